Source: an optimization exercise on an open RTL-to-GDS flow (aim: small area). Production flows keep margins and buffers that such runs may drop.
Where RTL was checked, it was by simulation tests only, not by an equivalence proof against the original.
Order is by start time. A run may have started before the one above it ended, and the first run may already hold edits.
Some runs may be left out. An edit can pass the tests and still lose a function that they never use.
No functional check of the RTL was part of run 3.
No driver is modelled on the clock port, so clocking that relies on it looks cheaper here than on a real chip.
Power and IR drop assume default switching activity.

===== flow/run.sh =====
#!/bin/bash
# synth_recipe.tcl (not shown) runs the flow's synth.tcl, then flattens the netlist and writes it again
# the make line also repeats each setting of config.mk as NAME=value (left out here)
make -C /OpenROAD-flow-scripts/flow DESIGN_CONFIG=/design/flow/config.mk WORK_HOME=/design/flow/orfs CLKGATE_MAP_FILE= SYNTH_SCRIPT=/design/flow/synth_recipe.tcl finish

===== flow/constraint.sdc =====
create_clock -name core_clock -period 25.0 [get_ports {iCLK}]
set_input_delay 5.0000 -clock core_clock [delete_from_list [all_inputs] [get_ports {iCLK}]]
set_output_delay 5.0000 -clock core_clock [all_outputs]
set_load 0.01 [all_outputs]

===== flow/design.v =====
module motor_pwm_phase #(parameter SIZE=16)(
                        iCLK, iENABLE,
                        iPERIOD, iDUTY, iDEADBAND,
                        iCOUNTER,
                        oPAD_P, oPAD_N );
  input iCLK, iENABLE;
  input [SIZE-1:0] iPERIOD, iDUTY, iDEADBAND, iCOUNTER;
  output oPAD_P, oPAD_N;
  reg [SIZE-1:0] A, B, C, D;
  reg pad_p, pad_n;
  always @( negedge iCLK or negedge iENABLE )
  begin
    if( !iENABLE ) begin
      pad_p <= 0;
      pad_n <= 1;
      A = -16'd1;
      B = -16'd1;
      C = 0;
      D = 0;
    end else begin
      if( iCOUNTER == 0 ) begin
        A = ( iPERIOD - iDUTY ) >> 1;
        B = A + iDEADBAND;
        C = A + iDUTY;
        D = C + iDEADBAND;
      end
      if( ( iCOUNTER < A ) || ( iCOUNTER > D ) ) begin
        pad_n <= 1;
      end else begin
        pad_n <= 0;
      end
      if( ( iCOUNTER < B ) || ( iCOUNTER > C ) ) begin
        pad_p <= 0;
      end else begin
        pad_p <= 1;
      end
    end
  end
  assign oPAD_P = pad_p;
  assign oPAD_N = pad_n;
endmodule
module motor_pwm #(parameter SIZE=16)(
                    iCLK, iENABLE,
                    iPERIOD, iDEADBAND,
                    iDUTY_A, iDUTY_B, iDUTY_C,
                    oPAD_AP, oPAD_AN,
                    oPAD_BP, oPAD_BN,
                    oPAD_CP, oPAD_CN );
  input iCLK, iENABLE;
  input [SIZE-1:0] iPERIOD, iDEADBAND;
  input [SIZE-1:0] iDUTY_A, iDUTY_B, iDUTY_C;
  output oPAD_AP, oPAD_AN;
  output oPAD_BP, oPAD_BN;
  output oPAD_CP, oPAD_CN;
  reg [SIZE-1:0] counter;
  motor_pwm_phase phaseA ( iCLK, iENABLE,
                           iPERIOD, iDUTY_A, iDEADBAND,
                           counter,
                           oPAD_AP, oPAD_AN );
  motor_pwm_phase phaseB ( iCLK, iENABLE,
                           iPERIOD, iDUTY_B, iDEADBAND,
                           counter,
                           oPAD_BP, oPAD_BN );
  motor_pwm_phase phaseC ( iCLK, iENABLE,
                           iPERIOD, iDUTY_C, iDEADBAND,
                           counter,
                           oPAD_CP, oPAD_CN );
  always @( posedge iCLK or negedge iENABLE )
  begin
    if( !iENABLE ) begin
      counter <= 16'hFFFF;
    end else begin
      counter <= counter + 1;
      if( counter >= iPERIOD ) begin
        counter <= 0;
      end
    end
  end
endmodule

===== flow/config.mk =====
export PLATFORM = sky130hd
export DESIGN_NAME = motor_pwm
export DESIGN_NICKNAME = motor_pwm
export VERILOG_FILES = /design/flow/design.v
export SDC_FILE = /design/flow/constraint.sdc
export NUM_CORES = 4
export LEC_CHECK = 0
export CAP_MARGIN = 20
export CORE_MARGIN = 2
export CORE_UTILIZATION = 40
export SLEW_MARGIN = 20

==> results.tsv, run 1 <==
stage	metric	value	unit
global_routing	number of global-route vias before repair	19310	
final_layout	leading cell type in the layout, fill and taps excluded	ha_1	
drt	via count normalized by instance count	5.612	
logic_synthesis	part of the Yosys area used for sequential elements	0.2552	
timing	Worst Clk Skew	0.06518	ns
worst_hold_path	hold path start	phaseB.D[3]$_DFF_NN0_	
setup_path	logic depth of the worst register-to-register path	19	
drt	routed via count	18280	
global_routing	pin count of the biggest net entering global routing	120	
die	chip height	236.1	um
logic_synthesis	number of distinct library cells after synthesis	73	
pwr	power per cell area	116.7	mW/mm^2
final_layout	most frequent cells in the layout	391 x ha_1, 364 x inv_1, 159 x a21oi_1	
logic_synthesis	simple-gate area share of the yosys netlist	0.1149	
clocking	number of resized instances in the post-cts repair step	0	
place	Port Buffer Count	87	
clocking	clock net sink count	214	
pwr	net load switching power	1.266	mW
logic_synthesis	number of nets in the synthesized netlist	2832	
pwr	portion of total power attributed to the clock network	0.169	
setup_path	worst flop-to-flop path startpoint	counter[0]$_DFF_PN1_	
status	status	finished clean	
setup_path	required time at the endpoint of the critical path	13.07	ns
clocking	maximum level of the CTS H-tree	1	
clocking	CTS tree	yes	
flow_run	max-cap violations	0	
final_layout	# fillers	5140	
die	initial cell density of the core	0.4028	
logic_synthesis	fraction of synthesized area in multiplexers	0.1006	
logic_synthesis	number of synthesized register bits	214	
die	Core Area	0.05350	sq mm
setup_path	class of the most critical setup path	in -> reg	
place	pre-CTS setup slack	0.5997	ns
clocking	later-pin clock latency in the skew report	0.63	ns
logic_synthesis	mean cell area of the mapped netlist	9.181	sq um
place	half-perimeter wire length after detailed placement	50210	um
drt	WL per Instance	20.04	um
timing	slew at the pin closest to its max-slew limit	0.9364	ns
pwr	post-route total power	2.868	mW
worst_hold_path	worst hold path type	reg -> reg	
clocking	CTS clk-pin slew, worst paths	0.05	ns
final_layout	Inserted Diodes	0	
die	Horiz. Die Dim	236.1	um
logic_synthesis	adder-cell area share of the yosys netlist	0.2382	
global_routing	global-route wire length before repair	102900	um
final_layout	area of all placed cells without fillers	0.02458	sq mm
setup_path	data arrival time of the critical path	11.81	ns
drt	Remaining DRCs	0	
drt	number of iterations in the first detailed-routing pass	5	
logic_synthesis	share of the synthesized netlist area taken by xor and xnor gates	0.06568	
logic_synthesis	post-synthesis compound-gate area fraction	0.1726	
global_routing	number of antenna violations at the first check in global routing	0	
timing	Final setup violation count	0	
final_layout	Area growth, synth to finish	14.09	%
clocking	number of buffers created by CTS	29	
logic_synthesis	number of standard cells after synthesis	2347	
logic_synthesis	total of warnings raised by yosys	2	
drt	count of antenna-violating nets left after detailed routing	0	
pwr	Max IR drop VDD	0.05906	mV
global_routing	aggregate global-route resource usage	0.2343	
setup_path	setup slack of the most critical reg-to-reg path	6.40	ns
logic_synthesis	synthesized area	0.02155	sq mm
die	cell row count	85	
final_layout	net count of the finished layout	3024	
logic_synthesis	primary flip-flop cell chosen by synthesis mapping	dfstp_2	
global_routing	gr ovfl total	0	
final_layout	layout cell share with drive strength beyond 1	0.1331	
setup_path	CP startpoint kind	input pin	
timing	total negative setup slack	0	ns
die	I/O Pins	88	
timing	unrepaired setup endpoints after global routing	false	
clocking	number of setup buffers added after CTS	0	
clocking	clock root cell	clkbuf_16	
drt	violation count after the first detailed-routing iteration	980	
pwr	leakage power total	12.72	nW
timing	final-report max-slew violation count	0	
logic_synthesis	number of enable flip-flop cells after synthesis	0	
pwr	fraction of power spent switching nets	0.4416	
logic_synthesis	largest family of logic cells by synthesized area	adder cells	
place	placed cell areas	0.02324	sq mm
timing	Post-Route Hold Slack	0.4218	ns
worst_hold_path	cell depth of the worst min-delay path	1	
setup_path	type of element capturing the critical path	flop	
timing	final critical-path setup slack	1.267	ns
setup_path	maximum fanout encountered on the critical timing path	6	
drt	drt total wl	65300	um
place	final weighted congestion in routability-driven placement	0.9161	
pwr	Sequential Power Share	0.251	
clocking	total of hold buffers inserted after clock tree synthesis	0	
pwr	Int Pwr	1.601	mW
worst_hold_path	end of the worst hold path	phaseB.D[3]$_DFF_NN0_	
die	area of the die	0.05574	sq mm
setup_path	Worst R2R End	phaseB.pad_n$_DFF_NN1_	
setup_path	crit path from	iPERIOD[1]	
clocking	Bufs on Longest Clock Path	3	
logic_synthesis	Async SR Flop Fraction	1.000	
pwr	power share of the combinational group	0.580	
timing	count of final hold-check violations	0	
timing	Max-slew headroom	0.3596	
==> worst max-delay path: stages <==
cell and delay [ns]:
clkdlybuf4s50_1 0.75, ha_1 0.31, a21oi_1 0.26, o21ai_0 0.18
a21o_1 0.21, a21o_1 0.19, xor2_1 0.17, ha_1 0.35
a21boi_0 0.25, o21ai_0 0.14, a21boi_0 0.49, o21ai_0 0.21
xnor2_1 0.34, ha_1 0.34, a21oi_1 0.23, o21ai_0 0.13
o21ba_2 0.27, o2111ai_1 0.12, a21oi_1 0.19, xnor3_1 0.25
xnor2_1 0.18, mux2i_1 0.10, ha_1 0.33, nand4_1 0.22
nor2_1 0.21, o21ai_0 0.13, o211ai_1 0.10, a22o_1 0.16
==> flip-flops by register name, indices dropped and copies added, names as in the netlist, 16 cells and up <==
register / count
phaseB.B: 16
phaseA.B: 16
phaseA.C: 16
phaseC.B: 16
phaseC.D: 16
phaseB.D: 16
phaseB.C: 16
phaseA.D: 16
phaseC.A: 16
phaseA.A: 16
counter: 16
phaseC.C: 16
phaseB.A: 16
==> power groups by stage <==
stage | clock [mW] | combinational, mW | sequential [mW]
CTS | 0.498 | 1.66 | 0.718
detailed placement | 0.0242 | 1.65 | 0.721
floorplan | 0.0242 | 1.24 | 0.658
finish | 0.485 | 1.66 | 0.720
global route | 0.524 | 1.87 | 0.739
global placement | 0.0242 | 1.59 | 0.713
==> cells by family (layout without fill, tap and decap cells) <==
logic type                 Yosys count  count (layout)
DFF                                214             214
and+or+nand+nor                    496             496
xor gates and xnor gates           160             160
muxes                              198             198
AOI/OAI and AO/OA                  574             574
adders and majority gates          403             403
buffers and inverters              302             517
==> worst max-delay path by stage <==
stage,to,cells after the start
final,phaseB.pad_n$_DFF_NN1_,28
after global routing,phaseB.pad_n$_DFF_NN1_,28
after CTS,phaseC.pad_n$_DFF_NN1_,28
after detailed placement,phaseC.pad_n$_DFF_NN1_,28
after global placement,phaseC.pad_n$_DFF_NN1_,28
after floorplan,phaseA.pad_n$_DFF_NN1_,27
==> layout make-up <==
cell class | count | area, sq um | area share
Inverter | 265 | 994.7 | 0.04046
Clock buffer | 38 | 814.5 | 0.03313
Tap cell | 696 | 870.8 | 0.03542
Multi-Input combinational cell | 1831 | 14910 | 0.6067
Clock inverter | 115 | 504.2 | 0.02051
Sequential cell | 214 | 5499 | 0.2237
Timing Repair Buffer | 99 | 985.9 | 0.04011
==> cells in the mapped netlist (22+ instances only) <==
cell,n,share of area
xor2_1,56,0.023
dfrtn_1,99,0.11
nor2_1,109,0.019
xnor2_1,103,0.042
nor2b_1,39,0.011
nor3_1,39,0.0091
dfstp_2,115,0.14
o21a_1,44,0.015
inv_1,266,0.046
nand2_1,129,0.022
clkbuf_1,29,0.0051
nand2b_1,25,0.0073
a21oi_1,159,0.037
ha_1,391,0.23
mux2_2,145,0.076
a31oi_1,22,0.0064
o21ai_0,112,0.026
nand3_1,30,0.0070
a21o_1,93,0.032
nand4_1,50,0.015
mux2i_1,52,0.024
==> metal layers <==
metal  wire [um]  up-vias  share of wire  global-route usage
li1            -     8811              -                   -
met1       28000     8911           0.43              0.2865
met2       31670      416           0.49              0.4164
met3        2537      145          0.039             0.02528
met4        3095        0          0.047              0.1009
met5           0        -              0                   0
==> stage by stage <==
| stage | utilization | std cells |
|---|---|---|
| finish | 0.4595 | 3258 |
| global route | 0.4595 | 3258 |
| CTS | 0.4590 | 3257 |
| detailed placement | 0.4344 | 3105 |
| global placement | 0.4342 | 3104 |
| floorplan | - | 2347 |
==> run 2: changes to the inputs <==
==> flow/design.v (replaced) <==
module motor_pwm_phase #(parameter SIZE=16)(
                        iCLK, iENABLE, iLOAD, iFIRST,
                        iPERIOD, iDUTY,
                        iCOUNTER, iCOUNTER_DB,
                        oPAD_P, oPAD_N );
  input iCLK, iENABLE, iLOAD, iFIRST;
  input [SIZE-1:0] iPERIOD, iDUTY, iCOUNTER, iCOUNTER_DB;
  output oPAD_P, oPAD_N;
  reg [SIZE-1:0] duty_q;
  wire [SIZE-1:0] duty_d = iLOAD ? iDUTY : duty_q;
  always @( posedge iCLK )
    duty_q <= duty_d;
  wire [SIZE:0] dc, sc;
  wire [SIZE-1:0] dif, sum;
  assign dc[0] = 1'b1;
  assign sc[0] = 1'b0;
  genvar i;
  generate
    for (i = 0; i < SIZE; i = i + 1) begin : g_add
      assign dif[i]  = iPERIOD[i] ^ ~duty_d[i] ^ dc[i];
      assign dc[i+1] = (iPERIOD[i] & ~duty_d[i]) | (dc[i] & (iPERIOD[i] ^ ~duty_d[i]));
      assign sum[i]  = iPERIOD[i] ^ duty_d[i] ^ sc[i];
      assign sc[i+1] = (iPERIOD[i] & duty_d[i]) | (sc[i] & (iPERIOD[i] ^ duty_d[i]));
    end
  endgenerate
  wire [SIZE-1:0] A = {1'b0, dif[SIZE-1:1]};
  wire [SIZE-1:0] C = {sc[SIZE] ^ ~dc[SIZE], sum[SIZE-1:1]};
  wire eqA = (iCOUNTER    == A);
  wire eqB = (iCOUNTER_DB == A);
  wire eqC = (iCOUNTER    == C);
  wire eqD = (iCOUNTER_DB == C);
  reg ltA, ltB, geC, geD;
  wire ltA_d = (iLOAD | ltA) & ~eqA;
  wire ltB_d = (iLOAD | ltB) & ~eqB;
  wire geC_d = (~iLOAD & geC) | eqC;
  wire geD_d = (~iLOAD & geD) | eqD;
  wire gtC = ~iLOAD & geC;
  wire gtD = ~iLOAD & geD;
  always @( negedge iCLK ) begin
    ltA <= ltA_d;
    ltB <= ltB_d;
    geC <= geC_d;
    geD <= geD_d;
  end
  reg pad_p, pad_n;
  always @( negedge iCLK or negedge iENABLE )
  begin
    if( !iENABLE ) begin
      pad_p <= 0;
      pad_n <= 1;
    end else begin
      pad_n <= iFIRST | ltA_d | gtD;
      pad_p <= ~iFIRST & ~ltB_d & ~gtC;
    end
  end
  assign oPAD_P = pad_p;
  assign oPAD_N = pad_n;
endmodule
module motor_pwm #(parameter SIZE=16)(
                    iCLK, iENABLE,
                    iPERIOD, iDEADBAND,
                    iDUTY_A, iDUTY_B, iDUTY_C,
                    oPAD_AP, oPAD_AN,
                    oPAD_BP, oPAD_BN,
                    oPAD_CP, oPAD_CN );
  input iCLK, iENABLE;
  input [SIZE-1:0] iPERIOD, iDEADBAND;
  input [SIZE-1:0] iDUTY_A, iDUTY_B, iDUTY_C;
  output oPAD_AP, oPAD_AN;
  output oPAD_BP, oPAD_BN;
  output oPAD_CP, oPAD_CN;
  reg [SIZE-1:0] counter;
  reg first;
  reg [SIZE-1:0] period_q, deadband_q;
  wire load = ~|counter;
  wire [SIZE-1:0] period_d   = load ? iPERIOD   : period_q;
  wire [SIZE-1:0] deadband_d = load ? iDEADBAND : deadband_q;
  wire [SIZE:0] lt;
  assign lt[0] = 1'b0;
  genvar i;
  generate
    for (i = 0; i < SIZE; i = i + 1) begin : g_cmp
      assign lt[i+1] = (~counter[i] & iPERIOD[i]) | (~(counter[i] ^ iPERIOD[i]) & lt[i]);
    end
  endgenerate
  wire wrap = first | ~lt[SIZE];
  wire [SIZE:0] ic;
  wire [SIZE-1:0] inc;
  assign ic[0] = 1'b1;
  generate
    for (i = 0; i < SIZE; i = i + 1) begin : g_inc
      assign inc[i]  = counter[i] ^ ic[i];
      assign ic[i+1] = counter[i] & ic[i];
    end
  endgenerate
  always @( posedge iCLK or negedge iENABLE )
    if( !iENABLE ) first <= 1'b1;
    else           first <= 1'b0;
  always @( posedge iCLK ) begin
    counter    <= wrap ? {SIZE{1'b0}} : inc;
    period_q   <= period_d;
    deadband_q <= deadband_d;
  end
  wire [SIZE:0] kc;
  wire [SIZE-1:0] kd;
  assign kc[0] = 1'b1;
  generate
    for (i = 0; i < SIZE; i = i + 1) begin : g_kd
      assign kd[i]   = counter[i] ^ ~deadband_d[i] ^ kc[i];
      assign kc[i+1] = (counter[i] & ~deadband_d[i]) | (kc[i] & (counter[i] ^ ~deadband_d[i]));
    end
  endgenerate
  motor_pwm_phase phaseA ( iCLK, iENABLE, load, first, period_d, iDUTY_A,
                           counter, kd, oPAD_AP, oPAD_AN );
  motor_pwm_phase phaseB ( iCLK, iENABLE, load, first, period_d, iDUTY_B,
                           counter, kd, oPAD_BP, oPAD_BN );
  motor_pwm_phase phaseC ( iCLK, iENABLE, load, first, period_d, iDUTY_C,
                           counter, kd, oPAD_CP, oPAD_CN );
endmodule
==> results.tsv, run 2 <==
stage	metric	value	unit
setup_path	CP startpoint kind	input pin	
die	Core Area	0.02196	sq mm
logic_synthesis	primary flip-flop cell chosen by synthesis mapping	dfxtp_1	
logic_synthesis	library cell with the largest summed area after synthesis	dfxtp_1	
logic_synthesis	most area-consuming cells after synthesis	dfxtp_1 24%, fa_1 22%, xor2_1 13%	
flow_run	max-cap violations	0	
timing	final-report max-slew violation count	0	
setup_path	class of the most critical setup path	in -> reg	
setup_path	slowest cell on the critical path	fa_1	
setup_path	data arrival time of the critical path	12.72	ns
clocking	CTS clk-pin slew, worst paths	0.05	ns
global_routing	aggregate global-route resource usage	0.2337	
timing	Worst Clk Skew	0.05881	ns
clocking	total of hold buffers inserted after clock tree synthesis	0	
worst_hold_path	worst hold path type	reg -> reg	
logic_synthesis	Async SR Flop Fraction	0.06087	
drt	violation count after the first detailed-routing iteration	450	
logic_synthesis	number of nets in the synthesized netlist	1061	
final_layout	net count of the finished layout	1181	
die	I/O Pins	88	
final_layout	most frequent cells in the layout	128 x xor2_1, 111 x inv_1, 108 x dfxtp_1	
global_routing	global-route wire length before repair	40350	um
timing	unrepaired setup endpoints after global routing	true	
drt	drt total wl	26710	um
setup_path	Slowest Stage Delay on Critical Path	0.50	ns
clocking	clock root cell	clkbuf_16	
drt	count of antenna-violating nets left after detailed routing	0	
logic_synthesis	synthesized area	0.008999	sq mm
timing	Final setup violation count	0	
place	half-perimeter wire length after detailed placement	21720	um
clocking	CTS tree	yes	
clocking	later-pin clock latency in the skew report	0.46	ns
global_routing	number of antenna violations at the first check in global routing	0	
drt	routed via count	6263	
drt	WL per Instance	21.28	um
final_layout	layout cell share with drive strength beyond 1	0.1949	
place	final weighted congestion in routability-driven placement	0.9910	
final_layout	Area growth, synth to finish	26.49	%
logic_synthesis	mean cell area of the mapped netlist	10.69	sq um
pwr	power per cell area	107.7	mW/mm^2
drt	Remaining DRCs	0	
place	placed cell areas	0.01032	sq mm
clocking	number of buffers created by CTS	17	
die	area of the die	0.02371	sq mm
logic_synthesis	number of synthesized register bits	115	
logic_synthesis	number of standard cells after synthesis	842	
logic_synthesis	most used standard cell by instance count after synthesis	xor2_1	
clocking	Bufs on Longest Clock Path	2	
setup_path	type of element capturing the critical path	flop	
drt	number of iterations in the first detailed-routing pass	5	
pwr	Max IR drop VDD	0.05083	mV
pwr	post-route total power	1.226	mW
clocking	clock net sink count	115	
place	Port Buffer Count	87	
drt	via count normalized by instance count	4.990	
timing	slew at the pin closest to its max-slew limit	1.011	ns
logic_synthesis	part of the Yosys area used for sequential elements	0.2603	
global_routing	pin count of the biggest net entering global routing	54	
status	status	finished clean	
final_layout	leading cell type in the layout, fill and taps excluded	xor2_1	
timing	Max-slew headroom	0.3243	
setup_path	required time at the endpoint of the critical path	12.88	ns
final_layout	# fillers	2006	
global_routing	number of global-route vias before repair	6591	
logic_synthesis	number of distinct library cells after synthesis	45	
timing	count of final hold-check violations	0	
logic_synthesis	ranking of synthesized cells by instance count	129 x xor2_1, 108 x dfxtp_1, 101 x inv_1	
die	chip height	154.0	um
die	cell row count	54	
logic_synthesis	number of enable flip-flop cells after synthesis	0	
logic_synthesis	share of the synthesized area in the top cell type	0.2403	
setup_path	maximum fanout encountered on the critical timing path	5	
die	initial cell density of the core	0.4098	
die	Horiz. Die Dim	154.0	um
logic_synthesis	total of warnings raised by yosys	2	
setup_path	Critical Path Most Common Cell	fa_2	
global_routing	gr ovfl total	0	
final_layout	area of all placed cells without fillers	0.01138	sq mm
clocking	maximum level of the CTS H-tree	4	
final_layout	Inserted Diodes	0	
pwr	leakage power total	5.057	nW
-- run 2: critical path: cells and delay by family --
kind / cells / cell delay (ns)
buffers and inverters: 4 / 0.44
adder cells (fa/ha/maj): 15 / 6.00
AO/OA/AOI/OAI: 3 / 0.60
AND/OR/NAND/NOR: 3 / 0.54
XOR/XNOR: 1 / 0.15
-- run 2: timing repair --
item / CTS / global route
buffers inserted: 1 / 2
resized for setup: 66 / 51
pin swaps: 19 / 38
setup endpoints to repair: 18 / 18
-- run 2: worst paths after layout --
check | slack [ns] | start | cells after the start | endpoint
min in group asynchronous | 5.11 | iENABLE | 1 | first$_DFF_PN1_
worst min register to register | 0.46 | deadband_q[0]$_DFF_P_ | 2 | deadband_q[0]$_DFF_P_
worst max register to register | 2.66 | counter[13]$_SDFF_PP0_ | 27 | phaseA.pad_p$_DFF_NN0_
worst max-delay path | 0.16 | iPERIOD[0] | 26 | phaseA.pad_p$_DFF_NN0_
worst min-delay path | 0.46 | deadband_q[0]$_DFF_P_ | 2 | deadband_q[0]$_DFF_P_
max in group asynchronous | 7.38 | iENABLE | 1 | phaseA.pad_n$_DFF_NN1_
-- run 2: per-layer routing --
metal / vias to the layer above / share of wire / GRT usage
li1: 2967 / - / -
met1: 3055 / 0.44 / 0.3018
met2: 202 / 0.49 / 0.3961
met3: 39 / 0.053 / 0.04932
met4: 0 / 0.020 / 0.06720
met5: - / 0 / 0
-- run 2: cell type report --
cell class | count | area [sq um] | share of cell area
well taps | 280 | 350.3 | 0.03078
clock buffers | 23 | 478.0 | 0.04199
repair buffers | 134 | 1239 | 0.1088
clock inverters | 24 | 230.2 | 0.02023
inverters | 100 | 375.4 | 0.03298
flip-flops and latches | 115 | 2342 | 0.2058
multi-input cells | 579 | 6367 | 0.5594
-- run 2: stage by stage --
| stage | cells | setup WS [ns] | setup TNS (ns) | hold WS, ns | util |
|---|---|---|---|---|---|
| after floorplan | 842 | 0.04568 | 0 | 0.4095 | - |
| after global placement | 1208 | -1.343 | -15.30 | 0.4339 | 0.4700 |
| after detailed placement | 1208 | -1.501 | -17.22 | 0.4443 | 0.4700 |
| after CTS | 1255 | 0.005199 | 0 | 0.4572 | 0.5126 |
| after global routing | 1255 | -0.05812 | -0.1376 | 0.4836 | 0.5183 |
| final | 1255 | 0.1607 | 0 | 0.4597 | 0.5183 |
-- run 2: kinds of logic after synthesis --
logic type                 after synthesis  share of synthesized area
xor gates and xnor gates               195                     0.1898
adders and majority gates              137                     0.2739
buffers and inverters                  148                    0.06994
and+or+nand+nor                        135                    0.08815
DFF                                    115                     0.2603
muxes                                   72                    0.08148
other                                    1                  0.0004167
AOI/OAI and AO/OA                       39                    0.03601
-- run 2: power by group --
part | switching [mW] | leakage (nW) | internal, mW
clock | 0.0975 | 0.397 | 0.188
combinational | 0.401 | 3.67 | 0.321
sequential | 0.00936 | 0.985 | 0.209
==> run 3: changes to the inputs <==
--- a/flow/design.v
+++ b/flow/design.v
@@ -2,3 +2,3 @@
                         iCLK, iENABLE, iLOAD, iFIRST,
-                        iPERIOD, iDUTY,
+                        iPERIOD, iPERIOD_N, iDUTY,
                         iCOUNTER, iCOUNTER_DB,
@@ -6,3 +6,3 @@
   input iCLK, iENABLE, iLOAD, iFIRST;
-  input [SIZE-1:0] iPERIOD, iDUTY, iCOUNTER, iCOUNTER_DB;
+  input [SIZE-1:0] iPERIOD, iPERIOD_N, iDUTY, iCOUNTER, iCOUNTER_DB;
   output oPAD_P, oPAD_N;
@@ -13,4 +13,4 @@
   wire [SIZE:0] dc, sc;
-  wire [SIZE-1:0] dif, sum;
-  assign dc[0] = 1'b1;
+  wire [SIZE-1:0] ndif, sum;
+  assign dc[0] = 1'b0;
   assign sc[0] = 1'b0;
@@ -19,4 +19,4 @@
     for (i = 0; i < SIZE; i = i + 1) begin : g_add
-      assign dif[i]  = iPERIOD[i] ^ ~duty_d[i] ^ dc[i];
-      assign dc[i+1] = (iPERIOD[i] & ~duty_d[i]) | (dc[i] & (iPERIOD[i] ^ ~duty_d[i]));
+      assign ndif[i] = iPERIOD_N[i] ^ duty_d[i] ^ dc[i];
+      assign dc[i+1] = (iPERIOD_N[i] & duty_d[i]) | (dc[i] & (iPERIOD_N[i] ^ duty_d[i]));
       assign sum[i]  = iPERIOD[i] ^ duty_d[i] ^ sc[i];
@@ -25,4 +25,4 @@
   endgenerate
-  wire [SIZE-1:0] A = {1'b0, dif[SIZE-1:1]};
-  wire [SIZE-1:0] C = {sc[SIZE] ^ ~dc[SIZE], sum[SIZE-1:1]};
+  wire [SIZE-1:0] A = {1'b0, ~ndif[SIZE-1:1]};
+  wire [SIZE-1:0] C = {sc[SIZE] ^ dc[SIZE], sum[SIZE-1:1]};
   wire eqA = (iCOUNTER    == A);
@@ -73,4 +73,4 @@
   reg first;
+  reg load;
   reg [SIZE-1:0] period_q, deadband_q;
-  wire load = ~|counter;
   wire [SIZE-1:0] period_d   = load ? iPERIOD   : period_q;
@@ -82,3 +82,3 @@
     for (i = 0; i < SIZE; i = i + 1) begin : g_cmp
-      assign lt[i+1] = (~counter[i] & iPERIOD[i]) | (~(counter[i] ^ iPERIOD[i]) & lt[i]);
+      assign lt[i+1] = iPERIOD[i] ? (~counter[i] | lt[i]) : (~counter[i] & lt[i]);
     end
@@ -100,2 +100,3 @@
     counter    <= wrap ? {SIZE{1'b0}} : inc;
+    load       <= wrap;
     period_q   <= period_d;
@@ -112,7 +113,8 @@
   endgenerate
-  motor_pwm_phase phaseA ( iCLK, iENABLE, load, first, period_d, iDUTY_A,
+  wire [SIZE-1:0] period_n = ~period_d;
+  motor_pwm_phase phaseA ( iCLK, iENABLE, load, first, period_d, period_n, iDUTY_A,
                            counter, kd, oPAD_AP, oPAD_AN );
-  motor_pwm_phase phaseB ( iCLK, iENABLE, load, first, period_d, iDUTY_B,
+  motor_pwm_phase phaseB ( iCLK, iENABLE, load, first, period_d, period_n, iDUTY_B,
                            counter, kd, oPAD_BP, oPAD_BN );
-  motor_pwm_phase phaseC ( iCLK, iENABLE, load, first, period_d, iDUTY_C,
+  motor_pwm_phase phaseC ( iCLK, iENABLE, load, first, period_d, period_n, iDUTY_C,
                            counter, kd, oPAD_CP, oPAD_CN );
==> results.tsv, run 3 <==
stage	metric	value	unit
status	status	finished clean	
setup_path	Stages on worst setup path	24	
timing	count of final hold-check violations	0	
setup_path	Slowest Stage Delay on Critical Path	0.49	ns
logic_synthesis	most area-consuming cells after synthesis	dfxtp_1 25%, fa_1 24%, xor2_1 11%	
setup_path	required time at the endpoint of the critical path	12.90	ns
place	half-perimeter wire length after detailed placement	20270	um
worst_hold_path	cell depth of the worst min-delay path	2	
setup_path	CP startpoint kind	input pin	
global_routing	gr ovfl total	0	
logic_synthesis	synthesized area	0.008852	sq mm
final_layout	Area growth, synth to finish	24.55	%
clocking	maximum level of the CTS H-tree	4	
drt	count of antenna-violating nets left after detailed routing	0	
logic_synthesis	library cell with the largest summed area after synthesis	dfxtp_1	
die	I/O Pins	88	
die	cell row count	54	
drt	Remaining DRCs	0	
setup_path	Critical Path Most Common Cell	fa_1	
logic_synthesis	number of standard cells after synthesis	792	
logic_synthesis	ranking of synthesized cells by instance count	115 x xor2_1, 109 x dfxtp_1, 104 x fa_1	
logic_synthesis	Async SR Flop Fraction	0.06034	
global_routing	global-route wire length before repair	37970	um
clocking	CTS clk-pin slew, worst paths	0.06	ns
setup_path	cell-by-cell trace of the critical path	clkdlybuf4s50_1 > mux2_4 > buf_4 > nand2_1 > fa_1 > fa_1 > fa_2 > fa_2 > fa_1 > fa_1 > fa_1 > fa_1 > fa_1 > fa_1 > fa_2 > fa_1 > fa_1 > fa_1 > inv_1 > fa_2 > xnor2_2 > nand4_1 > nor4_2 > a21o_1	
place	Port Buffer Count	87	
drt	drt total wl	24670	um
flow_run	max-cap violations	0	
clocking	clock net sink count	116	
timing	Max-slew headroom	0.3337	
die	area of the die	0.02334	sq mm
setup_path	class of the most critical setup path	in -> reg	
clocking	clock root cell	clkbuf_16	
place	final weighted congestion in routability-driven placement	0.9360	
logic_synthesis	mean cell area of the mapped netlist	11.18	sq um
final_layout	most frequent cells in the layout	115 x xor2_1, 108 x dfxtp_1, 105 x inv_1	
pwr	fraction of power spent switching nets	0.4161	
logic_synthesis	most used standard cell by instance count after synthesis	xor2_1	
worst_hold_path	worst hold path type	reg -> reg	
logic_synthesis	total of warnings raised by yosys	2	
final_layout	net count of the finished layout	1111	
setup_path	maximum fanout encountered on the critical timing path	5	
pwr	power share of the combinational group	0.583	
die	Core Area	0.02176	sq mm
global_routing	pin count of the biggest net entering global routing	36	
timing	Worst Clk Skew	0.05264	ns
timing	Post-Route Hold Slack	0.4532	ns
logic_synthesis	number of enable flip-flop cells after synthesis	0	
place	pre-CTS setup slack	-0.7042	ns
drt	via count normalized by instance count	4.917	
pwr	Sequential Power Share	0.189	
global_routing	number of antenna violations at the first check in global routing	0	
clocking	Bufs on Longest Clock Path	2	
setup_path	type of element capturing the critical path	flop	
drt	routed via count	5915	
setup_path	data arrival time of the critical path	12.61	ns
final_layout	leading cell type in the layout, fill and taps excluded	xor2_1	
pwr	net load switching power	0.5022	mW
setup_path	slowest cell on the critical path	clkdlybuf4s50_1	
logic_synthesis	number of nets in the synthesized netlist	993	
logic_synthesis	primary flip-flop cell chosen by synthesis mapping	dfxtp_1	
clocking	CTS tree	yes	
pwr	post-route total power	1.207	mW
logic_synthesis	number of synthesized register bits	116	
pwr	power per cell area	109.5	mW/mm^2
setup_path	critical path buffer and inverter count	3	
logic_synthesis	share of the synthesized area in the top cell type	0.2465	
timing	total negative setup slack	0	ns
timing	unrepaired setup endpoints after global routing	true	
logic_synthesis	number of distinct library cells after synthesis	63	
drt	WL per Instance	20.51	um
pwr	portion of total power attributed to the clock network	0.228	
die	initial cell density of the core	0.4069	
global_routing	aggregate global-route resource usage	0.2188	
clocking	later-pin clock latency in the skew report	0.45	ns
drt	number of iterations in the first detailed-routing pass	4	
pwr	leakage power total	4.711	nW
final_layout	layout cell share with drive strength beyond 1	0.1831	
clocking	number of buffers created by CTS	17	
timing	Final setup violation count	0	
final_layout	Inserted Diodes	0	
logic_synthesis	part of the Yosys area used for sequential elements	0.2669	
timing	slew at the pin closest to its max-slew limit	0.9717	ns
pwr	Int Pwr	0.7047	mW
place	Placed Instances	1155	
global_routing	number of global-route vias before repair	6209	
setup_path	logic depth of the worst register-to-register path	21	
drt	violation count after the first detailed-routing iteration	405	
timing	final critical-path setup slack	0.2856	ns
pwr	Max IR drop VDD	0.05752	mV
die	Horiz. Die Dim	152.8	um
final_layout	number of non-filler instances in the completed layout	1203	
timing	final-report max-slew violation count	0	
die	chip height	152.8	um
setup_path	Top delay family on crit path	adder cells	
[run 3: cell families after synthesis]
| logic type | synth area share |
|---|---|
| xor+xnor | 0.1898 |
| buf+inv | 0.07025 |
| fa+ha+maj | 0.2588 |
| flops | 0.2669 |
| simple gates | 0.06686 |
| mux | 0.09145 |
| compound gates | 0.05555 |
| other cells | 0.0004236 |
[run 3: final timing paths]
check	slack [ns]	endpoint	from
setup / recovery	0.29	phaseA.geC$_DFF_N_	iPERIOD[0]
hold / removal	0.45	period_q[9]$_DFF_P_	period_q[9]$_DFF_P_
setup reg to reg	4.41	phaseB.pad_n$_DFF_NN1_	load$_DFF_P_
hold reg to reg	0.45	period_q[9]$_DFF_P_	period_q[9]$_DFF_P_
max in group asynchronous	7.35	phaseC.pad_n$_DFF_NN1_	iENABLE
min in group asynchronous	5.14	first$_DFF_PN1_	iENABLE
[run 3: cell type report]
| type | count | area (sq um) |
|---|---|---|
| tap | 280 | 350.3 |
| multi-input combinational | 538 | 6063 |
| sequential | 116 | 2366 |
| clock inverter | 24 | 203.9 |
| fill | 1983 | 10730 |
| clock buffer | 23 | 478.0 |
| inverter | 93 | 362.8 |
| timing repair buffer | 129 | 1201 |
[run 3: through the flow]
stage	util	area, sq um
3_3_place_gp	0.4670	10160
4_1_cts	0.5020	10920
2_1_floorplan	-	8879
6_report	0.5068	11030
5_1_grt	0.5068	11030
3_5_place_dp	0.4670	10160
[run 3: routing by layer]
| layer | vias to the layer above | track usage | wire length [um] |
|---|---|---|---|
| li1 | 2801 | - | - |
| met1 | 2904 | 0.3047 | 11390 |
| met5 | - | 0 | 0 |
| met3 | 19 | 0.03840 | 1194 |
| met4 | 0 | 0.05203 | 336 |
| met2 | 191 | 0.3564 | 11760 |
[run 3: worst reg2reg max path, cell delays in order (launching register included)]
cell,delay (ns)
dfxtp_4,0.68
mux2_2,0.45
nor2b_1,0.15
fa_2,0.36
fa_2,0.37
fa_2,0.37
fa_2,0.37
fa_2,0.38
fa_2,0.39
fa_2,0.38
fa_2,0.37
fa_2,0.37
fa_2,0.37
fa_2,0.37
fa_2,0.37
fa_2,0.37
fa_2,0.37
fa_2,0.57
xnor2_1,0.09
nor4_1,0.27
a31oi_1,0.15
or3b_2,0.46
[run 3: power groups by stage]
stage	sequential [mW]	combinational, mW	clock [mW]
floorplan	0.221	0.484	0.00392
global placement	0.232	0.662	0.00392
detailed placement	0.232	0.660	0.00392
CTS	0.229	0.681	0.278
global route	0.231	0.760	0.286
finish	0.229	0.703	0.275
[run 3: what timing repair did]
action                     CTS  global route
setup endpoints to repair   10            14
hold buffers                 0             0
gates resized for setup     25            25
pin swaps                   12            12
setup buffers                0             2
==> run 4: changes to the inputs <==
--- a/flow/design.v
+++ b/flow/design.v
@@ -38,3 +38,3 @@
   wire gtD = ~iLOAD & geD;
-  always @( negedge iCLK ) begin
+  always @( posedge iCLK ) begin
     ltA <= ltA_d;
--- a/flow/config.mk
+++ b/flow/config.mk
@@ -9,3 +9,6 @@
 export CORE_MARGIN = 2
-export CORE_UTILIZATION = 40
+export CORE_UTILIZATION = 65
+export CTS_BUF_LIST = sky130_fd_sc_hd__clkbuf_4
+export CTS_CLUSTER_DIAMETER = 50
+export CTS_CLUSTER_SIZE = 20
 export SLEW_MARGIN = 20
==> results.tsv, run 4 <==
stage	metric	value	unit
die	initial cell density of the core	0.6614	
timing	count of final hold-check violations	0	
logic_synthesis	most area-consuming cells after synthesis	dfxtp_1 24%, fa_1 23%, xor2_1 13%	
pwr	Max IR drop VDD	0.05349	mV
logic_synthesis	Async SR Flop Fraction	0.06034	
logic_synthesis	total of warnings raised by yosys	2	
global_routing	number of global-route vias before repair	6756	
drt	violation count after the first detailed-routing iteration	586	
timing	slew at the pin closest to its max-slew limit	1.001	ns
setup_path	required time at the endpoint of the critical path	12.99	ns
final_layout	# fillers	893	
logic_synthesis	number of distinct library cells after synthesis	55	
logic_synthesis	share of the synthesized area in the top cell type	0.2386	
setup_path	maximum fanout encountered on the critical timing path	4	
drt	number of iterations in the first detailed-routing pass	8	
status	status	finished clean	
clocking	clock root cell	clkbuf_4	
global_routing	gr ovfl total	0	
timing	final critical-path setup slack	0.2517	ns
clocking	number of buffers created by CTS	17	
clocking	Bufs on Longest Clock Path	2	
final_layout	most frequent cells in the layout	132 x xor2_1, 108 x dfxtp_1, 87 x inv_1, 87 x clkdlybuf4s50_1, 76 x fa_1	
drt	count of antenna-violating nets left after detailed routing	0	
clocking	clock net sink count	116	
die	Horiz. Die Dim	122.6	um
logic_synthesis	number of synthesized register bits	116	
place	Port Buffer Count	87	
drt	routed via count	6374	
global_routing	number of antenna violations at the first check in global routing	1	
die	area of the die	0.01503	sq mm
clocking	total of hold buffers inserted after clock tree synthesis	0	
drt	Remaining DRCs	0	
drt	WL per Instance	22.55	um
timing	Worst Clk Skew	0.07977	ns
final_layout	leading cell type in the layout, fill and taps excluded	xor2_1	
die	cell row count	43	
timing	final-report max-slew violation count	0	
setup_path	CP startpoint kind	input pin	
setup_path	class of the most critical setup path	in -> reg	
clocking	later-pin clock latency in the skew report	0.55	ns
global_routing	global-route wire length before repair	38650	um
flow_run	max-cap violations	0	
timing	Max-slew headroom	0.3138	
die	I/O Pins	88	
logic_synthesis	most used standard cell by instance count after synthesis	xor2_1	
drt	drt total wl	25240	um
worst_hold_path	hold path start	phaseA.ltA$_DFF_P_	
global_routing	pin count of the biggest net entering global routing	50	
logic_synthesis	synthesized area	0.009145	sq mm
pwr	leakage power total	4.526	nW
logic_synthesis	library cell with the largest summed area after synthesis	dfxtp_1	
logic_synthesis	number of nets in the synthesized netlist	1028	
setup_path	type of element capturing the critical path	flop	
place	pre-CTS setup slack	-0.7197	ns
place	half-perimeter wire length after detailed placement	20610	um
final_layout	layout cell share with drive strength beyond 1	0.1547	
timing	Final setup violation count	0	
setup_path	setup slack of the most critical reg-to-reg path	3.57	ns
logic_synthesis	number of enable flip-flop cells after synthesis	0	
pwr	power per cell area	106.1	mW/mm^2
global_routing	aggregate global-route resource usage	0.3584	
setup_path	crit path from	iPERIOD[1]	
final_layout	net count of the finished layout	1125	
drt	via count normalized by instance count	5.696	
worst_hold_path	worst hold path type	reg -> reg	
logic_synthesis	mean cell area of the mapped netlist	11.06	sq um
final_layout	area of all placed cells without fillers	0.01062	sq mm
setup_path	worst flop-to-flop path startpoint	load$_DFF_P_	
clocking	CTS clk-pin slew, worst paths	0.11	ns
logic_synthesis	primary flip-flop cell chosen by synthesis mapping	dfxtp_1	
logic_synthesis	number of standard cells after synthesis	827	
setup_path	data arrival time of the critical path	12.74	ns
place	final weighted congestion in routability-driven placement	1.024	
logic_synthesis	part of the Yosys area used for sequential elements	0.2583	
die	Core Area	0.01383	sq mm
place	placed cell areas	0.01023	sq mm
clocking	maximum level of the CTS H-tree	4	
logic_synthesis	ranking of synthesized cells by instance count	132 x xor2_1, 109 x dfxtp_1, 104 x fa_1	
final_layout	Area growth, synth to finish	16.08	%
clocking	CTS tree	yes	
die	chip height	122.6	um
==> run 4: cell count changes after synthesis, moves of 4 or more <==
cell and delta:
xor2_1 +17, buf_4 +9, a21boi_2 -10, o22ai_1 +5
nor4_1 -4, nand2b_1 +5, nor2b_1 +6, a21boi_1 -4
xnor2_1 -16, nand4_1 +6, nand3b_1 +28, o22ai_2 +10
inv_1 -6
==> run 4: cell families (layout without fill, tap and decap cells) <==
kind of cell / Yosys count / after routing / synth area share
other cells: 1 / 3 / 0.0004101
buf+inv: 140 / 250 / 0.07224
flops: 116 / 116 / 0.2583
simple gates: 136 / 136 / 0.09140
xor+xnor: 192 / 192 / 0.1859
mux: 80 / 80 / 0.08989
compound gates: 42 / 42 / 0.05240
fa+ha+maj: 120 / 120 / 0.2494
==> run 4: stage by stage <==
step	hold slack, ns	setup TNS, ns	utilization	cells	power [mW]
detailed placement	0.4620	-3.146	0.7398	1080	0.9564
global placement	0.4555	-1.954	0.7398	1080	0.9431
finish	0.4872	0	0.7677	1119	1.127
floorplan	0.4184	0	-	827	0.7559
global route	0.4986	-0.02054	0.7675	1118	1.197
CTS	0.4774	0	0.7609	1114	1.104
==> run 4: critical path, cell delays in order <==
cell	delay [ns]
clkdlybuf4s50_1	0.53
mux2i_4	0.13
buf_4	0.21
fa_1	0.43
fa_1	0.40
fa_2	0.36
fa_1	0.38
fa_1	0.40
fa_2	0.36
fa_1	0.40
fa_1	0.41
fa_1	0.41
fa_1	0.40
fa_1	0.38
fa_1	0.36
inv_1	0.08
fa_1	0.19
fa_1	0.21
fa_1	0.47
buf_4	0.16
xor2_1	0.15
nor4_1	0.30
nand4_1	0.23
o22a_1	0.25
nor3_1	0.14
==> run 4: path summary, 6_finish.rpt <==
| check | end | depth (start not counted) |
|---|---|---|
| setup / recovery | phaseA.pad_p$_DFF_NN0_ | 25 |
| setup reg to reg | phaseB.pad_p$_DFF_NN0_ | 24 |
| min in group asynchronous | first$_DFF_PN1_ | 1 |
| hold reg to reg | phaseA.ltA$_DFF_P_ | 2 |
| hold / removal | phaseA.ltA$_DFF_P_ | 2 |
| max in group asynchronous | phaseC.pad_n$_DFF_NN1_ | 1 |
==> run 4: metal layers <==
metal / share of wire / global-route usage
met2: 0.48 / 0.5792
met3: 0.073 / 0.07017
met1: 0.43 / 0.4833
met4: 0.025 / 0.1272
met5: 0 / 0
==> run 4: what timing repair did <==
| item | 4_1_cts | 5_1_grt |
|---|---|---|
| pin swaps | 3 | 13 |
| setup endpoints to repair | 3 | 6 |
| resized for setup | 5 | 14 |
| setup buffers | 0 | 0 |
==> run 4: final cells by class <==
type	count	area, sq um	area share
timing repair buffer	125	1167	0.1100
clock buffer	18	135.1	0.01273
inverter	90	340.3	0.03206
sequential	116	2366	0.2229
antenna	2	5.005	0.0004715
tap	180	225.2	0.02122
multi-input combinational	571	6228	0.5868
clock inverter	17	147.6	0.01391
==> run 4: power by group <==
group	leakage (nW)	total (mW)	switching, mW	internal (mW)
combinational	3.37	0.746	0.423	0.323
sequential	0.995	0.240	0.0280	0.212
clock	0.156	0.140	0.0802	0.0601
==> run 5: changes to the inputs <==
--- a/flow/config.mk
+++ b/flow/config.mk
@@ -10,5 +10,5 @@
 export CORE_UTILIZATION = 65
-export CTS_BUF_LIST = sky130_fd_sc_hd__clkbuf_4
-export CTS_CLUSTER_DIAMETER = 50
-export CTS_CLUSTER_SIZE = 20
+export CTS_BUF_LIST = sky130_fd_sc_hd__clkbuf_8
+export CTS_CLUSTER_DIAMETER = 60
+export CTS_CLUSTER_SIZE = 30
 export SLEW_MARGIN = 20
==> results.tsv, run 5 <==
stage	metric	value	unit
logic_synthesis	total of warnings raised by yosys	2	
global_routing	fraction of met3 tracks used by global routing	0.06645	
setup_path	class of the most critical setup path	in -> reg	
pwr	power per cell area	109.2	mW/mm^2
die	cell row count	43	
global_routing	number of global-route vias before repair	6913	
global_routing	layer with the highest usage	met2	
drt	violation count after the first detailed-routing iteration	599	
drt	routed via count	6461	
place	Port Buffer Count	87	
place	pre-CTS setup slack	-0.7197	ns
final_layout	net count of the finished layout	1126	
logic_synthesis	ranking of synthesized cells by instance count	132 x xor2_1, 109 x dfxtp_1, 104 x fa_1	
drt	count of antenna-violating nets left after detailed routing	0	
die	chip height	122.6	um
pwr	Max IR drop VDD	0.06631	mV
drt	Remaining DRCs	0	
timing	final-report max-slew violation count	0	
clocking	Bufs on Longest Clock Path	2	
logic_synthesis	part of the Yosys area used for sequential elements	0.2583	
timing	unrepaired setup endpoints after global routing	false	
timing	Final setup violation count	0	
timing	total negative setup slack	0	ns
final_layout	most frequent cells in the layout	132 x xor2_1, 108 x dfxtp_1, 88 x inv_1	
logic_synthesis	number of standard cells after synthesis	827	
timing	Post-Route Hold Slack	0.4769	ns
logic_synthesis	number of enable flip-flop cells after synthesis	0	
clocking	maximum level of the CTS H-tree	4	
setup_path	CP startpoint kind	input pin	
final_layout	Area growth, synth to finish	17.60	%
logic_synthesis	Async SR Flop Fraction	0.06034	
timing	count of final hold-check violations	0	
logic_synthesis	most area-consuming cells after synthesis	dfxtp_1 24%, fa_1 23%, xor2_1 13%	
timing	Worst Clk Skew	0.05491	ns
drt	via count normalized by instance count	5.779	
clocking	clock root cell	clkbuf_8	
clocking	later-pin clock latency in the skew report	0.46	ns
global_routing	global-route wire length before repair	39740	um
logic_synthesis	synthesized area	0.009145	sq mm
place	half-perimeter wire length after detailed placement	20610	um
final_layout	final core occ	0.7778	
drt	number of iterations in the first detailed-routing pass	5	
logic_synthesis	share of the synthesized area in the top cell type	0.2386	
drt	WL per Instance	23.28	um
worst_hold_path	worst hold path type	reg -> reg	
logic_synthesis	number of distinct library cells after synthesis	55	
clocking	clock net sink count	116	
logic_synthesis	number of nets in the synthesized netlist	1028	
place	placed cell areas	0.01023	sq mm
global_routing	met2 Resource Use GR	0.6024	
final_layout	leading cell type in the layout, fill and taps excluded	xor2_1	
timing	Max-slew headroom	0.2935	
final_layout	# fillers	875	
timing	slew at the pin closest to its max-slew limit	1.030	ns
setup_path	maximum fanout encountered on the critical timing path	4	
global_routing	number of antenna violations at the first check in global routing	0	
die	I/O Pins	88	
global_routing	aggregate global-route resource usage	0.3692	
place	final weighted congestion in routability-driven placement	1.024	
final_layout	Inserted Diodes	0	
die	area of the die	0.01503	sq mm
global_routing	gr ovfl total	0	
global_routing	pin count of the biggest net entering global routing	50	
die	initial cell density of the core	0.6614	
setup_path	required time at the endpoint of the critical path	12.92	ns
status	status	finished clean	
logic_synthesis	mean cell area of the mapped netlist	11.06	sq um
clocking	total of hold buffers inserted after clock tree synthesis	0	
setup_path	type of element capturing the critical path	flop	
logic_synthesis	number of synthesized register bits	116	
clocking	CTS clk-pin slew, worst paths	0.08	ns
logic_synthesis	library cell with the largest summed area after synthesis	dfxtp_1	
die	Horiz. Die Dim	122.6	um
clocking	number of buffers created by CTS	17	
final_layout	area of all placed cells without fillers	0.01075	sq mm
global_routing	met1 Resource Use GR	0.4871	
logic_synthesis	most used standard cell by instance count after synthesis	xor2_1	
pwr	leakage power total	4.595	nW
final_layout	layout cell share with drive strength beyond 1	0.1599	
timing	final critical-path setup slack	0.2357	ns
clocking	CTS tree	yes	
die	Core Area	0.01383	sq mm
flow_run	max-cap violations	0	
logic_synthesis	primary flip-flop cell chosen by synthesis mapping	dfxtp_1	
setup_path	data arrival time of the critical path	12.68	ns
drt	drt total wl	26030	um
## run 5: cell counts after synthesis
No cell type changed its count.
## run 5: worst max-delay path, cell delays in order
cell and delay [ns]:
clkdlybuf4s50_1 0.47, mux2_2 0.20, buf_4 0.13, nor2b_1 0.05, fa_1 0.38, fa_1 0.40
fa_2 0.36, fa_1 0.38, fa_1 0.40, fa_2 0.37, fa_1 0.41, fa_2 0.36
fa_1 0.41, fa_1 0.41, fa_1 0.40, fa_1 0.38, inv_1 0.10, fa_2 0.21
fa_2 0.21, fa_1 0.44, buf_4 0.16, xor2_1 0.15, nor4_1 0.29, nand4_1 0.23
o22a_1 0.25, nor3_1 0.15
## run 5: timing repair
action	4_1_cts	5_1_grt
buffers inserted	0	1
gates resized for setup	9	15
cloned	0	0
setup endpoints to repair	4	6
pin swaps	3	21
## run 5: cells by family (layout without fill, tap and decap cells)
logic type               after synthesis  after routing  share of synthesized area
other                                  1              1                  0.0004101
adder cells (fa/ha/maj)              120            120                     0.2494
XOR/XNOR                             192            192                     0.1859
multiplexers                          80             80                    0.08989
AND/OR/NAND/NOR                      136            136                    0.09140
buffers and inverters                140            251                    0.07224
AO/OA/AOI/OAI                         42             42                    0.05240
flip-flops                           116            116                     0.2583
## run 5: metal layers
layer,vias up,wire length (um)
met3,48,1840
met4,0,722
li1,2896,-
met1,3228,10850
met2,289,12610
met5,-,0
## run 5: path summary, 6_finish.rpt
check,from,endpoint,slack [ns],cells after the start
hold reg to reg,phaseA.ltA$_DFF_P_,phaseA.ltA$_DFF_P_,0.48,2
min in group asynchronous,iENABLE,first$_DFF_PN1_,5.14,1
max in group asynchronous,iENABLE,phaseC.pad_n$_DFF_NN1_,7.31,1
setup reg to reg,load$_DFF_P_,phaseA.pad_p$_DFF_NN0_,3.59,23
hold / removal,phaseA.ltA$_DFF_P_,phaseA.ltA$_DFF_P_,0.48,2
setup / recovery,iPERIOD[0],phaseA.pad_p$_DFF_NN0_,0.24,26
## run 5: per-stage QoR
stage	instances	power, mW
floorplan	827	0.7559
global placement	1080	0.9431
detailed placement	1080	0.9564
CTS	1114	1.151
global route	1118	1.244
finish	1118	1.175
## run 5: power by group
part / switching [mW] / internal (mW) / leakage, nW
combinational: 0.430 / 0.326 / 3.39
clock: 0.0844 / 0.0938 / 0.212
sequential: 0.0278 / 0.213 / 0.995
total: 0.542 / 0.633 / 4.59
## run 5: final cells by class
cell class / count / area, sq um / share of cell area
tap: 180 / 225.2 / 0.02094
sequential: 116 / 2366 / 0.2200
multi-input combinational: 571 / 6236 / 0.5799
timing repair buffer: 126 / 1181 / 0.1098
inverter: 90 / 340.3 / 0.03165
clock inverter: 16 / 143.9 / 0.01338
clock buffer: 19 / 261.5 / 0.02432
==> run 6: changes to the inputs <==
==> flow/flow/run.sh (new file) <==
#!/bin/bash
# Standard ORFS layout (standard.sh, standard synthesis unchanged), with the
# port buffers inserted as the smallest buffer cell instead of the default choice.
set -euo pipefail
export BUFFER_PORTS_ARGS="-buffer_cell sky130_fd_sc_hd__buf_1"
bash standard.sh "BUFFER_PORTS_ARGS=$BUFFER_PORTS_ARGS" finish > standard_make.log 2>&1
==> flow/standard.sh (new file) <==
#!/bin/bash
# synth_recipe.tcl (not shown) runs the flow's synth.tcl, then flattens the netlist and writes it again
# the make line also repeats each setting of config.mk as NAME=value (left out here)
make -C /OpenROAD-flow-scripts/flow DESIGN_CONFIG=/design/flow/config.mk WORK_HOME=/design/flow/orfs CLKGATE_MAP_FILE= SYNTH_SCRIPT=/design/flow/synth_recipe.tcl "${@:-finish}"
--- a/flow/config.mk
+++ b/flow/config.mk
@@ -10,5 +10,5 @@
 export CORE_UTILIZATION = 65
-export CTS_BUF_LIST = sky130_fd_sc_hd__clkbuf_8
-export CTS_CLUSTER_DIAMETER = 60
-export CTS_CLUSTER_SIZE = 30
+export CTS_BUF_LIST = sky130_fd_sc_hd__clkbuf_4
+export CTS_CLUSTER_DIAMETER = 50
+export CTS_CLUSTER_SIZE = 20
 export SLEW_MARGIN = 20
removed: flow/run.sh
==> results.tsv, run 6 <==
stage	metric	value	unit
status	status	finished clean	
logic_synthesis	number of distinct library cells after synthesis	55	
worst_hold_path	worst hold path type	reg -> reg	
drt	number of iterations in the first detailed-routing pass	5	
final_layout	most frequent cells in the layout	132 x xor2_1, 108 x dfxtp_1, 87 x inv_1, 87 x buf_1, 86 x fa_1	
pwr	Sequential Power Share	0.212	
drt	met3 WL post-DR	1816	um
logic_synthesis	most used standard cell by instance count after synthesis	xor2_1	
logic_synthesis	library cell with the largest summed area after synthesis	dfxtp_1	
place	placed cell areas	0.009610	sq mm
timing	unrepaired setup endpoints after global routing	false	
clocking	later-pin clock latency in the skew report	0.55	ns
die	cell row count	43	
final_layout	leading cell type in the layout, fill and taps excluded	xor2_1	
setup_path	CP startpoint kind	input pin	
setup_path	required time at the endpoint of the critical path	12.96	ns
die	initial cell density of the core	0.6614	
drt	drt total wl	25120	um
logic_synthesis	number of synthesized register bits	116	
global_routing	global-route wire length before repair	38760	um
final_layout	area of all placed cells without fillers	0.009981	sq mm
logic_synthesis	primary flip-flop cell chosen by synthesis mapping	dfxtp_1	
drt	Remaining DRCs	0	
logic_synthesis	most area-consuming cells after synthesis	dfxtp_1 24%, fa_1 23%, xor2_1 13%	
place	final weighted congestion in routability-driven placement	1.032	
timing	final critical-path setup slack	0.2795	ns
worst_hold_path	cell depth of the worst min-delay path	2	
clocking	maximum level of the CTS H-tree	4	
logic_synthesis	fraction of synthesized area in multiplexers	0.08989	
final_layout	layout cell share with drive strength beyond 1	0.1327	
logic_synthesis	number of enable flip-flop cells after synthesis	0	
setup_path	logic depth of the worst register-to-register path	23	
die	I/O Pins	88	
setup_path	type of element capturing the critical path	flop	
setup_path	Critical Path Most Common Cell	fa_2	
timing	final-report max-slew violation count	0	
place	half-perimeter wire length after detailed placement	20680	um
final_layout	number of non-filler instances in the completed layout	1112	
logic_synthesis	simple-gate area share of the yosys netlist	0.09139	
final_layout	net count of the finished layout	1115	
logic_synthesis	part of the Yosys area used for sequential elements	0.2583	
setup_path	class of the most critical setup path	in -> reg	
logic_synthesis	mean cell area of the mapped netlist	11.06	sq um
die	Core Area	0.01383	sq mm
logic_synthesis	number of nets in the synthesized netlist	1028	
clocking	clock root cell	clkbuf_4	
pwr	portion of total power attributed to the clock network	0.136	
drt	metal1 wirelength	10670	um
drt	top routing layer used	met4	
pwr	power per cell area	113.0	mW/mm^2
die	Horiz. Die Dim	122.6	um
die	area of the die	0.01503	sq mm
global_routing	gr ovfl total	0	
pwr	net load switching power	0.5370	mW
clocking	CTS tree	yes	
timing	slew at the pin closest to its max-slew limit	1.117	ns
setup_path	maximum fanout encountered on the critical timing path	3	
logic_synthesis	Async SR Flop Fraction	0.06034	
logic_synthesis	adder-cell area share of the yosys netlist	0.2494	
global_routing	aggregate global-route resource usage	0.3608	
place	pre-CTS setup slack	-0.3604	ns
clocking	CTS clk-pin slew, worst paths	0.12	ns
timing	Worst Clk Skew	0.07546	ns
setup_path	slowest cell on the critical path	fa_1	
flow_run	max-cap violations	0	
drt	violation count after the first detailed-routing iteration	443	
logic_synthesis	post-synthesis compound-gate area fraction	0.05240	
global_routing	number of antenna violations at the first check in global routing	1	
logic_synthesis	ranking of synthesized cells by instance count	132 x xor2_1, 109 x dfxtp_1, 104 x fa_1	
drt	WL per Instance	22.59	um
clocking	Bufs on Longest Clock Path	2	
timing	Final setup violation count	0	
timing	Post-Route Hold Slack	0.4878	ns
final_layout	Area growth, synth to finish	9.139	%
pwr	post-route total power	1.127	mW
timing	Max-slew headroom	0.2555	
global_routing	number of global-route vias before repair	6832	
drt	wire length on met2	11830	um
logic_synthesis	number of standard cells after synthesis	827	
pwr	leakage power total	4.254	nW
drt	count of antenna-violating nets left after detailed routing	0	
pwr	fraction of power spent switching nets	0.4763	
die	chip height	122.6	um
logic_synthesis	total of warnings raised by yosys	2	
pwr	Int Pwr	0.5904	mW
drt	via count normalized by instance count	5.691	
clocking	clock net sink count	116	
place	Port Buffer Count	87	
global_routing	pin count of the biggest net entering global routing	44	
setup_path	cell-by-cell trace of the critical path	buf_1 > mux2_2 > nor2b_1 > fa_1 > fa_1 > fa_1 > fa_1 > fa_2 > fa_2 > fa_2 > fa_2 > fa_2 > fa_2 > fa_2 > fa_2 > fa_2 > fa_1 > fa_1 > xor2_1 > nand4_1 > nor4_1 > nor2_1 > or3b_2	
clocking	number of buffers created by CTS	17	
logic_synthesis	largest family of logic cells by synthesized area	adder cells	
setup_path	Slowest Stage Delay on Critical Path	0.58	ns
pwr	power share of the combinational group	0.652	
timing	count of final hold-check violations	0	
logic_synthesis	share of the synthesized netlist area taken by xor and xnor gates	0.1859	
logic_synthesis	share of the synthesized area in the top cell type	0.2386	
place	Placed Instances	1070	
logic_synthesis	synthesized area	0.009145	sq mm
pwr	Max IR drop VDD	0.05675	mV
setup_path	data arrival time of the critical path	12.68	ns
drt	routed via count	6328	
==> run 6: cell counts after synthesis <==
No cell type changed its count.
==> run 6: cell families after synthesis <==
| group | Yosys count |
|---|---|
| buffers and inverters | 140 |
| and+or+nand+nor | 136 |
| muxes | 80 |
| DFF | 116 |
| AOI/OAI and AO/OA | 42 |
| other | 1 |
| adders and majority gates | 120 |
| xor gates and xnor gates | 192 |
==> run 6: layer usage <==
layer,global-route usage,up-vias
met5,0,-
met4,0.1300,0
met3,0.1022,50
met2,0.5726,238
met1,0.4737,3155
li1,-,2885
==> run 6: critical path, delay by kind of cell <==
kind / cells / cell delay [ns]
xor+xnor: 1 / 0.17
mux: 1 / 0.28
fa+ha+maj: 15 / 6.10
simple gates: 5 / 1.08
buf+inv: 1 / 0.06
==> run 6: final cells by class <==
type / count / area, sq um
well taps: 180 / 225.2
multi-input cells: 571 / 6177
inverters: 90 / 340.3
flip-flops and latches: 116 / 2366
repair buffers: 115 / 540.5
fillers: 1040 / 3846
clock inverters: 18 / 191.4
clock buffers: 17 / 127.6
diodes: 5 / 12.51
==> run 6: final timing paths <==
path,start,endpoint,slack [ns]
max,iDUTY_B[0],phaseB.pad_n$_DFF_NN1_,0.28
min,phaseB.ltA$_DFF_P_,phaseB.ltA$_DFF_P_,0.49
max reg2reg,load$_DFF_P_,phaseB.pad_n$_DFF_NN1_,3.75
min reg2reg,phaseB.ltA$_DFF_P_,phaseB.ltA$_DFF_P_,0.49
max in group asynchronous,iENABLE,phaseC.pad_n$_DFF_NN1_,7.80
min in group asynchronous,iENABLE,first$_DFF_PN1_,4.65
==> run 6: timing repair <==
action,CTS,global route
setup buffers,0,1
endpoints found under the setup margin,0,3
hold endpoints to repair,0,0
hold buffers,0,0
gates resized for setup,0,5
==> run 6: metrics by stage <==
| step | utilization | TNS (ns) |
|---|---|---|
| detailed placement | 0.6951 | -0.9041 |
| global route | 0.7218 | 0 |
| global placement | 0.6951 | -0.4383 |
| finish | 0.7218 | 0 |
| CTS | 0.7179 | 0 |
| floorplan | - | 0 |
==> run 6: power groups by stage <==
stage	logic, mW	registers, mW	clock network [mW]
after detailed placement	0.704	0.243	0.000998
after global placement	0.695	0.240	0.000998
after floorplan	0.531	0.224	0.000998
after CTS	0.712	0.238	0.155
after global routing	0.789	0.242	0.164
final	0.735	0.239	0.154
==> run 7: changes to the inputs <==
--- a/flow/design.v
+++ b/flow/design.v
@@ -10,2 +10,3 @@
   wire [SIZE-1:0] duty_d = iLOAD ? iDUTY : duty_q;
+  wire [SIZE-1:0] duty_n = ~duty_d;
   always @( posedge iCLK )
@@ -14,4 +15,4 @@
   wire [SIZE-1:0] ndif, sum;
-  assign dc[0] = 1'b0;
-  assign sc[0] = 1'b0;
+  assign dc[0] = 1'b1;
+  assign sc[0] = 1'b1;
   genvar i;
@@ -19,6 +20,6 @@
     for (i = 0; i < SIZE; i = i + 1) begin : g_add
-      assign ndif[i] = iPERIOD_N[i] ^ duty_d[i] ^ dc[i];
-      assign dc[i+1] = (iPERIOD_N[i] & duty_d[i]) | (dc[i] & (iPERIOD_N[i] ^ duty_d[i]));
-      assign sum[i]  = iPERIOD[i] ^ duty_d[i] ^ sc[i];
-      assign sc[i+1] = (iPERIOD[i] & duty_d[i]) | (sc[i] & (iPERIOD[i] ^ duty_d[i]));
+      assign ndif[i] = ~(iPERIOD[i] ^ duty_n[i] ^ dc[i]);
+      assign dc[i+1] = (iPERIOD[i] & duty_n[i]) | (dc[i] & (iPERIOD[i] ^ duty_n[i]));
+      assign sum[i]  = ~(iPERIOD_N[i] ^ duty_n[i] ^ sc[i]);
+      assign sc[i+1] = (iPERIOD_N[i] & duty_n[i]) | (sc[i] & (iPERIOD_N[i] ^ duty_n[i]));
     end
@@ -26,3 +27,3 @@
   wire [SIZE-1:0] A = {1'b0, ~ndif[SIZE-1:1]};
-  wire [SIZE-1:0] C = {sc[SIZE] ^ dc[SIZE], sum[SIZE-1:1]};
+  wire [SIZE-1:0] C = {~sc[SIZE] ^ ~dc[SIZE], sum[SIZE-1:1]};
   wire eqA = (iCOUNTER    == A);
==> flow/flow/run.sh (replaced) <==
#!/bin/bash
# Standard ORFS layout (standard.sh, standard synthesis unchanged), with the
# port buffers inserted as the smallest buffer cell and no dummy clock loads in CTS.
set -euo pipefail
BP="-buffer_cell sky130_fd_sc_hd__buf_1"
CTS="-sink_clustering_enable -repair_clock_nets -buf_list sky130_fd_sc_hd__clkbuf_4 -sink_clustering_size 20 -sink_clustering_max_diameter 50 -dont_use_dummy_load"
export BUFFER_PORTS_ARGS="$BP" CTS_ARGS="$CTS"
bash standard.sh "BUFFER_PORTS_ARGS=$BP" "CTS_ARGS=$CTS" finish > standard_make.log 2>&1
--- a/flow/config.mk
+++ b/flow/config.mk
@@ -13,2 +13,3 @@
 export CTS_CLUSTER_SIZE = 20
+export GPL_TIMING_DRIVEN = 0
 export SLEW_MARGIN = 20
==> results.tsv, run 7 <==
stage	metric	value	unit
setup_path	cell-by-cell trace of the critical path	buf_1 > mux2i_4 > buf_4 > nand2_1 > fa_1 > fa_1 > fa_1 > fa_1 > fa_1 > fa_1 > fa_2 > fa_1 > fa_1 > fa_1 > fa_2 > fa_2 > fa_1 > fa_2 > fa_2 > xnor2_2 > nand4_1 > nor2_1 > a31oi_1 > or3b_2	
timing	Max-slew headroom	0.2028	
logic_synthesis	adder-cell area share of the yosys netlist	0.2658	
setup_path	class of the most critical setup path	in -> reg	
worst_hold_path	worst hold path type	reg -> reg	
status	status	finished clean	
place	Port Buffer Count	87	
logic_synthesis	mean cell area of the mapped netlist	11.04	sq um
die	Core Area	0.01277	sq mm
logic_synthesis	post-synthesis compound-gate area fraction	0.03983	
worst_hold_path	hold path start	phaseA.geD$_DFF_P_	
global_routing	gr ovfl total	0	
pwr	power share of the combinational group	0.633	
setup_path	Slowest Stage Delay on Critical Path	0.65	ns
drt	top routing layer used	met4	
clocking	total of hold buffers inserted after clock tree synthesis	0	
logic_synthesis	largest family of logic cells by synthesized area	adder cells	
global_routing	aggregate global-route resource usage	0.3834	
clocking	clock net sink count	116	
final_layout	area used by multi-input combinational logic	0.005851	sq mm
logic_synthesis	number of nets in the synthesized netlist	978	
logic_synthesis	number of synthesized register bits	116	
final_layout	leading cell type in the layout, fill and taps excluded	xnor2_1	
drt	drt total wl	25680	um
pwr	Sequential Power Share	0.251	
logic_synthesis	number of enable flip-flop cells after synthesis	0	
final_layout	# fillers	875	
global_routing	number of antenna violations at the first check in global routing	1	
setup_path	setup slack of the most critical reg-to-reg path	2.41	ns
setup_path	Critical Path Most Common Cell	fa_1	
logic_synthesis	most used standard cell by instance count after synthesis	xnor2_1	
timing	Final setup violation count	0	
setup_path	required time at the endpoint of the critical path	12.95	ns
setup_path	Worst R2R End	phaseA.pad_n$_DFF_NN1_	
pwr	Int Pwr	0.4705	mW
global_routing	number of global-route vias before repair	6935	
drt	count of antenna-violating nets left after detailed routing	0	
clocking	number of buffers created by CTS	17	
logic_synthesis	Async SR Flop Fraction	0.06034	
logic_synthesis	library cell with the largest summed area after synthesis	dfxtp_1	
clocking	CTS clk-pin slew, worst paths	0.10	ns
place	half-perimeter wire length after detailed placement	21420	um
final_layout	Inserted Diodes	0	
clocking	CTS tree	yes	
logic_synthesis	number of standard cells after synthesis	777	
timing	Worst Clk Skew	0.08196	ns
pwr	leakage power total	3.778	nW
final_layout	net count of the finished layout	1091	
global_routing	pin count of the biggest net entering global routing	17	
logic_synthesis	ranking of synthesized cells by instance count	145 x xnor2_1, 109 x dfxtp_1, 104 x fa_1	
final_layout	Area growth, synth to finish	9.732	%
timing	unrepaired setup endpoints after global routing	false	
pwr	net load switching power	0.3703	mW
die	chip height	118.9	um
drt	number of iterations in the first detailed-routing pass	5	
logic_synthesis	fraction of synthesized area in multiplexers	0.09600	
setup_path	data arrival time of the critical path	12.79	ns
die	area of the die	0.01413	sq mm
setup_path	worst flop-to-flop path startpoint	load$_DFF_P_	
logic_synthesis	synthesized area	0.008576	sq mm
final_layout	most frequent cells in the layout	143 x xnor2_1, 109 x dfxtp_1, 94 x buf_1	
logic_synthesis	simple-gate area share of the yosys netlist	0.07003	
logic_synthesis	primary flip-flop cell chosen by synthesis mapping	dfxtp_1	
timing	count of final hold-check violations	0	
setup_path	slowest cell on the critical path	fa_2	
drt	Remaining DRCs	0	
worst_hold_path	end of the worst hold path	phaseA.geD$_DFF_P_	
logic_synthesis	total of warnings raised by yosys	2	
clocking	later-pin clock latency in the skew report	0.57	ns
setup_path	maximum fanout encountered on the critical timing path	4	
drt	wire length on met2	12380	um
drt	via count normalized by instance count	5.851	
setup_path	CP startpoint kind	input pin	
setup_path	logic depth of the worst register-to-register path	24	
final_layout	area of all placed cells without fillers	0.009410	sq mm
final_layout	layout cell share with drive strength beyond 1	0.1081	
die	initial cell density of the core	0.6714	
clocking	Bufs on Longest Clock Path	2	
place	placed cell areas	0.009159	sq mm
timing	final-report max-slew violation count	0	
drt	violation count after the first detailed-routing iteration	388	
drt	WL per Instance	24.23	um
clocking	maximum level of the CTS H-tree	4	
die	Horiz. Die Dim	118.9	um
die	I/O Pins	88	
pwr	power per cell area	89.35	mW/mm^2
drt	routed via count	6202	
place	final weighted congestion in routability-driven placement	0.9630	
logic_synthesis	part of the Yosys area used for sequential elements	0.2755	
drt	met3 WL post-DR	1938	um
die	cell row count	41	
global_routing	global-route wire length before repair	38970	um
pwr	post-route total power	0.8409	mW
pwr	Max IR drop VDD	0.05332	mV
pwr	portion of total power attributed to the clock network	0.116	
logic_synthesis	most area-consuming cells after synthesis	dfxtp_1 25%, fa_1 24%, xnor2_1 15%	
clocking	clock root cell	clkbuf_4	
worst_hold_path	cell depth of the worst min-delay path	2	
flow_run	max-cap violations	0	
timing	slew at the pin closest to its max-slew limit	1.196	ns
logic_synthesis	share of the synthesized area in the top cell type	0.2544	
logic_synthesis	number of distinct library cells after synthesis	45	
drt	metal1 wirelength	10110	um
pwr	fraction of power spent switching nets	0.4404	
setup_path	type of element capturing the critical path	flop	
logic_synthesis	share of the synthesized netlist area taken by xor and xnor gates	0.1961	
final_layout	flip-flop and latch area	0.002362	sq mm
-- run 7: cell count changes after synthesis, moves of 11 or more --
cell | before | now
xnor2_1 | 59 | 145
xor2_1 | 132 | 47
nand3b_1 | 28 | 0
clkbuf_1 | 8 | 22
buf_2 | 22 | 11
mux2_2 | 7 | 18
-- run 7: kinds of logic (layout without fill, tap and decap cells) --
family / after synthesis / in the layout
simple gates: 104 / 104
other cells: 1 / 1
mux: 80 / 80
compound gates: 43 / 43
buf+inv: 121 / 232
fa+ha+maj: 120 / 120
xor+xnor: 192 / 192
flops: 116 / 116
-- run 7: layer usage --
metal | vias to the layer above | GRT usage
met5 | - | 0
li1 | 2726 | -
met2 | 290 | 0.6268
met4 | 0 | 0.1845
met3 | 84 | 0.1015
met1 | 3102 | 0.4731
-- run 7: through the flow --
step | setup TNS (ns) | std cells | setup slack [ns] | utilization | hold slack [ns]
2_1_floorplan | -0.008549 | 777 | -0.008549 | - | 0.4176
3_3_place_gp | -2.743 | 1036 | -0.7111 | 0.7170 | 0.4335
3_5_place_dp | -3.434 | 1036 | -0.7745 | 0.7170 | 0.4389
4_1_cts | 0 | 1057 | 0.03973 | 0.7323 | 0.4608
5_1_grt | 0 | 1060 | 0.005372 | 0.7367 | 0.4961
6_report | 0 | 1060 | 0.1661 | 0.7367 | 0.4708
-- run 7: how the worst max path moves through the flow --
| stage | from | end | slack (ns) | cells past startpoint |
|---|---|---|---|---|
| 2_1_floorplan | iPERIOD[1] | phaseB.pad_n$_DFF_NN1_ | -0.009 | 20 |
| 3_3_place_gp | iPERIOD[1] | phaseB.pad_p$_DFF_NN0_ | -0.71 | 22 |
| 3_5_place_dp | iPERIOD[0] | phaseB.pad_p$_DFF_NN0_ | -0.77 | 23 |
| 4_1_cts | iPERIOD[1] | phaseA.pad_n$_DFF_NN1_ | 0.04 | 22 |
| 5_1_grt | iPERIOD[0] | phaseA.pad_n$_DFF_NN1_ | 0.005 | 24 |
| 6_report | iPERIOD[0] | phaseA.pad_n$_DFF_NN1_ | 0.17 | 24 |
-- run 7: timing repair --
item / CTS / global route
cloned: 0 / 0
pin swaps: 2 / 5
gates resized for setup: 9 / 12
setup endpoints to repair: 5 / 6
setup buffers: 2 / 3
-- run 7: layout make-up --
type	instances	share of cell area
Clock inverter	3	0.001197
Sequential cell	116	0.2510
Buffer	43	0.02021
Clock buffer	17	0.01356
Timing Repair Buffer	92	0.03869
Multi-Input combinational cell	540	0.6217
Inverter	77	0.03071
Tap cell	172	0.02287
-- run 7: critical path, delay by kind of cell --
| kind | cells | cell delay, ns |
|---|---|---|
| buffers and inverters | 2 | 0.28 |
| multiplexers | 1 | 0.22 |
| adder cells (fa/ha/maj) | 15 | 6.15 |
| AO/OA/AOI/OAI | 1 | 0.12 |
| AND/OR/NAND/NOR | 4 | 0.85 |
| XOR/XNOR | 1 | 0.15 |
-- run 7: power groups by stage --
stage	Clock (mW)	Combinational, mW	Sequential [mW]
2_1_floorplan	0.000998	0.378	0.213
3_5_place_dp	0.000998	0.514	0.215
3_3_place_gp	0.000998	0.504	0.214
6_report	0.0976	0.532	0.211
5_1_grt	0.105	0.567	0.212
4_1_cts	0.0965	0.521	0.211
==> run 8: changes to the inputs <==
--- a/flow/flow/run.sh
+++ b/flow/flow/run.sh
@@ -6,3 +6,3 @@
 CTS="-sink_clustering_enable -repair_clock_nets -buf_list sky130_fd_sc_hd__clkbuf_4 -sink_clustering_size 20 -sink_clustering_max_diameter 50 -dont_use_dummy_load"
-export BUFFER_PORTS_ARGS="$BP" CTS_ARGS="$CTS"
-bash standard.sh "BUFFER_PORTS_ARGS=$BP" "CTS_ARGS=$CTS" finish > standard_make.log 2>&1
+export BUFFER_PORTS_ARGS="$BP" CTS_ARGS="$CTS" RECOVER_POWER=100
+bash standard.sh "BUFFER_PORTS_ARGS=$BP" "CTS_ARGS=$CTS" RECOVER_POWER=100 finish > standard_make.log 2>&1
--- a/flow/config.mk
+++ b/flow/config.mk
@@ -13,3 +13,2 @@
 export CTS_CLUSTER_SIZE = 20
-export GPL_TIMING_DRIVEN = 0
 export SLEW_MARGIN = 20
==> results.tsv, run 8 <==
stage	metric	value	unit
status	status	finished clean	
clocking	number of buffers created by CTS	17	
logic_synthesis	most area-consuming cells after synthesis	dfxtp_1 25%, fa_1 24%, xnor2_1 15%	
clocking	CTS tree	yes	
setup_path	Worst R2R End	phaseB.pad_n$_DFF_NN1_	
global_routing	global-route wire length before repair	36740	um
place	pre-CTS setup slack	-0.3996	ns
global_routing	number of antenna violations at the first check in global routing	0	
logic_synthesis	most used standard cell by instance count after synthesis	xnor2_1	
global_routing	pin count of the biggest net entering global routing	65	
clocking	later-pin clock latency in the skew report	0.58	ns
die	area of the die	0.01413	sq mm
logic_synthesis	part of the Yosys area used for sequential elements	0.2755	
final_layout	Area growth, synth to finish	7.660	%
logic_synthesis	number of distinct library cells after synthesis	45	
die	chip height	118.9	um
logic_synthesis	library cell with the largest summed area after synthesis	dfxtp_1	
logic_synthesis	synthesized area	0.008576	sq mm
setup_path	slowest cell on the critical path	fa_1	
timing	total negative setup slack	0	ns
global_routing	aggregate global-route resource usage	0.3606	
drt	routed via count	6031	
logic_synthesis	number of enable flip-flop cells after synthesis	0	
logic_synthesis	Async SR Flop Fraction	0.06034	
place	half-perimeter wire length after detailed placement	19990	um
logic_synthesis	adder-cell area share of the yosys netlist	0.2658	
final_layout	leading cell type in the layout, fill and taps excluded	xnor2_1	
final_layout	layout cell share with drive strength beyond 1	0.08548	
setup_path	Top delay family on crit path	adder cells	
logic_synthesis	mean cell area of the mapped netlist	11.04	sq um
final_layout	Inserted Diodes	0	
logic_synthesis	fraction of synthesized area in multiplexers	0.09600	
logic_synthesis	total of warnings raised by yosys	2	
setup_path	worst flop-to-flop path startpoint	load$_DFF_P_	
die	initial cell density of the core	0.6714	
pwr	power per cell area	89.41	mW/mm^2
die	Core Area	0.01277	sq mm
timing	count of final hold-check violations	0	
drt	count of antenna-violating nets left after detailed routing	0	
place	Placed Instances	1006	
logic_synthesis	ranking of synthesized cells by instance count	145 x xnor2_1, 109 x dfxtp_1, 104 x fa_1	
logic_synthesis	post-synthesis compound-gate area fraction	0.03983	
drt	drt total wl	24150	um
final_layout	# fillers	962	
logic_synthesis	number of nets in the synthesized netlist	978	
timing	slew at the pin closest to its max-slew limit	0.9941	ns
global_routing	number of global-route vias before repair	6419	
drt	violation count after the first detailed-routing iteration	515	
logic_synthesis	number of standard cells after synthesis	777	
clocking	maximum level of the CTS H-tree	4	
logic_synthesis	largest family of logic cells by synthesized area	adder cells	
setup_path	Slowest Stage Delay on Critical Path	0.55	ns
timing	final-report max-slew violation count	0	
setup_path	setup slack of the most critical reg-to-reg path	3.71	ns
timing	Worst Clk Skew	0.09157	ns
logic_synthesis	share of the synthesized netlist area taken by xor and xnor gates	0.1961	
setup_path	Critical Path Most Common Cell	fa_1	
die	I/O Pins	88	
clocking	clock root cell	clkbuf_4	
setup_path	type of element capturing the critical path	flop	
logic_synthesis	share of the synthesized area in the top cell type	0.2544	
final_layout	most frequent cells in the layout	145 x xnor2_1, 108 x dfxtp_1, 91 x fa_1	
place	Port Buffer Count	87	
worst_hold_path	worst hold path type	reg -> reg	
logic_synthesis	primary flip-flop cell chosen by synthesis mapping	dfxtp_1	
setup_path	critical path buffer and inverter count	2	
setup_path	data arrival time of the critical path	12.70	ns
setup_path	Stages on worst setup path	23	
place	final weighted congestion in routability-driven placement	0.9907	
timing	Max-slew headroom	0.3350	
setup_path	Critical path destination	phaseA.pad_n$_DFF_NN1_	
global_routing	gr ovfl total	0	
logic_synthesis	simple-gate area share of the yosys netlist	0.07003	
clocking	clock net sink count	116	
setup_path	required time at the endpoint of the critical path	12.96	ns
flow_run	max-cap violations	0	
setup_path	cell-by-cell trace of the critical path	buf_1 > mux2_4 > buf_4 > fa_1 > fa_1 > fa_1 > fa_1 > fa_1 > fa_1 > fa_1 > fa_1 > fa_1 > fa_1 > fa_1 > fa_1 > fa_1 > fa_1 > fa_1 > xnor2_1 > nand4_1 > nor2_1 > a31oi_1 > or3b_2	
final_layout	number of non-filler instances in the completed layout	1026	
clocking	CTS clk-pin slew, worst paths	0.08	ns
clocking	total of hold buffers inserted after clock tree synthesis	0	
timing	Final setup violation count	0	
setup_path	maximum fanout encountered on the critical timing path	4	
timing	final critical-path setup slack	0.2544	ns
clocking	Bufs on Longest Clock Path	2	
drt	Remaining DRCs	0	
die	Horiz. Die Dim	118.9	um
timing	unrepaired setup endpoints after global routing	false	
setup_path	crit path from	iPERIOD[1]	
drt	number of iterations in the first detailed-routing pass	5	
drt	via count normalized by instance count	5.878	
setup_path	class of the most critical setup path	in -> reg	
die	cell row count	41	
setup_path	CP startpoint kind	input pin	
pwr	Max IR drop VDD	0.04572	mV
drt	WL per Instance	23.53	um
logic_synthesis	number of synthesized register bits	116	
pwr	leakage power total	3.704	nW
setup_path	logic depth of the worst register-to-register path	20	
final_layout	net count of the finished layout	1057	
==> run 8: cell counts after synthesis <==
Identical to the previous run, type by type.
==> run 8: how the worst min path moves through the flow <==
stage	slack [ns]	depth (start not counted)	startpoint	end
finish	0.48	2	phaseC.geD$_DFF_P_	phaseC.geD$_DFF_P_
global route	0.51	2	phaseC.geD$_DFF_P_	phaseC.geD$_DFF_P_
CTS	0.47	2	phaseC.geD$_DFF_P_	phaseC.geD$_DFF_P_
detailed placement	0.45	2	phaseC.geD$_DFF_P_	phaseC.geD$_DFF_P_
global placement	0.43	2	phaseC.geD$_DFF_P_	phaseC.geD$_DFF_P_
floorplan	0.42	2	phaseA.geD$_DFF_P_	phaseA.geD$_DFF_P_
==> run 8: metal layers <==
| metal | vias up | wire length, um | GRT usage |
|---|---|---|---|
| met5 | - | 0 | 0 |
| met4 | 0 | 824 | 0.1458 |
| met3 | 54 | 2385 | 0.08621 |
| met2 | 320 | 11160 | 0.5560 |
| met1 | 2990 | 9771 | 0.4933 |
| li1 | 2667 | - | - |
==> run 8: cell families after synthesis <==
| logic type | Yosys count |
|---|---|
| buffers and inverters | 121 |
| DFF | 116 |
| other | 1 |
| xor gates and xnor gates | 192 |
| adders and majority gates | 120 |
| AOI/OAI and AO/OA | 43 |
| muxes | 80 |
| and+or+nand+nor | 104 |
==> run 8: cell type report <==
type | instances | area, sq um | share of cell area
clock buffers | 17 | 127.6 | 0.01382
clock inverters | 3 | 11.26 | 0.001220
inverters | 77 | 289.0 | 0.03131
multi-input cells | 540 | 5792 | 0.6273
flip-flops and latches | 116 | 2366 | 0.2563
well taps | 172 | 215.2 | 0.02331
repair buffers | 101 | 431.7 | 0.04675
==> run 8: worst register-to-register path, delay by kind of cell, from the launching register on <==
family | cells | cell delay, ns
adders and majority gates | 14 | 5.89
buffers and inverters | 1 | 0.86
and+or+nand+nor | 2 | 0.68
DFF | 1 | 0.67
muxes | 1 | 0.26
xor gates and xnor gates | 1 | 0.17
AOI/OAI and AO/OA | 1 | 0.12
==> run 8: where the power goes <==
part           switching, mW  internal, mW
clock                 0.0655        0.0315
combinational          0.281         0.231
sequential            0.0127         0.204
total                  0.359         0.466
==> run 8: timing repair <==
item,4_1_cts,5_1_grt
gates resized for setup,0,5
setup endpoints to repair,0,3
setup buffers,0,1
==> run 8: per-stage QoR <==
| stage | hold slack, ns | power, mW | area (sq um) | utilization |
|---|---|---|---|---|
| finish | 0.4819 | 0.8255 | 9233 | 0.7228 |
| global route | 0.5068 | 0.8676 | 9233 | 0.7228 |
| detailed placement | 0.4478 | 0.7226 | 9070 | 0.7101 |
| CTS | 0.4720 | 0.8173 | 9205 | 0.7206 |
| floorplan | 0.4176 | 0.5912 | 8617 | - |
| global placement | 0.4319 | 0.7146 | 9070 | 0.7101 |
==> run 9: changes to the inputs <==
==> flow/flow/run.sh (replaced) <==
#!/bin/bash
# Standard ORFS layout (standard.sh, standard synthesis unchanged), with the
# port buffers inserted as the smallest buffer cell and no dummy clock loads in CTS.
set -euo pipefail
BP="-buffer_cell sky130_fd_sc_hd__buf_1"
CTS="-sink_clustering_enable -repair_clock_nets -buf_list sky130_fd_sc_hd__clkbuf_4 -sink_clustering_size 20 -sink_clustering_max_diameter 50 -dont_use_dummy_load"
export BUFFER_PORTS_ARGS="$BP" CTS_ARGS="$CTS"
bash standard.sh "BUFFER_PORTS_ARGS=$BP" "CTS_ARGS=$CTS" finish > standard_make.log 2>&1
==> results.tsv, run 9 <==
stage	metric	value	unit
place	final weighted congestion in routability-driven placement	0.9907	
place	Port Buffer Count	87	
final_layout	leading cell type in the layout, fill and taps excluded	xnor2_1	
final_layout	flip-flop and latch area	0.002366	sq mm
die	Core Area	0.01277	sq mm
setup_path	class of the most critical setup path	in -> reg	
die	cell row count	41	
drt	Remaining DRCs	0	
logic_synthesis	most area-consuming cells after synthesis	dfxtp_1 25%, fa_1 24%, xnor2_1 15%	
clocking	CTS tree	yes	
drt	metal1 wirelength	9842	um
logic_synthesis	number of nets in the synthesized netlist	978	
die	initial cell density of the core	0.6714	
pwr	fraction of power spent switching nets	0.4347	
die	I/O Pins	88	
logic_synthesis	part of the Yosys area used for sequential elements	0.2755	
die	chip height	118.9	um
pwr	Max IR drop VDD	0.04645	mV
final_layout	Inserted Diodes	0	
flow_run	max-cap violations	0	
place	Placed Instances	1006	
global_routing	number of antenna violations at the first check in global routing	0	
final_layout	net count of the finished layout	1057	
worst_hold_path	cell depth of the worst min-delay path	2	
clocking	maximum level of the CTS H-tree	4	
logic_synthesis	ranking of synthesized cells by instance count	145 x xnor2_1, 109 x dfxtp_1, 104 x fa_1	
global_routing	pin count of the biggest net entering global routing	65	
global_routing	global-route wire length before repair	36740	um
final_layout	area used by multi-input combinational logic	0.005792	sq mm
status	status	finished clean	
logic_synthesis	mean cell area of the mapped netlist	11.04	sq um
final_layout	number of non-filler instances in the completed layout	1026	
logic_synthesis	most used standard cell by instance count after synthesis	xnor2_1	
setup_path	required time at the endpoint of the critical path	12.96	ns
setup_path	type of element capturing the critical path	flop	
setup_path	maximum fanout encountered on the critical timing path	4	
setup_path	setup slack of the most critical reg-to-reg path	3.73	ns
setup_path	CP startpoint kind	input pin	
logic_synthesis	library cell with the largest summed area after synthesis	dfxtp_1	
worst_hold_path	end of the worst hold path	phaseC.ltA$_DFF_P_	
timing	slew at the pin closest to its max-slew limit	1.015	ns
timing	final-report max-slew violation count	0	
place	pre-CTS setup slack	-0.3996	ns
pwr	power share of the combinational group	0.620	
clocking	number of buffers created by CTS	17	
pwr	net load switching power	0.3590	mW
logic_synthesis	primary flip-flop cell chosen by synthesis mapping	dfxtp_1	
final_layout	# fillers	962	
drt	via count normalized by instance count	5.861	
final_layout	area of all placed cells without fillers	0.009233	sq mm
pwr	post-route total power	0.8258	mW
pwr	power per cell area	89.44	mW/mm^2
timing	Final setup violation count	0	
pwr	Sequential Power Share	0.263	
timing	unrepaired setup endpoints after global routing	false	
clocking	later-pin clock latency in the skew report	0.57	ns
logic_synthesis	share of the synthesized area in the top cell type	0.2544	
drt	drt total wl	24200	um
clocking	CTS clk-pin slew, worst paths	0.09	ns
global_routing	aggregate global-route resource usage	0.3606	
global_routing	number of global-route vias before repair	6419	
logic_synthesis	number of standard cells after synthesis	777	
place	placed cell areas	0.009070	sq mm
worst_hold_path	hold path start	phaseC.ltA$_DFF_P_	
logic_synthesis	total of warnings raised by yosys	2	
setup_path	worst flop-to-flop path startpoint	load$_DFF_P_	
setup_path	logic depth of the worst register-to-register path	22	
drt	number of iterations in the first detailed-routing pass	5	
setup_path	Worst R2R End	phaseB.pad_p$_DFF_NN0_	
die	Horiz. Die Dim	118.9	um
place	half-perimeter wire length after detailed placement	19990	um
drt	WL per Instance	23.58	um
logic_synthesis	Async SR Flop Fraction	0.06034	
timing	final critical-path setup slack	0.2321	ns
pwr	leakage power total	3.703	nW
drt	top routing layer used	met4	
clocking	clock root cell	clkbuf_4	
final_layout	layout cell share with drive strength beyond 1	0.09016	
die	area of the die	0.01413	sq mm
clocking	Bufs on Longest Clock Path	2	
logic_synthesis	number of distinct library cells after synthesis	45	
pwr	portion of total power attributed to the clock network	0.117	
drt	met3 WL post-DR	2346	um
drt	count of antenna-violating nets left after detailed routing	0	
logic_synthesis	synthesized area	0.008576	sq mm
final_layout	Area growth, synth to finish	7.660	%
global_routing	gr ovfl total	0	
timing	Max-slew headroom	0.3211	
timing	count of final hold-check violations	0	
pwr	Int Pwr	0.4668	mW
worst_hold_path	worst hold path type	reg -> reg	
logic_synthesis	number of enable flip-flop cells after synthesis	0	
drt	violation count after the first detailed-routing iteration	538	
timing	Worst Clk Skew	0.08742	ns
drt	wire length on met2	11270	um
drt	routed via count	6013	
clocking	clock net sink count	116	
final_layout	most frequent cells in the layout	145 x xnor2_1, 108 x dfxtp_1, 91 x fa_1	
logic_synthesis	number of synthesized register bits	116	
setup_path	data arrival time of the critical path	12.72	ns
==> run 9: changes by cell type in the layout (fill, tap and decap cells not counted), sizes merged <==
cell	previous run	this run
clkbuf	18	17
buf	100	101
==> run 9: critical path, cell delays in order <==
cell,delay (ns)
buf_1,0.09
mux2_4,0.30
buf_4,0.18
fa_1,0.44
fa_1,0.40
fa_1,0.40
fa_1,0.39
fa_1,0.40
fa_1,0.39
fa_1,0.39
fa_1,0.40
fa_1,0.40
fa_1,0.41
fa_1,0.40
fa_1,0.41
fa_1,0.42
fa_1,0.41
fa_1,0.56
xnor2_1,0.14
nand4_1,0.11
nor2_1,0.12
a31oi_1,0.11
or3b_2,0.46
==> run 9: how the worst max path moves through the flow <==
stage / endpoint / depth (start not counted) / start / slack [ns]
floorplan: phaseB.pad_n$_DFF_NN1_ / 20 / iPERIOD[1] / -0.009
global placement: phaseB.pad_n$_DFF_NN1_ / 22 / iPERIOD[0] / -0.29
detailed placement: phaseB.pad_p$_DFF_NN0_ / 24 / iPERIOD[0] / -0.40
CTS: phaseB.pad_p$_DFF_NN0_ / 24 / iPERIOD[0] / 0.14
global route: phaseB.pad_n$_DFF_NN1_ / 22 / iPERIOD[0] / 0.002
finish: phaseA.pad_n$_DFF_NN1_ / 23 / iPERIOD[1] / 0.23
==> run 9: power by group through the flow <==
stage | Combinational (mW) | Sequential [mW] | Clock (mW)
detailed placement | 0.501 | 0.221 | 0.000998
finish | 0.512 | 0.217 | 0.0968
CTS | 0.502 | 0.217 | 0.0980
floorplan | 0.378 | 0.213 | 0.000998
global placement | 0.493 | 0.220 | 0.000998
global route | 0.544 | 0.219 | 0.105
==> run 9: through the flow <==
| stage | util | TNS, ns | hold WS (ns) |
|---|---|---|---|
| after floorplan | - | -0.008549 | 0.4176 |
| after global placement | 0.7101 | -1.034 | 0.4319 |
| after CTS | 0.7206 | 0 | 0.4720 |
| final | 0.7228 | 0 | 0.4848 |
| after global routing | 0.7228 | 0 | 0.5068 |
| after detailed placement | 0.7101 | -1.847 | 0.4478 |
==> run 9: per-layer routing <==
layer,vias to the layer above,GRT usage
li1,2670,-
met1,2960,0.4933
met2,336,0.5560
met3,47,0.08621
met4,0,0.1458
met5,-,0
==> run 9: repair_timing <==
| action | in CTS | in global routing |
|---|---|---|
| endpoints found under the setup margin | 0 | 3 |
| resized for setup | 0 | 5 |
| hold buffers | 0 | 0 |
| buffers inserted | 0 | 1 |
==> run 9: logic make-up after synthesis <==
kind of cell,Yosys count,synth area share
xor+xnor,192,0.1961
buf+inv,121,0.05632
fa+ha+maj,120,0.2658
flops,116,0.2755
simple gates,104,0.07003
mux,80,0.09600
compound gates,43,0.03983
other cells,1,0.0004373
==> run 9: final cells by class <==
type                            count  share of cell area
Sequential cell                   116              0.2563
Timing Repair Buffer              101             0.04675
Tap cell                          172             0.02331
Clock buffer                       17             0.01382
Clock inverter                      3            0.001220
Multi-Input combinational cell    540              0.6273
Inverter                           77             0.03131
==> run 10: changes to the inputs <==
--- a/flow/config.mk
+++ b/flow/config.mk
@@ -9,3 +9,3 @@
 export CORE_MARGIN = 2
-export CORE_UTILIZATION = 65
+export CORE_UTILIZATION = 78
 export CTS_BUF_LIST = sky130_fd_sc_hd__clkbuf_4
==> results.tsv, run 10 <==
stage	metric	value	unit
logic_synthesis	library cell with the largest summed area after synthesis	dfxtp_1	
logic_synthesis	share of the synthesized area in the top cell type	0.2544	
clocking	total of hold buffers inserted after clock tree synthesis	0	
clocking	maximum level of the CTS H-tree	4	
pwr	leakage power total	3.670	nW
setup_path	class of the most critical setup path	in -> reg	
worst_hold_path	worst hold path type	reg -> reg	
timing	slew at the pin closest to its max-slew limit	0.9477	ns
clocking	CTS clk-pin slew, worst paths	0.08	ns
pwr	net load switching power	0.3613	mW
logic_synthesis	Async SR Flop Fraction	0.06034	
clocking	number of buffers created by CTS	17	
flow_run	max-cap violations	0	
die	Horiz. Die Dim	108.9	um
setup_path	worst flop-to-flop path startpoint	load$_DFF_P_	
die	initial cell density of the core	0.7946	
die	area of the die	0.01185	sq mm
final_layout	number of non-filler instances in the completed layout	989	
logic_synthesis	total of warnings raised by yosys	2	
place	half-perimeter wire length after detailed placement	19180	um
setup_path	slowest cell on the critical path	fa_1	
clocking	Bufs on Longest Clock Path	2	
pwr	power per cell area	90.87	mW/mm^2
timing	unrepaired setup endpoints after global routing	false	
pwr	power share of the combinational group	0.627	
setup_path	type of element capturing the critical path	flop	
clocking	later-pin clock latency in the skew report	0.57	ns
die	cell row count	38	
global_routing	aggregate global-route resource usage	0.4257	
setup_path	CP startpoint kind	input pin	
place	Placed Instances	969	
worst_hold_path	hold path start	phaseB.geD$_DFF_P_	
pwr	Max IR drop VDD	0.06672	mV
timing	Max-slew headroom	0.3660	
clocking	clock root cell	clkbuf_4	
logic_synthesis	number of nets in the synthesized netlist	978	
setup_path	logic depth of the worst register-to-register path	21	
place	final weighted congestion in routability-driven placement	1.167	
drt	via count normalized by instance count	6.269	
drt	Remaining DRCs	0	
place	pre-CTS setup slack	-0.3722	ns
final_layout	layout cell share with drive strength beyond 1	0.08373	
setup_path	setup slack of the most critical reg-to-reg path	3.73	ns
setup_path	maximum fanout encountered on the critical timing path	4	
timing	final critical-path setup slack	0.1907	ns
drt	drt total wl	23320	um
drt	WL per Instance	23.58	um
pwr	Sequential Power Share	0.261	
setup_path	required time at the endpoint of the critical path	12.95	ns
setup_path	cell-by-cell trace of the critical path	buf_1 > mux2_4 > fa_1 > fa_1 > fa_1 > fa_1 > fa_1 > fa_1 > fa_1 > fa_1 > fa_1 > fa_2 > fa_2 > fa_2 > fa_2 > fa_2 > fa_1 > xor2_1 > nor4_1 > a31oi_1 > or3b_2	
die	I/O Pins	88	
drt	count of antenna-violating nets left after detailed routing	0	
timing	Final setup violation count	0	
timing	final-report max-slew violation count	0	
logic_synthesis	ranking of synthesized cells by instance count	145 x xnor2_1, 109 x dfxtp_1, 104 x fa_1	
global_routing	pin count of the biggest net entering global routing	49	
final_layout	Area growth, synth to finish	6.653	%
final_layout	most frequent cells in the layout	145 x xnor2_1, 108 x dfxtp_1, 90 x fa_1	
die	chip height	108.9	um
logic_synthesis	synthesized area	0.008576	sq mm
logic_synthesis	number of synthesized register bits	116	
drt	number of iterations in the first detailed-routing pass	6	
global_routing	global-route wire length before repair	35800	um
clocking	number of setup buffers added after CTS	0	
logic_synthesis	most used standard cell by instance count after synthesis	xnor2_1	
setup_path	Critical Path Most Common Cell	fa_1	
pwr	portion of total power attributed to the clock network	0.112	
pwr	fraction of power spent switching nets	0.4347	
logic_synthesis	part of the Yosys area used for sequential elements	0.2755	
setup_path	Slowest Stage Delay on Critical Path	0.53	ns
final_layout	leading cell type in the layout, fill and taps excluded	xnor2_1	
logic_synthesis	number of standard cells after synthesis	777	
logic_synthesis	mean cell area of the mapped netlist	11.04	sq um
clocking	clock net sink count	116	
status	status	finished clean	
final_layout	# fillers	592	
worst_hold_path	cell depth of the worst min-delay path	2	
logic_synthesis	number of enable flip-flop cells after synthesis	0	
drt	routed via count	6200	
global_routing	number of global-route vias before repair	6598	
setup_path	Worst R2R End	phaseB.pad_n$_DFF_NN1_	
global_routing	number of antenna violations at the first check in global routing	0	
timing	count of final hold-check violations	0	
final_layout	net count of the finished layout	1051	
worst_hold_path	end of the worst hold path	phaseB.geD$_DFF_P_	
logic_synthesis	most area-consuming cells after synthesis	dfxtp_1 25%, fa_1 24%, xnor2_1 15%	
clocking	CTS tree	yes	
drt	violation count after the first detailed-routing iteration	531	
logic_synthesis	primary flip-flop cell chosen by synthesis mapping	dfxtp_1	
pwr	Int Pwr	0.4698	mW
timing	Worst Clk Skew	0.09659	ns
logic_synthesis	number of distinct library cells after synthesis	45	
setup_path	data arrival time of the critical path	12.76	ns
global_routing	gr ovfl total	0	
place	Port Buffer Count	87	
die	Core Area	0.01079	sq mm
[run 10: power by group through the flow]
stage	combinational (mW)	sequential (mW)	clock [mW]
2_1_floorplan	0.378	0.213	0.000998
3_3_place_gp	0.492	0.220	0.000998
3_5_place_dp	0.502	0.221	0.000998
4_1_cts	0.505	0.217	0.0940
5_1_grt	0.551	0.219	0.101
6_report	0.521	0.217	0.0928
[run 10: per-layer routing]
| metal | share of wire | vias to the layer above | GRT usage | wire (um) |
|---|---|---|---|---|
| li1 | - | 2648 | - | - |
| met1 | 0.37 | 3055 | 0.5242 | 8672 |
| met2 | 0.47 | 383 | 0.6777 | 11050 |
| met3 | 0.098 | 114 | 0.1303 | 2293 |
| met4 | 0.056 | 0 | 0.2225 | 1304 |
| met5 | 0 | - | 0 | 0 |
[run 10: what timing repair did]
item                       4_1_cts  5_1_grt
hold endpoints to repair         0        0
gates resized for setup          0        5
setup endpoints to repair        0        4
[run 10: worst max-delay path: cells and delay by family]
kind            cells  cell delay (ns)
compound gates      1             0.14
xor+xnor            1             0.17
fa+ha+maj          15             6.41
buf+inv             1             0.09
mux                 1             0.30
simple gates        2             0.64
[run 10: cells by family (layout without fill, tap and decap cells)]
family / Yosys count / in the layout / synth area share
xor+xnor: 192 / 192 / 0.1961
buf+inv: 121 / 192 / 0.05632
fa+ha+maj: 120 / 120 / 0.2658
flops: 116 / 116 / 0.2755
simple gates: 104 / 104 / 0.07003
mux: 80 / 80 / 0.09600
compound gates: 43 / 43 / 0.03983
other cells: 1 / 2 / 0.0004373
[run 10: area by class of cell]
type,count,area (sq um),share of cell area
Antenna cell,1,2.502,0.0002736
Clock buffer,17,127.6,0.01395
Tap cell,140,175.2,0.01915
Clock inverter,3,11.26,0.001231
Inverter,77,289.0,0.03160
Sequential cell,116,2366,0.2587
Timing Repair Buffer,95,386.6,0.04227
Multi-Input combinational cell,540,5788,0.6328
[run 10: worst max-delay path by stage]
stage	slack, ns	cells past startpoint	start	endpoint
6_report	0.19	21	iPERIOD[1]	phaseB.pad_n$_DFF_NN1_
5_1_grt	0.03	21	iPERIOD[1]	phaseB.pad_n$_DFF_NN1_
4_1_cts	0.13	23	iPERIOD[1]	phaseB.pad_p$_DFF_NN0_
3_5_place_dp	-0.37	22	iPERIOD[1]	phaseC.pad_n$_DFF_NN1_
3_3_place_gp	-0.25	22	iPERIOD[1]	phaseC.pad_n$_DFF_NN1_
2_1_floorplan	-0.009	20	iPERIOD[1]	phaseB.pad_n$_DFF_NN1_
[run 10: metrics by stage]
stage	setup TNS, ns	total power, mW	cell area [sq um]	util	hold WS [ns]
3_5_place_dp	-1.922	0.7242	8992	0.8332	0.4431
3_3_place_gp	-0.9686	0.7126	8992	0.8332	0.4331
2_1_floorplan	-0.008549	0.5912	8617	-	0.4176
6_report	0	0.8311	9146	0.8474	0.4748
4_1_cts	0	0.8164	9128	0.8457	0.4626
5_1_grt	0	0.8702	9144	0.8472	0.5013
==> run 11: changes to the inputs <==
--- a/flow/flow/run.sh
+++ b/flow/flow/run.sh
@@ -5,3 +5,3 @@
 BP="-buffer_cell sky130_fd_sc_hd__buf_1"
-CTS="-sink_clustering_enable -repair_clock_nets -buf_list sky130_fd_sc_hd__clkbuf_4 -sink_clustering_size 20 -sink_clustering_max_diameter 50 -dont_use_dummy_load"
+CTS="-sink_clustering_enable -repair_clock_nets -buf_list sky130_fd_sc_hd__clkbuf_4 -sink_clustering_size 30 -sink_clustering_max_diameter 60 -dont_use_dummy_load"
 export BUFFER_PORTS_ARGS="$BP" CTS_ARGS="$CTS"
--- a/flow/config.mk
+++ b/flow/config.mk
@@ -9,3 +9,3 @@
 export CORE_MARGIN = 2
-export CORE_UTILIZATION = 78
+export CORE_UTILIZATION = 65
 export CTS_BUF_LIST = sky130_fd_sc_hd__clkbuf_4
==> results.tsv, run 11 <==
stage	metric	value	unit
setup_path	type of element capturing the critical path	flop	
clocking	later-pin clock latency in the skew report	0.57	ns
clocking	clock net sink count	116	
drt	count of antenna-violating nets left after detailed routing	0	
logic_synthesis	mean cell area of the mapped netlist	11.04	sq um
global_routing	aggregate global-route resource usage	0.3606	
drt	via count normalized by instance count	5.861	
logic_synthesis	ranking of synthesized cells by instance count	145 x xnor2_1, 109 x dfxtp_1, 104 x fa_1	
logic_synthesis	number of synthesized register bits	116	
global_routing	met2 Resource Use GR	0.5560	
place	final weighted congestion in routability-driven placement	0.9907	
setup_path	Slowest Stage Delay on Critical Path	0.56	ns
logic_synthesis	number of enable flip-flop cells after synthesis	0	
setup_path	cell-by-cell trace of the critical path	buf_1 > mux2_4 > buf_4 > fa_1 > fa_1 > fa_1 > fa_1 > fa_1 > fa_1 > fa_1 > fa_1 > fa_1 > fa_1 > fa_1 > fa_1 > fa_1 > fa_1 > fa_1 > xnor2_1 > nand4_1 > nor2_1 > a31oi_1 > or3b_2	
setup_path	slowest cell on the critical path	fa_1	
setup_path	Worst R2R End	phaseB.pad_p$_DFF_NN0_	
pwr	Max IR drop VDD	0.04645	mV
logic_synthesis	number of distinct library cells after synthesis	45	
timing	unrepaired setup endpoints after global routing	false	
die	chip height	118.9	um
global_routing	gr ovfl total	0	
drt	Remaining DRCs	0	
logic_synthesis	synthesized area	0.008576	sq mm
logic_synthesis	adder-cell area share of the yosys netlist	0.2658	
timing	Max-slew headroom	0.3211	
global_routing	global-route wire length before repair	36740	um
clocking	CTS clk-pin slew, worst paths	0.09	ns
global_routing	met1 Resource Use GR	0.4933	
timing	slew at the pin closest to its max-slew limit	1.015	ns
logic_synthesis	Async SR Flop Fraction	0.06034	
logic_synthesis	primary flip-flop cell chosen by synthesis mapping	dfxtp_1	
drt	routed via count	6013	
logic_synthesis	share of the synthesized netlist area taken by xor and xnor gates	0.1961	
timing	final critical-path setup slack	0.2321	ns
timing	Post-Route Hold Slack	0.4848	ns
setup_path	class of the most critical setup path	in -> reg	
flow_run	max-cap violations	0	
drt	drt total wl	24200	um
die	Horiz. Die Dim	118.9	um
setup_path	required time at the endpoint of the critical path	12.96	ns
setup_path	data arrival time of the critical path	12.72	ns
final_layout	net count of the finished layout	1057	
logic_synthesis	number of nets in the synthesized netlist	978	
logic_synthesis	part of the Yosys area used for sequential elements	0.2755	
setup_path	setup slack of the most critical reg-to-reg path	3.73	ns
logic_synthesis	simple-gate area share of the yosys netlist	0.07003	
logic_synthesis	share of the synthesized area in the top cell type	0.2544	
timing	total negative setup slack	0	ns
global_routing	pin count of the biggest net entering global routing	65	
setup_path	worst flop-to-flop path startpoint	load$_DFF_P_	
global_routing	layer with the highest usage	met2	
setup_path	logic depth of the worst register-to-register path	22	
clocking	maximum level of the CTS H-tree	4	
die	initial cell density of the core	0.6714	
drt	violation count after the first detailed-routing iteration	538	
logic_synthesis	fraction of synthesized area in multiplexers	0.09600	
pwr	power per cell area	89.44	mW/mm^2
final_layout	layout cell share with drive strength beyond 1	0.09016	
clocking	clock root cell	clkbuf_4	
setup_path	CP startpoint kind	input pin	
logic_synthesis	most used standard cell by instance count after synthesis	xnor2_1	
worst_hold_path	worst hold path type	reg -> reg	
die	I/O Pins	88	
worst_hold_path	cell depth of the worst min-delay path	2	
clocking	CTS tree	yes	
global_routing	number of antenna violations at the first check in global routing	0	
place	pre-CTS setup slack	-0.3996	ns
global_routing	number of global-route vias before repair	6419	
worst_hold_path	hold path start	phaseC.ltA$_DFF_P_	
pwr	leakage power total	3.703	nW
setup_path	Critical Path Most Common Cell	fa_1	
place	Port Buffer Count	87	
place	half-perimeter wire length after detailed placement	19990	um
timing	final-report max-slew violation count	0	
clocking	number of buffers created by CTS	17	
logic_synthesis	most area-consuming cells after synthesis	dfxtp_1 25%, fa_1 24%, xnor2_1 15%	
timing	Worst Clk Skew	0.08742	ns
final_layout	Inserted Diodes	0	
timing	Final setup violation count	0	
timing	count of final hold-check violations	0	
final_layout	leading cell type in the layout, fill and taps excluded	xnor2_1	
logic_synthesis	number of standard cells after synthesis	777	
die	area of the die	0.01413	sq mm
final_layout	Area growth, synth to finish	7.660	%
clocking	Bufs on Longest Clock Path	2	
die	Core Area	0.01277	sq mm
drt	number of iterations in the first detailed-routing pass	5	
die	cell row count	41	
logic_synthesis	total of warnings raised by yosys	2	
setup_path	maximum fanout encountered on the critical timing path	4	
status	status	finished clean	
logic_synthesis	library cell with the largest summed area after synthesis	dfxtp_1	
clocking	total of hold buffers inserted after clock tree synthesis	0	
worst_hold_path	end of the worst hold path	phaseC.ltA$_DFF_P_	
drt	WL per Instance	23.58	um
final_layout	most frequent cells in the layout	145 x xnor2_1, 108 x dfxtp_1, 91 x fa_1	
global_routing	fraction of met3 tracks used by global routing	0.08621	
logic_synthesis	largest family of logic cells by synthesized area	adder cells	
logic_synthesis	post-synthesis compound-gate area fraction	0.03983	
## run 11: cell count changes in the layout (fill, tap and decap cells not counted)
| cell | before | now |
|---|---|---|
| buf_4 | 8 | 14 |
| diode_2 | 1 | 0 |
| fa_1 | 90 | 91 |
| fa_2 | 14 | 13 |
| nor4_1 | 14 | 13 |
| nor4_2 | 1 | 2 |
## run 11: stage by stage
| stage | util | instances | power, mW | instance area, sq um |
|---|---|---|---|---|
| 3_3_place_gp | 0.7101 | 1006 | 0.7146 | 9070 |
| 3_5_place_dp | 0.7101 | 1006 | 0.7226 | 9070 |
| 2_1_floorplan | - | 777 | 0.5912 | 8617 |
| 6_report | 0.7228 | 1026 | 0.8258 | 9233 |
| 4_1_cts | 0.7206 | 1025 | 0.8173 | 9205 |
| 5_1_grt | 0.7228 | 1026 | 0.8679 | 9233 |
## run 11: cell type report
type / count / area (sq um)
Clock buffer: 17 / 127.6
Clock inverter: 3 / 11.26
Fill cell: 962 / 3541
Inverter: 77 / 289.0
Multi-Input combinational cell: 540 / 5792
Sequential cell: 116 / 2366
Tap cell: 172 / 215.2
Timing Repair Buffer: 101 / 431.7
## run 11: kinds of logic (layout without fill, tap and decap cells)
logic type | Yosys count | after routing
mux | 80 | 80
simple gates | 104 | 104
buf+inv | 121 | 198
flops | 116 | 116
xor+xnor | 192 | 192
compound gates | 43 | 43
other cells | 1 | 1
fa+ha+maj | 120 | 120
## run 11: what timing repair did
item | CTS | global route
setup buffers | 0 | 1
gates resized for setup | 0 | 5
hold endpoints to repair | 0 | 0
endpoints found under the setup margin | 0 | 3
## run 11: where the power goes
| part | total (mW) | leakage (nW) | switching, mW | internal, mW |
|---|---|---|---|---|
| logic | 0.512 | 2.61 | 0.281 | 0.231 |
| clock network | 0.0968 | 0.0942 | 0.0653 | 0.0315 |
| registers | 0.217 | 0.994 | 0.0129 | 0.204 |
| total | 0.826 | 3.70 | 0.359 | 0.467 |
## run 11: how the worst max path moves through the flow
stage | start | endpoint | slack [ns] | cells past startpoint
floorplan | iPERIOD[1] | phaseB.pad_n$_DFF_NN1_ | -0.009 | 20
global placement | iPERIOD[0] | phaseB.pad_n$_DFF_NN1_ | -0.29 | 22
detailed placement | iPERIOD[0] | phaseB.pad_p$_DFF_NN0_ | -0.40 | 24
CTS | iPERIOD[0] | phaseB.pad_p$_DFF_NN0_ | 0.14 | 24
global route | iPERIOD[0] | phaseB.pad_n$_DFF_NN1_ | 0.002 | 22
finish | iPERIOD[1] | phaseA.pad_n$_DFF_NN1_ | 0.23 | 23
## run 11: metal layers
layer / wire length (um) / part of all wire / vias up
li1: - / - / 2670
met1: 9842 / 0.41 / 2960
met5: 0 / 0 / -
met4: 743 / 0.031 / 0
met2: 11270 / 0.47 / 336
met3: 2346 / 0.097 / 47
## run 11: worst max-delay path: cells and delay by family
family,cells,cell delay (ns)
muxes,1,0.30
and+or+nand+nor,3,0.69
buffers and inverters,2,0.27
xor gates and xnor gates,1,0.14
AOI/OAI and AO/OA,1,0.11
adders and majority gates,15,6.22
==> run 12: changes to the inputs <==
--- a/flow/flow/run.sh
+++ b/flow/flow/run.sh
@@ -5,3 +5,3 @@
 BP="-buffer_cell sky130_fd_sc_hd__buf_1"
-CTS="-sink_clustering_enable -repair_clock_nets -buf_list sky130_fd_sc_hd__clkbuf_4 -sink_clustering_size 30 -sink_clustering_max_diameter 60 -dont_use_dummy_load"
+CTS="-sink_clustering_enable -repair_clock_nets -buf_list sky130_fd_sc_hd__clkbuf_4 -sink_clustering_size 20 -sink_clustering_max_diameter 50 -dont_use_dummy_load"
 export BUFFER_PORTS_ARGS="$BP" CTS_ARGS="$CTS"
--- a/flow/config.mk
+++ b/flow/config.mk
@@ -8,7 +8,7 @@
 export CAP_MARGIN = 20
+export CELL_PAD_IN_SITES_DETAIL_PLACEMENT = 0
+export CELL_PAD_IN_SITES_GLOBAL_PLACEMENT = 0
 export CORE_MARGIN = 2
-export CORE_UTILIZATION = 65
+export CORE_UTILIZATION = 78
 export CTS_BUF_LIST = sky130_fd_sc_hd__clkbuf_4
-export CTS_CLUSTER_DIAMETER = 50
-export CTS_CLUSTER_SIZE = 20
 export SLEW_MARGIN = 20
==> results.tsv, run 12 <==
stage	metric	value	unit
final_layout	Area growth, synth to finish	6.653	%
timing	Max-slew headroom	0.3660	
final_layout	layout cell share with drive strength beyond 1	0.08373	
drt	routed via count	6200	
place	final weighted congestion in routability-driven placement	1.167	
die	cell row count	38	
timing	count of final hold-check violations	0	
drt	via count normalized by instance count	6.269	
setup_path	maximum fanout encountered on the critical timing path	4	
setup_path	class of the most critical setup path	in -> reg	
logic_synthesis	library cell with the largest summed area after synthesis	dfxtp_1	
final_layout	most frequent cells in the layout	145 x xnor2_1, 108 x dfxtp_1, 90 x fa_1	
drt	count of antenna-violating nets left after detailed routing	0	
pwr	power per cell area	90.87	mW/mm^2
logic_synthesis	share of the synthesized area in the top cell type	0.2544	
drt	Remaining DRCs	0	
clocking	number of buffers created by CTS	17	
drt	violation count after the first detailed-routing iteration	531	
drt	WL per Instance	23.58	um
pwr	power share of the combinational group	0.627	
logic_synthesis	most area-consuming cells after synthesis	dfxtp_1 25%, fa_1 24%, xnor2_1 15%	
place	Placed Instances	969	
die	area of the die	0.01185	sq mm
logic_synthesis	number of enable flip-flop cells after synthesis	0	
setup_path	CP startpoint kind	input pin	
clocking	CTS tree	yes	
clocking	number of setup buffers added after CTS	0	
drt	drt total wl	23320	um
drt	wire length on met2	11050	um
timing	Worst Clk Skew	0.09659	ns
global_routing	gr ovfl total	0	
drt	top routing layer used	met4	
final_layout	net count of the finished layout	1051	
logic_synthesis	total of warnings raised by yosys	2	
global_routing	global-route wire length before repair	35800	um
logic_synthesis	number of standard cells after synthesis	777	
logic_synthesis	number of distinct library cells after synthesis	45	
place	Port Buffer Count	87	
timing	Final setup violation count	0	
logic_synthesis	part of the Yosys area used for sequential elements	0.2755	
logic_synthesis	primary flip-flop cell chosen by synthesis mapping	dfxtp_1	
drt	met3 WL post-DR	2293	um
pwr	leakage power total	3.670	nW
global_routing	number of global-route vias before repair	6598	
setup_path	Slowest Stage Delay on Critical Path	0.53	ns
logic_synthesis	ranking of synthesized cells by instance count	145 x xnor2_1, 109 x dfxtp_1, 104 x fa_1	
timing	Post-Route Hold Slack	0.4748	ns
pwr	Int Pwr	0.4698	mW
clocking	clock net sink count	116	
drt	number of iterations in the first detailed-routing pass	6	
place	half-perimeter wire length after detailed placement	19180	um
timing	slew at the pin closest to its max-slew limit	0.9477	ns
die	Horiz. Die Dim	108.9	um
global_routing	aggregate global-route resource usage	0.4257	
logic_synthesis	Async SR Flop Fraction	0.06034	
timing	final-report max-slew violation count	0	
setup_path	required time at the endpoint of the critical path	12.95	ns
logic_synthesis	most used standard cell by instance count after synthesis	xnor2_1	
setup_path	type of element capturing the critical path	flop	
pwr	Sequential Power Share	0.261	
logic_synthesis	number of nets in the synthesized netlist	978	
die	Core Area	0.01079	sq mm
pwr	fraction of power spent switching nets	0.4347	
clocking	later-pin clock latency in the skew report	0.57	ns
logic_synthesis	mean cell area of the mapped netlist	11.04	sq um
logic_synthesis	number of synthesized register bits	116	
final_layout	number of non-filler instances in the completed layout	989	
die	chip height	108.9	um
global_routing	pin count of the biggest net entering global routing	49	
timing	unrepaired setup endpoints after global routing	false	
setup_path	Critical Path Most Common Cell	fa_1	
final_layout	leading cell type in the layout, fill and taps excluded	xnor2_1	
flow_run	max-cap violations	0	
clocking	clock root cell	clkbuf_4	
logic_synthesis	synthesized area	0.008576	sq mm
status	status	finished clean	
place	placed cell areas	0.008992	sq mm
clocking	CTS clk-pin slew, worst paths	0.08	ns
final_layout	area of all placed cells without fillers	0.009146	sq mm
setup_path	cell-by-cell trace of the critical path	buf_1 > mux2_4 > fa_1 > fa_1 > fa_1 > fa_1 > fa_1 > fa_1 > fa_1 > fa_1 > fa_1 > fa_2 > fa_2 > fa_2 > fa_2 > fa_2 > fa_1 > xor2_1 > nor4_1 > a31oi_1 > or3b_2	
die	I/O Pins	88	
setup_path	slowest cell on the critical path	fa_1	
die	initial cell density of the core	0.7946	
worst_hold_path	worst hold path type	reg -> reg	
global_routing	number of antenna violations at the first check in global routing	0	
pwr	Max IR drop VDD	0.06672	mV
clocking	Bufs on Longest Clock Path	2	
clocking	maximum level of the CTS H-tree	4	
setup_path	data arrival time of the critical path	12.76	ns
pwr	portion of total power attributed to the clock network	0.112	
drt	metal1 wirelength	8672	um
pwr	net load switching power	0.3613	mW
run 12: metrics by stage:
step | setup WS, ns | setup TNS (ns) | power, mW | util
3_3_place_gp | -0.2472 | -0.9686 | 0.7126 | 0.8332
5_1_grt | 0.02716 | 0 | 0.8702 | 0.8472
3_5_place_dp | -0.3722 | -1.922 | 0.7242 | 0.8332
4_1_cts | 0.1291 | 0 | 0.8164 | 0.8457
2_1_floorplan | -0.008549 | -0.008549 | 0.5912 | -
6_report | 0.1907 | 0 | 0.8311 | 0.8474
run 12: cells by family after synthesis:
group	after synthesis	synth area share
buffers and inverters	121	0.05632
AOI/OAI and AO/OA	43	0.03983
DFF	116	0.2755
xor gates and xnor gates	192	0.1961
and+or+nand+nor	104	0.07003
other	1	0.0004373
muxes	80	0.09600
adders and majority gates	120	0.2658
run 12: worst paths after layout:
path,cells after the start,slack [ns],startpoint,end
hold reg to reg,2,0.47,phaseB.geD$_DFF_P_,phaseB.geD$_DFF_P_
min in group asynchronous,1,4.63,iENABLE,first$_DFF_PN1_
setup reg to reg,21,3.73,load$_DFF_P_,phaseB.pad_n$_DFF_NN1_
setup / recovery,21,0.19,iPERIOD[1],phaseB.pad_n$_DFF_NN1_
max in group asynchronous,1,7.80,iENABLE,phaseA.pad_n$_DFF_NN1_
hold / removal,2,0.47,phaseB.geD$_DFF_P_,phaseB.geD$_DFF_P_
run 12: layer usage:
layer | global-route usage | up-vias
met5 | 0 | -
met4 | 0.2225 | 0
met3 | 0.1303 | 114
met2 | 0.6777 | 383
met1 | 0.5242 | 3055
li1 | - | 2648
run 12: timing repair:
item | in CTS | in global routing
hold endpoints to repair | 0 | 0
resized for setup | 0 | 5
setup endpoints to repair | 0 | 4
hold buffers | 0 | 0
run 12: power by group through the flow:
| stage | sequential [mW] | clock, mW | combinational [mW] |
|---|---|---|---|
| 4_1_cts | 0.217 | 0.0940 | 0.505 |
| 3_3_place_gp | 0.220 | 0.000998 | 0.492 |
| 3_5_place_dp | 0.221 | 0.000998 | 0.502 |
| 5_1_grt | 0.219 | 0.101 | 0.551 |
| 6_report | 0.217 | 0.0928 | 0.521 |
| 2_1_floorplan | 0.213 | 0.000998 | 0.378 |
run 12: final cells by class:
class                           instances  area [sq um]
Antenna cell                            1         2.502
Fill cell                             592          1647
Sequential cell                       116          2366
Clock inverter                          3         11.26
Inverter                               77         289.0
Multi-Input combinational cell        540          5788
Clock buffer                           17         127.6
Tap cell                              140         175.2
Timing Repair Buffer                   95         386.6
run 12: critical path: cells and delay by family:
kind,cells,cell delay [ns]
buffers and inverters,1,0.09
and+or+nand+nor,2,0.64
adders and majority gates,15,6.41
xor gates and xnor gates,1,0.17
AOI/OAI and AO/OA,1,0.14
muxes,1,0.30
==> run 13: changes to the inputs <==
--- a/flow/design.v
+++ b/flow/design.v
@@ -75,5 +75,9 @@
   reg load;
-  reg [SIZE-1:0] period_q, deadband_q;
-  wire [SIZE-1:0] period_d   = load ? iPERIOD   : period_q;
-  wire [SIZE-1:0] deadband_d = load ? iDEADBAND : deadband_q;
+  reg [SIZE-1:0] period_q;
+  wire [SIZE-1:0] period_d = load ? iPERIOD : period_q;
+  reg [SIZE-1:0] cdb_q;
+  wire [SIZE-1:0] cdb_m = load ? ~iDEADBAND : cdb_q;
+  wire [SIZE:0] dc;
+  wire [SIZE-1:0] cdb;
+  assign dc[0] = 1'b1;
   wire [SIZE:0] lt;
@@ -99,24 +103,21 @@
     else           first <= 1'b0;
-  always @( posedge iCLK ) begin
-    counter    <= wrap ? {SIZE{1'b0}} : inc;
-    load       <= wrap;
-    period_q   <= period_d;
-    deadband_q <= deadband_d;
-  end
-  wire [SIZE:0] kc;
-  wire [SIZE-1:0] kd;
-  assign kc[0] = 1'b1;
   generate
-    for (i = 0; i < SIZE; i = i + 1) begin : g_kd
-      assign kd[i]   = counter[i] ^ ~deadband_d[i] ^ kc[i];
-      assign kc[i+1] = (counter[i] & ~deadband_d[i]) | (kc[i] & (counter[i] ^ ~deadband_d[i]));
+    for (i = 0; i < SIZE; i = i + 1) begin : g_cdb
+      assign cdb[i]  = cdb_m[i] ^ dc[i];
+      assign dc[i+1] = cdb_m[i] & dc[i];
     end
   endgenerate
+  always @( posedge iCLK ) begin
+    counter  <= wrap ? {SIZE{1'b0}} : inc;
+    load     <= wrap;
+    period_q <= period_d;
+    cdb_q    <= cdb;
+  end
   wire [SIZE-1:0] period_n = ~period_d;
   motor_pwm_phase phaseA ( iCLK, iENABLE, load, first, period_d, period_n, iDUTY_A,
-                           counter, kd, oPAD_AP, oPAD_AN );
+                           counter, cdb, oPAD_AP, oPAD_AN );
   motor_pwm_phase phaseB ( iCLK, iENABLE, load, first, period_d, period_n, iDUTY_B,
-                           counter, kd, oPAD_BP, oPAD_BN );
+                           counter, cdb, oPAD_BP, oPAD_BN );
   motor_pwm_phase phaseC ( iCLK, iENABLE, load, first, period_d, period_n, iDUTY_C,
-                           counter, kd, oPAD_CP, oPAD_CN );
+                           counter, cdb, oPAD_CP, oPAD_CN );
 endmodule
--- a/flow/config.mk
+++ b/flow/config.mk
@@ -8,4 +8,2 @@
 export CAP_MARGIN = 20
-export CELL_PAD_IN_SITES_DETAIL_PLACEMENT = 0
-export CELL_PAD_IN_SITES_GLOBAL_PLACEMENT = 0
 export CORE_MARGIN = 2
@@ -13,2 +11,4 @@
 export CTS_BUF_LIST = sky130_fd_sc_hd__clkbuf_4
+export CTS_CLUSTER_DIAMETER = 50
+export CTS_CLUSTER_SIZE = 20
 export SLEW_MARGIN = 20
==> results.tsv, run 13 <==
stage	metric	value	unit
status	status	finished clean	
logic_synthesis	part of the Yosys area used for sequential elements	0.2755	
logic_synthesis	ranking of synthesized cells by instance count	126 x xnor2_1, 109 x dfxtp_1, 90 x fa_1	
global_routing	aggregate global-route resource usage	0.4075	
clocking	later-pin clock latency in the skew report	0.56	ns
place	pre-CTS setup slack	-0.3681	ns
clocking	clock root cell	clkbuf_4	
global_routing	global-route wire length before repair	34430	um
place	Port Buffer Count	87	
setup_path	cell-by-cell trace of the critical path	buf_1 > mux2_4 > fa_1 > fa_1 > fa_1 > fa_1 > fa_1 > fa_1 > fa_1 > fa_1 > fa_2 > fa_2 > fa_2 > fa_2 > fa_2 > fa_2 > fa_1 > xor2_1 > nor4_1 > nand4_1 > o32a_1 > nor3_1	
place	final weighted congestion in routability-driven placement	0.9903	
timing	Worst Clk Skew	0.09563	ns
timing	final-report max-slew violation count	0	
pwr	leakage power total	3.660	nW
timing	count of final hold-check violations	0	
logic_synthesis	primary flip-flop cell chosen by synthesis mapping	dfxtp_1	
die	area of the die	0.01185	sq mm
final_layout	# fillers	615	
logic_synthesis	most area-consuming cells after synthesis	dfxtp_1 25%, fa_1 21%, xnor2_1 13%	
drt	count of antenna-violating nets left after detailed routing	0	
global_routing	pin count of the biggest net entering global routing	56	
setup_path	maximum fanout encountered on the critical timing path	3	
setup_path	type of element capturing the critical path	flop	
die	chip height	108.9	um
timing	Max-slew headroom	0.3884	
drt	routed via count	6230	
die	Core Area	0.01079	sq mm
timing	slew at the pin closest to its max-slew limit	0.9174	ns
die	Horiz. Die Dim	108.9	um
global_routing	number of antenna violations at the first check in global routing	1	
clocking	Bufs on Longest Clock Path	2	
final_layout	Area growth, synth to finish	5.909	%
worst_hold_path	hold path start	phaseA.ltA$_DFF_P_	
drt	violation count after the first detailed-routing iteration	629	
die	cell row count	38	
setup_path	Slowest Stage Delay on Critical Path	0.51	ns
setup_path	data arrival time of the critical path	12.71	ns
place	Placed Instances	978	
die	I/O Pins	88	
logic_synthesis	mean cell area of the mapped netlist	10.91	sq um
logic_synthesis	share of the synthesized area in the top cell type	0.2544	
timing	Final setup violation count	0	
setup_path	Worst R2R End	phaseC.pad_p$_DFF_NN0_	
drt	Remaining DRCs	0	
drt	number of iterations in the first detailed-routing pass	5	
setup_path	required time at the endpoint of the critical path	12.98	ns
logic_synthesis	number of distinct library cells after synthesis	52	
pwr	Max IR drop VDD	0.05562	mV
global_routing	gr ovfl total	0	
timing	final critical-path setup slack	0.2715	ns
logic_synthesis	number of standard cells after synthesis	786	
worst_hold_path	worst hold path type	reg -> reg	
final_layout	most frequent cells in the layout	126 x xnor2_1, 108 x dfxtp_1, 87 x buf_1	
die	initial cell density of the core	0.7946	
logic_synthesis	number of nets in the synthesized netlist	986	
clocking	clock net sink count	116	
setup_path	slowest cell on the critical path	fa_1	
setup_path	setup slack of the most critical reg-to-reg path	3.90	ns
worst_hold_path	end of the worst hold path	phaseA.ltA$_DFF_P_	
setup_path	CP startpoint kind	input pin	
timing	total negative setup slack	0	ns
setup_path	class of the most critical setup path	in -> reg	
final_layout	net count of the finished layout	1059	
worst_hold_path	cell depth of the worst min-delay path	2	
logic_synthesis	Async SR Flop Fraction	0.06034	
logic_synthesis	number of synthesized register bits	116	
clocking	number of buffers created by CTS	17	
setup_path	logic depth of the worst register-to-register path	21	
logic_synthesis	library cell with the largest summed area after synthesis	dfxtp_1	
final_layout	leading cell type in the layout, fill and taps excluded	xnor2_1	
logic_synthesis	synthesized area	0.008576	sq mm
setup_path	worst flop-to-flop path startpoint	load$_DFF_P_	
place	half-perimeter wire length after detailed placement	18510	um
logic_synthesis	total of warnings raised by yosys	2	
drt	WL per Instance	22.63	um
clocking	CTS clk-pin slew, worst paths	0.08	ns
global_routing	number of global-route vias before repair	6433	
drt	via count normalized by instance count	6.242	
clocking	maximum level of the CTS H-tree	4	
drt	drt total wl	22580	um
final_layout	number of non-filler instances in the completed layout	998	
clocking	CTS tree	yes	
setup_path	Critical Path Most Common Cell	fa_1	
logic_synthesis	number of enable flip-flop cells after synthesis	0	
logic_synthesis	most used standard cell by instance count after synthesis	xnor2_1	
final_layout	layout cell share with drive strength beyond 1	0.1039	
timing	Post-Route Hold Slack	0.4809	ns
flow_run	max-cap violations	0	
pwr	power per cell area	71.59	mW/mm^2
==> run 13: cell types whose count changed in the layout (fill, tap and decap cells not counted), moves of 11 or more <==
cell     previous run  this run
ha_1               15        28
inv_1              79        61
mux2i_1            61        46
nand2_1             6        34
o21ai_0             2        13
xnor2_1           145       126
xor2_1             47        64
==> run 13: where the power goes <==
part | switching [mW] | leakage, nW | total, mW | internal [mW]
combinational | 0.193 | 2.57 | 0.350 | 0.157
clock | 0.0621 | 0.0942 | 0.0936 | 0.0315
sequential | 0.00692 | 0.994 | 0.207 | 0.200
total | 0.262 | 3.66 | 0.650 | 0.388
==> run 13: logic make-up (layout without fill, tap and decap cells) <==
family / Yosys count / count (layout) / share of synthesized area
multiplexers: 64 / 64 / 0.07718
other: 1 / 2 / 0.0004373
buffers and inverters: 110 / 181 / 0.05865
AND/OR/NAND/NOR: 124 / 124 / 0.07922
adder cells (fa/ha/maj): 120 / 120 / 0.2533
XOR/XNOR: 191 / 191 / 0.1959
flip-flops: 116 / 116 / 0.2755
AO/OA/AOI/OAI: 60 / 60 / 0.05982
==> run 13: metal layers <==
layer	vias up	GRT usage	share of wire	routed length, um
met5	-	0	0	0
met4	0	0.1951	0.052	1180
met3	108	0.1052	0.10	2286
met2	407	0.6549	0.47	10570
met1	3003	0.5167	0.38	8544
li1	2712	-	-	-
==> run 13: final cells by class <==
class | instances | area [sq um] | share of cell area
Clock inverter | 3 | 11.26 | 0.001240
Inverter | 64 | 240.2 | 0.02645
Sequential cell | 116 | 2366 | 0.2605
Antenna cell | 1 | 2.502 | 0.0002755
Timing Repair Buffer | 97 | 401.6 | 0.04422
Clock buffer | 17 | 127.6 | 0.01405
Tap cell | 140 | 175.2 | 0.01929
Multi-Input combinational cell | 560 | 5758 | 0.6340
==> run 13: worst max-delay path by stage <==
stage                          start                      to  cells after the start  slack, ns
after floorplan           iPERIOD[1]  phaseB.pad_n$_DFF_NN1_                     21       0.01
after global placement    iPERIOD[1]  phaseB.pad_n$_DFF_NN1_                     22      -0.17
after detailed placement  iPERIOD[1]  phaseC.pad_p$_DFF_NN0_                     22      -0.37
after CTS                 iPERIOD[1]  phaseC.pad_p$_DFF_NN0_                     22       0.18
after global routing      iPERIOD[1]  phaseB.pad_n$_DFF_NN1_                     22      -0.03
final                     iPERIOD[1]  phaseC.pad_p$_DFF_NN0_                     22       0.27
==> run 13: worst max-delay path, delay by kind of cell <==
family | cells | cell delay, ns
AOI/OAI and AO/OA | 1 | 0.34
xor gates and xnor gates | 1 | 0.17
adders and majority gates | 15 | 6.21
buffers and inverters | 1 | 0.08
muxes | 1 | 0.29
and+or+nand+nor | 3 | 0.59
==> run 13: through the flow <==
step           utilization  area [sq um]  power (mW)
6_report            0.8415          9082      0.6502
5_1_grt             0.8415          9082      0.6848
4_1_cts             0.8400          9066      0.6428
3_5_place_dp        0.8275          8931      0.5512
3_3_place_gp        0.8275          8931      0.5364
2_1_floorplan            -          8610      0.4710
==> run 13: timing repair <==
action / in CTS / in global routing
endpoints found under the setup margin: 0 / 3
hold buffers: 0 / 0
resized for setup: 0 / 4
buffers inserted: 0 / 0
==> run 14: changes to the inputs <==
--- a/flow/config.mk
+++ b/flow/config.mk
@@ -11,4 +11,3 @@
 export CTS_BUF_LIST = sky130_fd_sc_hd__clkbuf_4
-export CTS_CLUSTER_DIAMETER = 50
-export CTS_CLUSTER_SIZE = 20
+export GPL_ROUTABILITY_DRIVEN = 0
 export SLEW_MARGIN = 20
==> results.tsv, run 14 <==
stage	metric	value	unit
drt	Remaining DRCs	0	
pwr	Max IR drop VDD	0.04614	mV
timing	final critical-path setup slack	0.2674	ns
place	pre-CTS setup slack	-0.3550	ns
setup_path	class of the most critical setup path	in -> reg	
drt	violation count after the first detailed-routing iteration	655	
die	I/O Pins	88	
timing	count of final hold-check violations	0	
setup_path	Critical Path Most Common Cell	fa_1	
drt	WL per Instance	22.80	um
final_layout	area used by multi-input combinational logic	0.005777	sq mm
global_routing	fraction of met3 tracks used by global routing	0.1034	
final_layout	net count of the finished layout	1057	
global_routing	aggregate global-route resource usage	0.4083	
final_layout	leading cell type in the layout, fill and taps excluded	xnor2_1	
setup_path	Worst R2R End	phaseC.pad_p$_DFF_NN0_	
setup_path	Top delay family on crit path	adder cells	
logic_synthesis	part of the Yosys area used for sequential elements	0.2755	
timing	Post-Route Hold Slack	0.4762	ns
clocking	clock net sink count	116	
setup_path	setup slack of the most critical reg-to-reg path	3.58	ns
setup_path	logic depth of the worst register-to-register path	22	
timing	slew at the pin closest to its max-slew limit	0.9127	ns
drt	count of antenna-violating nets left after detailed routing	0	
logic_synthesis	mean cell area of the mapped netlist	10.91	sq um
status	status	finished clean	
global_routing	met2 Resource Use GR	0.6598	
setup_path	required time at the endpoint of the critical path	12.99	ns
drt	routed via count	6132	
setup_path	slowest cell on the critical path	fa_1	
global_routing	number of antenna violations at the first check in global routing	0	
setup_path	cell-by-cell trace of the critical path	buf_1 > mux2_4 > fa_1 > fa_1 > fa_1 > fa_1 > fa_1 > fa_1 > fa_1 > fa_1 > fa_2 > fa_1 > fa_2 > fa_2 > fa_2 > fa_2 > fa_1 > buf_4 > xor2_1 > nor2_1 > nand4_1 > o32a_1 > nor3_2	
drt	number of iterations in the first detailed-routing pass	5	
global_routing	layer with the highest usage	met2	
final_layout	Area growth, synth to finish	5.924	%
logic_synthesis	most area-consuming cells after synthesis	dfxtp_1 25%, fa_1 21%, xnor2_1 13%	
logic_synthesis	ranking of synthesized cells by instance count	126 x xnor2_1, 109 x dfxtp_1, 90 x fa_1	
clocking	CTS clk-pin slew, worst paths	0.08	ns
final_layout	layout cell share with drive strength beyond 1	0.1064	
setup_path	maximum fanout encountered on the critical timing path	3	
logic_synthesis	synthesized area	0.008576	sq mm
clocking	number of buffers created by CTS	17	
clocking	number of resized instances in the post-cts repair step	0	
timing	unrepaired setup endpoints after global routing	false	
setup_path	CP startpoint kind	input pin	
place	half-perimeter wire length after detailed placement	18330	um
worst_hold_path	hold path start	phaseA.ltA$_DFF_P_	
clocking	maximum level of the CTS H-tree	4	
clocking	number of setup buffers added after CTS	0	
clocking	CTS tree	yes	
die	chip height	108.9	um
logic_synthesis	number of enable flip-flop cells after synthesis	0	
setup_path	Stages on worst setup path	23	
clocking	clock root cell	clkbuf_4	
final_layout	most frequent cells in the layout	126 x xnor2_1, 108 x dfxtp_1, 87 x buf_1	
logic_synthesis	most used standard cell by instance count after synthesis	xnor2_1	
final_layout	flip-flop and latch area	0.002366	sq mm
setup_path	type of element capturing the critical path	flop	
die	cell row count	38	
pwr	leakage power total	3.651	nW
clocking	Bufs on Longest Clock Path	2	
setup_path	Slowest Stage Delay on Critical Path	0.53	ns
clocking	later-pin clock latency in the skew report	0.57	ns
setup_path	Critical path destination	phaseB.pad_p$_DFF_NN0_	
die	Horiz. Die Dim	108.9	um
die	Core Area	0.01079	sq mm
logic_synthesis	primary flip-flop cell chosen by synthesis mapping	dfxtp_1	
drt	drt total wl	22680	um
final_layout	# fillers	636	
worst_hold_path	worst hold path type	reg -> reg	
global_routing	global-route wire length before repair	34450	um
timing	final-report max-slew violation count	0	
global_routing	gr ovfl total	0	
setup_path	data arrival time of the critical path	12.73	ns
drt	via count normalized by instance count	6.163	
global_routing	met1 Resource Use GR	0.5173	
logic_synthesis	total of warnings raised by yosys	2	
flow_run	max-cap violations	0	
logic_synthesis	number of distinct library cells after synthesis	52	
final_layout	area of all placed cells without fillers	0.009084	sq mm
timing	Max-slew headroom	0.3915	
die	initial cell density of the core	0.7946	
logic_synthesis	library cell with the largest summed area after synthesis	dfxtp_1	
die	area of the die	0.01185	sq mm
logic_synthesis	number of standard cells after synthesis	786	
logic_synthesis	number of nets in the synthesized netlist	986	
place	Port Buffer Count	87	
global_routing	number of global-route vias before repair	6432	
setup_path	critical path buffer and inverter count	2	
final_layout	Inserted Diodes	0	
timing	Final setup violation count	0	
logic_synthesis	number of synthesized register bits	116	
setup_path	crit path from	iPERIOD[1]	
logic_synthesis	share of the synthesized area in the top cell type	0.2544	
timing	Worst Clk Skew	0.09409	ns
global_routing	pin count of the biggest net entering global routing	58	
clocking	total of hold buffers inserted after clock tree synthesis	0	
setup_path	worst flop-to-flop path startpoint	load$_DFF_P_	
logic_synthesis	Async SR Flop Fraction	0.06034	
place	placed cell areas	0.008916	sq mm
pwr	power per cell area	71.84	mW/mm^2
## run 14: cell counts after synthesis
No cell type changed its count.
## run 14: cells by family (layout without fill, tap and decap cells)
| kind of cell | after synthesis | after routing | synth area share |
|---|---|---|---|
| XOR/XNOR | 191 | 191 | 0.1959 |
| AND/OR/NAND/NOR | 124 | 124 | 0.07922 |
| adder cells (fa/ha/maj) | 120 | 120 | 0.2533 |
| flip-flops | 116 | 116 | 0.2755 |
| buffers and inverters | 110 | 179 | 0.05865 |
| multiplexers | 64 | 64 | 0.07718 |
| AO/OA/AOI/OAI | 60 | 60 | 0.05982 |
| other | 1 | 1 | 0.0004373 |
## run 14: layout make-up
cell class,count,area share
clock inverter,3,0.001240
sequential,116,0.2605
clock buffer,17,0.01405
tap,140,0.01928
timing repair buffer,95,0.04256
multi-input combinational,560,0.6360
inverter,64,0.02645
## run 14: layer usage
| layer | vias to the layer above | wire, um | share of wire |
|---|---|---|---|
| met5 | - | 0 | 0 |
| met1 | 2918 | 8618 | 0.38 |
| met4 | 0 | 1124 | 0.050 |
| met3 | 100 | 2318 | 0.10 |
| li1 | 2697 | - | - |
| met2 | 417 | 10620 | 0.47 |
## run 14: stage by stage
step / cells / util / TNS [ns] / total power, mW
finish: 995 / 0.8416 / 0 / 0.6526
global route: 995 / 0.8416 / 0 / 0.6867
CTS: 995 / 0.8386 / 0 / 0.6411
detailed placement: 976 / 0.8261 / -1.780 / 0.5492
global placement: 976 / 0.8261 / -0.6866 / 0.5359
floorplan: 786 / - / 0 / 0.4710
## run 14: how the worst min path moves through the flow
stage	cells after the start	slack (ns)	end
finish	2	0.48	phaseA.ltA$_DFF_P_
CTS	2	0.47	phaseA.ltA$_DFF_P_
detailed placement	2	0.46	phaseA.ltA$_DFF_P_
global placement	1	0.45	phaseA.geD$_DFF_P_
floorplan	1	0.44	phaseA.geD$_DFF_P_
global route	2	0.49	phaseA.ltA$_DFF_P_
## run 14: power by group
part           internal (mW)  total [mW]  switching [mW]
logic                  0.157       0.351           0.194
registers              0.200       0.207         0.00685
clock network         0.0315      0.0951          0.0636
total                  0.389       0.653           0.264
## run 14: worst reg2reg max path, stage by stage (launching register included)
cell and delay [ns]:
dfxtp_4 0.60, buf_4 0.75, mux2i_1 0.26, fa_1 0.44, fa_1 0.42, fa_1 0.42
fa_1 0.43, fa_1 0.43, fa_1 0.44, fa_1 0.43, fa_1 0.43, fa_2 0.38
fa_2 0.38, fa_2 0.37, fa_2 0.38, fa_2 0.38, fa_2 0.37, fa_1 0.52
xor2_1 0.18, nor4_2 0.26, nand4_1 0.11, o32a_1 0.33, nor3_2 0.16
==> run 15: changes to the inputs <==
--- a/flow/config.mk
+++ b/flow/config.mk
@@ -11,3 +11,3 @@
 export CTS_BUF_LIST = sky130_fd_sc_hd__clkbuf_4
-export GPL_ROUTABILITY_DRIVEN = 0
+export PLACE_DENSITY = 0.85
 export SLEW_MARGIN = 20
==> results.tsv, run 15 <==
stage	metric	value	unit
final_layout	leading cell type in the layout, fill and taps excluded	xnor2_1	
timing	total negative setup slack	0	ns
logic_synthesis	number of synthesized register bits	116	
clocking	clock net sink count	116	
global_routing	number of global-route vias before repair	6567	
die	area of the die	0.01185	sq mm
die	Core Area	0.01079	sq mm
logic_synthesis	share of the synthesized area in the top cell type	0.2544	
logic_synthesis	primary flip-flop cell chosen by synthesis mapping	dfxtp_1	
pwr	Max IR drop VDD	0.05014	mV
worst_hold_path	worst hold path type	reg -> reg	
final_layout	net count of the finished layout	1058	
drt	violation count after the first detailed-routing iteration	663	
clocking	clock root cell	clkbuf_4	
logic_synthesis	library cell with the largest summed area after synthesis	dfxtp_1	
die	Horiz. Die Dim	108.9	um
final_layout	area of all placed cells without fillers	0.009086	sq mm
setup_path	class of the most critical setup path	in -> reg	
setup_path	worst flop-to-flop path startpoint	load$_DFF_P_	
logic_synthesis	part of the Yosys area used for sequential elements	0.2755	
place	final weighted congestion in routability-driven placement	0.9746	
final_layout	Inserted Diodes	0	
drt	via count normalized by instance count	6.285	
final_layout	layout cell share with drive strength beyond 1	0.1075	
setup_path	cell-by-cell trace of the critical path	buf_1 > mux2_4 > buf_4 > fa_1 > fa_1 > fa_1 > fa_1 > fa_1 > fa_1 > fa_1 > fa_1 > fa_1 > fa_1 > fa_1 > fa_1 > fa_1 > fa_1 > fa_1 > xnor2_1 > nand4_1 > nor4_2 > nor2_1 > a211o_1	
pwr	leakage power total	3.653	nW
final_layout	final core occ	0.8419	
drt	routed via count	6260	
drt	WL per Instance	23.40	um
setup_path	critical path buffer and inverter count	2	
global_routing	pin count of the biggest net entering global routing	55	
final_layout	most frequent cells in the layout	126 x xnor2_1, 108 x dfxtp_1, 87 x buf_1	
clocking	Bufs on Longest Clock Path	2	
setup_path	Stages on worst setup path	23	
timing	final critical-path setup slack	0.2129	ns
logic_synthesis	largest family of logic cells by synthesized area	adder cells	
timing	Final setup violation count	0	
logic_synthesis	fraction of synthesized area in multiplexers	0.07718	
die	initial cell density of the core	0.7946	
drt	drt total wl	23300	um
setup_path	logic depth of the worst register-to-register path	22	
timing	final-report max-slew violation count	0	
drt	Remaining DRCs	0	
final_layout	Area growth, synth to finish	5.953	%
logic_synthesis	adder-cell area share of the yosys netlist	0.2533	
timing	Worst Clk Skew	0.08804	ns
logic_synthesis	number of distinct library cells after synthesis	52	
global_routing	number of antenna violations at the first check in global routing	0	
logic_synthesis	share of the synthesized netlist area taken by xor and xnor gates	0.1959	
clocking	CTS clk-pin slew, worst paths	0.06	ns
global_routing	global-route wire length before repair	35650	um
clocking	maximum level of the CTS H-tree	4	
logic_synthesis	most used standard cell by instance count after synthesis	xnor2_1	
pwr	post-route total power	0.6526	mW
status	status	finished clean	
pwr	power per cell area	71.83	mW/mm^2
setup_path	data arrival time of the critical path	12.72	ns
logic_synthesis	total of warnings raised by yosys	2	
die	cell row count	38	
timing	Max-slew headroom	0.4149	
logic_synthesis	most area-consuming cells after synthesis	dfxtp_1 25%, fa_1 21%, xnor2_1 13%	
drt	number of iterations in the first detailed-routing pass	7	
global_routing	gr ovfl total	0	
logic_synthesis	number of nets in the synthesized netlist	986	
logic_synthesis	number of standard cells after synthesis	786	
setup_path	Worst R2R End	phaseC.pad_p$_DFF_NN0_	
setup_path	type of element capturing the critical path	flop	
die	chip height	108.9	um
setup_path	Critical Path Most Common Cell	fa_1	
setup_path	slowest cell on the critical path	fa_1	
setup_path	required time at the endpoint of the critical path	12.93	ns
timing	count of final hold-check violations	0	
logic_synthesis	ranking of synthesized cells by instance count	126 x xnor2_1, 109 x dfxtp_1, 90 x fa_1	
logic_synthesis	synthesized area	0.008576	sq mm
setup_path	Critical path destination	phaseA.pad_n$_DFF_NN1_	
setup_path	Top delay family on crit path	adder cells	
place	half-perimeter wire length after detailed placement	18820	um
drt	count of antenna-violating nets left after detailed routing	0	
setup_path	crit path from	iPERIOD[1]	
clocking	number of setup buffers added after CTS	0	
setup_path	CP startpoint kind	input pin	
clocking	later-pin clock latency in the skew report	0.55	ns
flow_run	max-cap violations	0	
place	pre-CTS setup slack	-0.3856	ns
timing	slew at the pin closest to its max-slew limit	0.8777	ns
logic_synthesis	simple-gate area share of the yosys netlist	0.07922	
logic_synthesis	post-synthesis compound-gate area fraction	0.05982	
setup_path	Slowest Stage Delay on Critical Path	0.59	ns
global_routing	aggregate global-route resource usage	0.4205	
logic_synthesis	number of enable flip-flop cells after synthesis	0	
logic_synthesis	mean cell area of the mapped netlist	10.91	sq um
setup_path	setup slack of the most critical reg-to-reg path	3.49	ns
die	I/O Pins	88	
clocking	number of buffers created by CTS	17	
place	placed cell areas	0.008924	sq mm
logic_synthesis	Async SR Flop Fraction	0.06034	
setup_path	maximum fanout encountered on the critical timing path	5	
place	Port Buffer Count	87	
clocking	CTS tree	yes	
-- run 15: per-stage QoR --
stage          std cells  hold slack (ns)
3_5_place_dp         977           0.4656
3_3_place_gp         977           0.4522
4_1_cts              996           0.4769
2_1_floorplan        786           0.4410
5_1_grt              996           0.5131
6_report             996           0.4931
-- run 15: worst min-delay path by stage --
| stage | from | to | cells past startpoint |
|---|---|---|---|
| floorplan | phaseA.geD$_DFF_P_ | phaseA.geD$_DFF_P_ | 1 |
| global route | phaseA.ltB$_DFF_P_ | phaseA.ltB$_DFF_P_ | 1 |
| CTS | phaseA.ltA$_DFF_P_ | phaseA.ltA$_DFF_P_ | 2 |
| global placement | phaseC.geD$_DFF_P_ | phaseC.geD$_DFF_P_ | 1 |
| finish | phaseA.ltA$_DFF_P_ | phaseA.ltA$_DFF_P_ | 2 |
| detailed placement | phaseA.ltA$_DFF_P_ | phaseA.ltA$_DFF_P_ | 2 |
-- run 15: what timing repair did --
item	in CTS	in global routing
setup endpoints to repair	0	5
resized for setup	0	8
hold buffers	0	0
-- run 15: worst min-delay path, stage by stage, from the launching register on --
cell	delay (ns)
dfxtp_1	0.31
nor2_1	0.08
nor2_1	0.06
-- run 15: power breakdown --
| part | internal (mW) | total (mW) | switching, mW |
|---|---|---|---|
| Clock | 0.0315 | 0.0935 | 0.0619 |
| Sequential | 0.200 | 0.207 | 0.00757 |
| Combinational | 0.157 | 0.352 | 0.194 |
-- run 15: layout make-up --
class | instances | area (sq um)
multi-input cells | 560 | 5772
flip-flops and latches | 116 | 2366
fillers | 607 | 1707
repair buffers | 96 | 394.1
inverters | 64 | 240.2
well taps | 140 | 175.2
clock buffers | 17 | 127.6
clock inverters | 3 | 11.26
-- run 15: kinds of logic (layout without fill, tap and decap cells) --
group / Yosys count / after routing
buffers and inverters: 110 / 180
AND/OR/NAND/NOR: 124 / 124
XOR/XNOR: 191 / 191
flip-flops: 116 / 116
multiplexers: 64 / 64
adder cells (fa/ha/maj): 120 / 120
other: 1 / 1
AO/OA/AOI/OAI: 60 / 60
-- run 15: layer usage --
metal  GRT usage  vias to the layer above  share of wire
met5           0                        -              0
met4      0.1969                        0          0.041
met3     0.08428                       88          0.090
met2      0.6737                      405           0.47
met1      0.5530                     3060           0.40
li1            -                     2707              -
==> run 16: changes to the inputs <==
--- a/flow/config.mk
+++ b/flow/config.mk
@@ -11,3 +11,3 @@
 export CTS_BUF_LIST = sky130_fd_sc_hd__clkbuf_4
-export PLACE_DENSITY = 0.85
 export SLEW_MARGIN = 20
+export SYNTH_HIERARCHICAL = 1
==> results.tsv, run 16 <==
stage	metric	value	unit
logic_synthesis	simple-gate area share of the yosys netlist	0.08751	
pwr	leakage power total	3.774	nW
setup_path	type of element capturing the critical path	flop	
setup_path	critical path buffer and inverter count	2	
drt	WL per Instance	23.58	um
setup_path	required time at the endpoint of the critical path	12.81	ns
setup_path	setup slack of the most critical reg-to-reg path	3.82	ns
place	final weighted congestion in routability-driven placement	1.057	
setup_path	Top delay family on crit path	adder cells	
pwr	net load switching power	0.2816	mW
drt	drt total wl	23750	um
clocking	CTS tree	yes	
pwr	power share of the combinational group	0.554	
logic_synthesis	post-synthesis compound-gate area fraction	0.04069	
clocking	maximum level of the CTS H-tree	4	
pwr	portion of total power attributed to the clock network	0.137	
logic_synthesis	total of warnings raised by yosys	8	
final_layout	Area growth, synth to finish	7.330	%
drt	routed via count	6281	
timing	Max-slew headroom	0.3599	
drt	via count normalized by instance count	6.237	
setup_path	Stages on worst setup path	23	
global_routing	pin count of the biggest net entering global routing	59	
drt	number of iterations in the first detailed-routing pass	5	
logic_synthesis	share of the synthesized netlist area taken by xor and xnor gates	0.1990	
clocking	later-pin clock latency in the skew report	0.54	ns
place	half-perimeter wire length after detailed placement	19720	um
clocking	clock net sink count	116	
drt	Remaining DRCs	0	
logic_synthesis	most area-consuming cells after synthesis	dfxtp_1 26%, fa_1 22%, xnor2_1 13%	
logic_synthesis	primary flip-flop cell chosen by synthesis mapping	dfxtp_1	
pwr	Max IR drop VDD	0.05719	mV
place	pre-CTS setup slack	-0.2000	ns
logic_synthesis	library cell with the largest summed area after synthesis	dfxtp_1	
clocking	Bufs on Longest Clock Path	2	
global_routing	aggregate global-route resource usage	0.4417	
final_layout	net count of the finished layout	1073	
worst_hold_path	worst hold path type	reg -> reg	
clocking	total of hold buffers inserted after clock tree synthesis	0	
clocking	number of resized instances in the post-cts repair step	0	
die	Horiz. Die Dim	107.6	um
setup_path	data arrival time of the critical path	12.64	ns
logic_synthesis	adder-cell area share of the yosys netlist	0.2612	
pwr	Sequential Power Share	0.309	
pwr	fraction of power spent switching nets	0.4178	
logic_synthesis	number of enable flip-flop cells after synthesis	0	
logic_synthesis	number of standard cells after synthesis	773	
global_routing	number of global-route vias before repair	6795	
logic_synthesis	fraction of synthesized area in multiplexers	0.07898	
setup_path	logic depth of the worst register-to-register path	20	
logic_synthesis	largest family of logic cells by synthesized area	adder cells	
setup_path	cell-by-cell trace of the critical path	buf_1 > mux2i_1 > inv_1 > or2_2 > fa_1 > fa_1 > fa_1 > fa_1 > fa_1 > fa_1 > fa_1 > fa_1 > fa_1 > fa_1 > fa_1 > fa_1 > fa_1 > fa_1 > fa_1 > xor2_1 > nor4_1 > and4_1 > o21a_1	
setup_path	crit path from	iPERIOD[0]	
pwr	post-route total power	0.6740	mW
die	Core Area	0.01037	sq mm
setup_path	Slowest Stage Delay on Critical Path	0.55	ns
final_layout	Inserted Diodes	0	
timing	final critical-path setup slack	0.1739	ns
timing	Final setup violation count	0	
setup_path	worst flop-to-flop path startpoint	load$_DFF_P_	
global_routing	global-route wire length before repair	36740	um
logic_synthesis	share of the synthesized area in the top cell type	0.2609	
logic_synthesis	number of nets in the synthesized netlist	973	
final_layout	# fillers	546	
setup_path	Critical Path Most Common Cell	fa_1	
timing	total negative setup slack	0	ns
die	chip height	107.6	um
logic_synthesis	part of the Yosys area used for sequential elements	0.2824	
clocking	number of setup buffers added after CTS	0	
logic_synthesis	Async SR Flop Fraction	0.06034	
final_layout	layout cell share with drive strength beyond 1	0.05511	
logic_synthesis	ranking of synthesized cells by instance count	127 x xnor2_1, 109 x dfxtp_1, 94 x inv_1	
timing	unrepaired setup endpoints after global routing	false	
flow_run	max-cap violations	0	
logic_synthesis	most used standard cell by instance count after synthesis	xnor2_1	
timing	final-report max-slew violation count	0	
setup_path	slowest cell on the critical path	fa_1	
logic_synthesis	synthesized area	0.008364	sq mm
die	cell row count	37	
clocking	number of buffers created by CTS	17	
timing	slew at the pin closest to its max-slew limit	0.9601	ns
clocking	CTS clk-pin slew, worst paths	0.08	ns
global_routing	gr ovfl total	0	
status	status	finished clean	
place	Port Buffer Count	87	
setup_path	Critical path destination	phaseA.pad_p$_DFF_NN0_	
die	initial cell density of the core	0.8066	
setup_path	maximum fanout encountered on the critical timing path	4	
pwr	power per cell area	75.08	mW/mm^2
timing	Worst Clk Skew	0.08566	ns
final_layout	final core occ	0.8657	
drt	violation count after the first detailed-routing iteration	572	
setup_path	class of the most critical setup path	in -> reg	
timing	count of final hold-check violations	0	
final_layout	most frequent cells in the layout	127 x xnor2_1, 108 x dfxtp_1, 94 x inv_1	
die	area of the die	0.01157	sq mm
die	I/O Pins	88	
place	Placed Instances	990	
final_layout	leading cell type in the layout, fill and taps excluded	xnor2_1	
setup_path	CP startpoint kind	input pin	
logic_synthesis	mean cell area of the mapped netlist	10.82	sq um
final_layout	number of non-filler instances in the completed layout	1007	
pwr	Int Pwr	0.3924	mW
clocking	clock root cell	clkbuf_4	
setup_path	Worst R2R End	phaseC.pad_p$_DFF_NN0_	
global_routing	number of antenna violations at the first check in global routing	0	
drt	count of antenna-violating nets left after detailed routing	0	
logic_synthesis	number of distinct library cells after synthesis	49	
logic_synthesis	number of synthesized register bits	116	
## run 16: cell count changes in the layout (fill, tap and decap cells not counted), sizes merged, moves of 8 or more
cell / before / now
nand2: 34 / 2
nand4: 33 / 15
nor4: 15 / 34
mux2: 17 / 0
nor2: 12 / 26
and2: 0 / 14
o21ai: 13 / 5
nor2b: 13 / 5
inv: 66 / 95
mux2i: 47 / 66
## run 16: area by class of cell
cell class / count / area, sq um / area share
Tap cell: 136 / 170.2 / 0.01895
Inverter: 92 / 345.3 / 0.03847
Clock buffer: 17 / 127.6 / 0.01422
Multi-Input combinational cell: 550 / 5585 / 0.6222
Sequential cell: 116 / 2366 / 0.2636
Timing Repair Buffer: 93 / 371.6 / 0.04139
Clock inverter: 3 / 11.26 / 0.001254
## run 16: how the worst min path moves through the flow
| stage | slack (ns) | depth (start not counted) | end | from |
|---|---|---|---|---|
| 2_1_floorplan | 0.42 | 2 | phaseA.ltB$_DFF_P_ | phaseA.ltB$_DFF_P_ |
| 3_3_place_gp | 0.43 | 2 | phaseB.ltB$_DFF_P_ | phaseB.ltB$_DFF_P_ |
| 3_5_place_dp | 0.44 | 2 | phaseA.ltA$_DFF_P_ | phaseA.ltA$_DFF_P_ |
| 4_1_cts | 0.46 | 2 | phaseA.ltA$_DFF_P_ | phaseA.ltA$_DFF_P_ |
| 5_1_grt | 0.47 | 2 | phaseA.ltA$_DFF_P_ | phaseA.ltA$_DFF_P_ |
| 6_report | 0.47 | 2 | phaseA.ltA$_DFF_P_ | phaseA.ltA$_DFF_P_ |
## run 16: modules after synthesis, one instance, submodules excluded
module	times used	cells
motor_pwm_phase	3	185
motor_pwm	1	218
## run 16: worst reg2reg max path, delay by kind of cell, from the launching register on
family                   cells  cell delay (ns)
buffers and inverters        1             0.83
flip-flops                   1             0.70
multiplexers                 1             0.36
XOR/XNOR                     1             0.15
AND/OR/NAND/NOR              2             0.25
adder cells (fa/ha/maj)     14             6.02
AO/OA/AOI/OAI                1             0.18
## run 16: per-stage QoR
step                area, sq um  hold slack [ns]
floorplan                  8364           0.4219
global placement           8850           0.4313
detailed placement         8850           0.4413
CTS                        8977           0.4619
global route               8977           0.4742
finish                     8977           0.4685
## run 16: logic make-up (layout without fill, tap and decap cells)
family          after synthesis  in the layout
compound gates               52             52
xor+xnor                    190            190
fa+ha+maj                   121            121
buf+inv                     107            205
flops                       116            116
mux                          66             66
other cells                   1              1
simple gates                120            120
## run 16: power by group through the flow
stage | clock network, mW | registers (mW) | logic (mW)
floorplan | 0.00150 | 0.209 | 0.265
global placement | 0.00150 | 0.211 | 0.345
detailed placement | 0.00150 | 0.212 | 0.359
CTS | 0.0930 | 0.208 | 0.362
global route | 0.0993 | 0.209 | 0.394
finish | 0.0924 | 0.208 | 0.374
## run 16: metal layers
layer  part of all wire  wire length, um  track usage
met3               0.10             2438       0.1447
met4              0.065             1545       0.2537
met1               0.35             8417       0.5134
met2               0.48            11340       0.7170
met5                  0                0            0
==> run 17: changes to the inputs <==
--- a/flow/flow/run.sh
+++ b/flow/flow/run.sh
@@ -5,3 +5,3 @@
 BP="-buffer_cell sky130_fd_sc_hd__buf_1"
-CTS="-sink_clustering_enable -repair_clock_nets -buf_list sky130_fd_sc_hd__clkbuf_4 -sink_clustering_size 20 -sink_clustering_max_diameter 50 -dont_use_dummy_load"
+CTS="-repair_clock_nets -buf_list sky130_fd_sc_hd__clkbuf_4 -dont_use_dummy_load"
 export BUFFER_PORTS_ARGS="$BP" CTS_ARGS="$CTS"
==> results.tsv, run 17 <==
stage	metric	value	unit
setup_path	Top delay family on crit path	adder cells	
timing	Worst Clk Skew	0.08566	ns
pwr	leakage power total	3.774	nW
setup_path	Critical Path Most Common Cell	fa_1	
global_routing	global-route wire length before repair	36740	um
pwr	post-route total power	0.6740	mW
final_layout	leading cell type in the layout, fill and taps excluded	xnor2_1	
logic_synthesis	primary flip-flop cell chosen by synthesis mapping	dfxtp_1	
logic_synthesis	mean cell area of the mapped netlist	10.82	sq um
final_layout	layout cell share with drive strength beyond 1	0.05511	
clocking	number of resized instances in the post-cts repair step	0	
clocking	maximum level of the CTS H-tree	4	
setup_path	class of the most critical setup path	in -> reg	
timing	Max-slew headroom	0.3599	
logic_synthesis	number of synthesized register bits	116	
logic_synthesis	number of standard cells after synthesis	773	
final_layout	area of all placed cells without fillers	0.008977	sq mm
die	I/O Pins	88	
clocking	clock root cell	clkbuf_4	
status	status	finished clean	
logic_synthesis	ranking of synthesized cells by instance count	127 x xnor2_1, 109 x dfxtp_1, 94 x inv_1	
drt	count of antenna-violating nets left after detailed routing	0	
clocking	total of hold buffers inserted after clock tree synthesis	0	
die	Horiz. Die Dim	107.6	um
clocking	clock net sink count	116	
die	chip height	107.6	um
setup_path	slowest cell on the critical path	fa_1	
clocking	CTS tree	yes	
global_routing	aggregate global-route resource usage	0.4417	
drt	drt total wl	23750	um
timing	final critical-path setup slack	0.1739	ns
timing	unrepaired setup endpoints after global routing	false	
place	half-perimeter wire length after detailed placement	19720	um
global_routing	number of global-route vias before repair	6795	
logic_synthesis	synthesized area	0.008364	sq mm
final_layout	Area growth, synth to finish	7.330	%
drt	WL per Instance	23.58	um
clocking	CTS clk-pin slew, worst paths	0.08	ns
logic_synthesis	number of nets in the synthesized netlist	973	
setup_path	type of element capturing the critical path	flop	
setup_path	CP startpoint kind	input pin	
place	pre-CTS setup slack	-0.2000	ns
timing	count of final hold-check violations	0	
die	Core Area	0.01037	sq mm
drt	Remaining DRCs	0	
global_routing	pin count of the biggest net entering global routing	59	
setup_path	Slowest Stage Delay on Critical Path	0.55	ns
pwr	power per cell area	75.08	mW/mm^2
global_routing	gr ovfl total	0	
setup_path	maximum fanout encountered on the critical timing path	4	
drt	via count normalized by instance count	6.237	
logic_synthesis	library cell with the largest summed area after synthesis	dfxtp_1	
logic_synthesis	most area-consuming cells after synthesis	dfxtp_1 26%, fa_1 22%, xnor2_1 13%	
final_layout	net count of the finished layout	1073	
timing	slew at the pin closest to its max-slew limit	0.9601	ns
flow_run	max-cap violations	0	
worst_hold_path	worst hold path type	reg -> reg	
clocking	number of buffers created by CTS	17	
final_layout	most frequent cells in the layout	127 x xnor2_1, 108 x dfxtp_1, 94 x inv_1	
final_layout	# fillers	546	
setup_path	data arrival time of the critical path	12.64	ns
timing	Post-Route Hold Slack	0.4685	ns
logic_synthesis	part of the Yosys area used for sequential elements	0.2824	
final_layout	Inserted Diodes	0	
clocking	later-pin clock latency in the skew report	0.54	ns
clocking	Bufs on Longest Clock Path	2	
logic_synthesis	total of warnings raised by yosys	8	
setup_path	required time at the endpoint of the critical path	12.81	ns
die	initial cell density of the core	0.8066	
logic_synthesis	most used standard cell by instance count after synthesis	xnor2_1	
logic_synthesis	Async SR Flop Fraction	0.06034	
drt	violation count after the first detailed-routing iteration	572	
drt	number of iterations in the first detailed-routing pass	5	
die	cell row count	37	
place	Port Buffer Count	87	
place	final weighted congestion in routability-driven placement	1.057	
clocking	number of setup buffers added after CTS	0	
logic_synthesis	number of enable flip-flop cells after synthesis	0	
die	area of the die	0.01157	sq mm
logic_synthesis	number of distinct library cells after synthesis	49	
drt	routed via count	6281	
logic_synthesis	share of the synthesized area in the top cell type	0.2609	
global_routing	number of antenna violations at the first check in global routing	0	
timing	Final setup violation count	0	
timing	final-report max-slew violation count	0	
pwr	Max IR drop VDD	0.05719	mV
setup_path	critical path buffer and inverter count	2	
place	placed cell areas	0.008850	sq mm
setup_path	cell-by-cell trace of the critical path	buf_1 > mux2i_1 > inv_1 > or2_2 > fa_1 > fa_1 > fa_1 > fa_1 > fa_1 > fa_1 > fa_1 > fa_1 > fa_1 > fa_1 > fa_1 > fa_1 > fa_1 > fa_1 > fa_1 > xor2_1 > nor4_1 > and4_1 > o21a_1	
[run 17: cell counts after synthesis]
Identical to the previous run, type by type.
[run 17: final cells by class]
class | instances | area [sq um] | area share
Clock buffer | 17 | 127.6 | 0.01422
Clock inverter | 3 | 11.26 | 0.001254
Inverter | 92 | 345.3 | 0.03847
Multi-Input combinational cell | 550 | 5585 | 0.6222
Sequential cell | 116 | 2366 | 0.2636
Tap cell | 136 | 170.2 | 0.01895
Timing Repair Buffer | 93 | 371.6 | 0.04139
[run 17: cell families (layout without fill, tap and decap cells)]
group	count (synthesis)	after routing	share of synthesized area
xor gates and xnor gates	190	190	0.1990
other	1	1	0.0004483
muxes	66	66	0.07898
and+or+nand+nor	120	120	0.08751
AOI/OAI and AO/OA	52	52	0.04069
buffers and inverters	107	205	0.04981
DFF	116	116	0.2824
adders and majority gates	121	121	0.2612
[run 17: through the flow]
stage | utilization | cells | TNS, ns
floorplan | - | 773 | 0
global placement | 0.8534 | 990 | 0
detailed placement | 0.8534 | 990 | -0.5351
CTS | 0.8657 | 1007 | 0
global route | 0.8657 | 1007 | 0
finish | 0.8657 | 1007 | 0
[run 17: worst paths after layout]
kind | cells past startpoint | endpoint | startpoint | slack (ns)
worst max-delay path | 23 | phaseA.pad_p$_DFF_NN0_ | iPERIOD[0] | 0.17
worst min-delay path | 2 | phaseA.ltA$_DFF_P_ | phaseA.ltA$_DFF_P_ | 0.47
worst max register to register | 20 | phaseC.pad_p$_DFF_NN0_ | load$_DFF_P_ | 3.82
worst min register to register | 2 | phaseA.ltA$_DFF_P_ | phaseA.ltA$_DFF_P_ | 0.47
max in group asynchronous | 1 | phaseA.pad_n$_DFF_NN1_ | iENABLE | 7.74
min in group asynchronous | 1 | first$_DFF_PN1_ | iENABLE | 4.70
[run 17: power breakdown]
part	switching [mW]	total (mW)	internal, mW	leakage [nW]
clock network	0.0608	0.0924	0.0315	0.0942
registers	0.00740	0.208	0.201	0.994
logic	0.213	0.374	0.160	2.69
[run 17: metal layers]
metal / global-route usage / wire [um]
met5: 0 / 0
met3: 0.1447 / 2438
met1: 0.5134 / 8417
met4: 0.2537 / 1545
met2: 0.7170 / 11340
[run 17: per-module statistics from Yosys (local to each module, per instance)]
module / flip-flops and latches / area [sq um] / cells inside
motor_pwm_phase: 22 / 2056 / 185
motor_pwm: 50 / 2197 / 218
[run 17: worst register-to-register path, stage by stage, from the launching register on]
cell and delay [ns]:
dfxtp_4 0.70, buf_4 0.83, mux2i_1 0.36, fa_1 0.48, fa_1 0.40, fa_1 0.40, fa_1 0.40, fa_1 0.40
fa_1 0.41, fa_1 0.44, fa_1 0.43, fa_1 0.41, fa_1 0.42, fa_1 0.46, fa_1 0.43, fa_1 0.40
fa_1 0.54, xor2_1 0.15, nor4_1 0.06, and4_1 0.19, o21a_1 0.18
==> run 18: changes to the inputs <==
--- a/flow/design.v
+++ b/flow/design.v
@@ -32,12 +32,8 @@
   wire eqD = (iCOUNTER_DB == C);
-  reg ltA, ltB, geC, geD;
-  wire ltA_d = (iLOAD | ltA) & ~eqA;
-  wire ltB_d = (iLOAD | ltB) & ~eqB;
-  wire geC_d = (~iLOAD & geC) | eqC;
-  wire geD_d = (~iLOAD & geD) | eqD;
+  reg geC, geD;
   wire gtC = ~iLOAD & geC;
   wire gtD = ~iLOAD & geD;
+  wire geC_d = gtC | eqC;
+  wire geD_d = gtD | eqD;
   always @( posedge iCLK ) begin
-    ltA <= ltA_d;
-    ltB <= ltB_d;
     geC <= geC_d;
@@ -46,2 +42,4 @@
   reg pad_p, pad_n;
+  wire ltA_d = (iLOAD | pad_n) & ~eqA;
+  wire ltB_d = (iLOAD | ~pad_p) & ~eqB;
   always @( negedge iCLK or negedge iENABLE )
--- a/flow/flow/run.sh
+++ b/flow/flow/run.sh
@@ -5,3 +5,3 @@
 BP="-buffer_cell sky130_fd_sc_hd__buf_1"
-CTS="-repair_clock_nets -buf_list sky130_fd_sc_hd__clkbuf_4 -dont_use_dummy_load"
+CTS="-sink_clustering_enable -repair_clock_nets -buf_list sky130_fd_sc_hd__clkbuf_8 -sink_clustering_size 20 -sink_clustering_max_diameter 50 -dont_use_dummy_load"
 export BUFFER_PORTS_ARGS="$BP" CTS_ARGS="$CTS"
==> results.tsv, run 18 <==
stage	metric	value	unit
global_routing	aggregate global-route resource usage	0.4287	
logic_synthesis	number of nets in the synthesized netlist	958	
drt	Remaining DRCs	0	
clocking	later-pin clock latency in the skew report	0.41	ns
clocking	number of buffers created by CTS	9	
logic_synthesis	number of enable flip-flop cells after synthesis	0	
die	chip height	106.6	um
global_routing	number of global-route vias before repair	6698	
drt	WL per Instance	23.17	um
drt	met3 WL post-DR	2403	um
setup_path	class of the most critical setup path	in -> reg	
setup_path	CP startpoint kind	input pin	
logic_synthesis	number of synthesized register bits	110	
setup_path	type of element capturing the critical path	flop	
logic_synthesis	part of the Yosys area used for sequential elements	0.2733	
pwr	power per cell area	73.70	mW/mm^2
clocking	Bufs on Longest Clock Path	2	
setup_path	Top delay family on crit path	adder cells	
setup_path	worst flop-to-flop path startpoint	load$_DFF_P_	
clocking	maximum level of the CTS H-tree	3	
logic_synthesis	number of distinct library cells after synthesis	48	
place	final weighted congestion in routability-driven placement	1.132	
timing	Post-Route Hold Slack	0.4764	ns
drt	count of antenna-violating nets left after detailed routing	0	
logic_synthesis	most used standard cell by instance count after synthesis	xnor2_1	
setup_path	maximum fanout encountered on the critical timing path	3	
setup_path	Slowest Stage Delay on Critical Path	0.53	ns
logic_synthesis	share of the synthesized area in the top cell type	0.2514	
place	Port Buffer Count	87	
global_routing	pin count of the biggest net entering global routing	54	
clocking	clock root cell	clkbuf_8	
timing	Final setup violation count	0	
timing	Worst Clk Skew	0.04356	ns
final_layout	most frequent cells in the layout	127 x xnor2_1, 102 x dfxtp_1, 94 x inv_1	
timing	slew at the pin closest to its max-slew limit	0.8729	ns
final_layout	leading cell type in the layout, fill and taps excluded	xnor2_1	
die	Core Area	0.01028	sq mm
worst_hold_path	hold path start	phaseC.geC$_DFF_P_	
setup_path	required time at the endpoint of the critical path	12.83	ns
drt	violation count after the first detailed-routing iteration	593	
timing	count of final hold-check violations	0	
drt	top routing layer used	met4	
drt	metal1 wirelength	8268	um
die	initial cell density of the core	0.7981	
drt	via count normalized by instance count	6.222	
pwr	leakage power total	3.720	nW
global_routing	number of antenna violations at the first check in global routing	0	
die	area of the die	0.01135	sq mm
setup_path	critical path buffer and inverter count	3	
logic_synthesis	mean cell area of the mapped netlist	10.82	sq um
status	status	finished clean	
final_layout	area used by multi-input combinational logic	0.005642	sq mm
timing	Max-slew headroom	0.4139	
final_layout	net count of the finished layout	1056	
setup_path	cell-by-cell trace of the critical path	buf_1 > mux2i_1 > inv_1 > buf_4 > or2_2 > fa_2 > fa_2 > fa_1 > fa_2 > fa_1 > fa_1 > fa_2 > fa_1 > fa_2 > fa_2 > fa_1 > fa_2 > fa_2 > fa_2 > fa_1 > xor2_1 > or4_4 > nor4_4 > o21ai_1	
timing	final-report max-slew violation count	0	
drt	drt total wl	22940	um
die	cell row count	37	
place	half-perimeter wire length after detailed placement	19020	um
setup_path	Critical Path Most Common Cell	fa_2	
final_layout	flip-flop and latch area	0.002246	sq mm
place	placed cell areas	0.008726	sq mm
flow_run	max-cap violations	0	
drt	number of iterations in the first detailed-routing pass	5	
final_layout	Inserted Diodes	0	
clocking	CTS tree	yes	
final_layout	final core occ	0.8713	
logic_synthesis	primary flip-flop cell chosen by synthesis mapping	dfxtp_1	
pwr	Max IR drop VDD	0.05405	mV
clocking	total of hold buffers inserted after clock tree synthesis	0	
logic_synthesis	synthesized area	0.008203	sq mm
clocking	CTS clk-pin slew, worst paths	0.09	ns
final_layout	number of non-filler instances in the completed layout	990	
place	Placed Instances	980	
global_routing	gr ovfl total	0	
setup_path	slowest cell on the critical path	fa_1	
final_layout	Area growth, synth to finish	9.167	%
die	I/O Pins	88	
pwr	post-route total power	0.6600	mW
die	Horiz. Die Dim	106.6	um
final_layout	area of all placed cells without fillers	0.008955	sq mm
logic_synthesis	number of standard cells after synthesis	758	
global_routing	global-route wire length before repair	35650	um
final_layout	layout cell share with drive strength beyond 1	0.08314	
logic_synthesis	most area-consuming cells after synthesis	dfxtp_1 25%, fa_1 22%, xnor2_1 14%	
drt	routed via count	6160	
final_layout	# fillers	532	
setup_path	crit path from	iPERIOD[0]	
logic_synthesis	ranking of synthesized cells by instance count	127 x xnor2_1, 103 x dfxtp_1, 94 x inv_1	
logic_synthesis	Async SR Flop Fraction	0.06364	
logic_synthesis	library cell with the largest summed area after synthesis	dfxtp_1	
clocking	clock net sink count	110	
logic_synthesis	total of warnings raised by yosys	8	
setup_path	data arrival time of the critical path	12.72	ns
worst_hold_path	worst hold path type	reg -> reg	
drt	wire length on met2	10840	um
-- run 18: cell count changes in the layout (fill, tap and decap cells not counted), moves of 6 or more --
cell / before / now
nor2_1: 26 / 17
fa_1: 90 / 71
buf_4: 6 / 12
clkbuf_4: 17 / 0
fa_2: 0 / 19
dfxtp_1: 108 / 102
clkbuf_8: 0 / 9
-- run 18: final timing paths --
kind / slack (ns) / end / cells past startpoint
min in group asynchronous: 4.78 / first$_DFF_PN1_ / 1
setup reg to reg: 3.71 / phaseA.pad_n$_DFF_NN1_ / 20
hold reg to reg: 0.48 / phaseC.geC$_DFF_P_ / 1
max in group asynchronous: 7.70 / phaseB.pad_n$_DFF_NN1_ / 1
setup / recovery: 0.11 / phaseA.pad_n$_DFF_NN1_ / 24
hold / removal: 0.48 / phaseC.geC$_DFF_P_ / 1
-- run 18: cells by family (layout without fill, tap and decap cells) --
| kind of cell | count (synthesis) | in the layout | share of synthesized area |
|---|---|---|---|
| AO/OA/AOI/OAI | 49 | 49 | 0.04012 |
| XOR/XNOR | 190 | 190 | 0.2029 |
| adder cells (fa/ha/maj) | 121 | 121 | 0.2663 |
| buffers and inverters | 107 | 203 | 0.05079 |
| flip-flops | 110 | 110 | 0.2733 |
| multiplexers | 66 | 66 | 0.08054 |
| other | 1 | 1 | 0.0004572 |
| AND/OR/NAND/NOR | 114 | 114 | 0.08557 |
-- run 18: per-module statistics from Yosys (local to each module, per instance) --
module | area [sq um] | flip-flops and latches | cells inside | copies in the design
motor_pwm | 2197 | 50 | 218 | 1
motor_pwm_phase | 2002 | 20 | 180 | 3
-- run 18: routing by layer --
metal,GRT usage,vias up
met1,0.5426,2976
met4,0.2505,0
met3,0.09381,104
met2,0.6813,418
li1,-,2662
met5,0,-
-- run 18: what timing repair did --
| action | CTS | global route |
|---|---|---|
| resized for setup | 0 | 27 |
| setup buffers | 0 | 1 |
| endpoints found under the setup margin | 0 | 6 |
-- run 18: metrics by stage --
| step | TNS [ns] | setup WS [ns] |
|---|---|---|
| after floorplan | 0 | 0.07764 |
| after global routing | -0.05151 | -0.03097 |
| after CTS | 0 | 0.1584 |
| final | 0 | 0.1093 |
| after global placement | -0.01964 | -0.01964 |
| after detailed placement | -1.100 | -0.2509 |
-- run 18: layout make-up --
| type | instances | area share |
|---|---|---|
| Multi-Input combinational cell | 541 | 0.6300 |
| Sequential cell | 110 | 0.2508 |
| Tap cell | 136 | 0.01900 |
| Clock buffer | 9 | 0.01383 |
| Timing Repair Buffer | 99 | 0.04653 |
| Clock inverter | 3 | 0.001258 |
| Inverter | 92 | 0.03856 |
-- run 18: where the power goes --
| group | internal [mW] | switching [mW] |
|---|---|---|
| sequential | 0.191 | 0.00796 |
| combinational | 0.167 | 0.206 |
| clock | 0.0330 | 0.0549 |
| total | 0.391 | 0.269 |
==> run 19: changes to the inputs <==
--- a/flow/flow/run.sh
+++ b/flow/flow/run.sh
@@ -5,3 +5,3 @@
 BP="-buffer_cell sky130_fd_sc_hd__buf_1"
-CTS="-sink_clustering_enable -repair_clock_nets -buf_list sky130_fd_sc_hd__clkbuf_8 -sink_clustering_size 20 -sink_clustering_max_diameter 50 -dont_use_dummy_load"
+CTS="-sink_clustering_enable -repair_clock_nets -buf_list {sky130_fd_sc_hd__clkbuf_4 sky130_fd_sc_hd__clkbuf_8} -sink_clustering_size 20 -sink_clustering_max_diameter 50 -dont_use_dummy_load"
 export BUFFER_PORTS_ARGS="$BP" CTS_ARGS="$CTS"
==> results.tsv, run 19 <==
stage	metric	value	unit
status	status	finished clean	
setup_path	required time at the endpoint of the critical path	12.83	ns
setup_path	class of the most critical setup path	in -> reg	
clocking	total of hold buffers inserted after clock tree synthesis	0	
setup_path	setup slack of the most critical reg-to-reg path	3.71	ns
setup_path	maximum fanout encountered on the critical timing path	3	
place	half-perimeter wire length after detailed placement	19020	um
global_routing	number of antenna violations at the first check in global routing	0	
setup_path	Slowest Stage Delay on Critical Path	0.53	ns
clocking	Bufs on Longest Clock Path	2	
final_layout	area of all placed cells without fillers	0.008955	sq mm
drt	count of antenna-violating nets left after detailed routing	0	
timing	Final setup violation count	0	
clocking	CTS clk-pin slew, worst paths	0.09	ns
worst_hold_path	worst hold path type	reg -> reg	
pwr	power per cell area	73.70	mW/mm^2
logic_synthesis	most used standard cell by instance count after synthesis	xnor2_1	
logic_synthesis	ranking of synthesized cells by instance count	127 x xnor2_1, 103 x dfxtp_1, 94 x inv_1	
global_routing	number of global-route vias before repair	6698	
pwr	net load switching power	0.2686	mW
clocking	CTS tree	yes	
flow_run	max-cap violations	0	
logic_synthesis	mean cell area of the mapped netlist	10.82	sq um
drt	drt total wl	22940	um
logic_synthesis	most area-consuming cells after synthesis	dfxtp_1 25%, fa_1 22%, xnor2_1 14%	
setup_path	Top delay family on crit path	adder cells	
pwr	Sequential Power Share	0.302	
setup_path	slowest cell on the critical path	fa_1	
die	chip height	106.6	um
timing	count of final hold-check violations	0	
clocking	maximum level of the CTS H-tree	3	
timing	slew at the pin closest to its max-slew limit	0.8729	ns
logic_synthesis	share of the synthesized area in the top cell type	0.2514	
pwr	Int Pwr	0.3914	mW
logic_synthesis	primary flip-flop cell chosen by synthesis mapping	dfxtp_1	
pwr	power share of the combinational group	0.565	
setup_path	Critical Path Most Common Cell	fa_2	
timing	Max-slew headroom	0.4139	
logic_synthesis	number of standard cells after synthesis	758	
logic_synthesis	synthesized area	0.008203	sq mm
die	I/O Pins	88	
setup_path	critical path buffer and inverter count	3	
logic_synthesis	simple-gate area share of the yosys netlist	0.08557	
pwr	Max IR drop VDD	0.05405	mV
clocking	number of buffers created by CTS	9	
final_layout	leading cell type in the layout, fill and taps excluded	xnor2_1	
setup_path	type of element capturing the critical path	flop	
logic_synthesis	number of synthesized register bits	110	
clocking	later-pin clock latency in the skew report	0.41	ns
logic_synthesis	number of enable flip-flop cells after synthesis	0	
setup_path	CP startpoint kind	input pin	
drt	number of iterations in the first detailed-routing pass	5	
final_layout	Area growth, synth to finish	9.167	%
die	Core Area	0.01028	sq mm
logic_synthesis	largest family of logic cells by synthesized area	adder cells	
logic_synthesis	number of nets in the synthesized netlist	958	
setup_path	data arrival time of the critical path	12.72	ns
logic_synthesis	library cell with the largest summed area after synthesis	dfxtp_1	
global_routing	gr ovfl total	0	
final_layout	net count of the finished layout	1056	
final_layout	number of non-filler instances in the completed layout	990	
final_layout	layout cell share with drive strength beyond 1	0.08314	
pwr	leakage power total	3.720	nW
final_layout	# fillers	532	
place	placed cell areas	0.008726	sq mm
logic_synthesis	number of distinct library cells after synthesis	48	
logic_synthesis	total of warnings raised by yosys	8	
die	initial cell density of the core	0.7981	
timing	final-report max-slew violation count	0	
place	final weighted congestion in routability-driven placement	1.132	
global_routing	aggregate global-route resource usage	0.4287	
die	Horiz. Die Dim	106.6	um
pwr	portion of total power attributed to the clock network	0.133	
place	Port Buffer Count	87	
logic_synthesis	post-synthesis compound-gate area fraction	0.04012	
pwr	fraction of power spent switching nets	0.4069	
die	area of the die	0.01135	sq mm
global_routing	global-route wire length before repair	35650	um
place	Placed Instances	980	
drt	via count normalized by instance count	6.222	
drt	Remaining DRCs	0	
clocking	clock root cell	clkbuf_8	
timing	total negative setup slack	0	ns
setup_path	cell-by-cell trace of the critical path	buf_1 > mux2i_1 > inv_1 > buf_4 > or2_2 > fa_2 > fa_2 > fa_1 > fa_2 > fa_1 > fa_1 > fa_2 > fa_1 > fa_2 > fa_2 > fa_1 > fa_2 > fa_2 > fa_2 > fa_1 > xor2_1 > or4_4 > nor4_4 > o21ai_1	
final_layout	final core occ	0.8713	
drt	WL per Instance	23.17	um
logic_synthesis	part of the Yosys area used for sequential elements	0.2733	
drt	violation count after the first detailed-routing iteration	593	
final_layout	most frequent cells in the layout	127 x xnor2_1, 102 x dfxtp_1, 94 x inv_1	
final_layout	Inserted Diodes	0	
logic_synthesis	adder-cell area share of the yosys netlist	0.2663	
drt	routed via count	6160	
clocking	clock net sink count	110	
timing	Worst Clk Skew	0.04356	ns
timing	Post-Route Hold Slack	0.4764	ns
global_routing	pin count of the biggest net entering global routing	54	
logic_synthesis	fraction of synthesized area in multiplexers	0.08054	
die	cell row count	37	
logic_synthesis	Async SR Flop Fraction	0.06364	
logic_synthesis	share of the synthesized netlist area taken by xor and xnor gates	0.2029	
run 19: cell counts after synthesis:
Identical to the previous run, type by type.
run 19: modules after synthesis (local to each module, per instance):
module,flops+latches,cell area (sq um)
motor_pwm,50,2197
motor_pwm_phase,20,2002
run 19: cell type report:
cell class	count	area, sq um	share of cell area
Tap cell	136	170.2	0.01900
Sequential cell	110	2246	0.2508
Timing Repair Buffer	99	416.7	0.04653
Clock buffer	9	123.9	0.01383
Inverter	92	345.3	0.03856
Multi-Input combinational cell	541	5642	0.6300
Clock inverter	3	11.26	0.001258
run 19: metrics by stage:
| stage | worst slack, ns | power [mW] |
|---|---|---|
| finish | 0.1093 | 0.6600 |
| floorplan | 0.07764 | 0.4660 |
| global placement | -0.01964 | 0.5428 |
| global route | -0.03097 | 0.6919 |
| detailed placement | -0.2509 | 0.5570 |
| CTS | 0.1584 | 0.6427 |
run 19: power by group through the flow:
| stage | Combinational (mW) | Clock, mW | Sequential (mW) |
|---|---|---|---|
| floorplan | 0.265 | 0.00150 | 0.199 |
| global placement | 0.340 | 0.00150 | 0.202 |
| detailed placement | 0.353 | 0.00150 | 0.203 |
| CTS | 0.355 | 0.0886 | 0.199 |
| global route | 0.396 | 0.0954 | 0.200 |
| finish | 0.373 | 0.0880 | 0.199 |
run 19: cells by family (layout without fill, tap and decap cells):
kind of cell	after synthesis	count (layout)
AOI/OAI and AO/OA	49	49
adders and majority gates	121	121
xor gates and xnor gates	190	190
other	1	1
buffers and inverters	107	203
DFF	110	110
and+or+nand+nor	114	114
muxes	66	66
run 19: final timing paths:
check                                        start                endpoint  cells after the start
max in group asynchronous                  iENABLE  phaseB.pad_n$_DFF_NN1_                      1
worst max register to register        load$_DFF_P_  phaseA.pad_n$_DFF_NN1_                     20
worst max-delay path                    iPERIOD[0]  phaseA.pad_n$_DFF_NN1_                     24
worst min register to register  phaseC.geC$_DFF_P_      phaseC.geC$_DFF_P_                      1
worst min-delay path            phaseC.geC$_DFF_P_      phaseC.geC$_DFF_P_                      1
min in group asynchronous                  iENABLE         first$_DFF_PN1_                      1
run 19: repair_timing:
item	4_1_cts	5_1_grt
setup endpoints to repair	0	6
gates resized for setup	0	27
setup buffers	0	1
run 19: per-layer routing:
layer  GRT usage  vias to the layer above  routed length, um
li1            -                     2662                  -
met1      0.5426                     2976               8268
met3     0.09381                      104               2403
met2      0.6813                      418              10840
met5           0                        -                  0
met4      0.2505                        0               1425
run 19: worst reg2reg max path, stage by stage, from the launching register on:
cell     delay (ns)
dfxtp_4        0.77
buf_4          0.76
mux2i_1        0.63
inv_1          0.30
fa_1           0.49
fa_2           0.35
fa_1           0.38
fa_1           0.40
fa_2           0.35
fa_1           0.39
fa_2           0.37
fa_2           0.36
fa_1           0.39
fa_2           0.35
fa_2           0.36
fa_2           0.42
fa_1           0.53
xor2_1         0.19
or4_4          0.53
nor4_4         0.28
o21ai_1        0.10
==> run 20: changes to the inputs <==
==> flow/flow/run.sh (replaced) <==
#!/bin/bash
# Standard ORFS layout (standard.sh, standard synthesis unchanged), with the
# port buffers inserted as the smallest buffer cell, no dummy clock loads in CTS, and
# the clock buffers that drive many flip-flops upsized after CTS.
set -euo pipefail
BP="-buffer_cell sky130_fd_sc_hd__buf_1"
CTS="-sink_clustering_enable -repair_clock_nets -buf_list sky130_fd_sc_hd__clkbuf_4 -sink_clustering_size 20 -sink_clustering_max_diameter 50 -dont_use_dummy_load"
FIX="$(pwd)/flow/cts_fix.tcl"
export BUFFER_PORTS_ARGS="$BP" CTS_ARGS="$CTS" POST_CTS_TCL="$FIX"
bash standard.sh "BUFFER_PORTS_ARGS=$BP" "CTS_ARGS=$CTS" "POST_CTS_TCL=$FIX" finish > standard_make.log 2>&1
==> flow/flow/cts_fix.tcl (new file) <==
foreach inst [get_cells *] {
  if { [get_property $inst ref_name] != "sky130_fd_sc_hd__clkbuf_4" } { continue }
  set out [get_pins -of_objects $inst -filter "direction == output"]
  set loads [get_pins -of_objects [get_nets -of_objects $out] -filter "direction == input"]
  if { [llength $loads] > 10 } {
    puts "cts_fix: [get_property $inst full_name] drives [llength $loads] pins, upsized"
    replace_cell $inst sky130_fd_sc_hd__clkbuf_8
  }
}
detailed_placement
check_placement -verbose
==> results.tsv, run 20 <==
stage	metric	value	unit
status	status	finished clean	
global_routing	gr ovfl total	0	
die	cell row count	37	
logic_synthesis	part of the Yosys area used for sequential elements	0.2733	
setup_path	required time at the endpoint of the critical path	12.95	ns
clocking	clock net sink count	110	
logic_synthesis	Async SR Flop Fraction	0.06364	
flow_run	max-cap violations	0	
timing	Max-slew headroom	0.4113	
logic_synthesis	primary flip-flop cell chosen by synthesis mapping	dfxtp_1	
global_routing	pin count of the biggest net entering global routing	54	
logic_synthesis	number of nets in the synthesized netlist	958	
timing	Post-Route Hold Slack	0.4763	ns
drt	violation count after the first detailed-routing iteration	634	
setup_path	CP startpoint kind	input pin	
final_layout	net count of the finished layout	1055	
die	chip height	106.6	um
setup_path	maximum fanout encountered on the critical timing path	4	
place	half-perimeter wire length after detailed placement	19020	um
clocking	CTS clk-pin slew, worst paths	0.09	ns
pwr	post-route total power	0.6483	mW
worst_hold_path	worst hold path type	reg -> reg	
logic_synthesis	most area-consuming cells after synthesis	dfxtp_1 25%, fa_1 22%, xnor2_1 14%	
global_routing	met2 Resource Use GR	0.6836	
worst_hold_path	cell depth of the worst min-delay path	1	
timing	unrepaired setup endpoints after global routing	false	
global_routing	number of global-route vias before repair	6774	
place	Port Buffer Count	87	
final_layout	leading cell type in the layout, fill and taps excluded	xnor2_1	
logic_synthesis	library cell with the largest summed area after synthesis	dfxtp_1	
global_routing	fraction of met3 tracks used by global routing	0.1202	
timing	slew at the pin closest to its max-slew limit	0.8768	ns
logic_synthesis	number of synthesized register bits	110	
timing	count of final hold-check violations	0	
logic_synthesis	number of enable flip-flop cells after synthesis	0	
logic_synthesis	ranking of synthesized cells by instance count	127 x xnor2_1, 103 x dfxtp_1, 94 x inv_1	
drt	routed via count	6178	
drt	drt total wl	22700	um
drt	Remaining DRCs	0	
pwr	leakage power total	3.697	nW
final_layout	area of all placed cells without fillers	0.008865	sq mm
logic_synthesis	number of distinct library cells after synthesis	48	
timing	Final setup violation count	0	
setup_path	class of the most critical setup path	in -> reg	
logic_synthesis	mean cell area of the mapped netlist	10.82	sq um
final_layout	Area growth, synth to finish	8.069	%
drt	via count normalized by instance count	6.247	
global_routing	global-route wire length before repair	35710	um
logic_synthesis	synthesized area	0.008203	sq mm
logic_synthesis	most used standard cell by instance count after synthesis	xnor2_1	
setup_path	logic depth of the worst register-to-register path	20	
global_routing	aggregate global-route resource usage	0.4306	
pwr	power per cell area	73.14	mW/mm^2
global_routing	met1 Resource Use GR	0.5313	
place	final weighted congestion in routability-driven placement	1.132	
final_layout	final core occ	0.8626	
final_layout	layout cell share with drive strength beyond 1	0.05862	
die	I/O Pins	88	
final_layout	most frequent cells in the layout	127 x xnor2_1, 102 x dfxtp_1, 94 x inv_1	
final_layout	Inserted Diodes	0	
drt	count of antenna-violating nets left after detailed routing	0	
clocking	later-pin clock latency in the skew report	0.52	ns
die	area of the die	0.01135	sq mm
place	placed cell areas	0.008726	sq mm
pwr	Max IR drop VDD	0.05077	mV
setup_path	data arrival time of the critical path	12.74	ns
clocking	CTS tree	yes	
logic_synthesis	share of the synthesized area in the top cell type	0.2514	
final_layout	# fillers	552	
setup_path	type of element capturing the critical path	flop	
drt	number of iterations in the first detailed-routing pass	11	
timing	Worst Clk Skew	0.07783	ns
global_routing	number of antenna violations at the first check in global routing	0	
drt	WL per Instance	22.96	um
die	Core Area	0.01028	sq mm
global_routing	layer with the highest usage	met2	
timing	final-report max-slew violation count	0	
die	initial cell density of the core	0.7981	
logic_synthesis	number of standard cells after synthesis	758	
logic_synthesis	total of warnings raised by yosys	8	
die	Horiz. Die Dim	106.6	um
==> run 20: cell count changes in the layout (fill, tap and decap cells not counted), sizes merged <==
cell / previous run / this run
buf: 99 / 98
==> run 20: critical path, stage by stage <==
cell      delay [ns]
buf_1           0.08
mux2i_1         0.21
inv_1           0.12
or2_2           0.32
fa_1            0.38
fa_1            0.40
fa_1            0.42
fa_1            0.40
fa_1            0.39
fa_1            0.39
fa_1            0.39
fa_1            0.39
fa_1            0.41
fa_1            0.41
fa_1            0.39
fa_1            0.39
fa_1            0.39
fa_1            0.43
fa_1            0.50
buf_4           0.16
xor2_1          0.15
nor4_2          0.23
nand4_1         0.16
a221oi_2        0.23
==> run 20: per-module statistics from Yosys (local to each module, per instance) <==
module,flops+latches,copies in the design
motor_pwm_phase,20,3
motor_pwm,50,1
==> run 20: power breakdown <==
group	leakage (nW)	internal [mW]	total (mW)	switching, mW
clock	0.0755	0.0291	0.0845	0.0553
combinational	2.68	0.163	0.365	0.202
sequential	0.946	0.191	0.199	0.00801
==> run 20: final timing paths <==
path                                     endpoint  slack (ns)                from
max                        phaseA.pad_p$_DFF_NN0_        0.21          iPERIOD[0]
min                            phaseC.geC$_DFF_P_        0.48  phaseC.geC$_DFF_P_
max reg2reg                phaseB.pad_n$_DFF_NN1_        3.64        load$_DFF_P_
min reg2reg                    phaseC.geC$_DFF_P_        0.48  phaseC.geC$_DFF_P_
max in group asynchronous  phaseB.pad_n$_DFF_NN1_        7.75             iENABLE
min in group asynchronous         first$_DFF_PN1_        4.70             iENABLE
==> run 20: cell type report <==
cell class,count,area (sq um),share of cell area
repair buffers,98,409.1,0.04615
well taps,136,170.2,0.01920
clock inverters,3,11.26,0.001270
inverters,92,345.3,0.03896
clock buffers,9,111.4,0.01256
flip-flops and latches,110,2246,0.2534
multi-input cells,541,5572,0.6285
==> run 20: routing by layer <==
| metal | wire (um) | up-vias |
|---|---|---|
| met5 | 0 | - |
| met4 | 1400 | 0 |
| met3 | 2458 | 108 |
| met2 | 10650 | 412 |
| met1 | 8200 | 2994 |
| li1 | - | 2664 |
==> run 20: logic make-up after synthesis <==
logic type                 synth area share
muxes                               0.08054
adders and majority gates            0.2663
xor gates and xnor gates             0.2029
and+or+nand+nor                     0.08557
buffers and inverters               0.05079
AOI/OAI and AO/OA                   0.04012
other                             0.0004572
DFF                                  0.2733
==> run 20: per-stage QoR <==
| stage | setup slack (ns) | TNS [ns] | cells |
|---|---|---|---|
| finish | 0.2114 | 0 | 989 |
| global route | 0.01581 | 0 | 989 |
| detailed placement | -0.2509 | -1.100 | 980 |
| global placement | -0.01964 | -0.01964 | 980 |
| floorplan | 0.07764 | 0 | 758 |
==> run 21: changes to the inputs <==
--- a/flow/design.v
+++ b/flow/design.v
@@ -8,7 +8,6 @@
   output oPAD_P, oPAD_N;
-  reg [SIZE-1:0] duty_q;
-  wire [SIZE-1:0] duty_d = iLOAD ? iDUTY : duty_q;
-  wire [SIZE-1:0] duty_n = ~duty_d;
+  reg [SIZE-1:0] duty_nq;
+  wire [SIZE-1:0] duty_n = iLOAD ? ~iDUTY : duty_nq;
   always @( posedge iCLK )
-    duty_q <= duty_d;
+    duty_nq <= duty_n;
   wire [SIZE:0] dc, sc;
==> results.tsv, run 21 <==
stage	metric	value	unit
final_layout	most frequent cells in the layout	127 x xnor2_1, 102 x dfxtp_1, 87 x buf_1	
logic_synthesis	part of the Yosys area used for sequential elements	0.2801	
drt	violation count after the first detailed-routing iteration	687	
setup_path	CP startpoint kind	input pin	
pwr	leakage power total	3.413	nW
setup_path	maximum fanout encountered on the critical timing path	4	
setup_path	required time at the endpoint of the critical path	12.91	ns
timing	count of final hold-check violations	0	
drt	routed via count	6466	
pwr	Sequential Power Share	0.305	
pwr	portion of total power attributed to the clock network	0.133	
logic_synthesis	number of distinct library cells after synthesis	47	
logic_synthesis	number of enable flip-flop cells after synthesis	0	
drt	via count normalized by instance count	6.466	
global_routing	global-route wire length before repair	36380	um
timing	final-report max-slew violation count	0	
drt	wire length on met2	11070	um
clocking	later-pin clock latency in the skew report	0.50	ns
pwr	Int Pwr	0.3764	mW
timing	Max-slew headroom	0.3153	
pwr	Max IR drop VDD	0.03583	mV
logic_synthesis	ranking of synthesized cells by instance count	127 x xnor2_1, 103 x dfxtp_1, 90 x fa_1	
die	chip height	105.3	um
die	area of the die	0.01109	sq mm
logic_synthesis	number of nets in the synthesized netlist	967	
logic_synthesis	library cell with the largest summed area after synthesis	dfxtp_1	
setup_path	Worst R2R End	phaseB.pad_n$_DFF_NN1_	
setup_path	type of element capturing the critical path	flop	
setup_path	data arrival time of the critical path	12.67	ns
die	Core Area	0.009864	sq mm
clocking	CTS clk-pin slew, worst paths	0.07	ns
drt	count of antenna-violating nets left after detailed routing	0	
final_layout	leading cell type in the layout, fill and taps excluded	xnor2_1	
timing	total negative setup slack	0	ns
final_layout	# fillers	489	
final_layout	flip-flop and latch area	0.002243	sq mm
logic_synthesis	share of the synthesized area in the top cell type	0.2576	
die	Horiz. Die Dim	105.3	um
logic_synthesis	mean cell area of the mapped netlist	10.44	sq um
pwr	net load switching power	0.2681	mW
place	half-perimeter wire length after detailed placement	18930	um
logic_synthesis	number of standard cells after synthesis	767	
die	cell row count	36	
setup_path	class of the most critical setup path	in -> reg	
drt	drt total wl	24090	um
clocking	CTS tree	yes	
drt	Remaining DRCs	0	
setup_path	Slowest Stage Delay on Critical Path	0.51	ns
global_routing	pin count of the biggest net entering global routing	49	
setup_path	slowest cell on the critical path	fa_1	
pwr	power per cell area	73.39	mW/mm^2
pwr	fraction of power spent switching nets	0.4160	
final_layout	Inserted Diodes	0	
global_routing	aggregate global-route resource usage	0.4444	
place	final weighted congestion in routability-driven placement	1.074	
global_routing	number of antenna violations at the first check in global routing	0	
worst_hold_path	end of the worst hold path	phaseC.geC$_DFF_P_	
logic_synthesis	primary flip-flop cell chosen by synthesis mapping	dfxtp_1	
status	status	finished clean	
logic_synthesis	most area-consuming cells after synthesis	dfxtp_1 26%, fa_1 23%, xnor2_1 14%	
drt	metal1 wirelength	8018	um
logic_synthesis	Async SR Flop Fraction	0.06364	
setup_path	Critical Path Most Common Cell	fa_1	
logic_synthesis	number of synthesized register bits	110	
drt	met3 WL post-DR	2907	um
die	I/O Pins	88	
worst_hold_path	hold path start	phaseC.geC$_DFF_P_	
drt	WL per Instance	24.09	um
worst_hold_path	worst hold path type	reg -> reg	
global_routing	number of global-route vias before repair	6724	
setup_path	worst flop-to-flop path startpoint	load$_DFF_P_	
logic_synthesis	total of warnings raised by yosys	8	
timing	Final setup violation count	0	
die	initial cell density of the core	0.8114	
setup_path	logic depth of the worst register-to-register path	24	
setup_path	cell-by-cell trace of the critical path	buf_1 > mux2i_2 > inv_1 > nand2b_1 > fa_2 > fa_2 > fa_1 > fa_1 > fa_1 > fa_1 > fa_2 > fa_2 > fa_1 > fa_1 > fa_2 > fa_1 > fa_2 > fa_2 > fa_1 > xnor2_1 > nand4_2 > nor4_2 > o21ai_1	
final_layout	Area growth, synth to finish	9.708	%
timing	slew at the pin closest to its max-slew limit	1.018	ns
flow_run	max-cap violations	0	
logic_synthesis	most used standard cell by instance count after synthesis	xnor2_1	
final_layout	net count of the finished layout	1069	
pwr	power share of the combinational group	0.563	
logic_synthesis	synthesized area	0.008004	sq mm
place	pre-CTS setup slack	-0.6161	ns
drt	top routing layer used	met4	
place	Port Buffer Count	87	
global_routing	gr ovfl total	0	
final_layout	layout cell share with drive strength beyond 1	0.08766	
clocking	clock net sink count	110	
timing	final critical-path setup slack	0.2389	ns
drt	number of iterations in the first detailed-routing pass	7	
final_layout	area used by multi-input combinational logic	0.005580	sq mm
timing	Worst Clk Skew	0.07310	ns
setup_path	setup slack of the most critical reg-to-reg path	3.87	ns
worst_hold_path	cell depth of the worst min-delay path	1	
## run 21: changes by cell type in the layout (fill, tap and decap cells not counted), moves of 3 or more
cell,change
a21oi_1,+3
buf_4,+8
fa_1,-22
fa_2,+22
inv_1,-40
mux2i_1,-47
nand2_1,+42
nand2b_1,+6
nor2_1,+3
o21ai_0,+42
or2_2,-6
## run 21: metal layers
metal | vias to the layer above | GRT usage
met5 | - | 0
met4 | 0 | 0.2571
met3 | 184 | 0.1113
met2 | 495 | 0.7304
met1 | 3044 | 0.5307
li1 | 2743 | -
## run 21: logic make-up (layout without fill, tap and decap cells)
family,Yosys count,count (layout),share of synthesized area
xor+xnor,190,190,0.2079
simple gates,159,159,0.1088
fa+ha+maj,121,121,0.2729
flops,110,110,0.2801
compound gates,94,94,0.06925
buf+inv,71,171,0.03423
mux,21,21,0.02626
other cells,1,1,0.0004685
## run 21: worst max-delay path by stage
stage | to | startpoint | cells past startpoint
final | phaseB.pad_n$_DFF_NN1_ | iPERIOD[0] | 23
after global routing | phaseB.pad_p$_DFF_NN0_ | iPERIOD[0] | 23
after floorplan | phaseC.pad_n$_DFF_NN1_ | iPERIOD[0] | 22
after global placement | phaseC.pad_n$_DFF_NN1_ | iPERIOD[0] | 23
after detailed placement | phaseA.pad_p$_DFF_NN0_ | iPERIOD[0] | 23
## run 21: worst max-delay path: cells and delay by family
kind / cells / cell delay (ns)
muxes: 1 / 0.18
buffers and inverters: 2 / 0.21
AOI/OAI and AO/OA: 1 / 0.10
adders and majority gates: 15 / 6.26
and+or+nand+nor: 3 / 0.65
xor gates and xnor gates: 1 / 0.24
## run 21: per-module statistics from Yosys, one instance, submodules excluded
module / times used / cells
motor_pwm: 1 / 218
motor_pwm_phase: 3 / 183
## run 21: per-stage QoR
step	power [mW]	cells	area, sq um	hold slack (ns)	utilization
2_1_floorplan	0.4535	767	8028	0.4313	-
3_3_place_gp	0.5264	990	8593	0.4478	0.8711
3_5_place_dp	0.5381	990	8593	0.4488	0.8711
5_1_grt	0.6710	1000	8781	0.4929	0.8902
6_report	0.6445	1000	8781	0.4810	0.8902
## run 21: area by class of cell
type,count,area share
Multi-Input combinational cell,586,0.6355
Sequential cell,110,0.2555
Timing Repair Buffer,106,0.05343
Inverter,53,0.02266
Tap cell,133,0.01895
Clock buffer,9,0.01268
Clock inverter,3,0.001282
## run 21: power groups by stage
stage | combinational (mW) | sequential [mW] | clock [mW]
3_5_place_dp | 0.336 | 0.200 | 0.00150
3_3_place_gp | 0.326 | 0.199 | 0.00150
2_1_floorplan | 0.253 | 0.199 | 0.00150
5_1_grt | 0.382 | 0.198 | 0.0914
6_report | 0.363 | 0.197 | 0.0854
==> run 22: changes to the inputs <==
--- a/flow/config.mk
+++ b/flow/config.mk
@@ -9,3 +9,3 @@
 export CORE_MARGIN = 2
-export CORE_UTILIZATION = 78
+export CORE_UTILIZATION = 72
 export CTS_BUF_LIST = sky130_fd_sc_hd__clkbuf_4
==> results.tsv, run 22 <==
stage	metric	value	unit
logic_synthesis	ranking of synthesized cells by instance count	127 x xnor2_1, 103 x dfxtp_1, 90 x fa_1	
global_routing	pin count of the biggest net entering global routing	48	
drt	violation count after the first detailed-routing iteration	535	
logic_synthesis	part of the Yosys area used for sequential elements	0.2801	
logic_synthesis	simple-gate area share of the yosys netlist	0.1088	
logic_synthesis	adder-cell area share of the yosys netlist	0.2729	
timing	Worst Clk Skew	0.06613	ns
place	Placed Instances	998	
logic_synthesis	fraction of synthesized area in multiplexers	0.02626	
die	Core Area	0.01084	sq mm
timing	count of final hold-check violations	0	
setup_path	class of the most critical setup path	in -> reg	
flow_run	max-cap violations	0	
die	initial cell density of the core	0.7383	
logic_synthesis	synthesized area	0.008004	sq mm
global_routing	global-route wire length before repair	35770	um
setup_path	maximum fanout encountered on the critical timing path	4	
pwr	portion of total power attributed to the clock network	0.134	
timing	Final setup violation count	0	
die	area of the die	0.01198	sq mm
logic_synthesis	share of the synthesized area in the top cell type	0.2576	
pwr	Int Pwr	0.3782	mW
logic_synthesis	post-synthesis compound-gate area fraction	0.06925	
logic_synthesis	largest family of logic cells by synthesized area	adder cells	
final_layout	leading cell type in the layout, fill and taps excluded	xnor2_1	
global_routing	aggregate global-route resource usage	0.4255	
final_layout	Area growth, synth to finish	10.43	%
clocking	CTS tree	yes	
place	placed cell areas	0.008610	sq mm
place	final weighted congestion in routability-driven placement	1.049	
setup_path	data arrival time of the critical path	12.79	ns
logic_synthesis	number of enable flip-flop cells after synthesis	0	
global_routing	number of antenna violations at the first check in global routing	0	
logic_synthesis	most area-consuming cells after synthesis	dfxtp_1 26%, fa_1 23%, xnor2_1 14%	
pwr	fraction of power spent switching nets	0.4160	
logic_synthesis	library cell with the largest summed area after synthesis	dfxtp_1	
logic_synthesis	total of warnings raised by yosys	8	
final_layout	Inserted Diodes	0	
logic_synthesis	primary flip-flop cell chosen by synthesis mapping	dfxtp_1	
die	Horiz. Die Dim	109.4	um
drt	count of antenna-violating nets left after detailed routing	0	
pwr	net load switching power	0.2694	mW
final_layout	number of non-filler instances in the completed layout	1010	
setup_path	type of element capturing the critical path	flop	
logic_synthesis	number of synthesized register bits	110	
final_layout	net count of the finished layout	1072	
final_layout	layout cell share with drive strength beyond 1	0.09770	
logic_synthesis	most used standard cell by instance count after synthesis	xnor2_1	
timing	Post-Route Hold Slack	0.4816	ns
drt	WL per Instance	24.35	um
drt	Remaining DRCs	0	
die	I/O Pins	88	
global_routing	number of global-route vias before repair	6493	
final_layout	# fillers	683	
global_routing	gr ovfl total	0	
clocking	later-pin clock latency in the skew report	0.50	ns
timing	Max-slew headroom	0.3562	
final_layout	most frequent cells in the layout	127 x xnor2_1, 102 x dfxtp_1, 87 x buf_1	
drt	number of iterations in the first detailed-routing pass	5	
logic_synthesis	number of standard cells after synthesis	767	
global_routing	fraction of met3 tracks used by global routing	0.09484	
timing	slew at the pin closest to its max-slew limit	0.9647	ns
pwr	post-route total power	0.6475	mW
drt	drt total wl	24590	um
die	chip height	109.4	um
pwr	Max IR drop VDD	0.05297	mV
pwr	Sequential Power Share	0.304	
logic_synthesis	number of distinct library cells after synthesis	47	
pwr	power share of the combinational group	0.562	
clocking	clock net sink count	110	
worst_hold_path	worst hold path type	reg -> reg	
global_routing	layer with the highest usage	met2	
setup_path	required time at the endpoint of the critical path	12.95	ns
pwr	power per cell area	73.26	mW/mm^2
logic_synthesis	Async SR Flop Fraction	0.06364	
logic_synthesis	mean cell area of the mapped netlist	10.44	sq um
global_routing	met1 Resource Use GR	0.4982	
status	status	finished clean	
setup_path	CP startpoint kind	input pin	
drt	routed via count	6306	
place	half-perimeter wire length after detailed placement	19630	um
drt	via count normalized by instance count	6.244	
pwr	leakage power total	3.426	nW
global_routing	met2 Resource Use GR	0.7068	
logic_synthesis	share of the synthesized netlist area taken by xor and xnor gates	0.2079	
timing	total negative setup slack	0	ns
final_layout	area of all placed cells without fillers	0.008838	sq mm
clocking	CTS clk-pin slew, worst paths	0.09	ns
die	cell row count	38	
logic_synthesis	number of nets in the synthesized netlist	967	
place	Port Buffer Count	87	
timing	final-report max-slew violation count	0	
-- run 22: cell counts after synthesis --
No cell type changed its count.
-- run 22: cell type report --
cell class / instances / area, sq um / share of cell area
multi-input cells: 586 / 5607 / 0.6343
flip-flops and latches: 110 / 2243 / 0.2538
repair buffers: 109 / 491.7 / 0.05563
inverters: 53 / 198.9 / 0.02251
well taps: 140 / 175.2 / 0.01982
clock buffers: 9 / 111.4 / 0.01260
clock inverters: 3 / 11.26 / 0.001274
-- run 22: kinds of logic after synthesis --
family                     after synthesis
other                                    1
buffers and inverters                   71
and+or+nand+nor                        159
xor gates and xnor gates               190
DFF                                    110
AOI/OAI and AO/OA                       94
adders and majority gates              121
muxes                                   21
-- run 22: final timing paths --
kind                                    start  cells past startpoint                endpoint  slack, ns
max reg2reg                      load$_DFF_P_                     24  phaseC.pad_p$_DFF_NN0_       3.49
max                                iPERIOD[0]                     23  phaseC.pad_p$_DFF_NN0_       0.15
min in group asynchronous             iENABLE                      1         first$_DFF_PN1_       4.73
max in group asynchronous             iENABLE                      1  phaseA.pad_n$_DFF_NN1_       7.73
min                        phaseC.geD$_DFF_P_                      1      phaseC.geD$_DFF_P_       0.48
min reg2reg                phaseC.geD$_DFF_P_                      1      phaseC.geD$_DFF_P_       0.48
-- run 22: power by group through the flow --
stage | logic (mW) | registers, mW | clock network, mW
floorplan | 0.253 | 0.199 | 0.00150
global placement | 0.335 | 0.199 | 0.00150
detailed placement | 0.342 | 0.200 | 0.00150
global route | 0.387 | 0.198 | 0.0920
finish | 0.364 | 0.197 | 0.0870
-- run 22: worst max-delay path: stages --
cell and delay (ns):
buf_1 0.11, mux2i_2 0.22, inv_1 0.13, nand2b_1 0.20, fa_2 0.39, fa_2 0.39
fa_1 0.44, fa_1 0.45, fa_1 0.43, fa_1 0.44, fa_2 0.39, fa_2 0.38
fa_2 0.39, fa_2 0.38, fa_2 0.38, fa_1 0.44, fa_1 0.43, fa_2 0.39
fa_2 0.63, xor2_1 0.09, nor4_2 0.25, nand4_1 0.16, a221oi_2 0.29
-- run 22: layer usage --
metal	part of all wire	vias up	routed length (um)
met5	0	-	0
met4	0.070	0	1711
met3	0.10	126	2523
met2	0.48	424	11860
met1	0.35	3012	8497
li1	-	2744	-
-- run 22: metrics by stage --
step,util,setup slack (ns)
after floorplan,-,0.008852
after global placement,0.7942,-0.3475
after detailed placement,0.7942,-0.7197
after global routing,0.8153,-0.08184
final,0.8153,0.1542
-- run 22: per-module statistics from Yosys (local to each module, per instance) --
module | flip-flops and latches | cells inside | times used
motor_pwm_phase | 20 | 183 | 3
motor_pwm | 50 | 218 | 1
==> run 23: changes to the inputs <==
--- a/flow/config.mk
+++ b/flow/config.mk
@@ -9,3 +9,3 @@
 export CORE_MARGIN = 2
-export CORE_UTILIZATION = 72
+export CORE_UTILIZATION = 83
 export CTS_BUF_LIST = sky130_fd_sc_hd__clkbuf_4
==> results.tsv, run 23 <==
stage	metric	value	unit
global_routing	aggregate global-route resource usage	0.6892	
logic_synthesis	share of the synthesized area in the top cell type	0.2576	
die	chip height	102.2	um
logic_synthesis	library cell with the largest summed area after synthesis	dfxtp_1	
die	cell row count	35	
logic_synthesis	Async SR Flop Fraction	0.06364	
place	pre-CTS setup slack	-0.8234	ns
place	placed cell areas	0.008588	sq mm
logic_synthesis	number of standard cells after synthesis	767	
logic_synthesis	number of nets in the synthesized netlist	967	
die	Horiz. Die Dim	102.2	um
global_routing	gr ovfl total	3	
logic_synthesis	ranking of synthesized cells by instance count	127 x xnor2_1, 103 x dfxtp_1, 90 x fa_1	
place	half-perimeter wire length after detailed placement	20210	um
status	error msg	[ERROR GRT-0116] Global routing finished with congestion. Check the congestion regions in the DRC Viewer.	
status	stage where the flow stopped	global routing (5_1_grt)	
logic_synthesis	number of synthesized register bits	110	
place	final weighted congestion in routability-driven placement	1.206	
logic_synthesis	most area-consuming cells after synthesis	dfxtp_1 26%, fa_1 23%, xnor2_1 14%	
status	status	did not finish	
global_routing	number of global-route vias before repair	8594	
logic_synthesis	number of enable flip-flop cells after synthesis	0	
logic_synthesis	part of the Yosys area used for sequential elements	0.2801	
logic_synthesis	mean cell area of the mapped netlist	10.44	sq um
logic_synthesis	total of warnings raised by yosys	8	
global_routing	pin count of the biggest net entering global routing	44	
logic_synthesis	most used standard cell by instance count after synthesis	xnor2_1	
die	I/O Pins	88	
die	initial cell density of the core	0.8621	
logic_synthesis	number of distinct library cells after synthesis	47	
logic_synthesis	primary flip-flop cell chosen by synthesis mapping	dfxtp_1	
logic_synthesis	synthesized area	0.008004	sq mm
clocking	clock net sink count	110	
place	Port Buffer Count	87	
global_routing	global-route wire length before repair	50820	um
[run 23: cell counts after synthesis]
No cell type changed its count.
[run 23: per-module statistics from Yosys (local to each module, per instance)]
| module | flip-flops and latches | times used | cells inside | cell area [sq um] |
|---|---|---|---|---|
| motor_pwm_phase | 20 | 3 | 183 | 1936 |
| motor_pwm | 50 | 1 | 218 | 2197 |
[run 23: how the worst max path moves through the flow]
stage / to / depth (start not counted)
after global placement: phaseC.pad_n$_DFF_NN1_ / 23
after detailed placement: phaseA.pad_p$_DFF_NN0_ / 23
after floorplan: phaseC.pad_n$_DFF_NN1_ / 22
[run 23: power groups by stage]
stage	Clock [mW]	Sequential, mW	Combinational (mW)
3_5_place_dp	0.00150	0.201	0.345
2_1_floorplan	0.00150	0.199	0.253
3_3_place_gp	0.00150	0.200	0.323
[run 23: cells by family after synthesis]
kind of cell             share of synthesized area
adder cells (fa/ha/maj)                     0.2729
other                                    0.0004685
AO/OA/AOI/OAI                              0.06925
XOR/XNOR                                    0.2079
multiplexers                               0.02626
AND/OR/NAND/NOR                             0.1088
flip-flops                                  0.2801
buffers and inverters                      0.03423
[run 23: metal layers]
layer	GRT overflow	global-route usage
met5	0	0.1298
met4	1	0.6564
met3	0	0.5068
met2	2	0.8816
met1	0	0.7055
[run 23: through the flow]
stage	hold slack, ns	instances
2_1_floorplan	0.4313	767
3_3_place_gp	0.4527	986
3_5_place_dp	0.4556	986
